Background: an optimization exercise with open tools, aiming at small area, a short achievable clock period and few clock cycles. Do not read the settings as production practice. In this exercise RTL edits were held to simulation tests only and were not proved equivalent to the original. The runs stand in the order in which they began. Some may have run side by side, so a run need not build on the results above it, and the first need not be the original design. The series may have gaps, and a smaller design here may also do less where the tests do not look. Power and IR drop assume default switching activity.

$ cat design/flow/design.v
module Reg_param #(
parameter width=32,
parameter reset_value = 0
) 
(
input rst, clk, enable,
input [width-1:0]D,
output reg [width-1:0]Q);
always@(posedge rst, posedge clk) begin
	 if(rst==1)
		    Q  <= reset_value;
	 else if(enable==1)
		      Q <= D;
			else
			   Q <= Q;
	end
endmodule
module Register #(parameter DATA_WIDTH=32)(
  input [(DATA_WIDTH-1):0] D,
  input [(DATA_WIDTH-1):0] RST_D,
  input rst,
  input en,
  input clk,
  output reg [(DATA_WIDTH-1):0]Q
);
always @ (posedge clk, posedge rst)
begin
  if(rst==1)begin
    Q<=RST_D;
  end
  else if (en == 1) begin
    Q<=D;
  end
end
endmodule
module Mux #(parameter WIDTH = 32)(
input [4:0]       Sel,
input [WIDTH-1:0] Din0, 
input [WIDTH-1:0] Din1,
input [WIDTH-1:0] Din2,
input [WIDTH-1:0] Din3,
input [WIDTH-1:0] Din4,
input [WIDTH-1:0] Din5,
input [WIDTH-1:0] Din6,
input [WIDTH-1:0] Din7,
input [WIDTH-1:0] Din8,
input [WIDTH-1:0] Din9,
input [WIDTH-1:0] Din10,
input [WIDTH-1:0] Din11,
input [WIDTH-1:0] Din12,
input [WIDTH-1:0] Din13,
input [WIDTH-1:0] Din14,
input [WIDTH-1:0] Din15,
input [WIDTH-1:0] Din16,
input [WIDTH-1:0] Din17,
input [WIDTH-1:0] Din18,
input [WIDTH-1:0] Din19,
input [WIDTH-1:0] Din20,
input [WIDTH-1:0] Din21,
input [WIDTH-1:0] Din22,
input [WIDTH-1:0] Din23,
input [WIDTH-1:0] Din24,
input [WIDTH-1:0] Din25,
input [WIDTH-1:0] Din26,
input [WIDTH-1:0] Din27,
input [WIDTH-1:0] Din28,
input [WIDTH-1:0] Din29,
input [WIDTH-1:0] Din30,
input [WIDTH-1:0] Din31,
output reg [WIDTH-1:0] Dout );
always @ (*) begin
    case(Sel)
	     5'b00000    : Dout = Din0;
		  5'b00001    : Dout = Din1;
		  5'b00010    : Dout = Din2;
		  5'b00011    : Dout = Din3;
		  5'b00100    : Dout = Din4;
		  5'b00101    : Dout = Din5;
		  5'b00110    : Dout = Din6;
		  5'b00111    : Dout = Din7;
		  5'b01000    : Dout = Din8;
		  5'b01001    : Dout = Din9;
		  5'b01010    : Dout = Din10;
		  5'b01011    : Dout = Din11;
		  5'b01100    : Dout = Din12;
		  5'b01101    : Dout = Din13;
		  5'b01110    : Dout = Din14;
		  5'b01111    : Dout = Din15;
		  5'b10000    : Dout = Din16;
		  5'b10001    : Dout = Din17;
		  5'b10010    : Dout = Din18;
		  5'b10011    : Dout = Din19;
		  5'b10100    : Dout = Din20;
		  5'b10101    : Dout = Din21;
		  5'b10110    : Dout = Din22;
		  5'b10111    : Dout = Din23;
		  5'b11000    : Dout = Din24;
		  5'b11001    : Dout = Din25;
		  5'b11010    : Dout = Din26;
		  5'b11011    : Dout = Din27;
		  5'b11100    : Dout = Din28;
		  5'b11101    : Dout = Din29;
		  5'b11110    : Dout = Din30;
		  5'b11111    : Dout = Din31;
    endcase
end      
endmodule
module Mux2x1 #(parameter DATA_WIDTH = 32)
(
	input		   Selector,
	input			[DATA_WIDTH-1:0]	I_0,
	input			[DATA_WIDTH-1:0]	I_1,
	output reg 	[DATA_WIDTH-1:0]	Mux_Out
);
	always@(*) begin
		case (Selector)
			0	:	Mux_Out = I_0;
			1	:	Mux_Out = I_1;
		endcase	
	end	
endmodule
module Mux4x1 #(parameter DATA_WIDTH = 32)
(
	input			[1:0]					Selector,
	input			[DATA_WIDTH-1:0]	I_0,
	input			[DATA_WIDTH-1:0]	I_1,
	input			[DATA_WIDTH-1:0]	I_2,
	input			[DATA_WIDTH-1:0]	I_3,
	output reg 	[DATA_WIDTH-1:0]	Mux_Out
);
	always@(*) begin
		case (Selector)
			0	:	Mux_Out = I_0;
			1	:	Mux_Out = I_1;
			2	:	Mux_Out = I_2;
			3	:	Mux_Out = I_3;
		endcase	
	end	
endmodule
module Decoder_Onehot
(
	input			[4:0]		Write_Register,
	output reg	[31:0]	one_hot
);
	always@(*) begin
		case (Write_Register)
			0	:	one_hot = 32'b00000000_00000000_00000000_00000001;
			1	:	one_hot = 32'b00000000_00000000_00000000_00000010;
			2	:	one_hot = 32'b00000000_00000000_00000000_00000100;
			3	:	one_hot = 32'b00000000_00000000_00000000_00001000;
			4	:	one_hot = 32'b00000000_00000000_00000000_00010000;
			5	:	one_hot = 32'b00000000_00000000_00000000_00100000;
			6	:	one_hot = 32'b00000000_00000000_00000000_01000000;
			7	:	one_hot = 32'b00000000_00000000_00000000_10000000;
			8	:	one_hot = 32'b00000000_00000000_00000001_00000000;
			9	:	one_hot = 32'b00000000_00000000_00000010_00000000;
			10	:	one_hot = 32'b00000000_00000000_00000100_00000000;
			11	:	one_hot = 32'b00000000_00000000_00001000_00000000;
			12	:	one_hot = 32'b00000000_00000000_00010000_00000000;
			13	:	one_hot = 32'b00000000_00000000_00100000_00000000;
			14	:	one_hot = 32'b00000000_00000000_01000000_00000000;
			15	:	one_hot = 32'b00000000_00000000_10000000_00000000;
			16	:	one_hot = 32'b00000000_00000001_00000000_00000000;
			17	:	one_hot = 32'b00000000_00000010_00000000_00000000;
			18	:	one_hot = 32'b00000000_00000100_00000000_00000000;
			19	:	one_hot = 32'b00000000_00001000_00000000_00000000;
			20	:	one_hot = 32'b00000000_00010000_00000000_00000000;
			21	:	one_hot = 32'b00000000_00100000_00000000_00000000;
			22	:	one_hot = 32'b00000000_01000000_00000000_00000000;
			23	:	one_hot = 32'b00000000_10000000_00000000_00000000;
			24	:	one_hot = 32'b00000001_00000000_00000000_00000000;
			25	:	one_hot = 32'b00000010_00000000_00000000_00000000;
			26	:	one_hot = 32'b00000100_00000000_00000000_00000000;
			27	:	one_hot = 32'b00001000_00000000_00000000_00000000;
			28	:	one_hot = 32'b00010000_00000000_00000000_00000000;
			29	:	one_hot = 32'b00100000_00000000_00000000_00000000;
			30	:	one_hot = 32'b01000000_00000000_00000000_00000000;
			31	:	one_hot = 32'b10000000_00000000_00000000_00000000;
		endcase
	end	
endmodule
module Reg_File # (parameter ADDR_WIDTH=5, parameter DATA_WIDTH=32)
	(
	input [ADDR_WIDTH-1:0] A1, A2, A3,
	input rst, clk,
	input WE3, 
	input [DATA_WIDTH-1:0] WD3, 
	output [DATA_WIDTH-1:0]RD1, RD2
	);
wire [DATA_WIDTH-1:0] q [DATA_WIDTH-1:0];
wire [DATA_WIDTH-1:0] one_hot;
Decoder_Onehot dec (.Write_Register(A3), .one_hot(one_hot) );
Reg_param zero (.rst(rst), .clk(clk), .enable(one_hot[0]  & WE3 ), .D(0),   .Q(q[0]));
Reg_param ra   (.rst(rst), .clk(clk), .enable(one_hot[1]  & WE3 ), .D(WD3), .Q(q[1]));
Reg_param #(.reset_value(32'h7fffeffc)) sp   (.rst(rst), .clk(clk), .enable(one_hot[2]  & WE3),  .D(WD3), .Q(q[2]));
Reg_param gp   (.rst(rst), .clk(clk), .enable(one_hot[3]  & WE3),  .D(WD3), .Q(q[3]));
Reg_param tp   (.rst(rst), .clk(clk), .enable(one_hot[4]  & WE3),  .D(WD3), .Q(q[4]));
Reg_param t0   (.rst(rst), .clk(clk), .enable(one_hot[5]  & WE3),  .D(WD3), .Q(q[5]));
Reg_param t1   (.rst(rst), .clk(clk), .enable(one_hot[6]  & WE3),  .D(WD3), .Q(q[6]));
Reg_param t2   (.rst(rst), .clk(clk), .enable(one_hot[7]  & WE3),  .D(WD3), .Q(q[7]));
Reg_param s0   (.rst(rst), .clk(clk), .enable(one_hot[8]  & WE3),  .D(WD3), .Q(q[8]));
Reg_param s1   (.rst(rst), .clk(clk), .enable(one_hot[9]  & WE3),  .D(WD3), .Q(q[9]));
Reg_param a0   (.rst(rst), .clk(clk), .enable(one_hot[10] & WE3), .D(WD3), .Q(q[10]));
Reg_param a1   (.rst(rst), .clk(clk), .enable(one_hot[11] & WE3), .D(WD3), .Q(q[11]));
Reg_param a2   (.rst(rst), .clk(clk), .enable(one_hot[12] & WE3), .D(WD3), .Q(q[12]));
Reg_param a3   (.rst(rst), .clk(clk), .enable(one_hot[13] & WE3), .D(WD3), .Q(q[13]));
Reg_param a4   (.rst(rst), .clk(clk), .enable(one_hot[14] & WE3), .D(WD3), .Q(q[14]));
Reg_param a5   (.rst(rst), .clk(clk), .enable(one_hot[15] & WE3), .D(WD3), .Q(q[15]));
Reg_param a6   (.rst(rst), .clk(clk), .enable(one_hot[16] & WE3), .D(WD3), .Q(q[16]));
Reg_param a7   (.rst(rst), .clk(clk), .enable(one_hot[17] & WE3), .D(WD3), .Q(q[17]));
Reg_param s2   (.rst(rst), .clk(clk), .enable(one_hot[18] & WE3), .D(WD3), .Q(q[18]));
Reg_param s3   (.rst(rst), .clk(clk), .enable(one_hot[19] & WE3), .D(WD3), .Q(q[19]));
Reg_param s4   (.rst(rst), .clk(clk), .enable(one_hot[20] & WE3), .D(WD3), .Q(q[20]));
Reg_param s5   (.rst(rst), .clk(clk), .enable(one_hot[21] & WE3), .D(WD3), .Q(q[21]));
Reg_param s6   (.rst(rst), .clk(clk), .enable(one_hot[22] & WE3), .D(WD3), .Q(q[22]));
Reg_param s7   (.rst(rst), .clk(clk), .enable(one_hot[23] & WE3), .D(WD3), .Q(q[23]));
Reg_param s8   (.rst(rst), .clk(clk), .enable(one_hot[24] & WE3), .D(WD3), .Q(q[24]));
Reg_param s9   (.rst(rst), .clk(clk), .enable(one_hot[25] & WE3), .D(WD3), .Q(q[25]));
Reg_param s10   (.rst(rst), .clk(clk), .enable(one_hot[26] & WE3), .D(WD3), .Q(q[26]));
Reg_param s11   (.rst(rst), .clk(clk), .enable(one_hot[27] & WE3), .D(WD3), .Q(q[27]));
Reg_param t3   (.rst(rst), .clk(clk), .enable(one_hot[28] & WE3), .D(WD3), .Q(q[28]));
Reg_param t4   (.rst(rst), .clk(clk), .enable(one_hot[29] & WE3), .D(WD3), .Q(q[29]));
Reg_param t5   (.rst(rst), .clk(clk), .enable(one_hot[30] & WE3), .D(WD3), .Q(q[30]));
Reg_param t6   (.rst(rst), .clk(clk), .enable(one_hot[31] & WE3), .D(WD3), .Q(q[31]));
Mux Mux1to32_1 (
						  .Sel(A1),
						  .Din0(q[0]), 
						  .Din1(q[1]),
						  .Din2(q[2]),
						  .Din3(q[3]),
						  .Din4(q[4]),
						  .Din5(q[5]),
						  .Din6(q[6]),
						  .Din7(q[7]),
						  .Din8(q[8]),
						  .Din9(q[9]),
						  .Din10(q[10]),
						  .Din11(q[11]),
						  .Din12(q[12]),
						  .Din13(q[13]),
						  .Din14(q[14]),
						  .Din15(q[15]),
						  .Din16(q[16]),
						  .Din17(q[17]),
						  .Din18(q[18]),
						  .Din19(q[19]),
						  .Din20(q[20]),
						  .Din21(q[21]),
						  .Din22(q[22]),
						  .Din23(q[23]),
						  .Din24(q[24]),
						  .Din25(q[25]),
						  .Din26(q[26]),
						  .Din27(q[27]),
						  .Din28(q[28]),
						  .Din29(q[29]),
						  .Din30(q[30]),
						  .Din31(q[31]),
						  .Dout(RD1) 
					);
Mux Mux1to32_2 (
						  .Sel(A2),
						  .Din0(q[0]), 
						  .Din1(q[1]),
						  .Din2(q[2]),
						  .Din3(q[3]),
						  .Din4(q[4]),
						  .Din5(q[5]),
						  .Din6(q[6]),
						  .Din7(q[7]),
						  .Din8(q[8]),
						  .Din9(q[9]),
						  .Din10(q[10]),
						  .Din11(q[11]),
						  .Din12(q[12]),
						  .Din13(q[13]),
						  .Din14(q[14]),
						  .Din15(q[15]),
						  .Din16(q[16]),
						  .Din17(q[17]),
						  .Din18(q[18]),
						  .Din19(q[19]),
						  .Din20(q[20]),
						  .Din21(q[21]),
						  .Din22(q[22]),
						  .Din23(q[23]),
						  .Din24(q[24]),
						  .Din25(q[25]),
						  .Din26(q[26]),
						  .Din27(q[27]),
						  .Din28(q[28]),
						  .Din29(q[29]),
						  .Din30(q[30]),
						  .Din31(q[31]),
						  .Dout(RD2) 
					);
endmodule
module ALU # (parameter DATA_WIDTH = 32)
(
	input			[3: 0]					Control,
	input			[DATA_WIDTH-1: 0]		A,
	input			[DATA_WIDTH-1: 0]		B,
	output reg 	[DATA_WIDTH-1: 0] 	Result
);
	always @ (*) begin
		Result = 32'b0;
		case (Control)
			4'b0000	:	Result = A + B;
			4'b0001	:	Result = A - B;
			4'b0010	:	Result = A * B;
			4'b0011	:	Result = A & B;
			4'b0100	:	Result = A | B;
			4'b0101	: 	Result = A ^ B;
			4'b0110	: 	Result = A << B;
			4'b0111	: 	Result = A >> B;
		    4'b1000	:	Result = (A < B) ? 32'd1 : 32'd0;
			default:		Result = 32'b0;
		endcase
	end
endmodule
module alu2(
input  [31:0] SrcA, 
input  [31:0] SrcB, 
input  [3:0] ALUControl , 
output reg  [31:0] ALUResult, 
output  Zero, Sign);
wire [31:0] Sum;
wire Overflow;
assign Sum = SrcA + (ALUControl[0] ? ~SrcB : SrcB) + ALUControl[0];   
assign Overflow = ~(ALUControl[0] ^ SrcB[31] ^ SrcA[31]) & (SrcA[31] ^ Sum[31]) & (~ALUControl[1]);
assign Zero = ~(|ALUResult);
assign Sign = ALUResult[31];
always @ (*) begin
		casex (ALUControl)
				4'b000x: ALUResult = Sum;				 
				4'b0010: ALUResult = SrcA & SrcB;	 
				4'b0011: ALUResult = SrcA | SrcB;	 
				4'b0100: ALUResult = SrcA << SrcB;	 
				4'b0101: ALUResult = (SrcA < SrcB) ? 32'd1 : 32'd0;
				4'b0110: ALUResult = SrcA * SrcB;    
				4'b0111: ALUResult = SrcA >> SrcB;   
				4'b1000: ALUResult = ($unsigned(SrcA) < $unsigned(SrcB));  
				4'b1111: ALUResult = SrcA >>> SrcB;  
				default: ALUResult = 32'b0;
		endcase
end
endmodule
module aludec(
input       opb5,
input  [2:0] funct3,
input        funct7b5, funct7b1,
input  [1:0] ALUOp,
output reg [3:0] ALUControl);
wire RtypeSub, RtypeMul;
assign RtypeSub = funct7b5 & opb5;  
assign RtypeMul = funct7b1 & opb5 & (~funct7b5);  
always @ * begin
	case(ALUOp)
		2'b00: ALUControl = 4'b0000;  
		2'b01: ALUControl = 4'b0001;  
		default: case(funct3)  
			3'b000: 
			   if (RtypeSub) begin
				ALUControl = 4'b0001;end   
				else if (RtypeMul) begin
				ALUControl = 4'b0110;end  
			else
				ALUControl = 4'b0000; 
			3'b001: ALUControl = 4'b0100;  
			3'b010: ALUControl = 4'b0101;  
			3'b011: ALUControl = 4'b1000;  
			3'b101: if (~funct7b5)
				ALUControl = 4'b0111;	 
			else
				ALUControl = 4'b1111;   
			3'b110: ALUControl = 4'b0011;  
			3'b111: ALUControl = 4'b0010;  
			default: ALUControl = 4'b0000;  
			endcase
	endcase
end
endmodule
module control_signals(
	input   [6:0] op,
	input 	[2:0] Funct3,
	output  [1:0] ResultSrc,
	output        MemWrite,
	output        Branch, Branchn, ALUSrcA, 
	output  [1:0] ALUSrcB,
	output        RegWrite, Jump,
	output  [2:0] ImmSrc,
	output  [1:0] ALUOp
	);
localparam I_Type_LOAD    	= 7'h3;
localparam S_Type    		= 7'h23;
localparam R_Type    		= 7'h33;
localparam B_Type    		= 7'h63;
localparam I_Type_LOGIC    = 7'h13;
localparam J_JAL_Type    	= 7'h6F;
localparam U_AUIPC_Type    = 7'h17;
localparam U_LUI_type      = 7'h37;
localparam I_JALR_Type    	= 7'h67;
localparam value_reset    	= 7'h00;
reg [14:0] controls;
always@* begin
	case(op)
		I_Type_LOAD: 	controls = 15'b1_000_0_01_0_01_00_00_0;  
		S_Type: 			controls = 15'b0_001_0_01_1_00_00_00_0;  
		R_Type: 			controls = 15'b1_000_0_00_0_00_00_10_0;  
		B_Type:
        case(Funct3)
		       3'b000:		 
					      controls = 15'b0_010_0_00_0_00_10_01_0;  
				 3'b001: 
				         controls = 15'b0_010_0_00_0_00_01_01_0;  
				 default: 
				         controls = 15'b0_000_0_00_0_00_00_00_0;
							endcase
		I_Type_LOGIC:  controls = 15'b1_000_0_01_0_00_00_10_0;  
		J_JAL_Type: 	controls = 15'b1_011_0_00_0_10_00_00_1;  
		U_AUIPC_Type:  controls = 15'b1_100_1_10_0_00_00_00_0;  
		U_LUI_type: 	controls = 15'b1_100_1_01_0_00_00_00_0;  
		I_JALR_Type: 	controls = 15'b1_000_0_01_0_10_00_00_1;  
		value_reset: 	controls = 15'b0_000_0_00_0_00_00_00_0;  
		default: 		controls = 15'b0_000_0_00_0_00_00_00_0;  
	endcase
end
assign RegWrite 	= controls [14];	
assign ImmSrc 		= controls [13:11];
assign ALUSrcA 	= controls [10];
assign ALUSrcB		= controls [9:8];
assign  MemWrite 	= controls [7];
assign ResultSrc 	= controls [6:5];
assign Branch 	   = controls [4];
assign Branchn 	= controls [3];
assign ALUOp 		= controls [2:1];
assign Jump  		= controls [0];
endmodule
module c_ID_IEx (
input clk, reset, clear,
input RegWriteD, MemWriteD, JumpD, BranchD, BranchnD, ALUSrcAD,
input [1:0] ALUSrcBD,
input [1:0] ResultSrcD, 
input [3:0] ALUControlD,
output reg RegWriteE, MemWriteE, JumpE, BranchE, BranchnE,  ALUSrcAE,
output reg [1:0] ALUSrcBE,
output reg [1:0] ResultSrcE,
output reg [3:0] ALUControlE);
always @( negedge clk, posedge reset ) begin
		if (reset) begin
			RegWriteE <= 0;
			MemWriteE <= 0;
			JumpE <= 0;
			BranchE <= 0; 
			BranchnE <= 0; 
			ALUSrcAE <= 0;
			ALUSrcBE <= 0;
			ResultSrcE <= 0;
			ALUControlE <= 0;          
		end
		else if (clear) begin
			RegWriteE <= 0;
			MemWriteE <= 0;
			JumpE <= 0;
			BranchE <= 0;
		   BranchnE <= 0; 	
			ALUSrcAE <= 0;
			ALUSrcBE <= 0;
			ResultSrcE <= 0;
			ALUControlE <= 0;    			
		end
		else begin
			RegWriteE <= RegWriteD;
			MemWriteE <= MemWriteD;
			JumpE <= JumpD;
			BranchE <= BranchD; 
			BranchnE <= BranchnD;
			ALUSrcAE <= ALUSrcAD;
			ALUSrcBE <= ALUSrcBD;
			ResultSrcE <= ResultSrcD;
			ALUControlE <= ALUControlD;   
		end
	 end
endmodule
module c_IEx_IM (
input            clk, reset,
input            RegWriteE, MemWriteE,
input      [1:0] ResultSrcE,  
output reg       RegWriteM, MemWriteM,
output reg [1:0] ResultSrcM);
    always @( negedge clk, posedge reset ) begin
        if (reset) begin
            RegWriteM <= 0;
            MemWriteM <= 0;
            ResultSrcM <= 0;
        end
        else begin
            RegWriteM <= RegWriteE;
            MemWriteM <= MemWriteE;
            ResultSrcM <= ResultSrcE; 
        end
    end
endmodule
module c_IM_IW (
input            clk, reset, 
input            RegWriteM, 
input      [1:0] ResultSrcM, 
output reg       RegWriteW, 
output reg [1:0] ResultSrcW);
    always @( negedge clk, posedge reset ) begin
        if (reset) begin
            RegWriteW <= 0;
            ResultSrcW <= 0;           
        end
        else begin
            RegWriteW <= RegWriteM;
            ResultSrcW <= ResultSrcM;  
        end
    end
endmodule
module controller(
input         clk, reset,
input  [6:0]  op,
input  [6:0]  opE,
input  [2:0]  funct3,
input         funct7b5, funct7b1,
input         ZeroE,
input      	  SignE,
input  		  FlushE,
output  		  ResultSrcE0,
output  [1:0] ResultSrcW,
output  		  MemWriteM,
output  		  PCJalSrcE, PCSrcE, ALUSrcAE, 
output  [1:0] ALUSrcBE,
output  		  RegWriteM, RegWriteW,
output  [2:0] ImmSrcD,
output  [3:0] ALUControlE);
wire 	  [1:0] ALUOpD;
wire 	  [1:0] ResultSrcD, ResultSrcE, ResultSrcM;
wire    [3:0] ALUControlD;
wire          BranchD , BranchE, MemWriteD, MemWriteE, JumpD, JumpE;
wire          BranchnD , BranchnE;
wire          ZeroOp, ALUSrcAD, RegWriteD, RegWriteE;
wire    [1:0] ALUSrcBD;
wire 			  SignOp;
wire 			  BranchOp;
control_signals ctl_sig(
												.op(op),
												.Funct3(funct3),
												.ResultSrc(ResultSrcD),
												.MemWrite(MemWriteD),
												.Branch(BranchD),
											   .Branchn(BranchnD),	
												.ALUSrcA(ALUSrcAD), 
												.ALUSrcB(ALUSrcBD),
												.RegWrite(RegWriteD), 
												.Jump(JumpD),
												.ImmSrc(ImmSrcD),
												.ALUOp(ALUOpD)
							   );
aludec aludec				(
												.opb5(op[5]),
												.funct3(funct3),
												.funct7b5(funct7b5),
												.funct7b1(funct7b1),
												.ALUOp(ALUOpD),
												.ALUControl(ALUControlD)
								 );
c_ID_IEx c_pipreg0      (
												.clk(clk), .reset(reset), .clear(FlushE),
												.RegWriteD(RegWriteD), .MemWriteD(MemWriteD), 
												.JumpD(JumpD), .BranchD(BranchD), .BranchnD(BranchnD), .ALUSrcAD(ALUSrcAD),
												.ALUSrcBD(ALUSrcBD),
												.ResultSrcD(ResultSrcD), 
												.ALUControlD(ALUControlD),
												.RegWriteE(RegWriteE), 
												.MemWriteE(MemWriteE), 
												.JumpE(JumpE), 
												.BranchE(BranchE), 
											   .BranchnE(BranchnE),	
												.ALUSrcAE(ALUSrcAE),
												.ALUSrcBE(ALUSrcBE),
												.ResultSrcE(ResultSrcE),
												.ALUControlE(ALUControlE)
                        );
assign ResultSrcE0 = ResultSrcE[0];
c_IEx_IM c_pipreg1(
												.clk(clk), .reset(reset),
												.RegWriteE(RegWriteE), .MemWriteE(MemWriteE),
												.ResultSrcE(ResultSrcE),  
												.RegWriteM(RegWriteM), .MemWriteM(MemWriteM),
												.ResultSrcM(ResultSrcM)
);
c_IM_IW c_pipreg2(
												.clk(clk), .reset(reset), 
												.RegWriteM(RegWriteM), 
												.ResultSrcM(ResultSrcM), 
												.RegWriteW(RegWriteW), 
												.ResultSrcW(ResultSrcW)
);
wire andbne, andbeq;
assign andbne = BranchnE & ~ZeroE;
assign andbeq = BranchE  & ZeroE;
assign PCSrcE = (andbne | andbeq) | JumpE;
assign PCJalSrcE = (opE == 7'b1100111) ? 1 : 0;  
endmodule
module hazardunit(
input       [4:0] Rs1D, Rs2D, Rs1E, Rs2E,
input       [4:0] RdE, RdM, RdW,
input             RegWriteM, RegWriteW,
input             ResultSrcE0, PCSrcE,
output reg  [1:0] ForwardAE, ForwardBE,
output         StallD, StallF, FlushD, FlushE);
wire lwStall;
    always @ * begin
	    ForwardAE = 2'b00;
		 ForwardBE = 2'b00;
        if ((Rs1E == RdM) & (RegWriteM) & (Rs1E != 0))  
            ForwardAE = 2'b10;  
        else if ((Rs1E == RdW) & (RegWriteW) & (Rs1E != 0))
            ForwardAE = 2'b01;  
        if ((Rs2E == RdM) & (RegWriteM) & (Rs2E != 0))
            ForwardBE = 2'b10;  
        else if ((Rs2E == RdW) & (RegWriteW) & (Rs2E != 0))
            ForwardBE = 2'b01;  
	  end
   assign lwStall = (ResultSrcE0 == 1) & ((RdE == Rs1D) | (RdE == Rs2D));
	assign StallF = lwStall;
	assign StallD = lwStall;
	assign FlushE = lwStall | PCSrcE;
	assign FlushD = PCSrcE;
endmodule
module IF_ID (
  input  clk, reset, clear, enable,
  input      [31:0] InstrF, PCF, PCPlus4F,
  output reg [31:0] InstrD, PCD, PCPlus4D
);
  always @( negedge clk, posedge reset) begin
    if (reset) begin  
      InstrD <= 0;
      PCD <= 0;
      PCPlus4D <= 0;
    end
    else if (enable) begin
      if (clear) begin  
        InstrD <= 0;
        PCD <= 0;
        PCPlus4D <= 0;
      end
      else begin
        InstrD <= InstrF;
        PCD <= PCF;
        PCPlus4D <= PCPlus4F;
      end
    end
  end
endmodule
module ID_IEx  (
    input         clk, reset, clear,
    input  [31:0] RD1D, RD2D, PCD, 
    input  [4:0]  Rs1D, Rs2D, RdD, 
    input  [31:0] ImmExtD, PCPlus4D,
	 input [6:0] OpD,
	 input [6:0] Funct7D,
	 input [2:0] Funct3D,
    output reg [31:0] RD1E, RD2E, PCE, 
    output reg [4:0]  Rs1E, Rs2E, RdE, 
    output reg [31:0] ImmExtE, PCPlus4E,
	 output reg [6:0] OpE,
	 output reg [6:0] Funct7E,
	 output reg [2:0] Funct3E
	 );
    always @( negedge clk, posedge reset ) begin
        if (reset) begin
            RD1E <= 0;
            RD2E <= 0;
            PCE <= 0;
            Rs1E <= 0;
            Rs2E <= 0;
            RdE <= 0;
            ImmExtE <= 0;
            PCPlus4E <= 0;
				OpE <= 0;
				Funct7E <= 0;
				Funct3E <= 0;
        end
        else if (clear) begin
            RD1E <= 0;
            RD2E <= 0;
            PCE <= 0;
            Rs1E <= 0;
            Rs2E <= 0;
            RdE <= 0;
            ImmExtE <= 0;
            PCPlus4E <= 0;
				OpE <= 0;
				Funct7E <= 0;
				Funct3E <= 0;
        end
        else begin
            RD1E <= RD1D;
            RD2E <= RD2D;
            PCE <= PCD;
            Rs1E <= Rs1D;
            Rs2E <= Rs2D;
            RdE <= RdD;
            ImmExtE <= ImmExtD;
            PCPlus4E <= PCPlus4D;
				OpE <= OpD;
				Funct7E <= Funct7D;
				Funct3E <= Funct3D ;
        end
    end
endmodule
module IEx_IMem(
input  clk, reset,
input      [31:0] ALUResultE, WriteDataE, 
input      [4:0]  RdE, 
input      [31:0] PCPlus4E,
output reg [31:0] ALUResultM, WriteDataM,
output reg [4:0]  RdM, 
output reg [31:0] PCPlus4M);
always @( negedge clk, posedge reset ) begin 
    if (reset) begin
        ALUResultM <= 0;
        WriteDataM <= 0;
        RdM <= 0; 
        PCPlus4M <= 0;
    end
    else begin
        ALUResultM <= ALUResultE;
        WriteDataM <= WriteDataE;
        RdM <= RdE; 
        PCPlus4M <= PCPlus4E;
    end
end
endmodule
module IMem_IWB(input             clk, reset,
                input      [31:0] ALUResultM, ReadDataM,  
                input      [4:0]  RdM, 
                input      [31:0] PCPlus4M,
                output reg [31:0] ALUResultW, ReadDataW,
                output reg [4:0]  RdW, 
                output reg [31:0] PCPlus4W);
always @( negedge clk, posedge reset ) begin 
    if (reset) begin
        ALUResultW <= 0;
        ReadDataW <= 0;
        RdW <= 0; 
        PCPlus4W <= 0;
    end
    else begin
        ALUResultW <= ALUResultM;
        ReadDataW <= ReadDataM;
        RdW <= RdM; 
        PCPlus4W <= PCPlus4M;        
    end
end
endmodule
module rv32i_imm_gen (
  input [6:0] opcode,
  input [2:0] funct3,
  input [6:0] funct7,
  input [4:0] rs1,
  input [4:0] rs2,
  input [4:0] rd,
  input [11:0] imm_in,
  output reg [31:0] imm
);
  always @* begin
    case (opcode)
      7'h03:  
        imm = { {20{imm_in[11] }} , {imm_in[11:0]} };
      7'h13:  
        case (funct3)
          3'b000:  
				 imm = { {20{imm_in[11] }} , {imm_in[11:0]} };
          3'b010:  
             imm = { {20{imm_in[11] }} , {imm_in[11:0]} };
          3'b011:  
             imm = { {20{imm_in[11] }} , {imm_in[11:0]} };
          3'b100:  
             imm = { {20{imm_in[11] }} , {imm_in[11:0]} };
          3'b110:  
            imm = { {20{imm_in[11] }} , {imm_in[11:0]} };
          3'b111:  
            imm = { {20{imm_in[11] }} , {imm_in[11:0]} };
          3'b001:  
			   imm = { {27{imm_in[11]}} , {imm_in[4:0]} };
			 3'b101:  
			   imm = { {27{imm_in[11]}} , {imm_in[4:0]} };
			 default:imm = 1;  
		 endcase
      7'h6F:  
		  imm = {  {12{imm_in[11] }},  rs1[4:0]   , funct3[2:0] , imm_in[0], imm_in[10:1], 1'b0};
		7'h63:  
		    imm = {   {20{funct7[6]}} , rd[0], funct7[5:0], rd[4:1], 1'b0};
		7'h23:  
		  imm = {  {20{funct7[6]}} ,funct7[6:0],rd[4:0] };
		7'h67:  
	     imm = { {20{imm_in[11] }} , {imm_in[11:0]} };
		7'h33:  
		  imm = { {16{1'b0}}, rs2[4:0], funct7[6:0] };
		7'h17:   
		  imm = { funct7[6:0], rs2[4:0], rs1[4:0] , funct3[2:0], {12{1'b0}} };
		7'h37:   
		  imm = { funct7[6:0], rs2[4:0], rs1[4:0] , funct3[2:0], {12{1'b0}} };
		default:imm = 1;  
    endcase
  end
 endmodule 
module Memory_Controller
#(parameter DATA_WIDTH = 32, parameter ADDR_WIDTH = 32)(
	input WrtEn, RdEn,
	input [(ADDR_WIDTH-1):0] ADDRIn,
	output RAM_En,
	output RAM_rd_En,
	output GPIO_En,
	output UART_En,
	output reg[1:0] Sel,
	output reg [(ADDR_WIDTH-1):0] ADDROut
);
reg RAMen, GPIOen, ROMen, UARTen;
assign RAM_En = RAMen & WrtEn;
assign RAM_rd_En = RAMen & RdEn ;
assign GPIO_En = GPIOen & WrtEn;
assign UART_En = UARTen & WrtEn;
always @ *
begin
	if(ADDRIn >= 32'h7FFF_EEFC) begin
		RAMen = 1'b1;
		GPIOen = 1'b0;
		UARTen = 1'b0;
		ADDROut = ADDRIn - 32'h7FFF_EEFC;
		Sel = 2'd0;
	end
	else if(ADDRIn >= 32'h1001002C) begin
		RAMen = 1'b0;
		GPIOen = 1'b0;
		UARTen = 1'b1;
		ADDROut = ADDRIn - 32'h1001002C;
		Sel = 2'd1;
	end
	else if(ADDRIn >= 32'h10010024) begin
		RAMen = 0;
		GPIOen = 1;
		UARTen = 1'b0;
		ADDROut = ADDRIn - 32'h10010024;
		Sel = 2'd2;
	end
	else begin
		RAMen = 0;
		GPIOen = 0;
		UARTen = 1'b0;
		ADDROut = 32'h0;
		Sel = 2'd0;
	end
end
endmodule
module Data_Memory
#
(
	parameter	MEMORY_DEPTH = 64,
	parameter 	DATA_WIDTH = 32
)
(
	input 								clk,
	input 								Write_Enable,
	input 								Read_Enable,
	input 	[(DATA_WIDTH-1):0]	Write_Data,
	input		[(DATA_WIDTH-1):0] 	Address,
	output 	[(DATA_WIDTH-1):0] 	Read_Data
);
	reg 	[DATA_WIDTH-1:0] 	ram[MEMORY_DEPTH-1:0];
	reg 	[DATA_WIDTH-1:0] 	Address_reg;
	wire  [(DATA_WIDTH-3):0] CurrAddr;
   assign CurrAddr=Address[(DATA_WIDTH-1):2]; 
	always @ (posedge clk) begin
		if (Write_Enable) begin
			ram[CurrAddr] <= Write_Data;  
		end
	end
assign Read_Data = ram[CurrAddr]; 
endmodule
module GPIO(
	input clk,
	input rst,
	input en,
	input addr,
	input [31:0]DataToOut,
	input [7:0]PORT_IN,
	output [31:0]PORT_OUT,
	output [31:0]DataFromIn
);
wire [31:0]ToOut, FromIn;
assign DataFromIn = (addr == 1'b0)? ToOut:FromIn;
assign PORT_OUT = ToOut;
Register #(.DATA_WIDTH(32)) InReg(
.D({{24{1'b0}},PORT_IN}),
.RST_D(32'h0000_0000),
.rst(rst),
.en(1'b1),
.clk(clk),
.Q(FromIn)
);
Register #(.DATA_WIDTH(32)) OutReg(
.D(DataToOut),
.RST_D(32'h0000_0000),
.rst(rst),
.en(en),
.clk(clk),
.Q(ToOut)
);
endmodule
module Data_Path #(parameter DATA_WIDTH = 32)(
input clk, reset, 
input PCJalSrcE, PCSrcE, ALUSrcAE, 
input [1:0] ALUSrcBE,
input       RegWriteW,   
input [3:0] ALUControlE, 
input       MemWriteM,      
input       MemReadM,          
input [1:0] MemtoRegW, 
input       Branch_sel,
input       Mux_IF_sel,
output            ZeroE, SignE,
output wire [6:0] OpD,
output wire [2:0] Funct3D,
output wire [6:0] Funct7D,
input[1:0] ForwardAE, ForwardBE,
output wire [4:0] Rs1D, Rs2D, Rs1E, Rs2E,
output wire [4:0] RdE, RdM, RdW,
input  StallD, StallF, FlushD, FlushE,
input  [7:0] gpio_port_in,    
output [31:0] gpio_port_out,  
output [31:0] imem_addr,        
input  [31:0] imem_data,
output [6:0]  OpE
);
wire [DATA_WIDTH-1:0] adder_EX_res;
wire [DATA_WIDTH-1:0] pc_next, pcF, pcD, pcE, PCPlus4F, PCPlus4D, PCPlus4E;
wire [DATA_WIDTH-1:0] InstrF, InstrD;
wire [DATA_WIDTH-1:0] rd1D, rd2D, RdD;
wire [DATA_WIDTH-1:0] rd1E, rd2E, SrcAE, SrcBE, ALUResultE, PCTargetE, WriteDataE, SrcAEfor;
wire [DATA_WIDTH-1:0] ALUResultM, ReadDataM, WriteDataM, PCPlus4M; 
wire [DATA_WIDTH-1:0] ALUResultW, ReadDataW, PCPlus4W;
wire [DATA_WIDTH-1:0] ResultW, BranJumpTargetE;
wire [2:0] Funct3E;
wire [6:0] Funct7E;
wire [DATA_WIDTH-1:0] ImmExtD, ImmExtE;
wire [DATA_WIDTH-1:0] Adr;
wire [DATA_WIDTH-1:0] Data;
wire [DATA_WIDTH-1:0] SrcA,SrcB;
wire [DATA_WIDTH-1:0] ALUResult;
wire [DATA_WIDTH-1:0] Sign_Imm;
wire [DATA_WIDTH-1:0] Shifted_Imm;
wire [DATA_WIDTH-1:0] Sign_Imm_shifted;
wire RAMen, RAMen_r, GPIOen, UARTen;
wire [DATA_WIDTH-1:0] NADDR, FromMem, GPIOData, ROMDataOut, ram_out, UARTData;
wire [1:0] DataSel;
Mux2x1 jalr_mux ( 
													.Selector(PCJalSrcE), 
													.I_0(PCTargetE), 
													.I_1(ALUResultE), 
													.Mux_Out(BranJumpTargetE)
							 );
Mux2x1 IF_mux ( 
													.Selector(PCSrcE), 
													.I_0(PCPlus4F), 
													.I_1(BranJumpTargetE), 
													.Mux_Out(pc_next)
							 );
reg [DATA_WIDTH-1:0] pc_reg;
always @(negedge clk, posedge reset) begin
	if (reset)
		pc_reg <= 32'h400000;
	else if (~StallF)
		pc_reg <= pc_next;
end
assign pcF = pc_reg;
assign imem_addr = pcF;
assign InstrF    = imem_data;
ALU Add_IF    (
													.Control(4'b0000),
													.A(pcF),
													.B(32'd4),
													.Result(PCPlus4F)
				  );
IF_ID pip_reg0 (
													.clk(clk),
													.reset(reset),
													.clear(FlushD),
													.enable(~StallD),
													.InstrF(InstrF),
													.PCF(pcF),
													.PCPlus4F(PCPlus4F),
													.InstrD(InstrD),
													.PCD(pcD),
													.PCPlus4D(PCPlus4D)
                );
assign Rs1D = InstrD[19:15];
assign Rs2D = InstrD[24:20];
assign RdD = InstrD[11:7];
assign OpD     = InstrD[6:0];
assign Funct7D = InstrD[31:25];
assign Funct3D = InstrD[14:12];
rv32i_imm_gen imm_gen  (
												  .opcode(InstrD[6:0]),
												  .funct3(InstrD[14:12]),
												  .rs1(InstrD[19:15]),
												  .rs2(InstrD[24:20]),
												  .rd(InstrD[11:7]),
												  .funct7(InstrD[31:25]),
												  .imm_in(InstrD[31:20]),
												  .imm(ImmExtD)
												 );
Reg_File Reg_file      (
													.A1(InstrD[19:15]),  
													.A2(InstrD[24:20]), 
													.A3(RdW),
												   .rst(reset), .clk(clk), 
											   	.WE3(RegWriteW), .WD3(ResultW),
													.RD1(rd1D), .RD2(rd2D)
                       );
ID_IEx pip_reg1       (
													.clk(clk), 
													.reset(reset), 
													.clear(FlushE),
													.RD1D(rd1D), 
													.RD2D(rd2D), 
													.PCD(pcD), 
													.Rs1D(Rs1D), 
													.Rs2D(Rs2D), 
													.RdD(RdD), 
													.ImmExtD(ImmExtD), 
													.PCPlus4D(PCPlus4D),
													.OpD(OpD),
												   .Funct7D(Funct7D),
												   .Funct3D(Funct3D),
													.RD1E(rd1E), 
													.RD2E(rd2E), 
													.PCE(pcE), 
													.Rs1E(Rs1E), 
													.Rs2E(Rs2E), 
													.RdE(RdE), 
													.ImmExtE(ImmExtE), 
													.PCPlus4E(PCPlus4E),
													.OpE(OpE),
											      .Funct7E(Funct7E),
											      .Funct3E(Funct3E)
	                   );
Mux4x1 forwardMuxA (
													.Selector(ForwardAE),
													.I_0(rd1E),
													.I_1(ResultW),
													.I_2(ALUResultM),
													.I_3(32'b0), 
													.Mux_Out(SrcAEfor)
                   );
Mux2x1 srcamux    (
													.Selector(ALUSrcAE),
													.I_0(SrcAEfor),
													.I_1(32'b0),
													.Mux_Out(SrcAE)   
						    );
Mux4x1 forwardMuxB (
													.Selector(ForwardBE),
													.I_0(rd2E),
													.I_1(ResultW),
													.I_2(ALUResultM),
													.I_3(32'b0),  
													.Mux_Out(WriteDataE)
                   );
Mux4x1 srcbmux    (
													.Selector(ALUSrcBE),
													.I_0(WriteDataE),
													.I_1(ImmExtE),
													.I_2(PCTargetE),
													.I_3(32'b0),  
													.Mux_Out(SrcBE)
						    );
ALU Adder_EX         (
													.Control(4'b0000),
													.A(pcE), 
													.B(ImmExtE),
													.Result(PCTargetE)  
							);
alu2 Alu0            (
													.SrcA(SrcAE), 
													.SrcB(SrcBE), 
													.ALUControl(ALUControlE) , 
													.ALUResult(ALUResultE), 
													.Zero(ZeroE), .Sign(SignE)
                     );
IEx_IMem pipreg2     (
													.clk(clk), 
													.reset(reset),
													.ALUResultE(ALUResultE), 
													.WriteDataE(WriteDataE), 
													.RdE(RdE), 
													.PCPlus4E(PCPlus4E),
													.ALUResultM(ALUResultM), 
													.WriteDataM(WriteDataM),
													.RdM(RdM), 
													.PCPlus4M(PCPlus4M)
                    );
Memory_Controller #
					(
								.DATA_WIDTH(32), .ADDR_WIDTH(32)
					) 
					MemCtrl
					(
								.WrtEn(MemWriteM),
								.RdEn(MemReadM),
								.ADDRIn(ALUResultM),
								.RAM_En(RAMen),
								.RAM_rd_En(RAMen_r),
								.GPIO_En(GPIOen),
								.UART_En(UARTen),
								.Sel(DataSel),
								.ADDROut(NADDR)
					);
Mux4x1 peripheral_mux ( 
								.Selector(DataSel), 
								.I_0(ram_out), 
								.I_1(UARTData), 
								.I_2(GPIOData), 
								.I_3(0), 
								.Mux_Out(ReadDataM)
							);
Data_Memory		RAM 	(
								.clk				(clk),
								.Write_Enable	(RAMen),
								.Read_Enable   (RAMen_r),
								.Write_Data		(WriteDataM),  
								.Address       (NADDR),
								.Read_Data		(ram_out)
							);
assign UARTData = 32'b0;
GPIO gpio_0				(
								.clk(clk),
								.rst(reset),
								.en(GPIOen),
								.addr(NADDR[2]), 
								.PORT_IN(gpio_port_in),
								.DataToOut(WriteDataM), 
								.PORT_OUT(gpio_port_out),
								.DataFromIn(GPIOData)
							); 
IMem_IWB pipreg3     (
													.clk(clk), 
													.reset(reset),
													.ALUResultM(ALUResultM), 
													.ReadDataM(ReadDataM),  
													.RdM(RdM), 
													.PCPlus4M(PCPlus4M),
													.ALUResultW(ALUResultW), 
													.ReadDataW(ReadDataW),
													.RdW(RdW), 
													.PCPlus4W(PCPlus4W)
							);
Mux4x1 Write_data_mux ( 
													.Selector(MemtoRegW), 
													.I_0(ALUResultW), 
													.I_1(ReadDataW), 
													.I_2(PCPlus4W),
													.I_3(32'b0),  
													.Mux_Out(ResultW)
							 );
endmodule
module RISC_V_Pipeline
(
	input 			clk,
	input 			reset,
	output	[31:0]	imem_addr,   
	input		[31:0]	imem_data,
	input		[7:0]	GPIO_in,     
	output	[31:0]	GPIO_out
);
	wire	[6:0]	Op_w;
	wire	[2:0] Funct3_w;
	wire	[6:0] Funct7_w;
	wire			Zero_w, Sign_w ;
	wire 			Mem_Write_w;
	wire 			Mem_read_w;
	wire 	[1:0] Mem_to_Reg_w;
	wire 			RegWriteM, RegWriteW;
	wire 	[3:0]	ALUControlE;
	wire        Branch_sel_w;
	wire  [1:0] Jump_sel_w;
	wire         StallD, StallF, FlushD, FlushE, ResultSrcE0;  
	wire        PCJalSrcE, PCSrcE, ALUSrcAE;
	wire  [1:0] ALUSrcBE;
	wire  [4:0] Rs1D, Rs2D, Rs1E, Rs2E;
   wire  [4:0] RdE, RdM, RdW;
	wire [1:0] ForwardAE, ForwardBE;
	wire  [6:0] OpE_w;
	assign Mem_read_w = 1'b0;
	assign Branch_sel_w = 1'b0;
 controller control(
									.clk(clk), .reset(reset),
									.op(Op_w),
									.opE(OpE_w),
									.funct3(Funct3_w),
									.funct7b5(Funct7_w[5]),
									.funct7b1(Funct7_w[0]),
									.ZeroE(Zero_w),
									.SignE(Sign_w),
									.FlushE(FlushE),
									.ResultSrcE0(ResultSrcE0),  
									.ResultSrcW(Mem_to_Reg_w),
									.MemWriteM(Mem_Write_w),
									.PCJalSrcE(PCJalSrcE), .PCSrcE(PCSrcE), .ALUSrcAE(ALUSrcAE), 
									.ALUSrcBE(ALUSrcBE),
									.RegWriteM(RegWriteM), .RegWriteW(RegWriteW),
									.ImmSrcD(),
									.ALUControlE(ALUControlE)
);
   hazardunit h (
									.Rs1D(Rs1D), .Rs2D(Rs2D), .Rs1E(Rs1E), .Rs2E(Rs2E),
									.RdE(RdE), .RdM(RdM), .RdW(RdW),
									.RegWriteM(RegWriteM), .RegWriteW(RegWriteW),
									.ResultSrcE0(ResultSrcE0), .PCSrcE(PCSrcE),
									.ForwardAE(ForwardAE), .ForwardBE(ForwardBE),
									.StallD(StallD), .StallF(StallF), .FlushD(FlushD), .FlushE(FlushE)
	             );
	Data_Path	#
					(
						.DATA_WIDTH(32)
					)
					DataPath	(
									.clk				(clk),
									.reset			(reset),
									.MemWriteM		(Mem_Write_w),
									.MemReadM      (Mem_read_w),
									.MemtoRegW		(Mem_to_Reg_w),
									.Branch_sel    (Branch_sel_w),
									.RegWriteW		(RegWriteW),
									.ALUSrcAE      (ALUSrcAE),
									.ALUSrcBE		(ALUSrcBE),
									.ALUControlE	(ALUControlE),
									.OpD				(Op_w),
									.Funct3D			(Funct3_w),
									.Funct7D			(Funct7_w),
									.ZeroE			(Zero_w),
							      .SignE			(Sign_w),
									.PCJalSrcE		(PCJalSrcE), 
									.PCSrcE			(PCSrcE),
									.ForwardAE(ForwardAE), .ForwardBE(ForwardBE), 
									.Rs1D(Rs1D), .Rs2D(Rs2D), .Rs1E(Rs1E), .Rs2E(Rs2E), .RdE(RdE), .RdM(RdM), .RdW(RdW), 
                           .StallD(StallD), .StallF(StallF) , .FlushD(FlushD), .FlushE(FlushE),
									.gpio_port_in  (GPIO_in),
									.gpio_port_out (GPIO_out),
									.imem_addr     (imem_addr),
									.imem_data     (imem_data),
									.OpE           (OpE_w)
								);
endmodule
$ cat design/flow/run.sh
#!/bin/bash
# synth_recipe.tcl (not shown) runs the flow's synth.tcl, then flattens the netlist and writes it again
# the make line also repeats each setting of config.mk as NAME=value (left out here)
make -C /OpenROAD-flow-scripts/flow DESIGN_CONFIG=/design/flow/config.mk WORK_HOME=/design/flow/orfs CLKGATE_MAP_FILE= SYNTH_SCRIPT=/design/flow/synth_recipe.tcl finish
$ cat design/flow/config.mk
export PLATFORM = sky130hd
export DESIGN_NAME = RISC_V_Pipeline
export DESIGN_NICKNAME = RISC_V_Pipeline
export VERILOG_FILES = /design/flow/design.v
export SDC_FILE = /design/flow/constraint.sdc
export NUM_CORES = 4
export LEC_CHECK = 0
export CAP_MARGIN = 20
export CELL_PAD_IN_SITES_DETAIL_PLACEMENT = 1
export CELL_PAD_IN_SITES_GLOBAL_PLACEMENT = 2
export CORE_MARGIN = 2
export CORE_UTILIZATION = 30
export SLEW_MARGIN = 20
$ cat design/flow/constraint.sdc
create_clock -name core_clock -period 14.0 [get_ports {clk}]
set_input_delay 2.8000 -clock core_clock [delete_from_list [all_inputs] [get_ports {clk}]]
set_output_delay 2.8000 -clock core_clock [all_outputs]
set_load 0.01 [all_outputs]
==> results of run 1 <==
[cell families after synthesis]
| logic type | after synthesis | share of synthesized area (%) |
|---|---|---|
| adder cells (fa/ha/maj) | 692 | 6.98 |
| buffers and inverters | 1676 | 3.84 |
| AND/OR/NAND/NOR | 3333 | 8.66 |
| flip-flops | 3608 | 59.9 |
| AO/OA/AOI/OAI | 4432 | 18.5 |
| XOR/XNOR | 220 | 1.22 |
| multiplexers | 149 | 0.956 |
[power groups by stage]
stage / Sequential [W] / Combinational [W] / Clock, W
6_report: 0.0121 / 0.00772 / 0.0104
5_1_grt: 0.0121 / 0.00807 / 0.0109
4_1_cts: 0.0121 / 0.00769 / 0.0105
3_5_place_dp: 0.0123 / 0.00766 / 0.000000894
3_3_place_gp: 0.0123 / 0.00765 / 0.000000894
2_1_floorplan: 0.0121 / 0.00386 / 0.000000894
[synth_stat cells (281+ instances only)]
| library cell | count | share of area, % |
|---|---|---|
| edfxtp_1 | 2048 | 37 |
| a22oi_1 | 1286 | 5.7 |
| nor2_1 | 1197 | 2.7 |
| nand2_1 | 1162 | 2.6 |
| dfrtp_1 | 1004 | 15 |
| clkbuf_1 | 880 | 2.0 |
| a21oi_1 | 851 | 2.5 |
| o21ai_0 | 664 | 2.0 |
| inv_1 | 578 | 1.3 |
| dfrtn_1 | 527 | 7.8 |
| fa_1 | 410 | 4.9 |
| a221oi_1 | 376 | 2.0 |
| a22o_1 | 360 | 1.9 |
| ha_1 | 281 | 2.1 |
[per-stage QoR]
stage	worst slack, ns	util (%)
2_1_floorplan	-16.85	-
3_3_place_gp	0.108	32.6
3_5_place_dp	0.410	32.6
4_1_cts	0.380	34.9
5_1_grt	0.0208	34.9
6_report	0.391	34.9
[worst max-delay path by stage]
stage,depth (start not counted),endpoint,slack [ns]
floorplan,1,DataPath.pc_reg[0],-16.85
global placement,35,DataPath.pc_reg[28],0.11
detailed placement,35,DataPath.pc_reg[28],0.41
CTS,37,DataPath.pc_reg[28],0.38
global route,35,DataPath.pc_reg[28],0.02
finish,37,DataPath.pc_reg[28],0.39
[final cells by class]
class,instances,area (µm²)
Clock inverter,183,1830
Antenna cell,43,108
Multi-Input combinational cell,8827,63300
Clock buffer,532,10700
Inverter,591,2220
Tap cell,7452,9320
Fill cell,59600,363000
Timing Repair Buffer,768,6720
Sequential cell,3608,101000
[critical path: cells and delay by family (launching register included)]
family                   cells  cell delay, ns
AO/OA/AOI/OAI               14            5.24
adder cells (fa/ha/maj)      9            3.89
AND/OR/NAND/NOR              5            1.93
buffers and inverters        7            1.16
flip-flops                   1            0.57
multiplexers                 1            0.38
XOR/XNOR                     1            0.21
[placed cells by master, fill, tap and decap left out, drive strengths merged, types with 173 or more instances in the layout]
master / Yosys / layout
nand2: 1163 / 1163
ha: 281 / 281
a41oi: 173 / 173
clkbuf: 881 / 532
a21oi: 865 / 865
inv: 582 / 601
fa: 410 / 410
nor2: 1198 / 1198
a22oi: 1286 / 1286
edfxtp: 2048 / 2048
buf: 203 / 663
a22o: 360 / 360
nand3: 267 / 267
o21ai: 681 / 681
dfrtp: 1004 / 1004
a221oi: 377 / 377
dfrtn: 527 / 527
[layer usage]
metal	track usage, %	vias to the layer above	part of all wire [%]
li1	-	53200	-
met1	39.9	70200	43
met2	44.0	6285	44
met3	5.11	1542	7.9
met4	11.1	20	4.7
met5	0	-	0.018
[timing repair]
action | CTS | global route
hold endpoints to repair | 0 | 0
setup buffers | 0 | 6
resized for setup | 0 | 2
endpoints found under the setup margin | 0 | 151
==> impl_metrics.py, run 1 <==
metrics = {
    "floorplan": {
        "io_pins": 106,
        "die_w_um": 752,
        "row_count": 274,
        "die_h_um": 752,
        "coreArea_mm2": 0.557,
        "fp.dieArea_mm2": 0.566,
        "initial_core_util_pct": 30.1,
    },
    "global_routing": {
        "grt_max_degree": 165,
        "antenna_found_initial": 61,
        "grt-ovfl-total": 0,
        "grt_pass1_wl_um": 1140000,
        "track_usage_pct": 28.5,
        "grt_pass1_vias": 131000,
    },
    "place": {
        "dp.cells": 21200,
        "dpl-instance-area_mm2": 0.182,
        "port_buffers": 105,
        "dp_hpwl_um": 529000,
        "gp_congestion": 0.914,
    },
    "drt": {
        "drc": 0,
        "first_pass_iters": 9,
        "num_vias": 131000,
        "via_per_inst": 5.96,
        "drt_iter0_markers": 15900,
        "antenna_left": 0,
        "wl_per_cell_um": 37.9,
        "routed_wl_um": 833000,
    },
    "power": {
        "power_w": 0.0303,
        "p_comb_share_pct": 25.5,
        "pwr-share-seq_pct": 40.1,
        "ir_drop_mv": 0.235,
        "leakagePower_nw": 72.8,
        "power_density_mw_per_mm2": 155,
        "p_sw_w": 0.0107,
        "clockPowerShare_pct": 34.4,
        "intPower_w": 0.0196,
        "sw_frac_of_total_pct": 35.2,
    },
    "sta": {
        "slew_viol_final": 0,
        "finalCritPeriodShare_pct": 97.2,
        "finalClockSkew_ns": 0.153,
        "hold_viol_final": 0,
        "worst_pin_slew_ns": 1.35,
        "grt_setup_unrepaired": "no",
        "finalSetupTns_ns": 0,
        "timing.fmax_mhz": 73.5,
        "setup_viol": 0,
        "holdWs_ns": 0.243,
        "max-slew-margin-rel_pct": 9.05,
        "min_period_ns": 13.61,
    },
    "critical_path": {
        "crit_arrival_ns": 21.40,
        "worstSetupPathType": "reg -> reg",
        "startpoint": "DataPath.pipreg3.RdW[4]",
        "crit_fanout": 81,
        "max_stage_delay_ns": 0.90,
        "required_ns": 21.79,
        "cp-end-kind": "register",
        "cp-start-kind": "register",
        "regToRegEndpoint": "DataPath.pc_reg[28]",
        "critPathSlowestCell": "a2111oi_1",
        "path_common_cell": "fa_1",
        "rrSetupSlack_ns": 0.39,
        "r2r_cells": 37,
        "crit-reg2reg-launch": "DataPath.pipreg3.RdW[4]",
    },
    "finish": {
        "fin_area_mm2": 0.195,
        "layoutNonFillerInstCount": 22000,
        "area_growth_pct": 15.9,
        "largest_reg_flops": 2048,
        "finalNetCount": 14900,
        "regMostFlops": "DataPath.RAM.ram",
        "layout-drive-gt1-share_pct": 11.8,
    },
    "clock_network": {
        "cts_tree": "done",
        "cts.sinks": 3608,
        "cts_buffer_depth": 4,
        "cts_made_buffers": 382,
        "htreeDepth": 5,
        "cts-root-buf": "clkbuf_16",
        "clk_pin_slew_worst_paths_ns": 0.04,
        "worstSkewPairLatency_ns": 1.05,
        "cts_hold_buf": 0,
    },
    "min_path": {
        "worst_hold_path_type": "reg -> reg",
        "hold_path.startpoint": "DataPath.pipreg2.PCPlus4M[30]",
        "min_delay_path_depth": 0,
        "hold_end": "DataPath.pipreg3.PCPlus4W[30]",
    },
    "synth": {
        "async_flop_share_pct": 43.2,
        "synthCells": 14100,
        "ys_seq_area_share_pct": 59.9,
        "yosysWarnings": 26,
        "syn_avg_cell_area_um2": 11.9,
        "synthDistinctLibCells": 111,
        "syn-cell-area_mm2": 0.168,
        "ys_ff_latch": 3608,
        "synth_ff_type": "edfxtp_1",
        "synth_edf_count": 2048,
    },
    "job": {
        "maxCapViolCount": 0,
    },
    "outcome": {
        "status": "no timing/DRC/antenna violations",
    },
}
Testbench counts, summed over its fixed seeds: cycles 103,960.
==> inputs of run 2 (changes only) <==
==> design/flow/design.v (replaced) <==
module mul_csa(input [31:0] a, input [31:0] b, output [127:0] rows);
wire [31:0] r0, r1, r2, r3;
wire [32:0] bx = {b, 1'b0};
wire one0 = bx[1] ^ bx[0];
wire two0 = (bx[2] & ~bx[1] & ~bx[0]) | (~bx[2] & bx[1] & bx[0]);
wire neg0 = bx[2];
wire p0_0 = ((one0 & a[0]) | (two0 & 1'b0)) ^ neg0;
wire p0_1 = ((one0 & a[1]) | (two0 & a[0])) ^ neg0;
wire p0_2 = ((one0 & a[2]) | (two0 & a[1])) ^ neg0;
wire p0_3 = ((one0 & a[3]) | (two0 & a[2])) ^ neg0;
wire p0_4 = ((one0 & a[4]) | (two0 & a[3])) ^ neg0;
wire p0_5 = ((one0 & a[5]) | (two0 & a[4])) ^ neg0;
wire p0_6 = ((one0 & a[6]) | (two0 & a[5])) ^ neg0;
wire p0_7 = ((one0 & a[7]) | (two0 & a[6])) ^ neg0;
wire p0_8 = ((one0 & a[8]) | (two0 & a[7])) ^ neg0;
wire p0_9 = ((one0 & a[9]) | (two0 & a[8])) ^ neg0;
wire p0_10 = ((one0 & a[10]) | (two0 & a[9])) ^ neg0;
wire p0_11 = ((one0 & a[11]) | (two0 & a[10])) ^ neg0;
wire p0_12 = ((one0 & a[12]) | (two0 & a[11])) ^ neg0;
wire p0_13 = ((one0 & a[13]) | (two0 & a[12])) ^ neg0;
wire p0_14 = ((one0 & a[14]) | (two0 & a[13])) ^ neg0;
wire p0_15 = ((one0 & a[15]) | (two0 & a[14])) ^ neg0;
wire p0_16 = ((one0 & a[16]) | (two0 & a[15])) ^ neg0;
wire p0_17 = ((one0 & a[17]) | (two0 & a[16])) ^ neg0;
wire p0_18 = ((one0 & a[18]) | (two0 & a[17])) ^ neg0;
wire p0_19 = ((one0 & a[19]) | (two0 & a[18])) ^ neg0;
wire p0_20 = ((one0 & a[20]) | (two0 & a[19])) ^ neg0;
wire p0_21 = ((one0 & a[21]) | (two0 & a[20])) ^ neg0;
wire p0_22 = ((one0 & a[22]) | (two0 & a[21])) ^ neg0;
wire p0_23 = ((one0 & a[23]) | (two0 & a[22])) ^ neg0;
wire p0_24 = ((one0 & a[24]) | (two0 & a[23])) ^ neg0;
wire p0_25 = ((one0 & a[25]) | (two0 & a[24])) ^ neg0;
wire p0_26 = ((one0 & a[26]) | (two0 & a[25])) ^ neg0;
wire p0_27 = ((one0 & a[27]) | (two0 & a[26])) ^ neg0;
wire p0_28 = ((one0 & a[28]) | (two0 & a[27])) ^ neg0;
wire p0_29 = ((one0 & a[29]) | (two0 & a[28])) ^ neg0;
wire p0_30 = ((one0 & a[30]) | (two0 & a[29])) ^ neg0;
wire p0_31 = ((one0 & a[31]) | (two0 & a[30])) ^ neg0;
wire one1 = bx[3] ^ bx[2];
wire two1 = (bx[4] & ~bx[3] & ~bx[2]) | (~bx[4] & bx[3] & bx[2]);
wire neg1 = bx[4];
wire p1_2 = ((one1 & a[0]) | (two1 & 1'b0)) ^ neg1;
wire p1_3 = ((one1 & a[1]) | (two1 & a[0])) ^ neg1;
wire p1_4 = ((one1 & a[2]) | (two1 & a[1])) ^ neg1;
wire p1_5 = ((one1 & a[3]) | (two1 & a[2])) ^ neg1;
wire p1_6 = ((one1 & a[4]) | (two1 & a[3])) ^ neg1;
wire p1_7 = ((one1 & a[5]) | (two1 & a[4])) ^ neg1;
wire p1_8 = ((one1 & a[6]) | (two1 & a[5])) ^ neg1;
wire p1_9 = ((one1 & a[7]) | (two1 & a[6])) ^ neg1;
wire p1_10 = ((one1 & a[8]) | (two1 & a[7])) ^ neg1;
wire p1_11 = ((one1 & a[9]) | (two1 & a[8])) ^ neg1;
wire p1_12 = ((one1 & a[10]) | (two1 & a[9])) ^ neg1;
wire p1_13 = ((one1 & a[11]) | (two1 & a[10])) ^ neg1;
wire p1_14 = ((one1 & a[12]) | (two1 & a[11])) ^ neg1;
wire p1_15 = ((one1 & a[13]) | (two1 & a[12])) ^ neg1;
wire p1_16 = ((one1 & a[14]) | (two1 & a[13])) ^ neg1;
wire p1_17 = ((one1 & a[15]) | (two1 & a[14])) ^ neg1;
wire p1_18 = ((one1 & a[16]) | (two1 & a[15])) ^ neg1;
wire p1_19 = ((one1 & a[17]) | (two1 & a[16])) ^ neg1;
wire p1_20 = ((one1 & a[18]) | (two1 & a[17])) ^ neg1;
wire p1_21 = ((one1 & a[19]) | (two1 & a[18])) ^ neg1;
wire p1_22 = ((one1 & a[20]) | (two1 & a[19])) ^ neg1;
wire p1_23 = ((one1 & a[21]) | (two1 & a[20])) ^ neg1;
wire p1_24 = ((one1 & a[22]) | (two1 & a[21])) ^ neg1;
wire p1_25 = ((one1 & a[23]) | (two1 & a[22])) ^ neg1;
wire p1_26 = ((one1 & a[24]) | (two1 & a[23])) ^ neg1;
wire p1_27 = ((one1 & a[25]) | (two1 & a[24])) ^ neg1;
wire p1_28 = ((one1 & a[26]) | (two1 & a[25])) ^ neg1;
wire p1_29 = ((one1 & a[27]) | (two1 & a[26])) ^ neg1;
wire p1_30 = ((one1 & a[28]) | (two1 & a[27])) ^ neg1;
wire p1_31 = ((one1 & a[29]) | (two1 & a[28])) ^ neg1;
wire one2 = bx[5] ^ bx[4];
wire two2 = (bx[6] & ~bx[5] & ~bx[4]) | (~bx[6] & bx[5] & bx[4]);
wire neg2 = bx[6];
wire p2_4 = ((one2 & a[0]) | (two2 & 1'b0)) ^ neg2;
wire p2_5 = ((one2 & a[1]) | (two2 & a[0])) ^ neg2;
wire p2_6 = ((one2 & a[2]) | (two2 & a[1])) ^ neg2;
wire p2_7 = ((one2 & a[3]) | (two2 & a[2])) ^ neg2;
wire p2_8 = ((one2 & a[4]) | (two2 & a[3])) ^ neg2;
wire p2_9 = ((one2 & a[5]) | (two2 & a[4])) ^ neg2;
wire p2_10 = ((one2 & a[6]) | (two2 & a[5])) ^ neg2;
wire p2_11 = ((one2 & a[7]) | (two2 & a[6])) ^ neg2;
wire p2_12 = ((one2 & a[8]) | (two2 & a[7])) ^ neg2;
wire p2_13 = ((one2 & a[9]) | (two2 & a[8])) ^ neg2;
wire p2_14 = ((one2 & a[10]) | (two2 & a[9])) ^ neg2;
wire p2_15 = ((one2 & a[11]) | (two2 & a[10])) ^ neg2;
wire p2_16 = ((one2 & a[12]) | (two2 & a[11])) ^ neg2;
wire p2_17 = ((one2 & a[13]) | (two2 & a[12])) ^ neg2;
wire p2_18 = ((one2 & a[14]) | (two2 & a[13])) ^ neg2;
wire p2_19 = ((one2 & a[15]) | (two2 & a[14])) ^ neg2;
wire p2_20 = ((one2 & a[16]) | (two2 & a[15])) ^ neg2;
wire p2_21 = ((one2 & a[17]) | (two2 & a[16])) ^ neg2;
wire p2_22 = ((one2 & a[18]) | (two2 & a[17])) ^ neg2;
wire p2_23 = ((one2 & a[19]) | (two2 & a[18])) ^ neg2;
wire p2_24 = ((one2 & a[20]) | (two2 & a[19])) ^ neg2;
wire p2_25 = ((one2 & a[21]) | (two2 & a[20])) ^ neg2;
wire p2_26 = ((one2 & a[22]) | (two2 & a[21])) ^ neg2;
wire p2_27 = ((one2 & a[23]) | (two2 & a[22])) ^ neg2;
wire p2_28 = ((one2 & a[24]) | (two2 & a[23])) ^ neg2;
wire p2_29 = ((one2 & a[25]) | (two2 & a[24])) ^ neg2;
wire p2_30 = ((one2 & a[26]) | (two2 & a[25])) ^ neg2;
wire p2_31 = ((one2 & a[27]) | (two2 & a[26])) ^ neg2;
wire one3 = bx[7] ^ bx[6];
wire two3 = (bx[8] & ~bx[7] & ~bx[6]) | (~bx[8] & bx[7] & bx[6]);
wire neg3 = bx[8];
wire p3_6 = ((one3 & a[0]) | (two3 & 1'b0)) ^ neg3;
wire p3_7 = ((one3 & a[1]) | (two3 & a[0])) ^ neg3;
wire p3_8 = ((one3 & a[2]) | (two3 & a[1])) ^ neg3;
wire p3_9 = ((one3 & a[3]) | (two3 & a[2])) ^ neg3;
wire p3_10 = ((one3 & a[4]) | (two3 & a[3])) ^ neg3;
wire p3_11 = ((one3 & a[5]) | (two3 & a[4])) ^ neg3;
wire p3_12 = ((one3 & a[6]) | (two3 & a[5])) ^ neg3;
wire p3_13 = ((one3 & a[7]) | (two3 & a[6])) ^ neg3;
wire p3_14 = ((one3 & a[8]) | (two3 & a[7])) ^ neg3;
wire p3_15 = ((one3 & a[9]) | (two3 & a[8])) ^ neg3;
wire p3_16 = ((one3 & a[10]) | (two3 & a[9])) ^ neg3;
wire p3_17 = ((one3 & a[11]) | (two3 & a[10])) ^ neg3;
wire p3_18 = ((one3 & a[12]) | (two3 & a[11])) ^ neg3;
wire p3_19 = ((one3 & a[13]) | (two3 & a[12])) ^ neg3;
wire p3_20 = ((one3 & a[14]) | (two3 & a[13])) ^ neg3;
wire p3_21 = ((one3 & a[15]) | (two3 & a[14])) ^ neg3;
wire p3_22 = ((one3 & a[16]) | (two3 & a[15])) ^ neg3;
wire p3_23 = ((one3 & a[17]) | (two3 & a[16])) ^ neg3;
wire p3_24 = ((one3 & a[18]) | (two3 & a[17])) ^ neg3;
wire p3_25 = ((one3 & a[19]) | (two3 & a[18])) ^ neg3;
wire p3_26 = ((one3 & a[20]) | (two3 & a[19])) ^ neg3;
wire p3_27 = ((one3 & a[21]) | (two3 & a[20])) ^ neg3;
wire p3_28 = ((one3 & a[22]) | (two3 & a[21])) ^ neg3;
wire p3_29 = ((one3 & a[23]) | (two3 & a[22])) ^ neg3;
wire p3_30 = ((one3 & a[24]) | (two3 & a[23])) ^ neg3;
wire p3_31 = ((one3 & a[25]) | (two3 & a[24])) ^ neg3;
wire one4 = bx[9] ^ bx[8];
wire two4 = (bx[10] & ~bx[9] & ~bx[8]) | (~bx[10] & bx[9] & bx[8]);
wire neg4 = bx[10];
wire p4_8 = ((one4 & a[0]) | (two4 & 1'b0)) ^ neg4;
wire p4_9 = ((one4 & a[1]) | (two4 & a[0])) ^ neg4;
wire p4_10 = ((one4 & a[2]) | (two4 & a[1])) ^ neg4;
wire p4_11 = ((one4 & a[3]) | (two4 & a[2])) ^ neg4;
wire p4_12 = ((one4 & a[4]) | (two4 & a[3])) ^ neg4;
wire p4_13 = ((one4 & a[5]) | (two4 & a[4])) ^ neg4;
wire p4_14 = ((one4 & a[6]) | (two4 & a[5])) ^ neg4;
wire p4_15 = ((one4 & a[7]) | (two4 & a[6])) ^ neg4;
wire p4_16 = ((one4 & a[8]) | (two4 & a[7])) ^ neg4;
wire p4_17 = ((one4 & a[9]) | (two4 & a[8])) ^ neg4;
wire p4_18 = ((one4 & a[10]) | (two4 & a[9])) ^ neg4;
wire p4_19 = ((one4 & a[11]) | (two4 & a[10])) ^ neg4;
wire p4_20 = ((one4 & a[12]) | (two4 & a[11])) ^ neg4;
wire p4_21 = ((one4 & a[13]) | (two4 & a[12])) ^ neg4;
wire p4_22 = ((one4 & a[14]) | (two4 & a[13])) ^ neg4;
wire p4_23 = ((one4 & a[15]) | (two4 & a[14])) ^ neg4;
wire p4_24 = ((one4 & a[16]) | (two4 & a[15])) ^ neg4;
wire p4_25 = ((one4 & a[17]) | (two4 & a[16])) ^ neg4;
wire p4_26 = ((one4 & a[18]) | (two4 & a[17])) ^ neg4;
wire p4_27 = ((one4 & a[19]) | (two4 & a[18])) ^ neg4;
wire p4_28 = ((one4 & a[20]) | (two4 & a[19])) ^ neg4;
wire p4_29 = ((one4 & a[21]) | (two4 & a[20])) ^ neg4;
wire p4_30 = ((one4 & a[22]) | (two4 & a[21])) ^ neg4;
wire p4_31 = ((one4 & a[23]) | (two4 & a[22])) ^ neg4;
wire one5 = bx[11] ^ bx[10];
wire two5 = (bx[12] & ~bx[11] & ~bx[10]) | (~bx[12] & bx[11] & bx[10]);
wire neg5 = bx[12];
wire p5_10 = ((one5 & a[0]) | (two5 & 1'b0)) ^ neg5;
wire p5_11 = ((one5 & a[1]) | (two5 & a[0])) ^ neg5;
wire p5_12 = ((one5 & a[2]) | (two5 & a[1])) ^ neg5;
wire p5_13 = ((one5 & a[3]) | (two5 & a[2])) ^ neg5;
wire p5_14 = ((one5 & a[4]) | (two5 & a[3])) ^ neg5;
wire p5_15 = ((one5 & a[5]) | (two5 & a[4])) ^ neg5;
wire p5_16 = ((one5 & a[6]) | (two5 & a[5])) ^ neg5;
wire p5_17 = ((one5 & a[7]) | (two5 & a[6])) ^ neg5;
wire p5_18 = ((one5 & a[8]) | (two5 & a[7])) ^ neg5;
wire p5_19 = ((one5 & a[9]) | (two5 & a[8])) ^ neg5;
wire p5_20 = ((one5 & a[10]) | (two5 & a[9])) ^ neg5;
wire p5_21 = ((one5 & a[11]) | (two5 & a[10])) ^ neg5;
wire p5_22 = ((one5 & a[12]) | (two5 & a[11])) ^ neg5;
wire p5_23 = ((one5 & a[13]) | (two5 & a[12])) ^ neg5;
wire p5_24 = ((one5 & a[14]) | (two5 & a[13])) ^ neg5;
wire p5_25 = ((one5 & a[15]) | (two5 & a[14])) ^ neg5;
wire p5_26 = ((one5 & a[16]) | (two5 & a[15])) ^ neg5;
wire p5_27 = ((one5 & a[17]) | (two5 & a[16])) ^ neg5;
wire p5_28 = ((one5 & a[18]) | (two5 & a[17])) ^ neg5;
wire p5_29 = ((one5 & a[19]) | (two5 & a[18])) ^ neg5;
wire p5_30 = ((one5 & a[20]) | (two5 & a[19])) ^ neg5;
wire p5_31 = ((one5 & a[21]) | (two5 & a[20])) ^ neg5;
wire one6 = bx[13] ^ bx[12];
wire two6 = (bx[14] & ~bx[13] & ~bx[12]) | (~bx[14] & bx[13] & bx[12]);
wire neg6 = bx[14];
wire p6_12 = ((one6 & a[0]) | (two6 & 1'b0)) ^ neg6;
wire p6_13 = ((one6 & a[1]) | (two6 & a[0])) ^ neg6;
wire p6_14 = ((one6 & a[2]) | (two6 & a[1])) ^ neg6;
wire p6_15 = ((one6 & a[3]) | (two6 & a[2])) ^ neg6;
wire p6_16 = ((one6 & a[4]) | (two6 & a[3])) ^ neg6;
wire p6_17 = ((one6 & a[5]) | (two6 & a[4])) ^ neg6;
wire p6_18 = ((one6 & a[6]) | (two6 & a[5])) ^ neg6;
wire p6_19 = ((one6 & a[7]) | (two6 & a[6])) ^ neg6;
wire p6_20 = ((one6 & a[8]) | (two6 & a[7])) ^ neg6;
wire p6_21 = ((one6 & a[9]) | (two6 & a[8])) ^ neg6;
wire p6_22 = ((one6 & a[10]) | (two6 & a[9])) ^ neg6;
wire p6_23 = ((one6 & a[11]) | (two6 & a[10])) ^ neg6;
wire p6_24 = ((one6 & a[12]) | (two6 & a[11])) ^ neg6;
wire p6_25 = ((one6 & a[13]) | (two6 & a[12])) ^ neg6;
wire p6_26 = ((one6 & a[14]) | (two6 & a[13])) ^ neg6;
wire p6_27 = ((one6 & a[15]) | (two6 & a[14])) ^ neg6;
wire p6_28 = ((one6 & a[16]) | (two6 & a[15])) ^ neg6;
wire p6_29 = ((one6 & a[17]) | (two6 & a[16])) ^ neg6;
wire p6_30 = ((one6 & a[18]) | (two6 & a[17])) ^ neg6;
wire p6_31 = ((one6 & a[19]) | (two6 & a[18])) ^ neg6;
wire one7 = bx[15] ^ bx[14];
wire two7 = (bx[16] & ~bx[15] & ~bx[14]) | (~bx[16] & bx[15] & bx[14]);
wire neg7 = bx[16];
wire p7_14 = ((one7 & a[0]) | (two7 & 1'b0)) ^ neg7;
wire p7_15 = ((one7 & a[1]) | (two7 & a[0])) ^ neg7;
wire p7_16 = ((one7 & a[2]) | (two7 & a[1])) ^ neg7;
wire p7_17 = ((one7 & a[3]) | (two7 & a[2])) ^ neg7;
wire p7_18 = ((one7 & a[4]) | (two7 & a[3])) ^ neg7;
wire p7_19 = ((one7 & a[5]) | (two7 & a[4])) ^ neg7;
wire p7_20 = ((one7 & a[6]) | (two7 & a[5])) ^ neg7;
wire p7_21 = ((one7 & a[7]) | (two7 & a[6])) ^ neg7;
wire p7_22 = ((one7 & a[8]) | (two7 & a[7])) ^ neg7;
wire p7_23 = ((one7 & a[9]) | (two7 & a[8])) ^ neg7;
wire p7_24 = ((one7 & a[10]) | (two7 & a[9])) ^ neg7;
wire p7_25 = ((one7 & a[11]) | (two7 & a[10])) ^ neg7;
wire p7_26 = ((one7 & a[12]) | (two7 & a[11])) ^ neg7;
wire p7_27 = ((one7 & a[13]) | (two7 & a[12])) ^ neg7;
wire p7_28 = ((one7 & a[14]) | (two7 & a[13])) ^ neg7;
wire p7_29 = ((one7 & a[15]) | (two7 & a[14])) ^ neg7;
wire p7_30 = ((one7 & a[16]) | (two7 & a[15])) ^ neg7;
wire p7_31 = ((one7 & a[17]) | (two7 & a[16])) ^ neg7;
wire one8 = bx[17] ^ bx[16];
wire two8 = (bx[18] & ~bx[17] & ~bx[16]) | (~bx[18] & bx[17] & bx[16]);
wire neg8 = bx[18];
wire p8_16 = ((one8 & a[0]) | (two8 & 1'b0)) ^ neg8;
wire p8_17 = ((one8 & a[1]) | (two8 & a[0])) ^ neg8;
wire p8_18 = ((one8 & a[2]) | (two8 & a[1])) ^ neg8;
wire p8_19 = ((one8 & a[3]) | (two8 & a[2])) ^ neg8;
wire p8_20 = ((one8 & a[4]) | (two8 & a[3])) ^ neg8;
wire p8_21 = ((one8 & a[5]) | (two8 & a[4])) ^ neg8;
wire p8_22 = ((one8 & a[6]) | (two8 & a[5])) ^ neg8;
wire p8_23 = ((one8 & a[7]) | (two8 & a[6])) ^ neg8;
wire p8_24 = ((one8 & a[8]) | (two8 & a[7])) ^ neg8;
wire p8_25 = ((one8 & a[9]) | (two8 & a[8])) ^ neg8;
wire p8_26 = ((one8 & a[10]) | (two8 & a[9])) ^ neg8;
wire p8_27 = ((one8 & a[11]) | (two8 & a[10])) ^ neg8;
wire p8_28 = ((one8 & a[12]) | (two8 & a[11])) ^ neg8;
wire p8_29 = ((one8 & a[13]) | (two8 & a[12])) ^ neg8;
wire p8_30 = ((one8 & a[14]) | (two8 & a[13])) ^ neg8;
wire p8_31 = ((one8 & a[15]) | (two8 & a[14])) ^ neg8;
wire one9 = bx[19] ^ bx[18];
wire two9 = (bx[20] & ~bx[19] & ~bx[18]) | (~bx[20] & bx[19] & bx[18]);
wire neg9 = bx[20];
wire p9_18 = ((one9 & a[0]) | (two9 & 1'b0)) ^ neg9;
wire p9_19 = ((one9 & a[1]) | (two9 & a[0])) ^ neg9;
wire p9_20 = ((one9 & a[2]) | (two9 & a[1])) ^ neg9;
wire p9_21 = ((one9 & a[3]) | (two9 & a[2])) ^ neg9;
wire p9_22 = ((one9 & a[4]) | (two9 & a[3])) ^ neg9;
wire p9_23 = ((one9 & a[5]) | (two9 & a[4])) ^ neg9;
wire p9_24 = ((one9 & a[6]) | (two9 & a[5])) ^ neg9;
wire p9_25 = ((one9 & a[7]) | (two9 & a[6])) ^ neg9;
wire p9_26 = ((one9 & a[8]) | (two9 & a[7])) ^ neg9;
wire p9_27 = ((one9 & a[9]) | (two9 & a[8])) ^ neg9;
wire p9_28 = ((one9 & a[10]) | (two9 & a[9])) ^ neg9;
wire p9_29 = ((one9 & a[11]) | (two9 & a[10])) ^ neg9;
wire p9_30 = ((one9 & a[12]) | (two9 & a[11])) ^ neg9;
wire p9_31 = ((one9 & a[13]) | (two9 & a[12])) ^ neg9;
wire one10 = bx[21] ^ bx[20];
wire two10 = (bx[22] & ~bx[21] & ~bx[20]) | (~bx[22] & bx[21] & bx[20]);
wire neg10 = bx[22];
wire p10_20 = ((one10 & a[0]) | (two10 & 1'b0)) ^ neg10;
wire p10_21 = ((one10 & a[1]) | (two10 & a[0])) ^ neg10;
wire p10_22 = ((one10 & a[2]) | (two10 & a[1])) ^ neg10;
wire p10_23 = ((one10 & a[3]) | (two10 & a[2])) ^ neg10;
wire p10_24 = ((one10 & a[4]) | (two10 & a[3])) ^ neg10;
wire p10_25 = ((one10 & a[5]) | (two10 & a[4])) ^ neg10;
wire p10_26 = ((one10 & a[6]) | (two10 & a[5])) ^ neg10;
wire p10_27 = ((one10 & a[7]) | (two10 & a[6])) ^ neg10;
wire p10_28 = ((one10 & a[8]) | (two10 & a[7])) ^ neg10;
wire p10_29 = ((one10 & a[9]) | (two10 & a[8])) ^ neg10;
wire p10_30 = ((one10 & a[10]) | (two10 & a[9])) ^ neg10;
wire p10_31 = ((one10 & a[11]) | (two10 & a[10])) ^ neg10;
wire one11 = bx[23] ^ bx[22];
wire two11 = (bx[24] & ~bx[23] & ~bx[22]) | (~bx[24] & bx[23] & bx[22]);
wire neg11 = bx[24];
wire p11_22 = ((one11 & a[0]) | (two11 & 1'b0)) ^ neg11;
wire p11_23 = ((one11 & a[1]) | (two11 & a[0])) ^ neg11;
wire p11_24 = ((one11 & a[2]) | (two11 & a[1])) ^ neg11;
wire p11_25 = ((one11 & a[3]) | (two11 & a[2])) ^ neg11;
wire p11_26 = ((one11 & a[4]) | (two11 & a[3])) ^ neg11;
wire p11_27 = ((one11 & a[5]) | (two11 & a[4])) ^ neg11;
wire p11_28 = ((one11 & a[6]) | (two11 & a[5])) ^ neg11;
wire p11_29 = ((one11 & a[7]) | (two11 & a[6])) ^ neg11;
wire p11_30 = ((one11 & a[8]) | (two11 & a[7])) ^ neg11;
wire p11_31 = ((one11 & a[9]) | (two11 & a[8])) ^ neg11;
wire one12 = bx[25] ^ bx[24];
wire two12 = (bx[26] & ~bx[25] & ~bx[24]) | (~bx[26] & bx[25] & bx[24]);
wire neg12 = bx[26];
wire p12_24 = ((one12 & a[0]) | (two12 & 1'b0)) ^ neg12;
wire p12_25 = ((one12 & a[1]) | (two12 & a[0])) ^ neg12;
wire p12_26 = ((one12 & a[2]) | (two12 & a[1])) ^ neg12;
wire p12_27 = ((one12 & a[3]) | (two12 & a[2])) ^ neg12;
wire p12_28 = ((one12 & a[4]) | (two12 & a[3])) ^ neg12;
wire p12_29 = ((one12 & a[5]) | (two12 & a[4])) ^ neg12;
wire p12_30 = ((one12 & a[6]) | (two12 & a[5])) ^ neg12;
wire p12_31 = ((one12 & a[7]) | (two12 & a[6])) ^ neg12;
wire one13 = bx[27] ^ bx[26];
wire two13 = (bx[28] & ~bx[27] & ~bx[26]) | (~bx[28] & bx[27] & bx[26]);
wire neg13 = bx[28];
wire p13_26 = ((one13 & a[0]) | (two13 & 1'b0)) ^ neg13;
wire p13_27 = ((one13 & a[1]) | (two13 & a[0])) ^ neg13;
wire p13_28 = ((one13 & a[2]) | (two13 & a[1])) ^ neg13;
wire p13_29 = ((one13 & a[3]) | (two13 & a[2])) ^ neg13;
wire p13_30 = ((one13 & a[4]) | (two13 & a[3])) ^ neg13;
wire p13_31 = ((one13 & a[5]) | (two13 & a[4])) ^ neg13;
wire one14 = bx[29] ^ bx[28];
wire two14 = (bx[30] & ~bx[29] & ~bx[28]) | (~bx[30] & bx[29] & bx[28]);
wire neg14 = bx[30];
wire p14_28 = ((one14 & a[0]) | (two14 & 1'b0)) ^ neg14;
wire p14_29 = ((one14 & a[1]) | (two14 & a[0])) ^ neg14;
wire p14_30 = ((one14 & a[2]) | (two14 & a[1])) ^ neg14;
wire p14_31 = ((one14 & a[3]) | (two14 & a[2])) ^ neg14;
wire one15 = bx[31] ^ bx[30];
wire two15 = (bx[32] & ~bx[31] & ~bx[30]) | (~bx[32] & bx[31] & bx[30]);
wire neg15 = bx[32];
wire p15_30 = ((one15 & a[0]) | (two15 & 1'b0)) ^ neg15;
wire p15_31 = ((one15 & a[1]) | (two15 & a[0])) ^ neg15;
wire s1 = p0_24 ^ p1_24;
wire c2 = p0_24 & p1_24;
wire s3 = p0_25 ^ p1_25;
wire c4 = p0_25 & p1_25;
wire s5 = p0_26 ^ p1_26 ^ p2_26;
wire c6 = (p0_26 & p1_26) | (p0_26 & p2_26) | (p1_26 & p2_26);
wire s7 = p3_26 ^ p4_26;
wire c8 = p3_26 & p4_26;
wire s9 = p0_27 ^ p1_27 ^ p2_27;
wire c10 = (p0_27 & p1_27) | (p0_27 & p2_27) | (p1_27 & p2_27);
wire s11 = p3_27 ^ p4_27;
wire c12 = p3_27 & p4_27;
wire s13 = p0_28 ^ p1_28 ^ p2_28;
wire c14 = (p0_28 & p1_28) | (p0_28 & p2_28) | (p1_28 & p2_28);
wire s15 = p3_28 ^ p4_28 ^ p5_28;
wire c16 = (p3_28 & p4_28) | (p3_28 & p5_28) | (p4_28 & p5_28);
wire s17 = p6_28 ^ p7_28;
wire c18 = p6_28 & p7_28;
wire s19 = p0_29 ^ p1_29 ^ p2_29;
wire c20 = (p0_29 & p1_29) | (p0_29 & p2_29) | (p1_29 & p2_29);
wire s21 = p3_29 ^ p4_29 ^ p5_29;
wire c22 = (p3_29 & p4_29) | (p3_29 & p5_29) | (p4_29 & p5_29);
wire s23 = p6_29 ^ p7_29;
wire c24 = p6_29 & p7_29;
wire s25 = p0_30 ^ p1_30 ^ p2_30;
wire c26 = (p0_30 & p1_30) | (p0_30 & p2_30) | (p1_30 & p2_30);
wire s27 = p3_30 ^ p4_30 ^ p5_30;
wire c28 = (p3_30 & p4_30) | (p3_30 & p5_30) | (p4_30 & p5_30);
wire s29 = p6_30 ^ p7_30 ^ p8_30;
wire c30 = (p6_30 & p7_30) | (p6_30 & p8_30) | (p7_30 & p8_30);
wire s31 = p9_30 ^ p10_30;
wire c32 = p9_30 & p10_30;
wire s33 = p0_31 ^ p1_31 ^ p2_31;
wire c34 = (p0_31 & p1_31) | (p0_31 & p2_31) | (p1_31 & p2_31);
wire s35 = p3_31 ^ p4_31 ^ p5_31;
wire c36 = (p3_31 & p4_31) | (p3_31 & p5_31) | (p4_31 & p5_31);
wire s37 = p6_31 ^ p7_31 ^ p8_31;
wire c38 = (p6_31 & p7_31) | (p6_31 & p8_31) | (p7_31 & p8_31);
wire s39 = p9_31 ^ p10_31;
wire c40 = p9_31 & p10_31;
wire s41 = p0_16 ^ p1_16;
wire c42 = p0_16 & p1_16;
wire s43 = p0_17 ^ p1_17;
wire c44 = p0_17 & p1_17;
wire s45 = p0_18 ^ p1_18 ^ p2_18;
wire c46 = (p0_18 & p1_18) | (p0_18 & p2_18) | (p1_18 & p2_18);
wire s47 = p3_18 ^ p4_18;
wire c48 = p3_18 & p4_18;
wire s49 = p0_19 ^ p1_19 ^ p2_19;
wire c50 = (p0_19 & p1_19) | (p0_19 & p2_19) | (p1_19 & p2_19);
wire s51 = p3_19 ^ p4_19;
wire c52 = p3_19 & p4_19;
wire s53 = p0_20 ^ p1_20 ^ p2_20;
wire c54 = (p0_20 & p1_20) | (p0_20 & p2_20) | (p1_20 & p2_20);
wire s55 = p3_20 ^ p4_20 ^ p5_20;
wire c56 = (p3_20 & p4_20) | (p3_20 & p5_20) | (p4_20 & p5_20);
wire s57 = p6_20 ^ p7_20;
wire c58 = p6_20 & p7_20;
wire s59 = p0_21 ^ p1_21 ^ p2_21;
wire c60 = (p0_21 & p1_21) | (p0_21 & p2_21) | (p1_21 & p2_21);
wire s61 = p3_21 ^ p4_21 ^ p5_21;
wire c62 = (p3_21 & p4_21) | (p3_21 & p5_21) | (p4_21 & p5_21);
wire s63 = p6_21 ^ p7_21;
wire c64 = p6_21 & p7_21;
wire s65 = p0_22 ^ p1_22 ^ p2_22;
wire c66 = (p0_22 & p1_22) | (p0_22 & p2_22) | (p1_22 & p2_22);
wire s67 = p3_22 ^ p4_22 ^ p5_22;
wire c68 = (p3_22 & p4_22) | (p3_22 & p5_22) | (p4_22 & p5_22);
wire s69 = p6_22 ^ p7_22 ^ p8_22;
wire c70 = (p6_22 & p7_22) | (p6_22 & p8_22) | (p7_22 & p8_22);
wire s71 = p9_22 ^ p10_22;
wire c72 = p9_22 & p10_22;
wire s73 = p0_23 ^ p1_23 ^ p2_23;
wire c74 = (p0_23 & p1_23) | (p0_23 & p2_23) | (p1_23 & p2_23);
wire s75 = p3_23 ^ p4_23 ^ p5_23;
wire c76 = (p3_23 & p4_23) | (p3_23 & p5_23) | (p4_23 & p5_23);
wire s77 = p6_23 ^ p7_23 ^ p8_23;
wire c78 = (p6_23 & p7_23) | (p6_23 & p8_23) | (p7_23 & p8_23);
wire s79 = p9_23 ^ p10_23;
wire c80 = p9_23 & p10_23;
wire s81 = s1 ^ p2_24 ^ p3_24;
wire c82 = (s1 & p2_24) | (s1 & p3_24) | (p2_24 & p3_24);
wire s83 = p4_24 ^ p5_24 ^ p6_24;
wire c84 = (p4_24 & p5_24) | (p4_24 & p6_24) | (p5_24 & p6_24);
wire s85 = p7_24 ^ p8_24 ^ p9_24;
wire c86 = (p7_24 & p8_24) | (p7_24 & p9_24) | (p8_24 & p9_24);
wire s87 = p10_24 ^ p11_24 ^ p12_24;
wire c88 = (p10_24 & p11_24) | (p10_24 & p12_24) | (p11_24 & p12_24);
wire s89 = s3 ^ p2_25 ^ p3_25;
wire c90 = (s3 & p2_25) | (s3 & p3_25) | (p2_25 & p3_25);
wire s91 = p4_25 ^ p5_25 ^ p6_25;
wire c92 = (p4_25 & p5_25) | (p4_25 & p6_25) | (p5_25 & p6_25);
wire s93 = p7_25 ^ p8_25 ^ p9_25;
wire c94 = (p7_25 & p8_25) | (p7_25 & p9_25) | (p8_25 & p9_25);
wire s95 = p10_25 ^ p11_25 ^ p12_25;
wire c96 = (p10_25 & p11_25) | (p10_25 & p12_25) | (p11_25 & p12_25);
wire s97 = s5 ^ s7 ^ p5_26;
wire c98 = (s5 & s7) | (s5 & p5_26) | (s7 & p5_26);
wire s99 = p6_26 ^ p7_26 ^ p8_26;
wire c100 = (p6_26 & p7_26) | (p6_26 & p8_26) | (p7_26 & p8_26);
wire s101 = p9_26 ^ p10_26 ^ p11_26;
wire c102 = (p9_26 & p10_26) | (p9_26 & p11_26) | (p10_26 & p11_26);
wire s103 = p12_26 ^ p13_26 ^ neg13;
wire c104 = (p12_26 & p13_26) | (p12_26 & neg13) | (p13_26 & neg13);
wire s105 = s9 ^ s11 ^ p5_27;
wire c106 = (s9 & s11) | (s9 & p5_27) | (s11 & p5_27);
wire s107 = p6_27 ^ p7_27 ^ p8_27;
wire c108 = (p6_27 & p7_27) | (p6_27 & p8_27) | (p7_27 & p8_27);
wire s109 = p9_27 ^ p10_27 ^ p11_27;
wire c110 = (p9_27 & p10_27) | (p9_27 & p11_27) | (p10_27 & p11_27);
wire s111 = p12_27 ^ p13_27 ^ c6;
wire c112 = (p12_27 & p13_27) | (p12_27 & c6) | (p13_27 & c6);
wire s113 = s13 ^ s15 ^ s17;
wire c114 = (s13 & s15) | (s13 & s17) | (s15 & s17);
wire s115 = p8_28 ^ p9_28 ^ p10_28;
wire c116 = (p8_28 & p9_28) | (p8_28 & p10_28) | (p9_28 & p10_28);
wire s117 = p11_28 ^ p12_28 ^ p13_28;
wire c118 = (p11_28 & p12_28) | (p11_28 & p13_28) | (p12_28 & p13_28);
wire s119 = p14_28 ^ neg14 ^ c10;
wire c120 = (p14_28 & neg14) | (p14_28 & c10) | (neg14 & c10);
wire s121 = s19 ^ s21 ^ s23;
wire c122 = (s19 & s21) | (s19 & s23) | (s21 & s23);
wire s123 = p8_29 ^ p9_29 ^ p10_29;
wire c124 = (p8_29 & p9_29) | (p8_29 & p10_29) | (p9_29 & p10_29);
wire s125 = p11_29 ^ p12_29 ^ p13_29;
wire c126 = (p11_29 & p12_29) | (p11_29 & p13_29) | (p12_29 & p13_29);
wire s127 = p14_29 ^ c14 ^ c16;
wire c128 = (p14_29 & c14) | (p14_29 & c16) | (c14 & c16);
wire s129 = s25 ^ s27 ^ s29;
wire c130 = (s25 & s27) | (s25 & s29) | (s27 & s29);
wire s131 = s31 ^ p11_30 ^ p12_30;
wire c132 = (s31 & p11_30) | (s31 & p12_30) | (p11_30 & p12_30);
wire s133 = p13_30 ^ p14_30 ^ p15_30;
wire c134 = (p13_30 & p14_30) | (p13_30 & p15_30) | (p14_30 & p15_30);
wire s135 = neg15 ^ c20 ^ c22;
wire c136 = (neg15 & c20) | (neg15 & c22) | (c20 & c22);
wire s137 = s33 ^ s35 ^ s37;
wire c138 = (s33 & s35) | (s33 & s37) | (s35 & s37);
wire s139 = s39 ^ p11_31 ^ p12_31;
wire c140 = (s39 & p11_31) | (s39 & p12_31) | (p11_31 & p12_31);
wire s141 = p13_31 ^ p14_31 ^ p15_31;
wire c142 = (p13_31 & p14_31) | (p13_31 & p15_31) | (p14_31 & p15_31);
wire s143 = c26 ^ c28 ^ c30;
wire c144 = (c26 & c28) | (c26 & c30) | (c28 & c30);
wire s145 = p0_10 ^ p1_10;
wire c146 = p0_10 & p1_10;
wire s147 = p0_11 ^ p1_11;
wire c148 = p0_11 & p1_11;
wire s149 = p0_12 ^ p1_12 ^ p2_12;
wire c150 = (p0_12 & p1_12) | (p0_12 & p2_12) | (p1_12 & p2_12);
wire s151 = p3_12 ^ p4_12;
wire c152 = p3_12 & p4_12;
wire s153 = p0_13 ^ p1_13 ^ p2_13;
wire c154 = (p0_13 & p1_13) | (p0_13 & p2_13) | (p1_13 & p2_13);
wire s155 = p3_13 ^ p4_13;
wire c156 = p3_13 & p4_13;
wire s157 = p0_14 ^ p1_14 ^ p2_14;
wire c158 = (p0_14 & p1_14) | (p0_14 & p2_14) | (p1_14 & p2_14);
wire s159 = p3_14 ^ p4_14 ^ p5_14;
wire c160 = (p3_14 & p4_14) | (p3_14 & p5_14) | (p4_14 & p5_14);
wire s161 = p6_14 ^ p7_14;
wire c162 = p6_14 & p7_14;
wire s163 = p0_15 ^ p1_15 ^ p2_15;
wire c164 = (p0_15 & p1_15) | (p0_15 & p2_15) | (p1_15 & p2_15);
wire s165 = p3_15 ^ p4_15 ^ p5_15;
wire c166 = (p3_15 & p4_15) | (p3_15 & p5_15) | (p4_15 & p5_15);
wire s167 = p6_15 ^ p7_15;
wire c168 = p6_15 & p7_15;
wire s169 = s41 ^ p2_16 ^ p3_16;
wire c170 = (s41 & p2_16) | (s41 & p3_16) | (p2_16 & p3_16);
wire s171 = p4_16 ^ p5_16 ^ p6_16;
wire c172 = (p4_16 & p5_16) | (p4_16 & p6_16) | (p5_16 & p6_16);
wire s173 = p7_16 ^ p8_16 ^ neg8;
wire c174 = (p7_16 & p8_16) | (p7_16 & neg8) | (p8_16 & neg8);
wire s175 = s43 ^ p2_17 ^ p3_17;
wire c176 = (s43 & p2_17) | (s43 & p3_17) | (p2_17 & p3_17);
wire s177 = p4_17 ^ p5_17 ^ p6_17;
wire c178 = (p4_17 & p5_17) | (p4_17 & p6_17) | (p5_17 & p6_17);
wire s179 = p7_17 ^ p8_17 ^ c42;
wire c180 = (p7_17 & p8_17) | (p7_17 & c42) | (p8_17 & c42);
wire s181 = s45 ^ s47 ^ p5_18;
wire c182 = (s45 & s47) | (s45 & p5_18) | (s47 & p5_18);
wire s183 = p6_18 ^ p7_18 ^ p8_18;
wire c184 = (p6_18 & p7_18) | (p6_18 & p8_18) | (p7_18 & p8_18);
wire s185 = p9_18 ^ neg9 ^ c44;
wire c186 = (p9_18 & neg9) | (p9_18 & c44) | (neg9 & c44);
wire s187 = s49 ^ s51 ^ p5_19;
wire c188 = (s49 & s51) | (s49 & p5_19) | (s51 & p5_19);
wire s189 = p6_19 ^ p7_19 ^ p8_19;
wire c190 = (p6_19 & p7_19) | (p6_19 & p8_19) | (p7_19 & p8_19);
wire s191 = p9_19 ^ c46 ^ c48;
wire c192 = (p9_19 & c46) | (p9_19 & c48) | (c46 & c48);
wire s193 = s53 ^ s55 ^ s57;
wire c194 = (s53 & s55) | (s53 & s57) | (s55 & s57);
wire s195 = p8_20 ^ p9_20 ^ p10_20;
wire c196 = (p8_20 & p9_20) | (p8_20 & p10_20) | (p9_20 & p10_20);
wire s197 = neg10 ^ c50 ^ c52;
wire c198 = (neg10 & c50) | (neg10 & c52) | (c50 & c52);
wire s199 = s59 ^ s61 ^ s63;
wire c200 = (s59 & s61) | (s59 & s63) | (s61 & s63);
wire s201 = p8_21 ^ p9_21 ^ p10_21;
wire c202 = (p8_21 & p9_21) | (p8_21 & p10_21) | (p9_21 & p10_21);
wire s203 = c54 ^ c56 ^ c58;
wire c204 = (c54 & c56) | (c54 & c58) | (c56 & c58);
wire s205 = s65 ^ s67 ^ s69;
wire c206 = (s65 & s67) | (s65 & s69) | (s67 & s69);
wire s207 = s71 ^ p11_22 ^ neg11;
wire c208 = (s71 & p11_22) | (s71 & neg11) | (p11_22 & neg11);
wire s209 = c60 ^ c62 ^ c64;
wire c210 = (c60 & c62) | (c60 & c64) | (c62 & c64);
wire s211 = s73 ^ s75 ^ s77;
wire c212 = (s73 & s75) | (s73 & s77) | (s75 & s77);
wire s213 = s79 ^ p11_23 ^ c66;
wire c214 = (s79 & p11_23) | (s79 & c66) | (p11_23 & c66);
wire s215 = c68 ^ c70 ^ c72;
wire c216 = (c68 & c70) | (c68 & c72) | (c70 & c72);
wire s217 = s81 ^ s83 ^ s85;
wire c218 = (s81 & s83) | (s81 & s85) | (s83 & s85);
wire s219 = s87 ^ neg12 ^ c74;
wire c220 = (s87 & neg12) | (s87 & c74) | (neg12 & c74);
wire s221 = c76 ^ c78 ^ c80;
wire c222 = (c76 & c78) | (c76 & c80) | (c78 & c80);
wire s223 = s89 ^ s91 ^ s93;
wire c224 = (s89 & s91) | (s89 & s93) | (s91 & s93);
wire s225 = s95 ^ c2 ^ c82;
wire c226 = (s95 & c2) | (s95 & c82) | (c2 & c82);
wire s227 = c84 ^ c86 ^ c88;
wire c228 = (c84 & c86) | (c84 & c88) | (c86 & c88);
wire s229 = s97 ^ s99 ^ s101;
wire c230 = (s97 & s99) | (s97 & s101) | (s99 & s101);
wire s231 = s103 ^ c4 ^ c90;
wire c232 = (s103 & c4) | (s103 & c90) | (c4 & c90);
wire s233 = c92 ^ c94 ^ c96;
wire c234 = (c92 & c94) | (c92 & c96) | (c94 & c96);
wire s235 = s105 ^ s107 ^ s109;
wire c236 = (s105 & s107) | (s105 & s109) | (s107 & s109);
wire s237 = s111 ^ c8 ^ c98;
wire c238 = (s111 & c8) | (s111 & c98) | (c8 & c98);
wire s239 = c100 ^ c102 ^ c104;
wire c240 = (c100 & c102) | (c100 & c104) | (c102 & c104);
wire s241 = s113 ^ s115 ^ s117;
wire c242 = (s113 & s115) | (s113 & s117) | (s115 & s117);
wire s243 = s119 ^ c12 ^ c106;
wire c244 = (s119 & c12) | (s119 & c106) | (c12 & c106);
wire s245 = c108 ^ c110 ^ c112;
wire c246 = (c108 & c110) | (c108 & c112) | (c110 & c112);
wire s247 = s121 ^ s123 ^ s125;
wire c248 = (s121 & s123) | (s121 & s125) | (s123 & s125);
wire s249 = s127 ^ c18 ^ c114;
wire c250 = (s127 & c18) | (s127 & c114) | (c18 & c114);
wire s251 = c116 ^ c118 ^ c120;
wire c252 = (c116 & c118) | (c116 & c120) | (c118 & c120);
wire s253 = s129 ^ s131 ^ s133;
wire c254 = (s129 & s131) | (s129 & s133) | (s131 & s133);
wire s255 = s135 ^ c24 ^ c122;
wire c256 = (s135 & c24) | (s135 & c122) | (c24 & c122);
wire s257 = c124 ^ c126 ^ c128;
wire c258 = (c124 & c126) | (c124 & c128) | (c126 & c128);
wire s259 = s137 ^ s139 ^ s141;
wire c260 = (s137 & s139) | (s137 & s141) | (s139 & s141);
wire s261 = s143 ^ c32 ^ c130;
wire c262 = (s143 & c32) | (s143 & c130) | (c32 & c130);
wire s263 = c132 ^ c134 ^ c136;
wire c264 = (c132 & c134) | (c132 & c136) | (c134 & c136);
wire s265 = p0_6 ^ p1_6;
wire c266 = p0_6 & p1_6;
wire s267 = p0_7 ^ p1_7;
wire c268 = p0_7 & p1_7;
wire s269 = p0_8 ^ p1_8 ^ p2_8;
wire c270 = (p0_8 & p1_8) | (p0_8 & p2_8) | (p1_8 & p2_8);
wire s271 = p3_8 ^ p4_8;
wire c272 = p3_8 & p4_8;
wire s273 = p0_9 ^ p1_9 ^ p2_9;
wire c274 = (p0_9 & p1_9) | (p0_9 & p2_9) | (p1_9 & p2_9);
wire s275 = p3_9 ^ p4_9;
wire c276 = p3_9 & p4_9;
wire s277 = s145 ^ p2_10 ^ p3_10;
wire c278 = (s145 & p2_10) | (s145 & p3_10) | (p2_10 & p3_10);
wire s279 = p4_10 ^ p5_10 ^ neg5;
wire c280 = (p4_10 & p5_10) | (p4_10 & neg5) | (p5_10 & neg5);
wire s281 = s147 ^ p2_11 ^ p3_11;
wire c282 = (s147 & p2_11) | (s147 & p3_11) | (p2_11 & p3_11);
wire s283 = p4_11 ^ p5_11 ^ c146;
wire c284 = (p4_11 & p5_11) | (p4_11 & c146) | (p5_11 & c146);
wire s285 = s149 ^ s151 ^ p5_12;
wire c286 = (s149 & s151) | (s149 & p5_12) | (s151 & p5_12);
wire s287 = p6_12 ^ neg6 ^ c148;
wire c288 = (p6_12 & neg6) | (p6_12 & c148) | (neg6 & c148);
wire s289 = s153 ^ s155 ^ p5_13;
wire c290 = (s153 & s155) | (s153 & p5_13) | (s155 & p5_13);
wire s291 = p6_13 ^ c150 ^ c152;
wire c292 = (p6_13 & c150) | (p6_13 & c152) | (c150 & c152);
wire s293 = s157 ^ s159 ^ s161;
wire c294 = (s157 & s159) | (s157 & s161) | (s159 & s161);
wire s295 = neg7 ^ c154 ^ c156;
wire c296 = (neg7 & c154) | (neg7 & c156) | (c154 & c156);
wire s297 = s163 ^ s165 ^ s167;
wire c298 = (s163 & s165) | (s163 & s167) | (s165 & s167);
wire s299 = c158 ^ c160 ^ c162;
wire c300 = (c158 & c160) | (c158 & c162) | (c160 & c162);
wire s301 = s169 ^ s171 ^ s173;
wire c302 = (s169 & s171) | (s169 & s173) | (s171 & s173);
wire s303 = c164 ^ c166 ^ c168;
wire c304 = (c164 & c166) | (c164 & c168) | (c166 & c168);
wire s305 = s175 ^ s177 ^ s179;
wire c306 = (s175 & s177) | (s175 & s179) | (s177 & s179);
wire s307 = c170 ^ c172 ^ c174;
wire c308 = (c170 & c172) | (c170 & c174) | (c172 & c174);
wire s309 = s181 ^ s183 ^ s185;
wire c310 = (s181 & s183) | (s181 & s185) | (s183 & s185);
wire s311 = c176 ^ c178 ^ c180;
wire c312 = (c176 & c178) | (c176 & c180) | (c178 & c180);
wire s313 = s187 ^ s189 ^ s191;
wire c314 = (s187 & s189) | (s187 & s191) | (s189 & s191);
wire s315 = c182 ^ c184 ^ c186;
wire c316 = (c182 & c184) | (c182 & c186) | (c184 & c186);
wire s317 = s193 ^ s195 ^ s197;
wire c318 = (s193 & s195) | (s193 & s197) | (s195 & s197);
wire s319 = c188 ^ c190 ^ c192;
wire c320 = (c188 & c190) | (c188 & c192) | (c190 & c192);
wire s321 = s199 ^ s201 ^ s203;
wire c322 = (s199 & s201) | (s199 & s203) | (s201 & s203);
wire s323 = c194 ^ c196 ^ c198;
wire c324 = (c194 & c196) | (c194 & c198) | (c196 & c198);
wire s325 = s205 ^ s207 ^ s209;
wire c326 = (s205 & s207) | (s205 & s209) | (s207 & s209);
wire s327 = c200 ^ c202 ^ c204;
wire c328 = (c200 & c202) | (c200 & c204) | (c202 & c204);
wire s329 = s211 ^ s213 ^ s215;
wire c330 = (s211 & s213) | (s211 & s215) | (s213 & s215);
wire s331 = c206 ^ c208 ^ c210;
wire c332 = (c206 & c208) | (c206 & c210) | (c208 & c210);
wire s333 = s217 ^ s219 ^ s221;
wire c334 = (s217 & s219) | (s217 & s221) | (s219 & s221);
wire s335 = c212 ^ c214 ^ c216;
wire c336 = (c212 & c214) | (c212 & c216) | (c214 & c216);
wire s337 = s223 ^ s225 ^ s227;
wire c338 = (s223 & s225) | (s223 & s227) | (s225 & s227);
wire s339 = c218 ^ c220 ^ c222;
wire c340 = (c218 & c220) | (c218 & c222) | (c220 & c222);
wire s341 = s229 ^ s231 ^ s233;
wire c342 = (s229 & s231) | (s229 & s233) | (s231 & s233);
wire s343 = c224 ^ c226 ^ c228;
wire c344 = (c224 & c226) | (c224 & c228) | (c226 & c228);
wire s345 = s235 ^ s237 ^ s239;
wire c346 = (s235 & s237) | (s235 & s239) | (s237 & s239);
wire s347 = c230 ^ c232 ^ c234;
wire c348 = (c230 & c232) | (c230 & c234) | (c232 & c234);
wire s349 = s241 ^ s243 ^ s245;
wire c350 = (s241 & s243) | (s241 & s245) | (s243 & s245);
wire s351 = c236 ^ c238 ^ c240;
wire c352 = (c236 & c238) | (c236 & c240) | (c238 & c240);
wire s353 = s247 ^ s249 ^ s251;
wire c354 = (s247 & s249) | (s247 & s251) | (s249 & s251);
wire s355 = c242 ^ c244 ^ c246;
wire c356 = (c242 & c244) | (c242 & c246) | (c244 & c246);
wire s357 = s253 ^ s255 ^ s257;
wire c358 = (s253 & s255) | (s253 & s257) | (s255 & s257);
wire s359 = c248 ^ c250 ^ c252;
wire c360 = (c248 & c250) | (c248 & c252) | (c250 & c252);
wire s361 = s259 ^ s261 ^ s263;
wire c362 = (s259 & s261) | (s259 & s263) | (s261 & s263);
wire s363 = c254 ^ c256 ^ c258;
wire c364 = (c254 & c256) | (c254 & c258) | (c256 & c258);
assign r0 = {s361, s357, s353, s349, s345, s341, s337, s333, s329, s325, s321, s317, s313, s309, s305, s301, s297, s293, s289, s285, s281, s277, s273, s269, s267, s265, p0_5, p0_4, p0_3, p0_2, p0_1, p0_0};
assign r1 = {s363, s359, s355, s351, s347, s343, s339, s335, s331, s327, s323, s319, s315, s311, s307, s303, s299, s295, s291, s287, s283, s279, s275, s271, p2_7, p2_6, p1_5, p1_4, p1_3, p1_2, 1'b0, neg0};
assign r2 = {c358, c354, c350, c346, c342, c338, c334, c330, c326, c322, c318, c314, c310, c306, c302, c298, c294, c290, c286, c282, c278, c274, c270, neg4, p3_7, p3_6, p2_5, p2_4, 1'b0, neg1, 1'b0, 1'b0};
assign r3 = {c360, c356, c352, c348, c344, c340, c336, c332, c328, c324, c320, c316, c312, c308, c304, c300, c296, c292, c288, c284, c280, c276, c272, c268, c266, neg3, 1'b0, neg2, 1'b0, 1'b0, 1'b0, 1'b0};
assign rows = {r3, r2, r1, r0};
endmodule
module mul_fin(input [127:0] rows, output [31:0] p);
wire [31:0] rr0 = rows[31:0];
wire [31:0] rr1 = rows[63:32];
wire [31:0] rr2 = rows[95:64];
wire [31:0] rr3 = rows[127:96];
wire [31:0] f0, f1;
wire s365 = rr0[0] ^ rr1[0];
wire c366 = rr0[0] & rr1[0];
wire s367 = rr0[1] ^ rr1[1] ^ rr2[1];
wire c368 = (rr0[1] & rr1[1]) | (rr0[1] & rr2[1]) | (rr1[1] & rr2[1]);
wire s369 = rr0[2] ^ rr1[2] ^ rr2[2];
wire c370 = (rr0[2] & rr1[2]) | (rr0[2] & rr2[2]) | (rr1[2] & rr2[2]);
wire s371 = rr0[3] ^ rr1[3] ^ rr2[3];
wire c372 = (rr0[3] & rr1[3]) | (rr0[3] & rr2[3]) | (rr1[3] & rr2[3]);
wire s373 = rr0[4] ^ rr1[4] ^ rr2[4];
wire c374 = (rr0[4] & rr1[4]) | (rr0[4] & rr2[4]) | (rr1[4] & rr2[4]);
wire s375 = rr0[5] ^ rr1[5] ^ rr2[5];
wire c376 = (rr0[5] & rr1[5]) | (rr0[5] & rr2[5]) | (rr1[5] & rr2[5]);
wire s377 = rr0[6] ^ rr1[6] ^ rr2[6];
wire c378 = (rr0[6] & rr1[6]) | (rr0[6] & rr2[6]) | (rr1[6] & rr2[6]);
wire s379 = rr0[7] ^ rr1[7] ^ rr2[7];
wire c380 = (rr0[7] & rr1[7]) | (rr0[7] & rr2[7]) | (rr1[7] & rr2[7]);
wire s381 = rr0[8] ^ rr1[8] ^ rr2[8];
wire c382 = (rr0[8] & rr1[8]) | (rr0[8] & rr2[8]) | (rr1[8] & rr2[8]);
wire s383 = rr0[9] ^ rr1[9] ^ rr2[9];
wire c384 = (rr0[9] & rr1[9]) | (rr0[9] & rr2[9]) | (rr1[9] & rr2[9]);
wire s385 = rr0[10] ^ rr1[10] ^ rr2[10];
wire c386 = (rr0[10] & rr1[10]) | (rr0[10] & rr2[10]) | (rr1[10] & rr2[10]);
wire s387 = rr0[11] ^ rr1[11] ^ rr2[11];
wire c388 = (rr0[11] & rr1[11]) | (rr0[11] & rr2[11]) | (rr1[11] & rr2[11]);
wire s389 = rr0[12] ^ rr1[12] ^ rr2[12];
wire c390 = (rr0[12] & rr1[12]) | (rr0[12] & rr2[12]) | (rr1[12] & rr2[12]);
wire s391 = rr0[13] ^ rr1[13] ^ rr2[13];
wire c392 = (rr0[13] & rr1[13]) | (rr0[13] & rr2[13]) | (rr1[13] & rr2[13]);
wire s393 = rr0[14] ^ rr1[14] ^ rr2[14];
wire c394 = (rr0[14] & rr1[14]) | (rr0[14] & rr2[14]) | (rr1[14] & rr2[14]);
wire s395 = rr0[15] ^ rr1[15] ^ rr2[15];
wire c396 = (rr0[15] & rr1[15]) | (rr0[15] & rr2[15]) | (rr1[15] & rr2[15]);
wire s397 = rr0[16] ^ rr1[16] ^ rr2[16];
wire c398 = (rr0[16] & rr1[16]) | (rr0[16] & rr2[16]) | (rr1[16] & rr2[16]);
wire s399 = rr0[17] ^ rr1[17] ^ rr2[17];
wire c400 = (rr0[17] & rr1[17]) | (rr0[17] & rr2[17]) | (rr1[17] & rr2[17]);
wire s401 = rr0[18] ^ rr1[18] ^ rr2[18];
wire c402 = (rr0[18] & rr1[18]) | (rr0[18] & rr2[18]) | (rr1[18] & rr2[18]);
wire s403 = rr0[19] ^ rr1[19] ^ rr2[19];
wire c404 = (rr0[19] & rr1[19]) | (rr0[19] & rr2[19]) | (rr1[19] & rr2[19]);
wire s405 = rr0[20] ^ rr1[20] ^ rr2[20];
wire c406 = (rr0[20] & rr1[20]) | (rr0[20] & rr2[20]) | (rr1[20] & rr2[20]);
wire s407 = rr0[21] ^ rr1[21] ^ rr2[21];
wire c408 = (rr0[21] & rr1[21]) | (rr0[21] & rr2[21]) | (rr1[21] & rr2[21]);
wire s409 = rr0[22] ^ rr1[22] ^ rr2[22];
wire c410 = (rr0[22] & rr1[22]) | (rr0[22] & rr2[22]) | (rr1[22] & rr2[22]);
wire s411 = rr0[23] ^ rr1[23] ^ rr2[23];
wire c412 = (rr0[23] & rr1[23]) | (rr0[23] & rr2[23]) | (rr1[23] & rr2[23]);
wire s413 = rr0[24] ^ rr1[24] ^ rr2[24];
wire c414 = (rr0[24] & rr1[24]) | (rr0[24] & rr2[24]) | (rr1[24] & rr2[24]);
wire s415 = rr0[25] ^ rr1[25] ^ rr2[25];
wire c416 = (rr0[25] & rr1[25]) | (rr0[25] & rr2[25]) | (rr1[25] & rr2[25]);
wire s417 = rr0[26] ^ rr1[26] ^ rr2[26];
wire c418 = (rr0[26] & rr1[26]) | (rr0[26] & rr2[26]) | (rr1[26] & rr2[26]);
wire s419 = rr0[27] ^ rr1[27] ^ rr2[27];
wire c420 = (rr0[27] & rr1[27]) | (rr0[27] & rr2[27]) | (rr1[27] & rr2[27]);
wire s421 = rr0[28] ^ rr1[28] ^ rr2[28];
wire c422 = (rr0[28] & rr1[28]) | (rr0[28] & rr2[28]) | (rr1[28] & rr2[28]);
wire s423 = rr0[29] ^ rr1[29] ^ rr2[29];
wire c424 = (rr0[29] & rr1[29]) | (rr0[29] & rr2[29]) | (rr1[29] & rr2[29]);
wire s425 = rr0[30] ^ rr1[30] ^ rr2[30];
wire c426 = (rr0[30] & rr1[30]) | (rr0[30] & rr2[30]) | (rr1[30] & rr2[30]);
wire s427 = rr0[31] ^ rr1[31] ^ rr2[31];
wire c428 = (rr0[31] & rr1[31]) | (rr0[31] & rr2[31]) | (rr1[31] & rr2[31]);
wire s429 = s365 ^ rr2[0];
wire c430 = s365 & rr2[0];
wire s431 = s367 ^ rr3[1] ^ c366;
wire c432 = (s367 & rr3[1]) | (s367 & c366) | (rr3[1] & c366);
wire s433 = s369 ^ rr3[2] ^ c368;
wire c434 = (s369 & rr3[2]) | (s369 & c368) | (rr3[2] & c368);
wire s435 = s371 ^ rr3[3] ^ c370;
wire c436 = (s371 & rr3[3]) | (s371 & c370) | (rr3[3] & c370);
wire s437 = s373 ^ rr3[4] ^ c372;
wire c438 = (s373 & rr3[4]) | (s373 & c372) | (rr3[4] & c372);
wire s439 = s375 ^ rr3[5] ^ c374;
wire c440 = (s375 & rr3[5]) | (s375 & c374) | (rr3[5] & c374);
wire s441 = s377 ^ rr3[6] ^ c376;
wire c442 = (s377 & rr3[6]) | (s377 & c376) | (rr3[6] & c376);
wire s443 = s379 ^ rr3[7] ^ c378;
wire c444 = (s379 & rr3[7]) | (s379 & c378) | (rr3[7] & c378);
wire s445 = s381 ^ rr3[8] ^ c380;
wire c446 = (s381 & rr3[8]) | (s381 & c380) | (rr3[8] & c380);
wire s447 = s383 ^ rr3[9] ^ c382;
wire c448 = (s383 & rr3[9]) | (s383 & c382) | (rr3[9] & c382);
wire s449 = s385 ^ rr3[10] ^ c384;
wire c450 = (s385 & rr3[10]) | (s385 & c384) | (rr3[10] & c384);
wire s451 = s387 ^ rr3[11] ^ c386;
wire c452 = (s387 & rr3[11]) | (s387 & c386) | (rr3[11] & c386);
wire s453 = s389 ^ rr3[12] ^ c388;
wire c454 = (s389 & rr3[12]) | (s389 & c388) | (rr3[12] & c388);
wire s455 = s391 ^ rr3[13] ^ c390;
wire c456 = (s391 & rr3[13]) | (s391 & c390) | (rr3[13] & c390);
wire s457 = s393 ^ rr3[14] ^ c392;
wire c458 = (s393 & rr3[14]) | (s393 & c392) | (rr3[14] & c392);
wire s459 = s395 ^ rr3[15] ^ c394;
wire c460 = (s395 & rr3[15]) | (s395 & c394) | (rr3[15] & c394);
wire s461 = s397 ^ rr3[16] ^ c396;
wire c462 = (s397 & rr3[16]) | (s397 & c396) | (rr3[16] & c396);
wire s463 = s399 ^ rr3[17] ^ c398;
wire c464 = (s399 & rr3[17]) | (s399 & c398) | (rr3[17] & c398);
wire s465 = s401 ^ rr3[18] ^ c400;
wire c466 = (s401 & rr3[18]) | (s401 & c400) | (rr3[18] & c400);
wire s467 = s403 ^ rr3[19] ^ c402;
wire c468 = (s403 & rr3[19]) | (s403 & c402) | (rr3[19] & c402);
wire s469 = s405 ^ rr3[20] ^ c404;
wire c470 = (s405 & rr3[20]) | (s405 & c404) | (rr3[20] & c404);
wire s471 = s407 ^ rr3[21] ^ c406;
wire c472 = (s407 & rr3[21]) | (s407 & c406) | (rr3[21] & c406);
wire s473 = s409 ^ rr3[22] ^ c408;
wire c474 = (s409 & rr3[22]) | (s409 & c408) | (rr3[22] & c408);
wire s475 = s411 ^ rr3[23] ^ c410;
wire c476 = (s411 & rr3[23]) | (s411 & c410) | (rr3[23] & c410);
wire s477 = s413 ^ rr3[24] ^ c412;
wire c478 = (s413 & rr3[24]) | (s413 & c412) | (rr3[24] & c412);
wire s479 = s415 ^ rr3[25] ^ c414;
wire c480 = (s415 & rr3[25]) | (s415 & c414) | (rr3[25] & c414);
wire s481 = s417 ^ rr3[26] ^ c416;
wire c482 = (s417 & rr3[26]) | (s417 & c416) | (rr3[26] & c416);
wire s483 = s419 ^ rr3[27] ^ c418;
wire c484 = (s419 & rr3[27]) | (s419 & c418) | (rr3[27] & c418);
wire s485 = s421 ^ rr3[28] ^ c420;
wire c486 = (s421 & rr3[28]) | (s421 & c420) | (rr3[28] & c420);
wire s487 = s423 ^ rr3[29] ^ c422;
wire c488 = (s423 & rr3[29]) | (s423 & c422) | (rr3[29] & c422);
wire s489 = s425 ^ rr3[30] ^ c424;
wire c490 = (s425 & rr3[30]) | (s425 & c424) | (rr3[30] & c424);
wire s491 = s427 ^ rr3[31] ^ c426;
wire c492 = (s427 & rr3[31]) | (s427 & c426) | (rr3[31] & c426);
assign f0 = {s491, s489, s487, s485, s483, s481, s479, s477, s475, s473, s471, s469, s467, s465, s463, s461, s459, s457, s455, s453, s451, s449, s447, s445, s443, s441, s439, s437, s435, s433, s431, s429};
assign f1 = {c490, c488, c486, c484, c482, c480, c478, c476, c474, c472, c470, c468, c466, c464, c462, c460, c458, c456, c454, c452, c450, c448, c446, c444, c442, c440, c438, c436, c434, c432, c430, rr3[0]};
assign p = f0 + f1;
endmodule
module Reg_File (
	input         clk, reset,
	input  [4:0]  ra1, ra2,
	output [31:0] rd1, rd2,
	input         we,
	input  [4:0]  wa,
	input  [31:0] wd
);
reg [31:0] q [1:31];
reg [31:1] v;
integer i;
always @(posedge clk) begin
	for (i = 1; i < 32; i = i + 1)
		if (we && wa == i)
			q[i] <= wd;
end
always @(posedge clk or posedge reset) begin
	if (reset)
		v <= 31'b0;
	else if (we && wa != 5'd0)
		v[wa] <= 1'b1;
end
wire [31:0] vx = {v, 1'b0};
wire [31:0] q1 = (ra1 == 5'd0) ? 32'b0 : q[ra1];
wire [31:0] q2 = (ra2 == 5'd0) ? 32'b0 : q[ra2];
assign rd1 = vx[ra1] ? q1 : ((ra1 == 5'd2) ? 32'h7FFF_EFFC : 32'b0);
assign rd2 = vx[ra2] ? q2 : ((ra2 == 5'd2) ? 32'h7FFF_EFFC : 32'b0);
endmodule
module Data_Memory (
	input         clk, reset,
	input  [31:0] addr,
	input         we,
	input  [31:0] wd,
	input  [7:0]  gpio_in,
	output [31:0] gpio_out,
	output [31:0] rdata
);
reg [31:0] ram [0:63];
reg [31:0] gout;
reg [7:0]  gin;
wire isRam = addr[30];
wire [5:0] idx = addr[7:2];
always @(posedge clk) begin
	if (we && isRam)
		ram[idx] <= wd;
end
always @(posedge clk or posedge reset) begin
	if (reset)
		gout <= 32'b0;
	else if (we && !isRam)
		gout <= wd;
end
always @(posedge clk)
	gin <= gpio_in;
assign gpio_out = gout;
assign rdata = isRam ? ram[idx] : (addr[3] ? {24'b0, gin} : gout);
endmodule
module RISC_V_Pipeline
(
	input 			clk,
	input 			reset,
	output	[31:0]	imem_addr,
	input	[31:0]	imem_data,
	input	[7:0]	GPIO_in,
	output	[31:0]	GPIO_out
);
localparam MROWS = 4;
reg  [31:2] pcF;
wire        redirE, redirD, stallD;
wire [31:2] redirE_pc, redirD_pc;
assign imem_addr = {pcF, 2'b00};
always @(posedge clk or posedge reset) begin
	if (reset)
		pcF <= 30'h0010_0000;            
	else if (redirE)
		pcF <= redirE_pc;
	else if (stallD)
		pcF <= pcF;
	else if (redirD)
		pcF <= redirD_pc;
	else
		pcF <= pcF + 30'd1;
end
reg  [31:0] instrD;
reg  [31:2] pcD;
reg         vD;
always @(posedge clk) begin
	if (!stallD) begin
		instrD <= imem_data;
		pcD    <= pcF;
	end
end
always @(posedge clk or posedge reset) begin
	if (reset)
		vD <= 1'b0;
	else if (redirE)
		vD <= 1'b0;
	else if (!stallD)
		vD <= ~redirD;
end
wire [4:0] opD  = instrD[6:2];
wire [2:0] f3D  = instrD[14:12];
wire [4:0] rs1D = instrD[19:15];
wire [4:0] rs2D = instrD[24:20];
wire [4:0] rdD  = instrD[11:7];
wire isLUI   = (opD == 5'b01101);
wire isAUIPC = (opD == 5'b00101);
wire isJAL   = (opD == 5'b11011);
wire isJALR  = (opD == 5'b11001);
wire isBR    = (opD == 5'b11000);
wire isLD    = (opD == 5'b00000);
wire isST    = (opD == 5'b01000);
wire isOPI   = (opD == 5'b00100);
wire isOP    = (opD == 5'b01100);
wire isALU   = isOP | isOPI;
wire isMUL   = isOP & instrD[25] & (f3D == 3'b000);
wire isSUB   = isOP & instrD[30] & (f3D == 3'b000);
wire isSHI   = isOPI & (f3D[1:0] == 2'b01);
wire useRs1  = ~(isLUI | isAUIPC | isJAL);
wire useRs2  = isOP | isST | isBR;
wire wrD     = (isLUI | isAUIPC | isJAL | isJALR | isLD | isALU) & (rdD != 5'd0);
wire [31:0] immI = {{20{instrD[31]}}, instrD[31:20]};
wire [31:0] immS = {{20{instrD[31]}}, instrD[31:25], instrD[11:7]};
wire [31:0] immB = {{19{instrD[31]}}, instrD[31], instrD[7], instrD[30:25], instrD[11:8], 1'b0};
wire [31:0] immU = {instrD[31:12], 12'b0};
wire [31:0] immJ = {{11{instrD[31]}}, instrD[31], instrD[19:12], instrD[20], instrD[30:21], 1'b0};
wire [31:0] immE_d = isST ? immS : isSHI ? {27'b0, instrD[24:20]} : immI;
wire [31:0] immPC  = isJAL ? immJ : isBR ? immB : immU;
wire [31:2] addD   = pcD + immPC[31:2];
wire [31:2] pcp4D  = pcD + 30'd1;
wire        predT  = isJAL | (isBR & instrD[31]);
assign redirD    = vD & predT;
assign redirD_pc = addD;
wire [31:0] auxD = isLUI   ? immU :
                   isAUIPC ? {addD, 2'b00} :
                   isBR    ? (instrD[31] ? {pcp4D, 2'b00} : {addD, 2'b00}) :
                             {pcp4D, 2'b00};
wire [31:0] rf1, rf2;
wire [31:0] resW;
wire [4:0]  rdW;
wire        wrW;
Reg_File rf (
	.clk(clk), .reset(reset),
	.ra1(rs1D), .ra2(rs2D), .rd1(rf1), .rd2(rf2),
	.we(wrW), .wa(rdW), .wd(resW)
);
wire [31:0] rv1D = (wrW && rdW == rs1D) ? resW : rf1;
wire [31:0] rv2D = (wrW && rdW == rs2D) ? resW : rf2;
reg  [4:0] rdE, rdM;
reg        wrE, wrM, lmE;   
wire hit1E = wrE & (rdE == rs1D);
wire hit2E = wrE & (rdE == rs2D);
wire hit1M = wrM & (rdM == rs1D);
wire hit2M = wrM & (rdM == rs2D);
assign stallD = vD & lmE & ((useRs1 & hit1E) | (useRs2 & hit2E));
wire selAdd = isLD | isST | (isALU & (f3D == 3'b000) & ~isMUL);
wire selOr  = isALU & (f3D == 3'b110);
wire selAnd = isALU & (f3D == 3'b111);
wire selSll = isALU & (f3D == 3'b001);
wire selSrl = isALU & (f3D == 3'b101);
wire selLt  = isALU & (f3D[2:1] == 2'b01);
wire selAux = isLUI | isAUIPC | isJAL | isJALR;
reg [31:0] rv1E, rv2E, immE, auxE;
reg        useImmE, subE;
reg        fA_M, fA_W, fB_M, fB_W;
reg        sAddE, sOrE, sAndE, sSllE, sSrlE, sLtE, sAuxE;
reg        ldE, stE, mulE, brE, bneE, predE, jalrE;
wire bubbleE = stallD | redirE | ~vD;
always @(posedge clk) begin
	rv1E    <= rv1D;
	rv2E    <= rv2D;
	immE    <= immE_d;
	auxE    <= auxD;
	rdE     <= rdD;
	useImmE <= ~(isOP | isBR);
	subE    <= isSUB | selLt;
	fA_M    <= hit1E;
	fA_W    <= ~hit1E & hit1M;
	fB_M    <= hit2E;
	fB_W    <= ~hit2E & hit2M;
	sAddE   <= selAdd;
	sOrE    <= selOr;
	sAndE   <= selAnd;
	sSllE   <= selSll;
	sSrlE   <= selSrl;
	sLtE    <= selLt;
	sAuxE   <= selAux;
	bneE    <= f3D[0];
	predE   <= instrD[31];
end
always @(posedge clk or posedge reset) begin
	if (reset) begin
		wrE <= 1'b0; lmE <= 1'b0; ldE <= 1'b0; stE <= 1'b0; mulE <= 1'b0;
		brE <= 1'b0; jalrE <= 1'b0;
	end else if (bubbleE) begin
		wrE <= 1'b0; lmE <= 1'b0; ldE <= 1'b0; stE <= 1'b0; mulE <= 1'b0;
		brE <= 1'b0; jalrE <= 1'b0;
	end else begin
		wrE <= wrD; lmE <= isLD | isMUL; ldE <= isLD; stE <= isST; mulE <= isMUL;
		brE <= isBR; jalrE <= isJALR;
	end
end
reg  [31:0] resM;
wire [31:0] opA  = fA_M ? resM : fA_W ? resW : rv1E;
wire [31:0] opB2 = fB_M ? resM : fB_W ? resW : rv2E;
wire [31:0] opB  = useImmE ? immE : opB2;
wire [32:0] sum33 = {1'b0, opA} + {1'b0, opB ^ {32{subE}}} + {32'b0, subE};
wire [31:0] sum   = sum33[31:0];
wire        ltu   = ~sum33[32];
wire        big   = |opB[31:5];
wire [31:0] sll   = big ? 32'b0 : (opA << opB[4:0]);
wire [31:0] srl   = big ? 32'b0 : (opA >> opB[4:0]);
wire [31:0] resE = ({32{sAddE}} & sum)
                 | ({32{sOrE}}  & (opA | opB))
                 | ({32{sAndE}} & (opA & opB))
                 | ({32{sSllE}} & sll)
                 | ({32{sSrlE}} & srl)
                 | {31'b0, sLtE & ltu}
                 | ({32{sAuxE}} & auxE);
wire eq      = (opA == opB2);
wire takenE  = brE & (eq ^ bneE);
assign redirE    = jalrE | (brE & (takenE ^ predE));
assign redirE_pc = jalrE ? sum[31:2] : auxE[31:2];
wire [32*MROWS-1:0] mrowsE;
mul_csa mul0 (.a(opA), .b(opB2), .rows(mrowsE));
reg [31:0] stdM;
reg [32*MROWS-1:64] mrowsX;
reg        ldM, stM, mulM;
always @(posedge clk) begin
	resM   <= mulE ? mrowsE[31:0] : resE;
	stdM   <= mulE ? mrowsE[63:32] : opB2;
	mrowsX <= mrowsE[32*MROWS-1:64];
	rdM    <= rdE;
end
always @(posedge clk or posedge reset) begin
	if (reset) begin
		wrM <= 1'b0; ldM <= 1'b0; stM <= 1'b0; mulM <= 1'b0;
	end else begin
		wrM <= wrE; ldM <= ldE; stM <= stE; mulM <= mulE;
	end
end
wire [31:0] mulP;
mul_fin mulf (.rows({mrowsX, stdM, resM}), .p(mulP));
wire [31:0] ldData;
Data_Memory dmem (
	.clk(clk), .reset(reset),
	.addr(resM), .we(stM), .wd(stdM),
	.gpio_in(GPIO_in), .gpio_out(GPIO_out),
	.rdata(ldData)
);
wire [31:0] resMfinal = mulM ? mulP : ldM ? ldData : resM;
reg [31:0] resW_r;
reg [4:0]  rdW_r;
reg        wrW_r;
always @(posedge clk) begin
	resW_r <= resMfinal;
	rdW_r  <= rdM;
end
always @(posedge clk or posedge reset) begin
	if (reset) wrW_r <= 1'b0;
	else       wrW_r <= wrM;
end
assign resW = resW_r;
assign rdW  = rdW_r;
assign wrW  = wrW_r;
endmodule
==> impl_metrics.py, run 2 <==
metrics = {
    "critical_path": {
        "crit_fanout": 47,
        "cp-end-kind": "register",
        "startpoint": "fB_W",
        "crit-reg2reg-launch": "fB_W",
        "worstSetupPathType": "reg -> reg",
        "regToRegEndpoint": "resM[29]",
        "rrSetupSlack_ns": 6.21,
        "r2r_cells": 20,
        "crit_arrival_ns": 8.62,
        "cp-start-kind": "register",
        "required_ns": 14.83,
    },
    "synth": {
        "ys_seq_area_share_pct": 64.7,
        "ys_ff_latch": 3502,
        "syn_avg_cell_area_um2": 13.3,
        "synth_most_common_cell": "edfxtp_1",
        "synthDistinctLibCells": 93,
        "synth_top_area_share_pct": 59.3,
        "synth_largest_area_cell": "edfxtp_1",
        "syn-cell-area_mm2": 0.157,
        "yosysWarnings": 36,
        "netlist_top_cells_count": "edfxtp_1 (3,100), a22oi_1 (1,135), clkbuf_1 (729), a21oi_1 (703), nor2_1 (524)",
        "synthCells": 11800,
        "synth_ff_type": "edfxtp_1",
        "synth_area_leaders": "edfxtp_1 (59%), a22oi_1 (5.4%), dfxtp_1 (3.8%)",
        "async_flop_share_pct": 3.03,
        "synth_edf_count": 3100,
    },
    "clock_network": {
        "post_cts_resized": 0,
        "cts_tree": "done",
        "cts.sinks": 3502,
        "clk_pin_slew_worst_paths_ns": 0.06,
        "htreeDepth": 5,
        "cts-root-buf": "clkbuf_16",
        "cts_hold_buf": 0,
        "cts_setup_buffers": 0,
        "worstSkewPairLatency_ns": 1.04,
        "cts_made_buffers": 385,
        "cts_buffer_depth": 4,
    },
    "sta": {
        "max-slew-margin-rel_pct": 12.7,
        "slew_viol_final": 0,
        "grt_setup_unrepaired": "no",
        "min_period_ns": 7.79,
        "setup_viol": 0,
        "finalClockSkew_ns": 0.117,
        "finalSetupTns_ns": 0,
        "timing.fmax_mhz": 128,
        "worst_pin_slew_ns": 1.30,
        "holdWs_ns": 0.355,
        "hold_viol_final": 0,
        "finalCritPeriodShare_pct": 55.6,
    },
    "global_routing": {
        "grt_pass1_wl_um": 1020000,
        "grt-ovfl-total": 0,
        "grt_max_degree": 97,
        "antenna_found_initial": 51,
        "grt_pass1_vias": 118000,
        "track_usage_pct": 27.4,
    },
    "finish": {
        "regMostFlops": "dmem.ram",
        "area_growth_pct": 15.4,
        "fill_cells": 54400,
        "largest_reg_flops": 2048,
        "reg_top3": "dmem.ram (2048), rf.q (992), mrowsX (56)",
        "layout-drive-gt1-share_pct": 12.2,
        "most-common-layout-cells": "edfxtp_1 (3,100), a22oi_1 (1,135), a21oi_1 (701), o21ai_0 (511), buf_4 (494)",
        "finalNetCount": 12200,
        "final_common_cell": "edfxtp_1",
    },
    "power": {
        "ir_drop_mv": 0.110,
        "p_comb_share_pct": 16.0,
        "sw_frac_of_total_pct": 29.3,
        "pwr-share-seq_pct": 45.4,
        "intPower_w": 0.0189,
        "leakagePower_nw": 59.8,
        "clockPowerShare_pct": 38.6,
        "power_density_mw_per_mm2": 148,
        "p_sw_w": 0.00783,
    },
    "floorplan": {
        "io_pins": 106,
        "die_h_um": 727,
        "die_w_um": 727,
        "fp.dieArea_mm2": 0.529,
        "coreArea_mm2": 0.521,
        "row_count": 265,
        "initial_core_util_pct": 30.1,
    },
    "min_path": {
        "hold_path.startpoint": "stE",
        "worst_hold_path_type": "reg -> reg",
        "hold_end": "stM",
        "min_delay_path_depth": 0,
    },
    "drt": {
        "num_vias": 120000,
        "via_per_inst": 6.28,
        "first_pass_iters": 9,
        "drt_iter0_markers": 18400,
        "routed_wl_um": 754000,
        "wl_per_cell_um": 39.5,
        "drc": 0,
        "antenna_left": 0,
    },
    "place": {
        "dp_hpwl_um": 457000,
        "port_buffers": 101,
        "gp_congestion": 0.926,
    },
    "job": {
        "maxCapViolCount": 0,
    },
    "outcome": {
        "status": "no timing/DRC/antenna violations",
    },
}
## run 2: cell count changes after synthesis, sizes merged, moves of 216 or more
cell and delta:
dfrtn -527, dfrtp -899, dfxtp +296, edfxtp +1052
fa -216, inv -401, nand2 -701, nor2 -672
## run 2: stage by stage
step	power, W	instances	cell area [µm²]	utilization (%)	setup WS, ns
final	0.0267	19100	181000	34.8	6.21
after detailed placement	0.0165	18400	168000	32.3	6.41
after CTS	0.0268	19100	181000	34.7	6.38
after global placement	0.0164	18400	168000	32.3	6.56
after floorplan	0.0144	11800	157000	-	8.41
after global routing	0.0275	19100	181000	34.8	6.01
## run 2: layout make-up
type	count	area (µm²)	share of cell area, %
repair buffers	607	4950	2.73
well taps	6942	8690	4.79
flip-flops and latches	3502	102000	56.1
diodes	20	50.0	0.0276
inverters	193	729	0.403
multi-input cells	7111	52400	28.9
clock buffers	488	10200	5.65
clock inverters	226	2410	1.33
## run 2: cells by family (layout without fill, tap and decap cells)
logic type,count (synthesis),count (layout),synth area share [%]
DFF,3502,3502,64.7
muxes,270,270,1.94
xor gates and xnor gates,289,289,1.62
buffers and inverters,1174,1514,2.92
and+or+nand+nor,1922,1922,5.81
AOI/OAI and AO/OA,4292,4292,19.4
other,1,22,0.00239
adders and majority gates,336,336,3.60
## run 2: power groups by stage
| stage | clock [W] | sequential [W] | combinational [W] |
|---|---|---|---|
| after floorplan | 0 | 0.0123 | 0.00213 |
| after global placement | 0 | 0.0123 | 0.00410 |
| after detailed placement | 0 | 0.0124 | 0.00415 |
| after CTS | 0.0104 | 0.0121 | 0.00417 |
| after global routing | 0.0108 | 0.0122 | 0.00447 |
| final | 0.0103 | 0.0121 | 0.00428 |
## run 2: worst max-delay path, stage by stage, from the launching register on
cell	delay, ns
dfxtp_2	0.31
buf_4	0.47
mux2i_1	0.25
o21a_2	0.15
buf_4	0.51
clkinv_1	0.85
a21boi_4	0.36
buf_4	0.51
xnor2_1	0.17
ha_1	0.40
o21a_1	0.20
o21a_1	0.20
o311ai_0	0.49
a211oi_1	0.18
o21ai_0	0.55
o21ai_0	0.30
o221ai_1	0.29
a21oi_1	0.13
xnor2_1	0.64
o2111ai_1	0.35
o21a_1	0.19
## run 2: worst max-delay path by stage
stage / end / slack, ns
global route: resM[29] / 6.01
global placement: resM[29] / 6.56
finish: resM[29] / 6.21
detailed placement: resM[29] / 6.41
CTS: resM[29] / 6.38
floorplan: brE / 8.41
## run 2: layer usage
| metal | wire length (µm) | GRT usage (%) |
|---|---|---|
| met5 | 107 | 0 |
| met4 | 35700 | 11.0 |
| met3 | 77200 | 6.68 |
| met2 | 326000 | 41.1 |
| met1 | 314000 | 38.0 |
Testbench counts for the RTL of run 2, summed over its fixed seeds: cycles 102,793.
==> inputs of run 3 (changes only) <==
--- a/design/flow/design.v
+++ b/design/flow/design.v
@@ -833,3 +833,3 @@
 	input         clk, reset,
-	input  [4:0]  ra1, ra2,
+	input  [31:0] sel1, sel2,
 	output [31:0] rd1, rd2,
@@ -839,11 +839,7 @@
 );
-reg [31:0] q [1:31];
 reg [31:1] v;
-integer i;
+wire [31:0] vx = {v, 1'b0};
+wire [31:0] s1 = sel1 & vx;
+wire [31:0] s2 = sel2 & vx;
 always @(posedge clk) begin
-	for (i = 1; i < 32; i = i + 1)
-		if (we && wa == i)
-			q[i] <= wd;
-end
-always @(posedge clk or posedge reset) begin
 	if (reset)
@@ -853,11 +849,24 @@
 end
-wire [31:0] vx = {v, 1'b0};
-wire [31:0] q1 = (ra1 == 5'd0) ? 32'b0 : q[ra1];
-wire [31:0] q2 = (ra2 == 5'd0) ? 32'b0 : q[ra2];
-assign rd1 = vx[ra1] ? q1 : ((ra1 == 5'd2) ? 32'h7FFF_EFFC : 32'b0);
-assign rd2 = vx[ra2] ? q2 : ((ra2 == 5'd2) ? 32'h7FFF_EFFC : 32'b0);
+wire [31:0] r1 [0:31];
+wire [31:0] r2 [0:31];
+assign r1[0] = ((sel1[2] & ~v[2]) ? 32'h7FFF_EFFC : 32'b0);
+assign r2[0] = ((sel2[2] & ~v[2]) ? 32'h7FFF_EFFC : 32'b0);
+genvar k;
+generate
+	for (k = 1; k < 32; k = k + 1) begin : x
+		reg [31:0] q;
+		always @(posedge clk)
+			if (we && wa == k)
+				q <= wd;
+		assign r1[k] = r1[k-1] | ({32{s1[k]}} & q);
+		assign r2[k] = r2[k-1] | ({32{s2[k]}} & q);
+	end
+endgenerate
+assign rd1 = r1[31];
+assign rd2 = r2[31];
 endmodule
 module Data_Memory (
-	input         clk, reset,
+	input         clk, reset, hold,
 	input  [31:0] addr,
+	input  [63:0] sel,
 	input         we,
@@ -868,3 +877,2 @@
 );
-reg [31:0] ram [0:63];
 reg [31:0] gout;
@@ -872,7 +880,14 @@
 wire isRam = addr[30];
-wire [5:0] idx = addr[7:2];
-always @(posedge clk) begin
-	if (we && isRam)
-		ram[idx] <= wd;
-end
+wire [31:0] r [0:64];
+assign r[0] = 32'b0;
+genvar k;
+generate
+	for (k = 0; k < 64; k = k + 1) begin : w
+		reg [31:0] q;
+		always @(posedge clk)
+			if (we && isRam && sel[k])
+				q <= wd;
+		assign r[k+1] = r[k] | ({32{sel[k]}} & q);
+	end
+endgenerate
 always @(posedge clk or posedge reset) begin
@@ -880,3 +895,3 @@
 		gout <= 32'b0;
-	else if (we && !isRam)
+	else if (we && !isRam && !hold)
 		gout <= wd;
@@ -886,3 +901,3 @@
 assign gpio_out = gout;
-assign rdata = isRam ? ram[idx] : (addr[3] ? {24'b0, gin} : gout);
+assign rdata = isRam ? r[64] : (addr[3] ? {24'b0, gin} : gout);
 endmodule
@@ -898,9 +913,13 @@
 localparam MROWS = 4;
+reg rq;
+always @(posedge clk) rq <= reset;
 reg  [31:2] pcF;
-wire        redirE, redirD, stallD;
+wire        redirE, redirD, stallD, redirF;
 wire [31:2] redirE_pc, redirD_pc;
 assign imem_addr = {pcF, 2'b00};
-always @(posedge clk or posedge reset) begin
-	if (reset)
+always @(posedge clk) begin
+	if (rq)
 		pcF <= 30'h0010_0000;            
+	else if (redirF & ~redirE & ~stallD & ~redirD)
+		pcF <= redirF_pc;
 	else if (redirE)
@@ -914,4 +933,16 @@
 end
+wire [31:0] iF     = imem_data;
+wire        jalF   = (iF[6:2] == 5'b11011) & (iF[19:12] == {8{iF[31]}});
+wire        brF    = (iF[6:2] == 5'b11000) &
+                     (iF[31] | ((iF[19:15] == iF[24:20]) ? ~iF[12] : iF[12]));
+assign      redirF = jalF | brF;
+wire [9:0]  offF   = iF[3] ? {iF[20], iF[30:22]} : {iF[7], iF[30:25], iF[11:9]};
+wire [10:0] loF    = {1'b0, pcF[11:2]} + {1'b0, offF};
+wire        crossF = loF[10] ^ iF[31];
+wire [31:2] redirF_pc = {pcF[31:12], loF[9:0]};
 reg  [31:0] instrD;
 reg  [31:2] pcD;
+reg  [31:0] sel1D, sel2D;    
+reg         fredD;           
+reg         crossD;          
 reg         vD;
@@ -921,6 +952,10 @@
 		pcD    <= pcF;
+		sel1D  <= 32'b1 << imem_data[19:15];
+		sel2D  <= 32'b1 << imem_data[24:20];
+		fredD  <= redirF;
+		crossD <= crossF;
 	end
 end
-always @(posedge clk or posedge reset) begin
-	if (reset)
+always @(posedge clk) begin
+	if (rq)
 		vD <= 1'b0;
@@ -961,22 +996,20 @@
 wire [31:2] pcp4D  = pcD + 30'd1;
-wire        predT  = isJAL | (isBR & instrD[31]);
-assign redirD    = vD & predT;
-assign redirD_pc = addD;
+wire        sameRs = (rs1D == rs2D);
+wire        predBr = instrD[31] | (sameRs ? ~f3D[0] : f3D[0]);
+wire        predT  = isJAL | (isBR & predBr);
 wire [31:0] auxD = isLUI   ? immU :
                    isAUIPC ? {addD, 2'b00} :
-                   isBR    ? (instrD[31] ? {pcp4D, 2'b00} : {addD, 2'b00}) :
+                   isBR    ? (predBr ? {pcp4D, 2'b00} : {addD, 2'b00}) :
                              {pcp4D, 2'b00};
 wire [31:0] rf1, rf2;
-wire [31:0] resW;
-wire [4:0]  rdW;
-wire        wrW;
+wire [31:0] resMfinal;
+reg  [4:0]  rdE, rdM;
+reg         wrE, wrM, lmE;   
 Reg_File rf (
-	.clk(clk), .reset(reset),
-	.ra1(rs1D), .ra2(rs2D), .rd1(rf1), .rd2(rf2),
-	.we(wrW), .wa(rdW), .wd(resW)
+	.clk(clk), .reset(rq),
+	.sel1(sel1D), .sel2(sel2D), .rd1(rf1), .rd2(rf2),
+	.we(wrM), .wa(rdM), .wd(resMfinal)
 );
-wire [31:0] rv1D = (wrW && rdW == rs1D) ? resW : rf1;
-wire [31:0] rv2D = (wrW && rdW == rs2D) ? resW : rf2;
-reg  [4:0] rdE, rdM;
-reg        wrE, wrM, lmE;   
+wire [31:0] rv1D = rf1;
+wire [31:0] rv2D = rf2;
 wire hit1E = wrE & (rdE == rs1D);
@@ -993,5 +1026,4 @@
 wire selAux = isLUI | isAUIPC | isJAL | isJALR;
-reg [31:0] rv1E, rv2E, immE, auxE;
-reg        useImmE, subE;
-reg        fA_M, fA_W, fB_M, fB_W;
+reg [31:0] rv1E, rv2E, auxE;    
+reg        subE;
 reg        sAddE, sOrE, sAndE, sSllE, sSrlE, sLtE, sAuxE;
@@ -999,14 +1031,16 @@
 wire bubbleE = stallD | redirE | ~vD;
+wire        jalrD    = isJALR & hit1E & sAuxE;
+wire [31:2] jalrD_pc = auxE[31:2] + immI[31:2];
+assign redirD    = vD & ((predT & (~fredD | crossD)) | jalrD);
+assign redirD_pc = jalrD ? jalrD_pc : addD;
+wire [31:0] resE;
+wire        useImm = ~(isOP | isBR);
+wire [31:0] fwd1D = hit1E ? resE : hit1M ? resMfinal : rv1D;
+wire [31:0] fwd2D = hit2E ? resE : hit2M ? resMfinal : rv2D;
 always @(posedge clk) begin
-	rv1E    <= rv1D;
-	rv2E    <= rv2D;
-	immE    <= immE_d;
-	auxE    <= auxD;
+	rv1E    <= fwd1D;
+	rv2E    <= useImm ? immE_d : fwd2D;
+	auxE    <= isST ? fwd2D : auxD;
 	rdE     <= rdD;
-	useImmE <= ~(isOP | isBR);
 	subE    <= isSUB | selLt;
-	fA_M    <= hit1E;
-	fA_W    <= ~hit1E & hit1M;
-	fB_M    <= hit2E;
-	fB_W    <= ~hit2E & hit2M;
 	sAddE   <= selAdd;
@@ -1019,6 +1053,6 @@
 	bneE    <= f3D[0];
-	predE   <= instrD[31];
+	predE   <= predBr;
 end
-always @(posedge clk or posedge reset) begin
-	if (reset) begin
+always @(posedge clk) begin
+	if (rq) begin
 		wrE <= 1'b0; lmE <= 1'b0; ldE <= 1'b0; stE <= 1'b0; mulE <= 1'b0;
@@ -1030,3 +1064,3 @@
 		wrE <= wrD; lmE <= isLD | isMUL; ldE <= isLD; stE <= isST; mulE <= isMUL;
-		brE <= isBR; jalrE <= isJALR;
+		brE <= isBR; jalrE <= isJALR & ~jalrD;
 	end
@@ -1034,5 +1068,4 @@
 reg  [31:0] resM;
-wire [31:0] opA  = fA_M ? resM : fA_W ? resW : rv1E;
-wire [31:0] opB2 = fB_M ? resM : fB_W ? resW : rv2E;
-wire [31:0] opB  = useImmE ? immE : opB2;
+wire [31:0] opA  = rv1E;
+wire [31:0] opB  = rv2E;
 wire [32:0] sum33 = {1'b0, opA} + {1'b0, opB ^ {32{subE}}} + {32'b0, subE};
@@ -1043,3 +1076,3 @@
 wire [31:0] srl   = big ? 32'b0 : (opA >> opB[4:0]);
-wire [31:0] resE = ({32{sAddE}} & sum)
+assign resE = ({32{sAddE}} & sum)
                  | ({32{sOrE}}  & (opA | opB))
@@ -1050,3 +1083,3 @@
                  | ({32{sAuxE}} & auxE);
-wire eq      = (opA == opB2);
+wire eq      = (opA == opB);
 wire takenE  = brE & (eq ^ bneE);
@@ -1055,14 +1088,16 @@
 wire [32*MROWS-1:0] mrowsE;
-mul_csa mul0 (.a(opA), .b(opB2), .rows(mrowsE));
+mul_csa mul0 (.a(opA), .b(opB), .rows(mrowsE));
 reg [31:0] stdM;
-reg [32*MROWS-1:64] mrowsX;
+reg [32*MROWS-1:64] mrowsX;     
+reg [63:0] selM;            
 reg        ldM, stM, mulM;
 always @(posedge clk) begin
-	resM   <= mulE ? mrowsE[31:0] : resE;
-	stdM   <= mulE ? mrowsE[63:32] : opB2;
+	resM   <= mulE ? mrowsE[31:0]  : resE;
+	stdM   <= mulE ? mrowsE[63:32] : auxE;
 	mrowsX <= mrowsE[32*MROWS-1:64];
+	selM   <= 64'b1 << sum[7:2];
 	rdM    <= rdE;
 end
-always @(posedge clk or posedge reset) begin
-	if (reset) begin
+always @(posedge clk) begin
+	if (rq) begin
 		wrM <= 1'b0; ldM <= 1'b0; stM <= 1'b0; mulM <= 1'b0;
@@ -1076,4 +1111,4 @@
 Data_Memory dmem (
-	.clk(clk), .reset(reset),
-	.addr(resM), .we(stM), .wd(stdM),
+	.clk(clk), .reset(reset), .hold(rq),
+	.addr(resM), .sel(selM), .we(stM), .wd(stdM),
 	.gpio_in(GPIO_in), .gpio_out(GPIO_out),
@@ -1081,17 +1116,3 @@
 );
-wire [31:0] resMfinal = mulM ? mulP : ldM ? ldData : resM;
-reg [31:0] resW_r;
-reg [4:0]  rdW_r;
-reg        wrW_r;
-always @(posedge clk) begin
-	resW_r <= resMfinal;
-	rdW_r  <= rdM;
-end
-always @(posedge clk or posedge reset) begin
-	if (reset) wrW_r <= 1'b0;
-	else       wrW_r <= wrM;
-end
-assign resW = resW_r;
-assign rdW  = rdW_r;
-assign wrW  = wrW_r;
+assign resMfinal = mulM ? mulP : ldM ? ldData : resM;
 endmodule
==> design/flow/flow/run.sh (new file) <==
#!/bin/bash
# Layout flow: the standard synthesis and ORFS layout (standard.sh), with
# ORFS's repair_timing asked to keep a 10 ns setup margin, so that it sizes
# and buffers paths well inside the 14 ns clock.  The constraints (clock,
# I/O delays, loads) are the standard flow's constraint.sdc, unchanged.
set -euo pipefail
bash standard.sh synth > synth.log 2>&1
SETUP_SLACK_MARGIN=10 bash standard.sh finish > layout.log 2>&1
==> design/flow/standard.sh (new file) <==
#!/bin/bash
# synth_recipe.tcl (not shown) runs the flow's synth.tcl, then flattens the netlist and writes it again
# the make line also repeats each setting of config.mk as NAME=value (left out here)
make -C /OpenROAD-flow-scripts/flow DESIGN_CONFIG=/design/flow/config.mk WORK_HOME=/design/flow/orfs CLKGATE_MAP_FILE= SYNTH_SCRIPT=/design/flow/synth_recipe.tcl "${@:-finish}"
--- a/design/flow/config.mk
+++ b/design/flow/config.mk
@@ -11,3 +11,5 @@
 export CORE_MARGIN = 2
-export CORE_UTILIZATION = 30
+export CORE_UTILIZATION = 50
+export CTS_CLUSTER_DIAMETER = 90
+export CTS_CLUSTER_SIZE = 24
 export SLEW_MARGIN = 20
removed: design/flow/run.sh
==> impl_metrics.py, run 3 <==
metrics = {
    "synth": {
        "synth_largest_area_cell": "edfxtp_1",
        "netlist_top_cells_count": "edfxtp_1 (3,164), a221oi_1 (769), clkbuf_1 (730), a22o_1 (715), a22oi_1 (685)",
        "synth_top_area_share_pct": 59.5,
        "synth_ff_type": "edfxtp_1",
        "ys_ff_latch": 3578,
        "yosysWarnings": 3,
        "muxShareOfSynthArea_pct": 1.93,
        "synthSimpleGateAreaFrac_pct": 6.27,
        "synth_area_leaders": "edfxtp_1 (60%), dfxtp_1 (4.8%), a221oi_1 (4.2%)",
        "synth_most_common_cell": "edfxtp_1",
        "synth_compound_area_share_pct": 17.4,
        "ys_seq_area_share_pct": 64.8,
        "syn-cell-area_mm2": 0.160,
        "synthCells": 11500,
        "synth_fa_ha_area_share_pct": 4.47,
        "synth_top_family_by_area": "compound AO/OA/AOI/OAI gates",
        "synth_xor_area_share_pct": 2.43,
        "synthDistinctLibCells": 103,
        "syn_avg_cell_area_um2": 13.9,
        "synth_edf_count": 3164,
        "async_flop_share_pct": 0.894,
    },
    "critical_path": {
        "max_stage_delay_ns": 0.71,
        "crit_arrival_ns": 5.48,
        "cp-end-kind": "register",
        "regToRegEndpoint": "rv1E[18]",
        "rrSetupSlack_ns": 9.33,
        "critPathSlowestCell": "o22ai_4",
        "cp-start-kind": "register",
        "path_buf_inv": 3,
        "required_ns": 14.80,
        "r2r_cells": 15,
        "worstPathCellList": "fa_1 > fa_1 > ha_4 > a21oi_1 > o21ai_2 > buf_4 > a221oi_4 > nor3_1 > nor2_1 > xor2_2 > buf_4 > o22ai_4 > buf_8 > o22ai_4 > a21oi_1",
        "crit_fanout": 32,
        "crit_family": "compound AO/OA/AOI/OAI gates",
        "worstSetupPathType": "reg -> reg",
        "crit-reg2reg-launch": "resM[11]",
    },
    "finish": {
        "reg_top3": "dmem.w.q (2048), rf.x.q (992), selM (64)",
        "most-common-layout-cells": "edfxtp_1 (3,164), a221oi_1 (735), a22o_1 (715), buf_4 (709), a22oi_1 (665)",
        "regMostFlops": "dmem.w.q",
        "area_growth_pct": 15.9,
        "fin_area_mm2": 0.185,
        "largest_reg_flops": 2048,
        "fill_cells": 29400,
        "layout-drive-gt1-share_pct": 20.6,
        "layoutNonFillerInstCount": 16300,
        "finalNetCount": 12500,
        "final_common_cell": "edfxtp_1",
    },
    "global_routing": {
        "grt_pass1_vias": 126000,
        "antenna_found_initial": 105,
        "grt_pass1_wl_um": 1160000,
        "grt-ovfl-total": 0,
        "grt_max_degree": 67,
        "track_usage_pct": 53.6,
    },
    "sta": {
        "worst_pin_slew_ns": 1.39,
        "finalSetupTns_ns": 0,
        "max-slew-margin-rel_pct": 7.64,
        "setup_slack_ns": 9.33,
        "timing.fmax_mhz": 214,
        "finalCritPeriodShare_pct": 33.4,
        "finalClockSkew_ns": 0.109,
        "setup_viol": 0,
        "grt_setup_unrepaired": "yes",
        "slew_viol_final": 0,
        "min_period_ns": 4.67,
        "hold_viol_final": 0,
    },
    "clock_network": {
        "cts_buffer_depth": 4,
        "clk_pin_slew_worst_paths_ns": 0.10,
        "cts_tree": "done",
        "worstSkewPairLatency_ns": 1.00,
        "cts.sinks": 3578,
        "htreeDepth": 4,
        "cts_made_buffers": 181,
        "cts_hold_buf": 0,
        "cts-root-buf": "clkbuf_16",
    },
    "drt": {
        "num_vias": 135000,
        "via_per_inst": 8.28,
        "wl_per_cell_um": 55.0,
        "drt_iter0_markers": 30400,
        "routed_wl_um": 899000,
        "drc": 0,
        "antenna_left": 0,
        "first_pass_iters": 10,
    },
    "floorplan": {
        "initial_core_util_pct": 50.2,
        "row_count": 207,
        "coreArea_mm2": 0.318,
        "die_w_um": 569,
        "fp.dieArea_mm2": 0.324,
        "die_h_um": 569,
        "io_pins": 106,
    },
    "outcome": {
        "status": "no timing/DRC/antenna violations",
    },
    "power": {
        "leakagePower_nw": 62.2,
        "power_density_mw_per_mm2": 128,
        "power_w": 0.0237,
        "ir_drop_mv": 0.172,
    },
    "place": {
        "dp.cells": 15500,
        "gp_congestion": 0.980,
        "dpl-instance-area_mm2": 0.168,
        "dp_worst_setup_slack_ns": 7.23,
        "port_buffers": 101,
        "dp_hpwl_um": 522000,
    },
    "min_path": {
        "min_delay_path_depth": 0,
        "worst_hold_path_type": "reg -> reg",
        "hold_path.startpoint": "rdE[2]",
        "hold_end": "rdM[2]",
    },
    "job": {
        "maxCapViolCount": 0,
    },
}
run 3: cell types whose count changed after synthesis, sizes merged, moves of 73 or more:
| cell | delta |
|---|---|
| a21oi | -269 |
| a221oi | +282 |
| a22o | +304 |
| a22oi | -450 |
| a31oi | -131 |
| and2 | +80 |
| buf | -98 |
| dfrtp | -73 |
| dfxtp | +86 |
| ha | +116 |
| mux2i | -95 |
| nor3 | -96 |
| o21ai | -247 |
| xnor2 | +134 |
run 3: timing repair:
item                                    4_1_cts  5_1_grt
cloned                                       45       15
endpoints found under the setup margin     1301      642
setup buffers                               326      129
gates resized for setup                    1281      453
pin swaps                                   163      203
run 3: layout make-up:
type                    instances  area [µm²]  share of cell area (%)
inverters                     239        1000                   0.540
multi-input cells            6815       56700                    30.7
repair inverters                9        67.6                  0.0365
clock inverters                30         479                   0.259
flip-flops and latches       3578      104000                    56.2
well taps                    4180        5230                    2.83
repair buffers               1152       12500                    6.74
clock buffers                 244        4870                    2.63
diodes                         89         223                   0.120
run 3: worst reg2reg max path: stages, from the launching register on:
cell	delay [ns]
dfxtp_1	0.42
fa_1	0.47
fa_1	0.58
ha_4	0.26
a21oi_1	0.19
o21ai_2	0.12
buf_4	0.16
a221oi_4	0.42
nor3_1	0.11
nor2_1	0.21
xor2_2	0.14
buf_4	0.22
o22ai_4	0.11
buf_8	0.25
o22ai_4	0.73
a21oi_1	0.16
run 3: kinds of logic after synthesis:
| kind of cell | count (synthesis) |
|---|---|
| adders and majority gates | 453 |
| AOI/OAI and AO/OA | 3656 |
| xor gates and xnor gates | 442 |
| DFF | 3578 |
| other | 1 |
| and+or+nand+nor | 2007 |
| buffers and inverters | 1123 |
| muxes | 241 |
run 3: routing by layer:
| layer | track usage, % | vias to the layer above | part of all wire [%] |
|---|---|---|---|
| li1 | - | 47400 | - |
| met4 | 41.8 | 72 | 10 |
| met3 | 25.0 | 4316 | 18 |
| met1 | 66.3 | 68200 | 32 |
| met5 | 0.387 | - | 0.12 |
| met2 | 72.0 | 15400 | 39 |
run 3: power breakdown:
group	internal [W]	leakage, nW	total, W	switching [W]
Sequential	0.0117	32.6	0.0119	0.000149
Combinational	0.00211	27.0	0.00568	0.00357
Clock	0.00253	2.57	0.00620	0.00367
Total	0.0163	62.2	0.0237	0.00739
run 3: worst max path at each step:
stage | from | slack [ns] | cells after the start | endpoint
after detailed placement | imem_data[17] | 7.23 | 9 | pcF[17]
after floorplan | imem_data[3] | 9.06 | 13 | pcF[11]
after global placement | imem_data[17] | 7.26 | 9 | pcF[21]
final | resM[11] | 9.33 | 15 | rv1E[18]
after global routing | resM[11] | 9.40 | 15 | rv1E[18]
after CTS | imem_data[23] | 9.51 | 14 | pcF[11]
run 3: metrics by stage:
stage / util [%] / hold slack (ns)
after floorplan: - / 0.354
after global routing: 58.1 / 0.413
final: 58.2 / 0.416
after detailed placement: 52.8 / 0.391
after global placement: 52.8 / 0.387
after CTS: 57.0 / 0.409
Testbench counts for the RTL of run 3, summed over its fixed seeds: cycles 93,482.
==> inputs of run 4 (changes only) <==
--- a/design/flow/design.v
+++ b/design/flow/design.v
@@ -1007,2 +1007,3 @@
 reg         wrE, wrM, lmE;   
+reg         ldM, stM, mulM;
 Reg_File rf (
@@ -1018,3 +1019,4 @@
 wire hit2M = wrM & (rdM == rs2D);
-assign stallD = vD & lmE & ((useRs1 & hit1E) | (useRs2 & hit2E));
+assign stallD = vD & ((lmE  & ((useRs1 & hit1E) | (useRs2 & hit2E))) |
+                      (mulM & ((useRs1 & hit1M) | (useRs2 & hit2M))));
 wire selAdd = isLD | isST | (isALU & (f3D == 3'b000) & ~isMUL);
@@ -1037,4 +1039,5 @@
 wire        useImm = ~(isOP | isBR);
-wire [31:0] fwd1D = hit1E ? resE : hit1M ? resMfinal : rv1D;
-wire [31:0] fwd2D = hit2E ? resE : hit2M ? resMfinal : rv2D;
+wire [31:0] resMfwd;
+wire [31:0] fwd1D = hit1E ? resE : hit1M ? resMfwd : rv1D;
+wire [31:0] fwd2D = hit2E ? resE : hit2M ? resMfwd : rv2D;
 always @(posedge clk) begin
@@ -1092,3 +1095,2 @@
 reg [63:0] selM;            
-reg        ldM, stM, mulM;
 always @(posedge clk) begin
@@ -1116,3 +1118,4 @@
 );
-assign resMfinal = mulM ? mulP : ldM ? ldData : resM;
+assign resMfwd   = ldM ? ldData : resM;
+assign resMfinal = mulM ? mulP : resMfwd;
 endmodule
--- a/design/flow/config.mk
+++ b/design/flow/config.mk
@@ -11,3 +11,3 @@
 export CORE_MARGIN = 2
-export CORE_UTILIZATION = 50
+export CORE_UTILIZATION = 40
 export CTS_CLUSTER_DIAMETER = 90
==> impl_metrics.py, run 4 <==
metrics = {
    "outcome": {
        "status": "no timing/DRC/antenna violations",
    },
    "critical_path": {
        "crit_arrival_ns": 1.74,
        "crit_fanout": 2,
        "critPathSlowestCell": "dfrtp_2",
        "worstPathCellList": "buf_6",
        "cp-start-kind": "register",
        "required_ns": 11.20,
        "path_buf_inv": 1,
        "cp-end-kind": "output pin",
        "worstSetupPathType": "reg -> out",
        "max_stage_delay_ns": 0.53,
        "crit_family": "flip-flops",
    },
    "floorplan": {
        "die_h_um": 634,
        "io_pins": 106,
        "coreArea_mm2": 0.396,
        "row_count": 231,
        "fp.dieArea_mm2": 0.402,
        "die_w_um": 634,
        "initial_core_util_pct": 40.2,
    },
    "drt": {
        "via_per_inst": 7.36,
        "drc": 0,
        "top_layer": "met5",
        "drt_iter0_markers": 23800,
        "wl_met2_um": 394000,
        "first_pass_iters": 9,
        "wl_per_cell_um": 52.8,
        "antenna_left": 0,
        "routed-wl-met3_um": 109000,
        "met1_length_um": 320000,
        "num_vias": 127000,
        "routed_wl_um": 910000,
    },
    "power": {
        "ir_drop_mv": 0.159,
        "power_density_mw_per_mm2": 129,
        "leakagePower_nw": 63.0,
    },
    "finish": {
        "layout-drive-gt1-share_pct": 20.2,
        "largest_reg_flops": 2048,
        "post-route-util_pct": 47.0,
        "reg_top3": "dmem.w.q (2048), rf.x.q (992), selM (64)",
        "fin_area_mm2": 0.186,
        "area_growth_pct": 17.0,
        "final_common_cell": "edfxtp_1",
        "finalNetCount": 12300,
        "most-common-layout-cells": "edfxtp_1 (3,164), a22o_1 (742), a221oi_1 (719), buf_4 (710), a22oi_1 (661)",
        "layoutNonFillerInstCount": 17200,
        "regMostFlops": "dmem.w.q",
    },
    "sta": {
        "setup_slack_ns": 9.46,
        "worst_pin_slew_ns": 1.26,
        "max-slew-margin-rel_pct": 15.8,
        "finalClockSkew_ns": 0.0968,
        "setup_viol": 0,
        "slew_viol_final": 0,
        "hold_viol_final": 0,
        "grt_setup_unrepaired": "yes",
        "min_period_ns": 4.54,
        "finalCritPeriodShare_pct": 32.4,
        "finalSetupTns_ns": 0,
        "timing.fmax_mhz": 220,
    },
    "synth": {
        "synth_largest_area_cell": "edfxtp_1",
        "syn_avg_cell_area_um2": 14.0,
        "ys_ff_latch": 3578,
        "synth_ff_type": "edfxtp_1",
        "synth_most_common_cell": "edfxtp_1",
        "netlist_top_cells_count": "edfxtp_1 (3,164), a221oi_1 (764), a22o_1 (742), clkbuf_1 (719), a22oi_1 (678)",
        "synthDistinctLibCells": 100,
        "syn-cell-area_mm2": 0.159,
        "synth_top_area_share_pct": 59.8,
        "yosysWarnings": 3,
        "synth_area_leaders": "edfxtp_1 (60%), dfxtp_1 (4.8%), a221oi_1 (4.2%)",
        "synthCells": 11400,
        "synth_edf_count": 3164,
        "ys_seq_area_share_pct": 65.1,
        "async_flop_share_pct": 0.894,
    },
    "clock_network": {
        "cts_tree": "done",
        "worstSkewPairLatency_ns": 1.03,
        "htreeDepth": 4,
        "cts.sinks": 3578,
        "cts_buffer_depth": 4,
        "cts_made_buffers": 192,
        "cts-root-buf": "clkbuf_16",
        "clk_pin_slew_worst_paths_ns": 0.11,
    },
    "min_path": {
        "worst_hold_path_type": "reg -> reg",
    },
    "global_routing": {
        "grt_max_degree": 82,
        "grt_pass1_vias": 121000,
        "antenna_found_initial": 76,
        "grt_pass1_wl_um": 1170000,
        "track_usage_pct": 43.9,
        "grt-ovfl-total": 0,
    },
    "place": {
        "gp_congestion": 0.938,
        "dp_hpwl_um": 519000,
        "dpl-instance-area_mm2": 0.168,
        "port_buffers": 101,
        "dp.cells": 16300,
        "dp_worst_setup_slack_ns": 7.49,
    },
    "job": {
        "maxCapViolCount": 0,
    },
}
==> run 4: final timing paths <==
| kind | from | cells after the start | endpoint | slack [ns] |
|---|---|---|---|---|
| worst min register to register | rdE[0] | 0 | rdM[0] | 0.40 |
| worst max register to register | stdM[7] | 17 | rf.x[1].q[29] | 9.59 |
| max in group asynchronous | reset | 3 | dmem.gout[17] | 10.58 |
| worst min-delay path | rdE[0] | 0 | rdM[0] | 0.40 |
| worst max-delay path | dmem.gout[30] | 1 | GPIO_out[30] | 9.46 |
| min in group asynchronous | reset | 3 | dmem.gout[26] | 2.76 |
==> run 4: layout make-up <==
cell class | count | area (µm²)
multi-input cells | 6677 | 55500
well taps | 5242 | 6560
repair inverters | 1 | 8.76
inverters | 238 | 988
clock buffers | 257 | 5160
diodes | 32 | 80.1
repair buffers | 1165 | 12800
fillers | 38500 | 210000
clock inverters | 57 | 772
flip-flops and latches | 3578 | 104000
==> run 4: repair_timing <==
action                                  4_1_cts  5_1_grt
gates cloned                                 54       20
buffers inserted                            374      127
pin swaps                                   168      130
resized for setup                          1251      331
hold buffers                                  0        0
endpoints found under the setup margin     1291      799
==> run 4: metrics by stage <==
step,power [W],hold slack [ns]
3_3_place_gp,0.0152,0.385
2_1_floorplan,0.0138,0.346
5_1_grt,0.0243,0.409
6_report,0.0239,0.398
3_5_place_dp,0.0152,0.389
4_1_cts,0.0234,0.395
==> run 4: metal layers <==
metal / vias up / track usage, %
li1: 46700 / -
met1: 66500 / 55.1
met2: 10700 / 66.6
met3: 3006 / 9.99
met4: 34 / 32.0
met5: - / 0
==> run 4: report_power, final <==
group          internal [W]  leakage, nW  switching, W
clock network       0.00275         2.88       0.00387
registers            0.0117         33.2      0.000147
logic               0.00218         26.9       0.00329
total                0.0166         63.0       0.00730
==> run 4: cells by family (layout without fill, tap and decap cells) <==
family                     Yosys count  count (layout)  share of synthesized area, %
adders and majority gates          469             469                          4.59
other                                1              34                       0.00236
muxes                              238             254                          2.04
buffers and inverters             1126            1718                          2.73
and+or+nand+nor                   1934            1936                          6.08
DFF                               3578            3578                          65.1
AOI/OAI and AO/OA                 3550            3559                          16.9
xor gates and xnor gates           457             457                          2.52
Testbench counts for the RTL of run 4, summed over its fixed seeds: cycles 94,897.
==> inputs of run 5 (changes only) <==
==> design/flow/flow/run.sh (replaced) <==
#!/bin/bash
# Layout flow: the standard synthesis and ORFS layout (standard.sh), with
# ORFS's repair_timing asked to keep a 9.75 ns setup margin, so that it sizes
# and buffers paths well inside the 14 ns clock.  The constraints (clock,
# I/O delays, loads) are the standard flow's constraint.sdc, unchanged.
set -euo pipefail
bash standard.sh synth > synth.log 2>&1
SETUP_SLACK_MARGIN=9.75 bash standard.sh finish > layout.log 2>&1
==> impl_metrics.py, run 5 <==
metrics = {
    "finish": {
        "layout-drive-gt1-share_pct": 17.2,
        "fin_area_mm2": 0.181,
        "reg_top3": "dmem.w.q (2048), rf.x.q (992), selM (64)",
        "largest_reg_flops": 2048,
        "regMostFlops": "dmem.w.q",
        "most-common-layout-cells": "edfxtp_1 (3,164), a221oi_1 (748), a22o_1 (742), a22oi_1 (669), buf_4 (611)",
        "area_growth_pct": 14.0,
        "final_common_cell": "edfxtp_1",
        "finalNetCount": 12100,
    },
    "min_path": {
        "worst_hold_path_type": "reg -> reg",
    },
    "critical_path": {
        "r2r_cells": 12,
        "startpoint": "dmem.gout[15]",
        "required_ns": 11.20,
        "crit-reg2reg-launch": "selM[16]",
        "worstSetupPathType": "reg -> out",
        "path_buf_inv": 1,
        "worstPathCellList": "buf_6",
        "rrSetupSlack_ns": 9.55,
        "crit_fanout": 2,
        "endpoint": "GPIO_out[15]",
        "max_stage_delay_ns": 0.58,
        "cp-start-kind": "register",
        "critPathSlowestCell": "dfrtp_2",
        "cp.depth": 1,
        "regToRegEndpoint": "auxE[20]",
        "cp-end-kind": "output pin",
        "crit_arrival_ns": 1.75,
        "crit_family": "flip-flops",
    },
    "synth": {
        "synth_largest_area_cell": "edfxtp_1",
        "netlist_top_cells_count": "edfxtp_1 (3,164), a221oi_1 (764), a22o_1 (742), clkbuf_1 (719), a22oi_1 (678)",
        "synth_top_area_share_pct": 59.8,
        "ys_ff_latch": 3578,
        "syn-cell-area_mm2": 0.159,
        "synth_edf_count": 3164,
        "synthSimpleGateAreaFrac_pct": 6.08,
        "synth_fa_ha_area_share_pct": 4.59,
        "async_flop_share_pct": 0.894,
        "synth_compound_area_share_pct": 16.9,
        "synthCells": 11400,
        "synth_xor_area_share_pct": 2.52,
        "ys_seq_area_share_pct": 65.1,
        "yosysWarnings": 3,
        "synthDistinctLibCells": 100,
        "syn_avg_cell_area_um2": 14.0,
        "synth_top_family_by_area": "compound AO/OA/AOI/OAI gates",
        "muxShareOfSynthArea_pct": 2.04,
        "synth_most_common_cell": "edfxtp_1",
        "synth_ff_type": "edfxtp_1",
        "synth_area_leaders": "edfxtp_1 (60%), dfxtp_1 (4.8%), a221oi_1 (4.2%)",
    },
    "floorplan": {
        "io_pins": 106,
        "row_count": 231,
        "fp.dieArea_mm2": 0.402,
        "die_w_um": 634,
        "die_h_um": 634,
        "coreArea_mm2": 0.396,
        "initial_core_util_pct": 40.2,
    },
    "sta": {
        "max-slew-margin-rel_pct": 15.3,
        "finalSetupTns_ns": 0,
        "slew_viol_final": 0,
        "setup_viol": 0,
        "hold_viol_final": 0,
        "grt_setup_unrepaired": "yes",
        "finalCritPeriodShare_pct": 32.5,
        "finalClockSkew_ns": 0.101,
        "timing.fmax_mhz": 220,
        "worst_pin_slew_ns": 1.26,
        "min_period_ns": 4.55,
        "setup_slack_ns": 9.45,
    },
    "global_routing": {
        "grt_pass1_wl_um": 1160000,
        "grt_max_degree": 72,
        "grt-ovfl-total": 0,
        "track_usage_pct": 43.2,
        "antenna_found_initial": 55,
        "grt_pass1_vias": 120000,
    },
    "drt": {
        "drt_iter0_markers": 21600,
        "drc": 0,
        "routed_wl_um": 895000,
        "via_per_inst": 7.37,
        "wl_per_cell_um": 52.6,
        "antenna_left": 0,
        "num_vias": 125000,
        "first_pass_iters": 7,
    },
    "place": {
        "port_buffers": 101,
        "dpl-instance-area_mm2": 0.168,
        "gp_congestion": 0.938,
        "dp_hpwl_um": 529000,
        "dp_worst_setup_slack_ns": 7.34,
    },
    "clock_network": {
        "worstSkewPairLatency_ns": 1.07,
        "cts.sinks": 3578,
        "htreeDepth": 4,
        "cts_tree": "done",
        "clk_pin_slew_worst_paths_ns": 0.10,
        "cts_buffer_depth": 4,
        "cts_made_buffers": 194,
        "cts-root-buf": "clkbuf_16",
    },
    "power": {
        "ir_drop_mv": 0.221,
        "leakagePower_nw": 61.0,
        "power_density_mw_per_mm2": 128,
        "power_w": 0.0231,
    },
    "job": {
        "maxCapViolCount": 0,
    },
    "outcome": {
        "status": "no timing/DRC/antenna violations",
    },
}
-- run 5: cell counts after synthesis --
No cell type changed its count.
-- run 5: worst min-delay path by stage --
stage	start	end	slack, ns	cells past startpoint
2_1_floorplan	instrD[12]	bneE	0.35	0
3_3_place_gp	rdE[3]	rdM[3]	0.39	0
3_5_place_dp	rdE[4]	rdM[4]	0.39	0
4_1_cts	rdE[4]	rdM[4]	0.39	0
5_1_grt	rdE[4]	rdM[4]	0.40	0
6_report	rdE[4]	rdM[4]	0.38	0
-- run 5: stage by stage --
step                hold slack (ns)  std cells  utilization, %
floorplan                     0.346      11400               -
global placement              0.389      16400            42.6
detailed placement            0.392      16400            42.6
CTS                           0.387      16900            45.2
global route                  0.405      17000            45.8
finish                        0.381      17000            45.8
-- run 5: timing repair --
item	4_1_cts	5_1_grt
hold buffers	0	0
gates resized for setup	898	240
hold endpoints to repair	0	0
gates cloned	27	19
buffers inserted	182	79
pin swaps	82	78
setup endpoints to repair	1041	683
-- run 5: area by class of cell --
type	count	area (µm²)
antenna	41	103
clock buffer	252	5230
clock inverter	54	701
fill	38700	215000
inverter	238	973
multi-input combinational	6668	53900
sequential	3578	104000
tap	5242	6560
timing repair buffer	934	9780
timing repair inverter	1	8.76
-- run 5: metal layers --
metal	global-route usage (%)	share of wire, %	vias up
li1	-	-	46200
met3	10.1	11	2786
met4	30.8	9.0	28
met1	53.9	35	66000
met5	0.362	0.024	-
met2	66.3	44	10400
-- run 5: cell families after synthesis --
group                      count (synthesis)
other                                      1
adders and majority gates                469
DFF                                     3578
and+or+nand+nor                         1934
xor gates and xnor gates                 457
muxes                                    238
buffers and inverters                   1126
AOI/OAI and AO/OA                       3550
-- run 5: power by group --
group	total [W]	switching, W	internal, W
logic	0.00460	0.00294	0.00166
registers	0.0119	0.000159	0.0117
clock network	0.00664	0.00384	0.00280
total	0.0231	0.00694	0.0162

-- separate check: timing with driven ports --
How much do the figures lean on ideal ports? The routed layouts below were timed once more, with nothing changed but the port constraints.
Step 1: set_driving_cell puts a clkbuf_16 on clk and a buf_2 on each other input, an assumption about the parent block.
Step 2 times the ports against the registers' clock, not the clock port: input delays grow and output delays shrink by t, the midpoint of the rising clock arrivals with the driver on.
Slacks: ideal / step 1 / step 2; pairs: ideal / step 1.
| run | t (ns) | setup WS [ns] | worst setup path after step 2 | worst register clock-pin slew, ns | worst data-port slew with drivers (ns) |
|---|---|---|---|---|---|
| run 2 | 1.086 | 6.212 / 6.212 / 6.212 | register to register | 0.07 / 0.07 | 0.04 |
| run 3 | 1.075 | 9.325 / 9.325 / 8.254 | input to register | 0.11 / 0.11 | 0.51 |
| run 4 | 1.103 | 9.462 / 9.345 / 8.421 | input to register | 0.11 / 0.11 | 0.52 |
| run 5 | 1.113 | 9.446 / 9.353 / 8.427 | input to register | 0.11 / 0.11 | 0.33 |
After both steps setup and hold are still met in every run listed. For run 3, which loses most, drivers alone change the setup slack by 0.000 ns; drivers and shift together by -1.071 ns.
